Source: an optimization exercise on an open RTL-to-GDS flow (aim: small area and a short achievable clock period). Production flows keep margins and buffers that such runs may drop. At most, simulation tests tie the RTL to the original design; equivalence was not proved. Runs are listed by start time; runs that overlapped did not see each other's results, and the first one shown may already differ from the original design. The series may have gaps, and a smaller design here may also do less where the tests do not look. Only the layout flow was run in run 2; the RTL was not checked for function there. No activity file was given, so power comes from the tool's default toggle rates.

File: config.mk
export PLATFORM = sky130hd
export DESIGN_NAME = enigma_part3
export DESIGN_NICKNAME = enigma_part3
export VERILOG_FILES = /design/flow/design.v
export SDC_FILE = /design/flow/constraint.sdc
export NUM_CORES = 8
export LEC_CHECK = 0
export CAP_MARGIN = 35
export CORE_MARGIN = 2
export CORE_UTILIZATION = 25
export SLEW_MARGIN = 35
File: constraint.sdc
create_clock -name core_clock -period 20.0 [get_ports {clk}]
set_input_delay 4.0000 -clock core_clock [delete_from_list [all_inputs] [get_ports {clk}]]
set_output_delay 4.0000 -clock core_clock [all_outputs]
set_load 0.01 [all_outputs]
File: design.v
module rotorA(clk, srst_n, load, encrypt, table_idx, code_in, rotorB_backward_out, rotorA_shift_amount, rotorA_forward_out, rotorA_backward_out);
input clk;
input srst_n;
input load;
input encrypt;
input [2-1:0] table_idx;
input [6-1:0] code_in;
input [6-1:0] rotorB_backward_out;
input [2-1:0] rotorA_shift_amount;
output reg [6-1:0] rotorA_forward_out;
output reg [6-1:0] rotorA_backward_out;
reg [6-1:0] rotorA_r   [0:64-1];
reg [6-1:0] rotorA_tmp [0:64-1];
reg [6-1:0] load_cnt;
reg [6-1:0] load_cnt_tmp;
integer i;
integer j;
always@(posedge clk)begin
    if (~srst_n) begin
        load_cnt <= 6'b0;
        for (i = 0; i < 64; i = i + 1) begin
            rotorA_r[i] <= 0;
        end
    end else begin
        load_cnt <= load_cnt_tmp;
        for (i = 0; i < 64; i = i + 1) begin
            rotorA_r[i] <= rotorA_tmp[i];
        end
    end
end
always@(*)begin
    if (load && table_idx == 2'b00) begin
        for (i = 0; i < 64; i = i + 1) begin
            rotorA_tmp[i] = rotorA_r[i];
        end
        rotorA_tmp[load_cnt] = code_in;
        if (load_cnt != 6'd63) begin
            load_cnt_tmp = load_cnt + 1;
        end else begin
            load_cnt_tmp = load_cnt;
        end
    end else if (encrypt) begin
        if (rotorA_shift_amount == 3) begin
            for (j = 63; j > 2; j = j - 1) begin
                rotorA_tmp[j] = rotorA_r[j - 3];
            end
            rotorA_tmp[0] = rotorA_r[61];
            rotorA_tmp[1] = rotorA_r[62];
            rotorA_tmp[2] = rotorA_r[63];
        end else if (rotorA_shift_amount == 2) begin
            for (j = 63; j > 1; j = j - 1) begin
                rotorA_tmp[j] = rotorA_r[j - 2];
            end
            rotorA_tmp[0] = rotorA_r[62];
            rotorA_tmp[1] = rotorA_r[63];
        end else if (rotorA_shift_amount == 1) begin
            for (j = 63; j > 0; j = j - 1) begin
                rotorA_tmp[j] = rotorA_r[j - 1];
            end
            rotorA_tmp[0] = rotorA_r[63];
        end else begin
            for (j = 63; j >= 0; j = j - 1) begin
                rotorA_tmp[j] = rotorA_r[j];
            end
        end
        load_cnt_tmp = load_cnt;
    end else begin
        for (j = 63; j >= 0; j = j - 1) begin
            rotorA_tmp[j] = rotorA_r[j];
        end
        load_cnt_tmp = load_cnt;
    end
end
always@(*)begin
    if (encrypt == 1) begin
        rotorA_forward_out = rotorA_r[code_in];
    end else begin
        rotorA_forward_out = 0;
    end
end
always@(*)begin
    case (rotorB_backward_out)
        rotorA_r[0]: rotorA_backward_out  = 6'd0;
        rotorA_r[1]: rotorA_backward_out  = 6'd1;
        rotorA_r[2]: rotorA_backward_out  = 6'd2;
        rotorA_r[3]: rotorA_backward_out  = 6'd3;
        rotorA_r[4]: rotorA_backward_out  = 6'd4;
        rotorA_r[5]: rotorA_backward_out  = 6'd5;
        rotorA_r[6]: rotorA_backward_out  = 6'd6;
        rotorA_r[7]: rotorA_backward_out  = 6'd7;
        rotorA_r[8]: rotorA_backward_out  = 6'd8;
        rotorA_r[9]: rotorA_backward_out  = 6'd9;
        rotorA_r[10]: rotorA_backward_out = 6'd10;
        rotorA_r[11]: rotorA_backward_out = 6'd11;
        rotorA_r[12]: rotorA_backward_out = 6'd12;
        rotorA_r[13]: rotorA_backward_out = 6'd13;
        rotorA_r[14]: rotorA_backward_out = 6'd14;
        rotorA_r[15]: rotorA_backward_out = 6'd15;
        rotorA_r[16]: rotorA_backward_out = 6'd16;
        rotorA_r[17]: rotorA_backward_out = 6'd17;
        rotorA_r[18]: rotorA_backward_out = 6'd18;
        rotorA_r[19]: rotorA_backward_out = 6'd19;
        rotorA_r[20]: rotorA_backward_out = 6'd20;
        rotorA_r[21]: rotorA_backward_out = 6'd21;
        rotorA_r[22]: rotorA_backward_out = 6'd22;
        rotorA_r[23]: rotorA_backward_out = 6'd23;
        rotorA_r[24]: rotorA_backward_out = 6'd24;
        rotorA_r[25]: rotorA_backward_out = 6'd25;
        rotorA_r[26]: rotorA_backward_out = 6'd26;
        rotorA_r[27]: rotorA_backward_out = 6'd27;
        rotorA_r[28]: rotorA_backward_out = 6'd28;
        rotorA_r[29]: rotorA_backward_out = 6'd29;
        rotorA_r[30]: rotorA_backward_out = 6'd30;
        rotorA_r[31]: rotorA_backward_out = 6'd31;
        rotorA_r[32]: rotorA_backward_out = 6'd32;
        rotorA_r[33]: rotorA_backward_out = 6'd33;
        rotorA_r[34]: rotorA_backward_out = 6'd34;
        rotorA_r[35]: rotorA_backward_out = 6'd35;
        rotorA_r[36]: rotorA_backward_out = 6'd36;
        rotorA_r[37]: rotorA_backward_out = 6'd37;
        rotorA_r[38]: rotorA_backward_out = 6'd38;
        rotorA_r[39]: rotorA_backward_out = 6'd39;
        rotorA_r[40]: rotorA_backward_out = 6'd40;
        rotorA_r[41]: rotorA_backward_out = 6'd41;
        rotorA_r[42]: rotorA_backward_out = 6'd42;
        rotorA_r[43]: rotorA_backward_out = 6'd43;
        rotorA_r[44]: rotorA_backward_out = 6'd44;
        rotorA_r[45]: rotorA_backward_out = 6'd45;
        rotorA_r[46]: rotorA_backward_out = 6'd46;
        rotorA_r[47]: rotorA_backward_out = 6'd47;
        rotorA_r[48]: rotorA_backward_out = 6'd48;
        rotorA_r[49]: rotorA_backward_out = 6'd49;
        rotorA_r[50]: rotorA_backward_out = 6'd50;
        rotorA_r[51]: rotorA_backward_out = 6'd51;
        rotorA_r[52]: rotorA_backward_out = 6'd52;
        rotorA_r[53]: rotorA_backward_out = 6'd53;
        rotorA_r[54]: rotorA_backward_out = 6'd54;
        rotorA_r[55]: rotorA_backward_out = 6'd55;
        rotorA_r[56]: rotorA_backward_out = 6'd56;
        rotorA_r[57]: rotorA_backward_out = 6'd57;
        rotorA_r[58]: rotorA_backward_out = 6'd58;
        rotorA_r[59]: rotorA_backward_out = 6'd59;
        rotorA_r[60]: rotorA_backward_out = 6'd60;
        rotorA_r[61]: rotorA_backward_out = 6'd61;
        rotorA_r[62]: rotorA_backward_out = 6'd62;
        rotorA_r[63]: rotorA_backward_out = 6'd63;
        default:    rotorA_backward_out = 6'd0;
    endcase
end
endmodule
module rotorB(clk, srst_n, load, encrypt, crypt_mode, table_idx, code_in, rotorA_forward_out, plugboard_backward_out, rotorB_shift_mode, rotorB_forward_out, rotorB_backward_out, rotorA_shift_amount);
input clk;
input srst_n;
input load;
input encrypt;
input crypt_mode;
input [2-1:0] table_idx;
input [6-1:0] code_in;
input [6-1:0] rotorA_forward_out;
input [6-1:0] plugboard_backward_out;
input [2-1:0] rotorB_shift_mode;
output reg [6-1:0] rotorB_forward_out;
output reg [6-1:0] rotorB_backward_out;
output reg [2-1:0] rotorA_shift_amount;
reg [6-1:0] rotorB_r   [0:64-1];
reg [6-1:0] rotorB_tmp [0:64-1];
reg [6-1:0] rotorB_fix [0:64-1];
reg [6-1:0] load_cnt;
reg [6-1:0] load_cnt_tmp;
integer i;
integer j;
always@(posedge clk)begin
    if (~srst_n) begin
        load_cnt <= 6'b0;
        for (i = 0; i < 64; i = i + 1) begin
            rotorB_r[i] <= 0;
        end
    end else begin
        load_cnt <= load_cnt_tmp;
        for (i = 0; i < 64; i = i + 1) begin
            rotorB_r[i] <= rotorB_fix[i];
        end
    end
end
always@(*)begin
    if (load && table_idx == 2'b01) begin
        for (i = 0; i < 64; i = i + 1) begin
            rotorB_fix[i] = rotorB_r[i];
        end
        rotorB_fix[load_cnt] = code_in;
        if (load_cnt != 6'd63) begin
            load_cnt_tmp = load_cnt + 1;
        end else begin
            load_cnt_tmp = load_cnt;
        end
    end else if (encrypt) begin
        if (rotorB_shift_mode == 3) begin
            for (j = 0; j < 16; j = j + 1) begin
                rotorB_tmp[j*4] =   rotorB_r[j*4];
                rotorB_tmp[j*4+1] = rotorB_r[j*4+3];
                rotorB_tmp[j*4+2] = rotorB_r[j*4+2];
                rotorB_tmp[j*4+3] = rotorB_r[j*4+1];
            end
        end else if (rotorB_shift_mode == 2) begin
            for (j = 0; j < 16; j = j + 1) begin
                rotorB_tmp[j*4] =   rotorB_r[j*4+1];
                rotorB_tmp[j*4+1] = rotorB_r[j*4+2];
                rotorB_tmp[j*4+2] = rotorB_r[j*4+3];
                rotorB_tmp[j*4+3] = rotorB_r[j*4];
            end
        end else if (rotorB_shift_mode == 1) begin
            for (j = 0; j < 16; j = j + 1) begin
                rotorB_tmp[j*4] =   rotorB_r[j*4+2];
                rotorB_tmp[j*4+1] = rotorB_r[j*4];
                rotorB_tmp[j*4+2] = rotorB_r[j*4+3];
                rotorB_tmp[j*4+3] = rotorB_r[j*4+1];
            end
        end else begin
            for (j = 0; j < 16; j = j + 1) begin
                rotorB_tmp[j*4] =   rotorB_r[j*4+1];
                rotorB_tmp[j*4+1] = rotorB_r[j*4+3];
                rotorB_tmp[j*4+2] = rotorB_r[j*4];
                rotorB_tmp[j*4+3] = rotorB_r[j*4+2];
            end
        end
        rotorB_fix[0]  = rotorB_tmp[56];
        rotorB_fix[1]  = rotorB_tmp[61];
        rotorB_fix[2]  = rotorB_tmp[25];
        rotorB_fix[3]  = rotorB_tmp[17];
        rotorB_fix[4]  = rotorB_tmp[42];
        rotorB_fix[5]  = rotorB_tmp[48];
        rotorB_fix[6]  = rotorB_tmp[23];
        rotorB_fix[7]  = rotorB_tmp[43];
        rotorB_fix[8]  = rotorB_tmp[10];
        rotorB_fix[9]  = rotorB_tmp[28];
        rotorB_fix[10] = rotorB_tmp[58];
        rotorB_fix[11] = rotorB_tmp[24];
        rotorB_fix[12] = rotorB_tmp[21];
        rotorB_fix[13] = rotorB_tmp[29];
        rotorB_fix[14] = rotorB_tmp[18];
        rotorB_fix[15] = rotorB_tmp[38];
        rotorB_fix[16] = rotorB_tmp[26];
        rotorB_fix[17] = rotorB_tmp[13];
        rotorB_fix[18] = rotorB_tmp[57];
        rotorB_fix[19] = rotorB_tmp[6];
        rotorB_fix[20] = rotorB_tmp[22];
        rotorB_fix[21] = rotorB_tmp[47];
        rotorB_fix[22] = rotorB_tmp[8];
        rotorB_fix[23] = rotorB_tmp[40];
        rotorB_fix[24] = rotorB_tmp[54];
        rotorB_fix[25] = rotorB_tmp[2];
        rotorB_fix[26] = rotorB_tmp[32];
        rotorB_fix[27] = rotorB_tmp[63];
        rotorB_fix[28] = rotorB_tmp[14];
        rotorB_fix[29] = rotorB_tmp[34];
        rotorB_fix[30] = rotorB_tmp[60];
        rotorB_fix[31] = rotorB_tmp[55];
        rotorB_fix[32] = rotorB_tmp[49];
        rotorB_fix[33] = rotorB_tmp[16];
        rotorB_fix[34] = rotorB_tmp[9];
        rotorB_fix[35] = rotorB_tmp[44];
        rotorB_fix[36] = rotorB_tmp[5];
        rotorB_fix[37] = rotorB_tmp[3];
        rotorB_fix[38] = rotorB_tmp[53];
        rotorB_fix[39] = rotorB_tmp[46];
        rotorB_fix[40] = rotorB_tmp[51];
        rotorB_fix[41] = rotorB_tmp[39];
        rotorB_fix[42] = rotorB_tmp[30];
        rotorB_fix[43] = rotorB_tmp[11];
        rotorB_fix[44] = rotorB_tmp[15];
        rotorB_fix[45] = rotorB_tmp[4];
        rotorB_fix[46] = rotorB_tmp[36];
        rotorB_fix[47] = rotorB_tmp[59];
        rotorB_fix[48] = rotorB_tmp[50];
        rotorB_fix[49] = rotorB_tmp[19];
        rotorB_fix[50] = rotorB_tmp[35];
        rotorB_fix[51] = rotorB_tmp[52];
        rotorB_fix[52] = rotorB_tmp[62];
        rotorB_fix[53] = rotorB_tmp[1];
        rotorB_fix[54] = rotorB_tmp[37];
        rotorB_fix[55] = rotorB_tmp[7];
        rotorB_fix[56] = rotorB_tmp[12];
        rotorB_fix[57] = rotorB_tmp[45];
        rotorB_fix[58] = rotorB_tmp[31];
        rotorB_fix[59] = rotorB_tmp[27];
        rotorB_fix[60] = rotorB_tmp[41];
        rotorB_fix[61] = rotorB_tmp[20];
        rotorB_fix[62] = rotorB_tmp[0];
        rotorB_fix[63] = rotorB_tmp[33];
        load_cnt_tmp = load_cnt;
    end else begin
        for (i = 0; i < 64; i = i + 1) begin
            rotorB_fix[i] = rotorB_r[i];
        end
        load_cnt_tmp = load_cnt;
    end
end
always@(*)begin
    if (encrypt == 1) begin
        rotorB_forward_out = rotorB_r[rotorA_forward_out];
    end else begin
        rotorB_forward_out = 0;
    end
end
always@(*)begin
    case (plugboard_backward_out)
        rotorB_r[0]: rotorB_backward_out  = 6'd0;
        rotorB_r[1]: rotorB_backward_out  = 6'd1;
        rotorB_r[2]: rotorB_backward_out  = 6'd2;
        rotorB_r[3]: rotorB_backward_out  = 6'd3;
        rotorB_r[4]: rotorB_backward_out  = 6'd4;
        rotorB_r[5]: rotorB_backward_out  = 6'd5;
        rotorB_r[6]: rotorB_backward_out  = 6'd6;
        rotorB_r[7]: rotorB_backward_out  = 6'd7;
        rotorB_r[8]: rotorB_backward_out  = 6'd8;
        rotorB_r[9]: rotorB_backward_out  = 6'd9;
        rotorB_r[10]: rotorB_backward_out = 6'd10;
        rotorB_r[11]: rotorB_backward_out = 6'd11;
        rotorB_r[12]: rotorB_backward_out = 6'd12;
        rotorB_r[13]: rotorB_backward_out = 6'd13;
        rotorB_r[14]: rotorB_backward_out = 6'd14;
        rotorB_r[15]: rotorB_backward_out = 6'd15;
        rotorB_r[16]: rotorB_backward_out = 6'd16;
        rotorB_r[17]: rotorB_backward_out = 6'd17;
        rotorB_r[18]: rotorB_backward_out = 6'd18;
        rotorB_r[19]: rotorB_backward_out = 6'd19;
        rotorB_r[20]: rotorB_backward_out = 6'd20;
        rotorB_r[21]: rotorB_backward_out = 6'd21;
        rotorB_r[22]: rotorB_backward_out = 6'd22;
        rotorB_r[23]: rotorB_backward_out = 6'd23;
        rotorB_r[24]: rotorB_backward_out = 6'd24;
        rotorB_r[25]: rotorB_backward_out = 6'd25;
        rotorB_r[26]: rotorB_backward_out = 6'd26;
        rotorB_r[27]: rotorB_backward_out = 6'd27;
        rotorB_r[28]: rotorB_backward_out = 6'd28;
        rotorB_r[29]: rotorB_backward_out = 6'd29;
        rotorB_r[30]: rotorB_backward_out = 6'd30;
        rotorB_r[31]: rotorB_backward_out = 6'd31;
        rotorB_r[32]: rotorB_backward_out = 6'd32;
        rotorB_r[33]: rotorB_backward_out = 6'd33;
        rotorB_r[34]: rotorB_backward_out = 6'd34;
        rotorB_r[35]: rotorB_backward_out = 6'd35;
        rotorB_r[36]: rotorB_backward_out = 6'd36;
        rotorB_r[37]: rotorB_backward_out = 6'd37;
        rotorB_r[38]: rotorB_backward_out = 6'd38;
        rotorB_r[39]: rotorB_backward_out = 6'd39;
        rotorB_r[40]: rotorB_backward_out = 6'd40;
        rotorB_r[41]: rotorB_backward_out = 6'd41;
        rotorB_r[42]: rotorB_backward_out = 6'd42;
        rotorB_r[43]: rotorB_backward_out = 6'd43;
        rotorB_r[44]: rotorB_backward_out = 6'd44;
        rotorB_r[45]: rotorB_backward_out = 6'd45;
        rotorB_r[46]: rotorB_backward_out = 6'd46;
        rotorB_r[47]: rotorB_backward_out = 6'd47;
        rotorB_r[48]: rotorB_backward_out = 6'd48;
        rotorB_r[49]: rotorB_backward_out = 6'd49;
        rotorB_r[50]: rotorB_backward_out = 6'd50;
        rotorB_r[51]: rotorB_backward_out = 6'd51;
        rotorB_r[52]: rotorB_backward_out = 6'd52;
        rotorB_r[53]: rotorB_backward_out = 6'd53;
        rotorB_r[54]: rotorB_backward_out = 6'd54;
        rotorB_r[55]: rotorB_backward_out = 6'd55;
        rotorB_r[56]: rotorB_backward_out = 6'd56;
        rotorB_r[57]: rotorB_backward_out = 6'd57;
        rotorB_r[58]: rotorB_backward_out = 6'd58;
        rotorB_r[59]: rotorB_backward_out = 6'd59;
        rotorB_r[60]: rotorB_backward_out = 6'd60;
        rotorB_r[61]: rotorB_backward_out = 6'd61;
        rotorB_r[62]: rotorB_backward_out = 6'd62;
        rotorB_r[63]: rotorB_backward_out = 6'd63;
        default:    rotorB_backward_out = 6'd0;
    endcase
end
always@(*)begin
    if (crypt_mode == 1'b1) begin
        rotorA_shift_amount = rotorB_backward_out[5:4];
    end else begin
        rotorA_shift_amount = rotorA_forward_out[5:4];
    end
end
endmodule
module plugboard(clk, srst_n, load, encrypt, crypt_mode, table_idx, code_in, rotorB_forward_out, reflector_out, rotorB_shift_mode, plugboard_forward_out, plugboard_backward_out);
input clk;
input srst_n;
input load;
input encrypt;
input crypt_mode;
input [2-1:0] table_idx;
input [6-1:0] code_in;
input [6-1:0] rotorB_forward_out;
input [6-1:0] reflector_out;
output reg [2-1:0] rotorB_shift_mode;
output reg [6-1:0] plugboard_forward_out;
output reg [6-1:0] plugboard_backward_out;
reg [6-1:0] plugboard_r   [0:64-1];
reg [6-1:0] plugboard_tmp [0:64-1];
reg count;
reg count_tmp;
reg [6-1:0] load_cnt;
reg [6-1:0] load_cnt_tmp;
reg [6-1:0] save;
reg [6-1:0] save_tmp;
integer i;
integer j;
always@(posedge clk)begin
    if (~srst_n) begin
        count <= 1'b0;
        save <= 6'b0;
        for (i = 0; i < 64; i = i + 1) begin
            plugboard_r[i] <= i;
        end
    end else begin
        count <= count_tmp;
        save <= save_tmp;
        for (i = 0; i < 64; i = i + 1) begin
            plugboard_r[i] <= plugboard_tmp[i];
        end
    end
end
always@(*)begin
    if (load && table_idx == 2'b10) begin
        if (count) begin
            count_tmp = 0;
            save_tmp = 0;
            for (i = 0; i < 64; i = i + 1) begin
                plugboard_tmp[i] = plugboard_r[i];
            end
            plugboard_tmp[save] = plugboard_r[code_in];
            plugboard_tmp[code_in] = plugboard_r[save];
        end else begin
	        count_tmp = 1;
            save_tmp = code_in;
            for (i = 0; i < 64; i = i + 1) begin
                plugboard_tmp[i] = plugboard_r[i];
            end
        end
    end else begin
        for (i = 0; i < 64; i = i + 1) begin
            plugboard_tmp[i] = plugboard_r[i];
        end
        save_tmp = 0;
        count_tmp = count;
    end
end
always@(*)begin
    if (encrypt == 1) begin
        plugboard_forward_out = plugboard_r[rotorB_forward_out];
    end else begin
        plugboard_forward_out = 0;
    end
end
always@(*)begin
    plugboard_backward_out = plugboard_r[reflector_out];
end
always@(*)begin
    if (crypt_mode == 1'b1) begin
        rotorB_shift_mode = plugboard_backward_out[1:0];
    end else begin
        rotorB_shift_mode = rotorB_forward_out[1:0];
    end
end
endmodule
module reflector(plugboard_forward_out, reflector_out);
input [6-1:0] plugboard_forward_out;
output reg [6-1:0] reflector_out;
always@(*)begin
    reflector_out = 6'd63 - plugboard_forward_out;
end
endmodule
module enigma_part3(clk, srst_n, load, encrypt, crypt_mode, table_idx, code_in, code_out, code_valid);
input clk;          
input srst_n;       
input load;         
input encrypt;      
input crypt_mode;   
input [2-1:0] table_idx;  
input [6-1:0] code_in;	 
output reg [6-1:0] code_out;    
output reg code_valid;          
wire [5:0] rotorA_forward_out;
wire [5:0] rotorA_backward_out;
wire [5:0] rotorB_forward_out;
wire [5:0] rotorB_backward_out;
wire [5:0] plugboard_forward_out;
wire [5:0] plugboard_backward_out;
wire [5:0] reflector_out;
wire [1:0] rotorA_shift_amount;
wire [1:0] rotorB_shift_mode;
reg load_reg;
reg encrypt_reg;
reg [1:0] table_idx_reg;
reg [5:0] code_in_reg;
reg crypt_mode_reg;
reg [5:0] code_out_reg;
reg code_valid_reg;
rotorA rotorA_U0
(
	.clk(clk),
	.srst_n(srst_n),
	.load(load_reg),
	.encrypt(encrypt_reg),
	.table_idx(table_idx_reg),
	.code_in(code_in_reg),
	.rotorB_backward_out(rotorB_backward_out),
	.rotorA_shift_amount(rotorA_shift_amount),
	.rotorA_forward_out(rotorA_forward_out),
	.rotorA_backward_out(rotorA_backward_out)
);
rotorB rotorB_U1
(
	.clk(clk),
	.srst_n(srst_n),
	.load(load_reg),
	.encrypt(encrypt_reg),
	.crypt_mode(crypt_mode_reg),
	.table_idx(table_idx_reg),
	.code_in(code_in_reg),
	.rotorA_forward_out(rotorA_forward_out),
	.plugboard_backward_out(plugboard_backward_out),
	.rotorB_shift_mode(rotorB_shift_mode),
	.rotorB_forward_out(rotorB_forward_out),
	.rotorB_backward_out(rotorB_backward_out),
	.rotorA_shift_amount(rotorA_shift_amount)
);
plugboard plugboard_U2
(
	.clk(clk),
	.srst_n(srst_n),
	.load(load_reg),
	.encrypt(encrypt_reg),
	.crypt_mode(crypt_mode_reg),
	.table_idx(table_idx_reg),
	.code_in(code_in_reg),
	.rotorB_forward_out(rotorB_forward_out),
	.reflector_out(reflector_out),
	.rotorB_shift_mode(rotorB_shift_mode),
	.plugboard_forward_out(plugboard_forward_out),
	.plugboard_backward_out(plugboard_backward_out)
);
reflector reflector_U3
(
	.plugboard_forward_out(plugboard_forward_out),
	.reflector_out(reflector_out)
);
always @(posedge clk) begin
	if (~srst_n) begin
		load_reg <= 0;
		encrypt_reg <= 0;
		table_idx_reg <= 0; 
		code_in_reg <= 0;
		crypt_mode_reg <= 0;
	end else begin
		load_reg <= load;
		encrypt_reg <= encrypt;
		table_idx_reg <= table_idx; 
		code_in_reg <= code_in;
		crypt_mode_reg <= crypt_mode;
	end
end
always @(*) begin
	if (encrypt_reg) begin
		code_out_reg = rotorA_backward_out; 
		code_valid_reg = 1;
	end else begin
		code_out_reg = 0; 
		code_valid_reg = 0;
	end
end
always @(posedge clk) begin
	if (~srst_n) begin
		code_out <= 0; 
		code_valid <= 0;
	end else begin
		code_out <= code_out_reg; 
		code_valid <= code_valid_reg;
	end
end
endmodule
File: run.sh
#!/bin/bash
# synth_recipe.tcl (not shown) runs the flow's synth.tcl, then flattens the netlist and writes it again
# the make line also repeats each setting of config.mk as NAME=value (left out here)
make -C /OpenROAD-flow-scripts/flow DESIGN_CONFIG=/design/flow/config.mk WORK_HOME=/design/flow/orfs CLKGATE_MAP_FILE= SYNTH_SCRIPT=/design/flow/synth_recipe.tcl finish
==> metrics.cfg, run 1 <==
[run_status]
status=finished clean

[timing]
rsz0062_at_grt=no
finClkSkew_ns=0.07178
period_share_pct=94.53
setup_slack_ns=1.093
worst_slew_pin_slew_ns=1.178
setup_tns_ns=0
maxSlewHeadroom_pct=21.45
whs_ns=0.4686
finalHoldViolations=0
setup_violations=0
fmax_mhz=52.89
min_period_ns=18.91
slew_violations=0

[worst_setup_path]
start_kind=register
crit_path_max_incr_delay_ns=1.13
rr_startpoint=code_in_reg[5]
arrival_ns=19.71
end_kind=register
r2r_slack_ns=1.09
critical_path_class=reg -> reg
path_max_fanout=30
worstPathRequired_ns=20.80
rr_worst_depth=55
slowest_stage=a211oi_4
reg2reg_to=code_out[0]
worst_path_most_repeated_cell=buf_4

[clocking]
root_buffer=clkbuf_16
cts_sinks=1189
tritoncts=done
cts_max_level=4
clock_latency_ns=0.99
holdBufCountCts=0
clockBufferDepth=4
cts.clk_slew.worst_paths_ns=0.06
cts_resized=0
numCtsBuffers=169
post_cts_buffers=0

[route]
drtIter0Drc=29520
drtAntennaViolNets=0
drc=0
firstDrtPassIters=17
vias=150600
avgViaCountPerCell=7.214
routedWlPerCell_um=54.79
wl_mm=1144

[synth]
synth_ff_type=dfxtp_1
syn-cell-area_mm2=0.09931
syn_area_per_cell_um2=6.969
yosysMostFrequentCell=nand2_1
synthMuxAreaShare_pct=2.907
synth-seq-cells=1189
synth.net_count=14270
synth_area_leaders=dfxtp_1 24%, o211ai_1 7.9%, nand2_1 7.0%, o21ai_0 6.8%, a31oi_1 5.0%
synthSimpleGateAreaFrac_pct=24.59
synth-adder-area-share_pct=0.1008
yosysUniqueCellTypes=130
synth_common_cells=1841 x nand2_1, 1353 x o21ai_0, 1189 x dfxtp_1
yosysWarnings=12
yosysSeqAreaShare_pct=23.97
async_reset_ff_share_pct=0
synth_top_family_by_area=compound AO/OA/AOI/OAI gates
synth_edf_count=0
synth_top_area_share_pct=23.97
yosysTopAreaCell=dfxtp_1
synth-compound-area-share_pct=36.33
synth-xor-area-share_pct=5.000
syn-instance-count=14250

[placed_design]
routabilityCongestion=1.219
io_buffers=19
placed_cells=20210
dpl_cell_area_mm2=0.1203
post-place-ws_ns=2.245
dp_hpwl_mm=878.3

[layout]
final_layout_size_suffix_gt1_share_pct=19.73
fin_cells=20870
final_util_pct=32.07
final_nets=15170
syn2layout_area_growth_pct=27.79
final_cell_area_mm2=0.1269
largestRegisters=plugboard_U2.plugboard_r: 384 flops, rotorA_U0.rotorA_r: 384 flops, rotorB_U1.rotorB_r: 384 flops

[die]
num_io_pins=20
core_region_area_mm2=0.3957
die_width_um=634.3
rows=231
die_h_um=634.3
dieArea_mm2=0.4023
start_util_pct=25.10

[power_and_ir_drop]
power.leakage_nw=44.56
irDropWorstVdd_uv=67.40
power.density_mw_per_mm2=96.03
power_mw=12.19

[hold_path]
hold_depth=2
hold_start=plugboard_U2.plugboard_r[54][4]
hp-class=reg -> reg
whs_endpoint=plugboard_U2.plugboard_r[54][4]

[global_routing]
antenna_found_initial=302
grt_max_degree=190
grt_pass1_wl_mm=1425
grt_overflow=0
gr-usage-all-layers_pct=54.26
grt_pass1_vias=125600

[job]
drv_cap=0

-- cells in the final DEF (no fill, tap or decap), types with 131 or more instances in the layout --
master     instances
mux2i_1          211
buf_4           2026
buf_12           190
o21ai_0         1319
nor3_1           217
a211oi_1         196
and3_1           138
a31oi_1          780
nor4_1           153
o21ai_1          168
xor2_1           261
diode_2          347
nand4_1          333
a221oi_1         131
o211ai_1        1046
nor2_1           938
xnor2_1          306
a22o_1           143
nand2_1         1820
clkbuf_16        170
dfxtp_1         1142
nand3_1          878
a21oi_1          427
a22oi_1          239
-- layout make-up --
| type | count | area (µm²) |
|---|---|---|
| diodes | 347 | 868.3 |
| clock buffers | 235 | 4788 |
| clock inverters | 66 | 782.0 |
| fillers | 42810 | 268800 |
| inverters | 113 | 431.7 |
| multi-input cells | 11420 | 70130 |
| flip-flops and latches | 1189 | 23860 |
| well taps | 5242 | 6559 |
| repair buffers | 2259 | 19490 |
-- cells by family after synthesis --
kind of cell | after synthesis
AOI/OAI and AO/OA | 5407
xor gates and xnor gates | 567
adders and majority gates | 8
buffers and inverters | 1641
DFF | 1189
muxes | 280
and+or+nand+nor | 5158
-- per-layer routing --
| layer | up-vias | part of all wire, % | global-route usage [%] |
|---|---|---|---|
| met4 | 114 | 8.7 | 39.36 |
| met3 | 3891 | 16 | 33.68 |
| li1 | 56470 | - | - |
| met2 | 15140 | 36 | 68.68 |
| met1 | 74940 | 39 | 64.21 |
| met5 | - | 0.39 | 11.39 |
-- critical path, delay by kind of cell, from the launching register on --
kind	cells	cell delay, ns
AO/OA/AOI/OAI	18	7.28
AND/OR/NAND/NOR	16	4.99
buffers and inverters	18	4.38
flip-flops	1	0.87
multiplexers	1	0.59
XOR/XNOR	2	0.39
-- power by group --
group,internal [mW],switching (mW)
Sequential,2.50,0.496
Clock,1.83,1.44
Combinational,2.24,3.68
Total,6.57,5.61
-- worst max-delay path by stage --
| stage | from | end | slack (ns) | depth (start not counted) |
|---|---|---|---|---|
| floorplan | code_in_reg[5] | code_out[0] | 8.23 | 54 |
| finish | code_in_reg[5] | code_out[0] | 1.09 | 55 |
| global placement | code_in_reg[5] | code_out[0] | 1.77 | 57 |
| CTS | code_in_reg[5] | code_out[2] | 2.17 | 56 |
| detailed placement | code_in_reg[5] | code_out[2] | 2.24 | 56 |
| global route | code_in_reg[5] | code_out[2] | 1.59 | 53 |
==> inputs of run 2 (changes only) <==
==> design.v (replaced) <==
module enigma_part3(clk, srst_n, load, encrypt, crypt_mode, table_idx, code_in, code_out, code_valid);
input clk;
input srst_n;
input load;
input encrypt;
input crypt_mode;
input [1:0] table_idx;
input [5:0] code_in;
output [5:0] code_out;
output code_valid;
integer i, j;
reg [5:0] A [0:63];    
reg [5:0] B [0:63];    
reg [5:0] P [0:63];    
reg ld_r, enc_r, md_r;
reg [1:0] ti_r;
reg [5:0] cu;          
reg [5:0] ra [0:3];    
reg [5:0] off;         
reg       pcnt;        
reg [5:0] psa;         
reg [5:0] ppa;         
reg       val_r;
reg [5:0] bb_r;
reg [5:0] off_r;
wire ldB = ld_r & (ti_r == 2'd1);
wire ldP = ld_r & (ti_r == 2'd2);
wire [5:0] fa = ra[cu[1:0]];
wire [5:0] fb = B[fa];
wire [5:0] i1 = enc_r ? fb : cu;
wire [5:0] fp = P[i1];
wire [5:0] bp = P[~fp];
reg [5:0] bb;
always @(*) begin
    bb = 6'd0;
    for (i = 0; i < 64; i = i + 1)
        if (B[i] == bp) bb = bb | i[5:0];
end
wire [1:0] s = md_r ? bb[5:4] : fa[5:4];
wire [1:0] m = md_r ? bp[1:0] : fb[1:0];
wire [1:0] s_eff = enc_r ? s : 2'd0;
wire [5:0] u = code_in - off;
wire [3:0] h = u[5:2];
wire [3:0] hm = h - 4'd1;
reg  [5:0] ra_nx [0:3];
always @(*) begin
    for (j = 0; j < 4; j = j + 1)
        ra_nx[j] = A[{(j[1:0] <= u[1:0]) ? h : hm, j[1:0]}];
end
always @(posedge clk) begin
    if (~srst_n) begin
        ld_r <= 1'b0;
        enc_r <= 1'b0;
        off <= 6'd0;
        val_r <= 1'b0;
    end else begin
        ld_r <= load;
        enc_r <= encrypt;
        off <= off + {4'd0, s_eff};
        val_r <= enc_r;
    end
    md_r <= crypt_mode;
    ti_r <= table_idx;
    cu <= {u[5:2], u[1:0] - s_eff};
    for (j = 0; j < 4; j = j + 1) ra[j] <= ra_nx[j];
    bb_r <= bb;
    off_r <= off;
end
always @(posedge clk) begin
    if (srst_n & load & (table_idx == 2'd0)) begin
        for (i = 0; i < 63; i = i + 1) A[i] <= A[i+1];
        A[63] <= code_in;
    end
end
reg [5:0] Bg [0:63];
always @(*) begin
    for (j = 0; j < 16; j = j + 1) begin
        case (m)
        2'd3: begin Bg[j*4] = B[j*4];   Bg[j*4+1] = B[j*4+3]; Bg[j*4+2] = B[j*4+2]; Bg[j*4+3] = B[j*4+1]; end
        2'd2: begin Bg[j*4] = B[j*4+1]; Bg[j*4+1] = B[j*4+2]; Bg[j*4+2] = B[j*4+3]; Bg[j*4+3] = B[j*4];   end
        2'd1: begin Bg[j*4] = B[j*4+2]; Bg[j*4+1] = B[j*4];   Bg[j*4+2] = B[j*4+3]; Bg[j*4+3] = B[j*4+1]; end
        default: begin Bg[j*4] = B[j*4+1]; Bg[j*4+1] = B[j*4+3]; Bg[j*4+2] = B[j*4]; Bg[j*4+3] = B[j*4+2]; end
        endcase
    end
end
always @(posedge clk) begin
    if (ldB) begin
        for (i = 0; i < 63; i = i + 1) B[i] <= B[i+1];
        B[63] <= cu;
    end else if (enc_r) begin
        B[0]  <= Bg[56]; B[1]  <= Bg[61]; B[2]  <= Bg[25]; B[3]  <= Bg[17];
        B[4]  <= Bg[42]; B[5]  <= Bg[48]; B[6]  <= Bg[23]; B[7]  <= Bg[43];
        B[8]  <= Bg[10]; B[9]  <= Bg[28]; B[10] <= Bg[58]; B[11] <= Bg[24];
        B[12] <= Bg[21]; B[13] <= Bg[29]; B[14] <= Bg[18]; B[15] <= Bg[38];
        B[16] <= Bg[26]; B[17] <= Bg[13]; B[18] <= Bg[57]; B[19] <= Bg[6];
        B[20] <= Bg[22]; B[21] <= Bg[47]; B[22] <= Bg[8];  B[23] <= Bg[40];
        B[24] <= Bg[54]; B[25] <= Bg[2];  B[26] <= Bg[32]; B[27] <= Bg[63];
        B[28] <= Bg[14]; B[29] <= Bg[34]; B[30] <= Bg[60]; B[31] <= Bg[55];
        B[32] <= Bg[49]; B[33] <= Bg[16]; B[34] <= Bg[9];  B[35] <= Bg[44];
        B[36] <= Bg[5];  B[37] <= Bg[3];  B[38] <= Bg[53]; B[39] <= Bg[46];
        B[40] <= Bg[51]; B[41] <= Bg[39]; B[42] <= Bg[30]; B[43] <= Bg[11];
        B[44] <= Bg[15]; B[45] <= Bg[4];  B[46] <= Bg[36]; B[47] <= Bg[59];
        B[48] <= Bg[50]; B[49] <= Bg[19]; B[50] <= Bg[35]; B[51] <= Bg[52];
        B[52] <= Bg[62]; B[53] <= Bg[1];  B[54] <= Bg[37]; B[55] <= Bg[7];
        B[56] <= Bg[12]; B[57] <= Bg[45]; B[58] <= Bg[31]; B[59] <= Bg[27];
        B[60] <= Bg[41]; B[61] <= Bg[20]; B[62] <= Bg[0];  B[63] <= Bg[33];
    end
end
wire [5:0] pd = ppa ^ fp;    
always @(posedge clk) begin
    if (~srst_n) begin
        pcnt <= 1'b0;
        for (i = 0; i < 64; i = i + 1) P[i] <= i[5:0];
    end else if (ldP) begin
        pcnt <= ~pcnt;
        if (pcnt) begin
            for (i = 0; i < 64; i = i + 1)
                if (i[5:0] == psa || i[5:0] == cu) P[i] <= P[i] ^ pd;
        end
    end
    if (ldP & ~pcnt) begin
        psa <= cu;
        ppa <= fp;
    end
end
reg [5:0] pa;
always @(*) begin
    pa = 6'd0;
    for (i = 0; i < 64; i = i + 1)
        if (A[i] == bb_r) pa = pa | i[5:0];
end
assign code_out = val_r ? pa + off_r : 6'd0;
assign code_valid = val_r;
endmodule
==> metrics.cfg, run 2 <==
[worst_setup_path]
startpoint=cu[0]
worst_path_most_repeated_cell=buf_4
end_kind=register
path_max_fanout=63
slowest_stage=mux4_2
arrival_ns=16.69
critical_path_class=reg -> reg
rr_worst_depth=37
crit_path_max_incr_delay_ns=1.02
worstPathRequired_ns=20.74
rr_startpoint=cu[0]
endpoint=off[4]
start_kind=register
reg2reg_to=off[4]
r2r_slack_ns=4.06

[clocking]
cts_resized=0
tritoncts=done
holdBufCountCts=0
cts.clk_slew.worst_paths_ns=0.06
root_buffer=clkbuf_16
clockBufferDepth=4
cts_max_level=4
post_cts_buffers=0
cts_sinks=1219
numCtsBuffers=153
clock_latency_ns=0.93

[timing]
slew_violations=0
fmax_mhz=62.72
period_share_pct=79.72
finClkSkew_ns=0.1395
maxSlewHeadroom_pct=21.11
worst_slew_pin_slew_ns=1.183
min_period_ns=15.94
setup_violations=0
rsz0062_at_grt=no
finalHoldViolations=0
setup_tns_ns=0
setup_slack_ns=4.056

[synth]
synth-compound-area-share_pct=22.64
yosysMostFrequentCell=o21ai_0
synth-xor-area-share_pct=8.865
synth_common_cells=1025 x o21ai_0, 801 x nand2_1, 780 x edfxtp_1
synth_top_area_share_pct=30.43
yosysWarnings=7
synthSimpleGateAreaFrac_pct=18.86
yosysUniqueCellTypes=121
synth.net_count=8629
synthMuxAreaShare_pct=1.879
syn_area_per_cell_um2=8.959
synth-adder-area-share_pct=0.4357
yosysTopAreaCell=edfxtp_1
synth_edf_count=780
synth_area_leaders=edfxtp_1 30%, dfxtp_1 11%, o21ai_0 6.7%, xnor2_1 4.6%, xor2_1 4.3%
syn-instance-count=8591
yosysSeqAreaShare_pct=41.85
async_reset_ff_share_pct=0
synth-seq-cells=1219
synth_top_family_by_area=compound AO/OA/AOI/OAI gates
synth_ff_type=edfxtp_1
syn-cell-area_mm2=0.07696

[die]
core_region_area_mm2=0.3061
dieArea_mm2=0.3123
die_h_um=558.8
num_io_pins=20
start_util_pct=25.15
die_width_um=558.8
rows=203

[layout]
final_layout_size_suffix_gt1_share_pct=8.219
largestRegisters=A: 384 flops, B: 384 flops, P: 384 flops
final_common_cell=o21ai_0
final_nets=8129
syn2layout_area_growth_pct=11.85
layout_common_cells=1025 x o21ai_0, 790 x nand2_1, 780 x edfxtp_1

[route]
avgViaCountPerCell=6.272
drtAntennaViolNets=0
route.met2.wl_mm=193.8
firstDrtPassIters=10
routedWlPerCell_um=38.94
drtIter0Drc=15010
top_layer=met5
routedLengthMet1_mm=190.8
wl_mm=480.3
wl_met3_mm=59.52
drc=0
vias=77370

[hold_path]
hp-class=reg -> reg

[run_status]
status=finished clean

[global_routing]
grt_overflow=0
grt_max_degree=256
gr-usage-all-layers_pct=29.60
antenna_found_initial=62
grt_pass1_wl_mm=637.6
grt_pass1_vias=68820

[placed_design]
post-place-ws_ns=4.914
dp_hpwl_mm=349.7
io_buffers=19
routabilityCongestion=1.137

[job]
drv_cap=0

run 2: cells by family after synthesis:
kind of cell | Yosys count
and+or+nand+nor | 2817
adders and majority gates | 25
xor gates and xnor gates | 779
AOI/OAI and AO/OA | 2638
buffers and inverters | 980
muxes | 133
DFF | 1219
run 2: critical path, delay by kind of cell (launching register included):
kind	cells	cell delay, ns
fa+ha+maj	2	0.74
simple gates	19	7.42
mux	1	1.02
xor+xnor	2	0.87
flops	1	0.90
buf+inv	6	1.85
compound gates	7	2.74
run 2: worst min-delay path by stage:
stage            from       end  cells after the start
2_1_floorplan  off[3]  off_r[3]                      0
3_3_place_gp   off[4]  off_r[4]                      0
3_5_place_dp   off[3]  off_r[3]                      0
4_1_cts        off[3]  off_r[3]                      0
5_1_grt        off[4]  off_r[4]                      0
6_report       off[3]  off_r[3]                      0
run 2: layout make-up:
class	instances	area, µm²
clock inverter	60	645.6
sequential	1219	32230
multi-input combinational	6392	41220
fill	32350	220000
inverter	63	237.7
antenna	34	85.08
tap	4100	5130
clock buffer	205	4239
timing repair buffer	262	2301
run 2: metrics by stage:
stage,utilization [%],hold WS (ns),area [µm²],std cells
final,28.13,0.2784,86090,12340
after global routing,28.10,0.3110,86020,12310
after CTS,28.04,0.2915,85810,12300
after detailed placement,26.44,0.3433,80920,12030
after global placement,26.37,0.3362,80720,12030
after floorplan,-,0.3308,76970,8591
run 2: metal layers:
layer  track usage, %  vias up
li1                 -    31310
met1            39.44    38200
met5                0        -
met2            41.33     6414
met4            18.74       32
met3            8.826     1412
Power of run 2 is not shown: default switching activity piles up to over one toggle a cycle in this logic, so the estimate is an artifact.
==> inputs of run 3 (changes only) <==
==> design.v (replaced) <==
module enigma_part3(clk, srst_n, load, encrypt, crypt_mode, table_idx, code_in, code_out, code_valid);
input clk;
input srst_n;
input load;
input encrypt;
input crypt_mode;
input [1:0] table_idx;
input [5:0] code_in;
output [5:0] code_out;
output code_valid;
integer i, j;
reg [5:0] A [0:63];    
reg [5:0] B [0:63];    
reg [5:0] P [0:63];    
wire [383:0] Av, Bv, Pv;
genvar g;
generate
    for (g = 0; g < 64; g = g + 1) begin : flat
        assign Av[g*6 +: 6] = A[g];
        assign Bv[g*6 +: 6] = B[g];
        assign Pv[g*6 +: 6] = P[g];
    end
endgenerate
reg ld_r, enc_r, md_r;
reg [1:0] ti_r;
reg [5:0] cu;          
reg [5:0] ra0, ra1, ra2, ra3;    
reg [5:0] offb;        
reg [1:0] sr;          
reg       pcnt;        
reg [5:0] psa;         
reg [5:0] ppa;         
reg       val_r;
reg [5:0] bb_r;
reg [5:0] off_r;
wire [5:0] off = offb + {4'd0, sr};    
wire ldB = ld_r & (ti_r == 2'd1);
wire ldP = ld_r & (ti_r == 2'd2);
wire [5:0] fa, fb, fp, bp, bb;
mux4x6 u_fa (.a(ra0), .b(ra1), .c(ra2), .d(ra3), .s(cu[1:0]), .y(fa));
lut64 u_b (.tbl(Bv), .idx(fa), .y(fb));
wire [5:0] i1 = enc_r ? fb : cu;
lut64 u_p1 (.tbl(Pv), .idx(i1), .y(fp));
lut64 u_p2 (.tbl(Pv), .idx(~fp), .y(bp));
cam64 u_bi (.tbl(Bv), .key(bp), .y(bb));
wire [1:0] m = md_r ? bp[1:0] : fb[1:0];
wire [1:0] s_e = fa[5:4];
wire [1:0] s_d = bb[5:4];
wire [1:0] s_eff = enc_r ? (md_r ? s_d : s_e) : 2'd0;
wire [5:0] u = code_in - off;
wire [3:0] h = u[5:2];
wire [3:0] hm = h - 4'd1;
wire [5:0] ra0_nx, ra1_nx, ra2_nx, ra3_nx;
lut16 u_a0 (.tbl({Av[378 +: 6], Av[354 +: 6], Av[330 +: 6], Av[306 +: 6], Av[282 +: 6], Av[258 +: 6], Av[234 +: 6], Av[210 +: 6],
                  Av[186 +: 6], Av[162 +: 6], Av[138 +: 6], Av[114 +: 6], Av[90 +: 6],  Av[66 +: 6],  Av[42 +: 6],  Av[18 +: 6]}),
            .idx(u[1:0] >= 2'd3 ? h : hm), .y(ra3_nx));
lut16 u_a1 (.tbl({Av[372 +: 6], Av[348 +: 6], Av[324 +: 6], Av[300 +: 6], Av[276 +: 6], Av[252 +: 6], Av[228 +: 6], Av[204 +: 6],
                  Av[180 +: 6], Av[156 +: 6], Av[132 +: 6], Av[108 +: 6], Av[84 +: 6],  Av[60 +: 6],  Av[36 +: 6],  Av[12 +: 6]}),
            .idx(u[1:0] >= 2'd2 ? h : hm), .y(ra2_nx));
lut16 u_a2 (.tbl({Av[366 +: 6], Av[342 +: 6], Av[318 +: 6], Av[294 +: 6], Av[270 +: 6], Av[246 +: 6], Av[222 +: 6], Av[198 +: 6],
                  Av[174 +: 6], Av[150 +: 6], Av[126 +: 6], Av[102 +: 6], Av[78 +: 6],  Av[54 +: 6],  Av[30 +: 6],  Av[6 +: 6]}),
            .idx(u[1:0] >= 2'd1 ? h : hm), .y(ra1_nx));
lut16 u_a3 (.tbl({Av[360 +: 6], Av[336 +: 6], Av[312 +: 6], Av[288 +: 6], Av[264 +: 6], Av[240 +: 6], Av[216 +: 6], Av[192 +: 6],
                  Av[168 +: 6], Av[144 +: 6], Av[120 +: 6], Av[96 +: 6],  Av[72 +: 6],  Av[48 +: 6],  Av[24 +: 6],  Av[0 +: 6]}),
            .idx(h), .y(ra0_nx));
wire [1:0] cu_nx;
mux4x2 u_cu (.a(u[1:0]), .b(u[1:0] - 2'd1), .c(u[1:0] - 2'd2), .d(u[1:0] - 2'd3), .s(s_eff), .y(cu_nx));
always @(posedge clk) begin
    if (~srst_n) begin
        ld_r <= 1'b0;
        enc_r <= 1'b0;
        offb <= 6'd0;
        sr <= 2'd0;
        val_r <= 1'b0;
    end else begin
        ld_r <= load;
        enc_r <= encrypt;
        offb <= off;
        sr <= s_eff;
        val_r <= enc_r;
    end
    md_r <= crypt_mode;
    ti_r <= table_idx;
    cu <= {u[5:2], cu_nx};
    ra0 <= ra0_nx; ra1 <= ra1_nx; ra2 <= ra2_nx; ra3 <= ra3_nx;
    bb_r <= bb;
    off_r <= off;
end
always @(posedge clk) begin
    if (srst_n & load & (table_idx == 2'd0)) begin
        for (i = 0; i < 63; i = i + 1) A[i] <= A[i+1];
        A[63] <= code_in;
    end
end
wire [3:0] bsel = {4{enc_r}} & {m == 2'd3, m == 2'd2, m == 2'd1, m == 2'd0};
wire bselh = ~enc_r & ~ldB;
wire bsell = ldB;    
always @(posedge clk) begin
    B[0] <= ({6{bsel[0]}} & B[57]) | ({6{bsel[1]}} & B[58]) | ({6{bsel[2]}} & B[57]) | ({6{bsel[3]}} & B[56]) | ({6{bsell}} & B[1]) | ({6{bselh}} & B[0]);
    B[1] <= ({6{bsel[0]}} & B[63]) | ({6{bsel[1]}} & B[60]) | ({6{bsel[2]}} & B[62]) | ({6{bsel[3]}} & B[63]) | ({6{bsell}} & B[2]) | ({6{bselh}} & B[1]);
    B[2] <= ({6{bsel[0]}} & B[27]) | ({6{bsel[1]}} & B[24]) | ({6{bsel[2]}} & B[26]) | ({6{bsel[3]}} & B[27]) | ({6{bsell}} & B[3]) | ({6{bselh}} & B[2]);
    B[3] <= ({6{bsel[0]}} & B[19]) | ({6{bsel[1]}} & B[16]) | ({6{bsel[2]}} & B[18]) | ({6{bsel[3]}} & B[19]) | ({6{bsell}} & B[4]) | ({6{bselh}} & B[3]);
    B[4] <= ({6{bsel[0]}} & B[40]) | ({6{bsel[1]}} & B[43]) | ({6{bsel[2]}} & B[43]) | ({6{bsel[3]}} & B[42]) | ({6{bsell}} & B[5]) | ({6{bselh}} & B[4]);
    B[5] <= ({6{bsel[0]}} & B[49]) | ({6{bsel[1]}} & B[50]) | ({6{bsel[2]}} & B[49]) | ({6{bsel[3]}} & B[48]) | ({6{bsell}} & B[6]) | ({6{bselh}} & B[5]);
    B[6] <= ({6{bsel[0]}} & B[22]) | ({6{bsel[1]}} & B[21]) | ({6{bsel[2]}} & B[20]) | ({6{bsel[3]}} & B[21]) | ({6{bsell}} & B[7]) | ({6{bselh}} & B[6]);
    B[7] <= ({6{bsel[0]}} & B[42]) | ({6{bsel[1]}} & B[41]) | ({6{bsel[2]}} & B[40]) | ({6{bsel[3]}} & B[41]) | ({6{bsell}} & B[8]) | ({6{bselh}} & B[7]);
    B[8] <= ({6{bsel[0]}} & B[8]) | ({6{bsel[1]}} & B[11]) | ({6{bsel[2]}} & B[11]) | ({6{bsel[3]}} & B[10]) | ({6{bsell}} & B[9]) | ({6{bselh}} & B[8]);
    B[9] <= ({6{bsel[0]}} & B[29]) | ({6{bsel[1]}} & B[30]) | ({6{bsel[2]}} & B[29]) | ({6{bsel[3]}} & B[28]) | ({6{bsell}} & B[10]) | ({6{bselh}} & B[9]);
    B[10] <= ({6{bsel[0]}} & B[56]) | ({6{bsel[1]}} & B[59]) | ({6{bsel[2]}} & B[59]) | ({6{bsel[3]}} & B[58]) | ({6{bsell}} & B[11]) | ({6{bselh}} & B[10]);
    B[11] <= ({6{bsel[0]}} & B[25]) | ({6{bsel[1]}} & B[26]) | ({6{bsel[2]}} & B[25]) | ({6{bsel[3]}} & B[24]) | ({6{bsell}} & B[12]) | ({6{bselh}} & B[11]);
    B[12] <= ({6{bsel[0]}} & B[23]) | ({6{bsel[1]}} & B[20]) | ({6{bsel[2]}} & B[22]) | ({6{bsel[3]}} & B[23]) | ({6{bsell}} & B[13]) | ({6{bselh}} & B[12]);
    B[13] <= ({6{bsel[0]}} & B[31]) | ({6{bsel[1]}} & B[28]) | ({6{bsel[2]}} & B[30]) | ({6{bsel[3]}} & B[31]) | ({6{bsell}} & B[14]) | ({6{bselh}} & B[13]);
    B[14] <= ({6{bsel[0]}} & B[16]) | ({6{bsel[1]}} & B[19]) | ({6{bsel[2]}} & B[19]) | ({6{bsel[3]}} & B[18]) | ({6{bsell}} & B[15]) | ({6{bselh}} & B[14]);
    B[15] <= ({6{bsel[0]}} & B[36]) | ({6{bsel[1]}} & B[39]) | ({6{bsel[2]}} & B[39]) | ({6{bsel[3]}} & B[38]) | ({6{bsell}} & B[16]) | ({6{bselh}} & B[15]);
    B[16] <= ({6{bsel[0]}} & B[24]) | ({6{bsel[1]}} & B[27]) | ({6{bsel[2]}} & B[27]) | ({6{bsel[3]}} & B[26]) | ({6{bsell}} & B[17]) | ({6{bselh}} & B[16]);
    B[17] <= ({6{bsel[0]}} & B[15]) | ({6{bsel[1]}} & B[12]) | ({6{bsel[2]}} & B[14]) | ({6{bsel[3]}} & B[15]) | ({6{bsell}} & B[18]) | ({6{bselh}} & B[17]);
    B[18] <= ({6{bsel[0]}} & B[59]) | ({6{bsel[1]}} & B[56]) | ({6{bsel[2]}} & B[58]) | ({6{bsel[3]}} & B[59]) | ({6{bsell}} & B[19]) | ({6{bselh}} & B[18]);
    B[19] <= ({6{bsel[0]}} & B[4]) | ({6{bsel[1]}} & B[7]) | ({6{bsel[2]}} & B[7]) | ({6{bsel[3]}} & B[6]) | ({6{bsell}} & B[20]) | ({6{bselh}} & B[19]);
    B[20] <= ({6{bsel[0]}} & B[20]) | ({6{bsel[1]}} & B[23]) | ({6{bsel[2]}} & B[23]) | ({6{bsel[3]}} & B[22]) | ({6{bsell}} & B[21]) | ({6{bselh}} & B[20]);
    B[21] <= ({6{bsel[0]}} & B[46]) | ({6{bsel[1]}} & B[45]) | ({6{bsel[2]}} & B[44]) | ({6{bsel[3]}} & B[45]) | ({6{bsell}} & B[22]) | ({6{bselh}} & B[21]);
    B[22] <= ({6{bsel[0]}} & B[9]) | ({6{bsel[1]}} & B[10]) | ({6{bsel[2]}} & B[9]) | ({6{bsel[3]}} & B[8]) | ({6{bsell}} & B[23]) | ({6{bselh}} & B[22]);
    B[23] <= ({6{bsel[0]}} & B[41]) | ({6{bsel[1]}} & B[42]) | ({6{bsel[2]}} & B[41]) | ({6{bsel[3]}} & B[40]) | ({6{bsell}} & B[24]) | ({6{bselh}} & B[23]);
    B[24] <= ({6{bsel[0]}} & B[52]) | ({6{bsel[1]}} & B[55]) | ({6{bsel[2]}} & B[55]) | ({6{bsel[3]}} & B[54]) | ({6{bsell}} & B[25]) | ({6{bselh}} & B[24]);
    B[25] <= ({6{bsel[0]}} & B[0]) | ({6{bsel[1]}} & B[3]) | ({6{bsel[2]}} & B[3]) | ({6{bsel[3]}} & B[2]) | ({6{bsell}} & B[26]) | ({6{bselh}} & B[25]);
    B[26] <= ({6{bsel[0]}} & B[33]) | ({6{bsel[1]}} & B[34]) | ({6{bsel[2]}} & B[33]) | ({6{bsel[3]}} & B[32]) | ({6{bsell}} & B[27]) | ({6{bselh}} & B[26]);
    B[27] <= ({6{bsel[0]}} & B[62]) | ({6{bsel[1]}} & B[61]) | ({6{bsel[2]}} & B[60]) | ({6{bsel[3]}} & B[61]) | ({6{bsell}} & B[28]) | ({6{bselh}} & B[27]);
    B[28] <= ({6{bsel[0]}} & B[12]) | ({6{bsel[1]}} & B[15]) | ({6{bsel[2]}} & B[15]) | ({6{bsel[3]}} & B[14]) | ({6{bsell}} & B[29]) | ({6{bselh}} & B[28]);
    B[29] <= ({6{bsel[0]}} & B[32]) | ({6{bsel[1]}} & B[35]) | ({6{bsel[2]}} & B[35]) | ({6{bsel[3]}} & B[34]) | ({6{bsell}} & B[30]) | ({6{bselh}} & B[29]);
    B[30] <= ({6{bsel[0]}} & B[61]) | ({6{bsel[1]}} & B[62]) | ({6{bsel[2]}} & B[61]) | ({6{bsel[3]}} & B[60]) | ({6{bsell}} & B[31]) | ({6{bselh}} & B[30]);
    B[31] <= ({6{bsel[0]}} & B[54]) | ({6{bsel[1]}} & B[53]) | ({6{bsel[2]}} & B[52]) | ({6{bsel[3]}} & B[53]) | ({6{bsell}} & B[32]) | ({6{bselh}} & B[31]);
    B[32] <= ({6{bsel[0]}} & B[51]) | ({6{bsel[1]}} & B[48]) | ({6{bsel[2]}} & B[50]) | ({6{bsel[3]}} & B[51]) | ({6{bsell}} & B[33]) | ({6{bselh}} & B[32]);
    B[33] <= ({6{bsel[0]}} & B[17]) | ({6{bsel[1]}} & B[18]) | ({6{bsel[2]}} & B[17]) | ({6{bsel[3]}} & B[16]) | ({6{bsell}} & B[34]) | ({6{bselh}} & B[33]);
    B[34] <= ({6{bsel[0]}} & B[11]) | ({6{bsel[1]}} & B[8]) | ({6{bsel[2]}} & B[10]) | ({6{bsel[3]}} & B[11]) | ({6{bsell}} & B[35]) | ({6{bselh}} & B[34]);
    B[35] <= ({6{bsel[0]}} & B[45]) | ({6{bsel[1]}} & B[46]) | ({6{bsel[2]}} & B[45]) | ({6{bsel[3]}} & B[44]) | ({6{bsell}} & B[36]) | ({6{bselh}} & B[35]);
    B[36] <= ({6{bsel[0]}} & B[7]) | ({6{bsel[1]}} & B[4]) | ({6{bsel[2]}} & B[6]) | ({6{bsel[3]}} & B[7]) | ({6{bsell}} & B[37]) | ({6{bselh}} & B[36]);
    B[37] <= ({6{bsel[0]}} & B[2]) | ({6{bsel[1]}} & B[1]) | ({6{bsel[2]}} & B[0]) | ({6{bsel[3]}} & B[1]) | ({6{bsell}} & B[38]) | ({6{bselh}} & B[37]);
    B[38] <= ({6{bsel[0]}} & B[55]) | ({6{bsel[1]}} & B[52]) | ({6{bsel[2]}} & B[54]) | ({6{bsel[3]}} & B[55]) | ({6{bsell}} & B[39]) | ({6{bselh}} & B[38]);
    B[39] <= ({6{bsel[0]}} & B[44]) | ({6{bsel[1]}} & B[47]) | ({6{bsel[2]}} & B[47]) | ({6{bsel[3]}} & B[46]) | ({6{bsell}} & B[40]) | ({6{bselh}} & B[39]);
    B[40] <= ({6{bsel[0]}} & B[50]) | ({6{bsel[1]}} & B[49]) | ({6{bsel[2]}} & B[48]) | ({6{bsel[3]}} & B[49]) | ({6{bsell}} & B[41]) | ({6{bselh}} & B[40]);
    B[41] <= ({6{bsel[0]}} & B[38]) | ({6{bsel[1]}} & B[37]) | ({6{bsel[2]}} & B[36]) | ({6{bsel[3]}} & B[37]) | ({6{bsell}} & B[42]) | ({6{bselh}} & B[41]);
    B[42] <= ({6{bsel[0]}} & B[28]) | ({6{bsel[1]}} & B[31]) | ({6{bsel[2]}} & B[31]) | ({6{bsel[3]}} & B[30]) | ({6{bsell}} & B[43]) | ({6{bselh}} & B[42]);
    B[43] <= ({6{bsel[0]}} & B[10]) | ({6{bsel[1]}} & B[9]) | ({6{bsel[2]}} & B[8]) | ({6{bsel[3]}} & B[9]) | ({6{bsell}} & B[44]) | ({6{bselh}} & B[43]);
    B[44] <= ({6{bsel[0]}} & B[14]) | ({6{bsel[1]}} & B[13]) | ({6{bsel[2]}} & B[12]) | ({6{bsel[3]}} & B[13]) | ({6{bsell}} & B[45]) | ({6{bselh}} & B[44]);
    B[45] <= ({6{bsel[0]}} & B[5]) | ({6{bsel[1]}} & B[6]) | ({6{bsel[2]}} & B[5]) | ({6{bsel[3]}} & B[4]) | ({6{bsell}} & B[46]) | ({6{bselh}} & B[45]);
    B[46] <= ({6{bsel[0]}} & B[37]) | ({6{bsel[1]}} & B[38]) | ({6{bsel[2]}} & B[37]) | ({6{bsel[3]}} & B[36]) | ({6{bsell}} & B[47]) | ({6{bselh}} & B[46]);
    B[47] <= ({6{bsel[0]}} & B[58]) | ({6{bsel[1]}} & B[57]) | ({6{bsel[2]}} & B[56]) | ({6{bsel[3]}} & B[57]) | ({6{bsell}} & B[48]) | ({6{bselh}} & B[47]);
    B[48] <= ({6{bsel[0]}} & B[48]) | ({6{bsel[1]}} & B[51]) | ({6{bsel[2]}} & B[51]) | ({6{bsel[3]}} & B[50]) | ({6{bsell}} & B[49]) | ({6{bselh}} & B[48]);
    B[49] <= ({6{bsel[0]}} & B[18]) | ({6{bsel[1]}} & B[17]) | ({6{bsel[2]}} & B[16]) | ({6{bsel[3]}} & B[17]) | ({6{bsell}} & B[50]) | ({6{bselh}} & B[49]);
    B[50] <= ({6{bsel[0]}} & B[34]) | ({6{bsel[1]}} & B[33]) | ({6{bsel[2]}} & B[32]) | ({6{bsel[3]}} & B[33]) | ({6{bsell}} & B[51]) | ({6{bselh}} & B[50]);
    B[51] <= ({6{bsel[0]}} & B[53]) | ({6{bsel[1]}} & B[54]) | ({6{bsel[2]}} & B[53]) | ({6{bsel[3]}} & B[52]) | ({6{bsell}} & B[52]) | ({6{bselh}} & B[51]);
    B[52] <= ({6{bsel[0]}} & B[60]) | ({6{bsel[1]}} & B[63]) | ({6{bsel[2]}} & B[63]) | ({6{bsel[3]}} & B[62]) | ({6{bsell}} & B[53]) | ({6{bselh}} & B[52]);
    B[53] <= ({6{bsel[0]}} & B[3]) | ({6{bsel[1]}} & B[0]) | ({6{bsel[2]}} & B[2]) | ({6{bsel[3]}} & B[3]) | ({6{bsell}} & B[54]) | ({6{bselh}} & B[53]);
    B[54] <= ({6{bsel[0]}} & B[39]) | ({6{bsel[1]}} & B[36]) | ({6{bsel[2]}} & B[38]) | ({6{bsel[3]}} & B[39]) | ({6{bsell}} & B[55]) | ({6{bselh}} & B[54]);
    B[55] <= ({6{bsel[0]}} & B[6]) | ({6{bsel[1]}} & B[5]) | ({6{bsel[2]}} & B[4]) | ({6{bsel[3]}} & B[5]) | ({6{bsell}} & B[56]) | ({6{bselh}} & B[55]);
    B[56] <= ({6{bsel[0]}} & B[13]) | ({6{bsel[1]}} & B[14]) | ({6{bsel[2]}} & B[13]) | ({6{bsel[3]}} & B[12]) | ({6{bsell}} & B[57]) | ({6{bselh}} & B[56]);
    B[57] <= ({6{bsel[0]}} & B[47]) | ({6{bsel[1]}} & B[44]) | ({6{bsel[2]}} & B[46]) | ({6{bsel[3]}} & B[47]) | ({6{bsell}} & B[58]) | ({6{bselh}} & B[57]);
    B[58] <= ({6{bsel[0]}} & B[30]) | ({6{bsel[1]}} & B[29]) | ({6{bsel[2]}} & B[28]) | ({6{bsel[3]}} & B[29]) | ({6{bsell}} & B[59]) | ({6{bselh}} & B[58]);
    B[59] <= ({6{bsel[0]}} & B[26]) | ({6{bsel[1]}} & B[25]) | ({6{bsel[2]}} & B[24]) | ({6{bsel[3]}} & B[25]) | ({6{bsell}} & B[60]) | ({6{bselh}} & B[59]);
    B[60] <= ({6{bsel[0]}} & B[43]) | ({6{bsel[1]}} & B[40]) | ({6{bsel[2]}} & B[42]) | ({6{bsel[3]}} & B[43]) | ({6{bsell}} & B[61]) | ({6{bselh}} & B[60]);
    B[61] <= ({6{bsel[0]}} & B[21]) | ({6{bsel[1]}} & B[22]) | ({6{bsel[2]}} & B[21]) | ({6{bsel[3]}} & B[20]) | ({6{bsell}} & B[62]) | ({6{bselh}} & B[61]);
    B[62] <= ({6{bsel[0]}} & B[1]) | ({6{bsel[1]}} & B[2]) | ({6{bsel[2]}} & B[1]) | ({6{bsel[3]}} & B[0]) | ({6{bsell}} & B[63]) | ({6{bselh}} & B[62]);
    B[63] <= ({6{bsel[0]}} & B[35]) | ({6{bsel[1]}} & B[32]) | ({6{bsel[2]}} & B[34]) | ({6{bsel[3]}} & B[35]) | ({6{bsell}} & cu) | ({6{bselh}} & B[63]);
end
wire [5:0] pd = ppa ^ fp;    
always @(posedge clk) begin
    if (~srst_n) begin
        pcnt <= 1'b0;
        for (i = 0; i < 64; i = i + 1) P[i] <= i[5:0];
    end else if (ldP) begin
        pcnt <= ~pcnt;
        if (pcnt) begin
            for (i = 0; i < 64; i = i + 1)
                if (i[5:0] == psa || i[5:0] == cu) P[i] <= P[i] ^ pd;
        end
    end
    if (ldP & ~pcnt) begin
        psa <= cu;
        ppa <= fp;
    end
end
wire [5:0] pa;
cam64 u_ai (.tbl(Av), .key(bb_r), .y(pa));
assign code_out = val_r ? pa + off_r : 6'd0;
assign code_valid = val_r;
endmodule
module lut64(tbl, idx, y);
input [383:0] tbl;
input [5:0] idx;
output reg [5:0] y;
reg [7:0] lo, hi;
integer i;
always @(*) begin
    lo = 8'd1 << idx[2:0];
    hi = 8'd1 << idx[5:3];
    y = 6'd0;
    for (i = 0; i < 64; i = i + 1)
        y = y | ({6{lo[i % 8] & hi[i / 8]}} & tbl[i*6 +: 6]);
end
endmodule
module lut16(tbl, idx, y);
input [95:0] tbl;
input [3:0] idx;
output [5:0] y;
assign y = tbl[idx*6 +: 6];
endmodule
module cam64(tbl, key, y);
input [383:0] tbl;
input [5:0] key;
output reg [5:0] y;
integer i;
always @(*) begin
    y = 6'd0;
    for (i = 0; i < 64; i = i + 1)
        if (tbl[i*6 +: 6] == key) y = y | i[5:0];
end
endmodule
module mux4x6(a, b, c, d, s, y);
input [5:0] a, b, c, d;
input [1:0] s;
output [5:0] y;
assign y = s[1] ? (s[0] ? d : c) : (s[0] ? b : a);
endmodule
module mux4x2(a, b, c, d, s, y);
input [1:0] a, b, c, d;
input [1:0] s;
output [1:0] y;
assign y = s[1] ? (s[0] ? d : c) : (s[0] ? b : a);
endmodule
==> flow/run.sh (new file) <==
#!/bin/bash
# The standard layout (standard.sh) with extra settings from
# flow/extra.mk. make's output goes to standard.log; each ORFS step writes
# its own log under orfs/logs/.
set -euo pipefail
cat flow/extra.mk >> config.mk
bash standard.sh > standard.log 2>&1
==> flow/extra.mk (new file) <==
# Settings added to the standard flow's config.mk by flow/run.sh.
# Timing repair aims for 12 ns of setup slack, so it keeps shortening the
# critical paths well past the 20 ns clock period.
export SETUP_SLACK_MARGIN = 12
# The slow OR3/OR4 cells are left out of mapping and repair.
export DONT_USE_CELLS = sky130_fd_sc_hd__or4_1 sky130_fd_sc_hd__or4_2 sky130_fd_sc_hd__or4_4 sky130_fd_sc_hd__or4b_1 sky130_fd_sc_hd__or4b_2 sky130_fd_sc_hd__or4b_4 sky130_fd_sc_hd__or4bb_1 sky130_fd_sc_hd__or4bb_2 sky130_fd_sc_hd__or4bb_4 sky130_fd_sc_hd__or3_1 sky130_fd_sc_hd__or3_2 sky130_fd_sc_hd__or3_4 sky130_fd_sc_hd__or3b_1 sky130_fd_sc_hd__or3b_2 sky130_fd_sc_hd__or3b_4
==> standard.sh (new file) <==
#!/bin/bash
# synth_recipe.tcl (not shown) runs the flow's synth.tcl, then flattens the netlist and writes it again
# the make line also repeats each setting of config.mk as NAME=value (left out here)
make -C /OpenROAD-flow-scripts/flow DESIGN_CONFIG=/design/flow/config.mk WORK_HOME=/design/flow/orfs CLKGATE_MAP_FILE= SYNTH_SCRIPT=/design/flow/synth_recipe.tcl "${@:-finish}"
==> config.mk (replaced) <==
export PLATFORM = sky130hd
export DESIGN_NAME = enigma_part3
export DESIGN_NICKNAME = enigma_part3
export VERILOG_FILES = /design/flow/design.v
export SDC_FILE = /design/flow/constraint.sdc
export NUM_CORES = 8
export LEC_CHECK = 0
export CAP_MARGIN = 10
export CORE_MARGIN = 2
export CORE_UTILIZATION = 40
export SLEW_MARGIN = 10
export SYNTH_HIERARCHICAL = 1
export SYNTH_MINIMUM_KEEP_SIZE = 0
export TNS_END_PERCENT = 5
# Settings added to bench's config.mk by flow/run.sh.
# Timing repair aims for 12 ns of setup slack, so it keeps shortening the
# critical paths well past the 20 ns clock period.
export SETUP_SLACK_MARGIN = 12
# The slow OR3/OR4 cells are left out of mapping and repair.
export DONT_USE_CELLS = sky130_fd_sc_hd__or4_1 sky130_fd_sc_hd__or4_2 sky130_fd_sc_hd__or4_4 sky130_fd_sc_hd__or4b_1 sky130_fd_sc_hd__or4b_2 sky130_fd_sc_hd__or4b_4 sky130_fd_sc_hd__or4bb_1 sky130_fd_sc_hd__or4bb_2 sky130_fd_sc_hd__or4bb_4 sky130_fd_sc_hd__or3_1 sky130_fd_sc_hd__or3_2 sky130_fd_sc_hd__or3_4 sky130_fd_sc_hd__or3b_1 sky130_fd_sc_hd__or3b_2 sky130_fd_sc_hd__or3b_4
removed: run.sh
==> metrics.cfg, run 3 <==
[worst_setup_path]
endpoint=cu[0]
path_buf_inv=11
crit_path_max_incr_delay_ns=0.62
end_kind=register
rr_startpoint=cu[0]
worst_path_most_repeated_cell=nand4_1
path_max_fanout=35
rr_worst_depth=39
critPathTopFamily=simple AND/OR/NAND/NOR gates
arrival_ns=10.85
start_kind=register
slowest_stage=nor4_4
worstPathRequired_ns=20.67
critical_path_class=reg -> reg
r2r_slack_ns=9.82
crit_cells=39
startpoint=cu[0]
reg2reg_to=cu[0]

[synth]
synth_area_leaders=dfxtp_1 23%, edfxtp_1 16%, a221o_1 7.9%, xor2_1 7.1%, xnor2_1 5.1%
yosysSeqAreaShare_pct=39.24
syn-cell-area_mm2=0.07239
synth_edf_count=396
yosysWarnings=12
synth_common_cells=825 x dfxtp_1, 588 x xor2_1, 573 x a221o_1
async_reset_ff_share_pct=0
synth_top_area_share_pct=22.82
syn_area_per_cell_um2=10.15
syn-instance-count=7133
synth.net_count=7164
synth_ff_type=dfxtp_1
synth-seq-cells=1221
yosysUniqueCellTypes=81
yosysTopAreaCell=dfxtp_1
yosysMostFrequentCell=dfxtp_1

[timing]
worst_slew_pin_slew_ns=1.444
slew_violations=0
period_share_pct=50.92
fmax_mhz=98.19
finalHoldViolations=0
setup_tns_ns=0
rsz0062_at_grt=yes
setup_violations=0
finClkSkew_ns=0.05875
maxSlewHeadroom_pct=3.720
min_period_ns=10.18

[hold_path]
hp-class=reg -> reg

[clocking]
clockBufferDepth=3
cts_sinks=1221
tritoncts=done
clock_latency_ns=0.84
root_buffer=clkbuf_16
cts.clk_slew.worst_paths_ns=0.06
cts_max_level=4
holdBufCountCts=0
numCtsBuffers=140

[die]
num_io_pins=20
die_h_um=429.4
die_width_um=429.4
start_util_pct=40.14
dieArea_mm2=0.1844
rows=156
core_region_area_mm2=0.1804

[run_status]
status=finished clean

[route]
firstDrtPassIters=10
routedWlPerCell_um=40.46
drtAntennaViolNets=0
vias=68850
avgViaCountPerCell=7.083
wl_mm=393.3
drtIter0Drc=10760
drc=0

[placed_design]
io_buffers=19
dp_hpwl_mm=261.3
routabilityCongestion=1.125

[layout]
largestRegisters=A: 384 flops, B: 384 flops, P: 384 flops
syn2layout_area_growth_pct=19.30
final_layout_size_suffix_gt1_share_pct=19.16
layout_common_cells=816 x dfxtp_1, 573 x a221o_1, 551 x xor2_1
final_common_cell=dfxtp_1
final_nets=7259

[job]
drv_cap=0

[global_routing]
gr-usage-all-layers_pct=40.88
antenna_found_initial=15
grt_pass1_wl_mm=533.2
grt_overflow=0
grt_pass1_vias=63010
grt_max_degree=208

-- run 3: worst min path at each step --
stage               startpoint       end  slack (ns)  depth (start not counted)
CTS                    A[2][0]   A[1][0]        0.47                          0
global placement       A[3][3]   A[2][3]        0.47                          0
detailed placement    A[42][1]  A[41][1]        0.48                          0
finish                 A[2][0]   A[1][0]        0.48                          0
global route           A[3][3]   A[2][3]        0.50                          0
floorplan                cu[2]    psa[2]        0.40                          0
-- run 3: cell type report --
class / instances / area (µm²)
flip-flops and latches: 1221 / 28440
clock buffers: 187 / 3916
repair buffers: 557 / 6342
well taps: 2370 / 2965
repair inverters: 1 / 6.256
multi-input cells: 5277 / 43610
inverters: 30 / 133.9
clock inverters: 66 / 914.6
fillers: 16690 / 93990
diodes: 12 / 30.03
-- run 3: repair_timing --
| item | CTS | global route |
|---|---|---|
| gates cloned | 46 | 7 |
| setup buffers | 235 | 31 |
| gates resized for setup | 642 | 171 |
| setup endpoints to repair | 786 | 527 |
| pin swaps | 119 | 50 |
-- run 3: kinds of logic (layout without fill, tap and decap cells) --
group	after synthesis	after routing	synth area share, %
buf+inv	642	841	5.123
mux	329	329	6.715
xor+xnor	1015	1015	12.34
other cells	0	12	0
flops	1221	1221	39.24
simple gates	2137	2140	16.71
compound gates	1769	1773	19.49
fa+ha+maj	20	20	0.3699
-- run 3: per-module statistics from Yosys, one instance, submodules excluded --
module | flip-flops and latches | cells | times used | cell area [µm²]
mux4x2 | 0 | 2 | 1 | 52.55
lut16 | 0 | 53 | 4 | 782.0
lut64 | 0 | 469 | 3 | 3328
enigma_part3 | 1221 | 4291 | 1 | 49230
cam64 | 0 | 607 | 2 | 4920
mux4x6 | 0 | 7 | 1 | 146.4
-- run 3: stage by stage --
stage / hold WS, ns / utilization, % / cell area [µm²] / cells / setup WS, ns
2_1_floorplan: 0.4029 / - / 72410 / 7133 / 5.644
3_3_place_gp: 0.4697 / 41.00 / 73940 / 9130 / 4.069
3_5_place_dp: 0.4771 / 41.02 / 73980 / 9134 / 5.251
4_1_cts: 0.4748 / 47.14 / 85030 / 9668 / 10.40
5_1_grt: 0.4957 / 47.87 / 86340 / 9713 / 10.04
6_report: 0.4814 / 47.88 / 86360 / 9721 / 9.815
-- run 3: layer usage --
metal	share of wire [%]	vias up	GRT usage, %
met4	9.0	4	29.19
met2	41	5496	58.88
li1	-	27540	-
met1	38	34390	52.34
met5	0.036	-	0.3903
met3	12	1427	11.61
Power of run 3 is left out for the same reason.
==> inputs of run 4 (changes only) <==
--- a/design.v
+++ b/design.v
@@ -24,66 +24,96 @@
 reg ld_r, enc_r, md_r;
 reg [1:0] ti_r;
 reg [5:0] cu;          
-reg [5:0] ra0, ra1, ra2, ra3;    
+reg [3:0] sel;         
+reg [7:0] ra0l, ra1l, ra2l, ra3l, ra0h, ra1h, ra2h, ra3h;
 reg [5:0] offb;        
-reg [1:0] sr;          
+reg [3:0] sro;         
 reg       pcnt;        
 reg [5:0] psa;         
 reg [5:0] ppa;         
 reg       val_r;
 reg [5:0] bb_r;
+reg [5:0] bbn_r;       
 reg [5:0] off_r;
-wire [5:0] off = offb + {4'd0, sr};    
+wire [5:0] off = offb + {4'd0, sro[3] | sro[2], sro[3] | sro[1]};    
 wire ldB = ld_r & (ti_r == 2'd1);
 wire ldP = ld_r & (ti_r == 2'd2);
-wire [5:0] fa, fb, fp, bp, bb;
-mux4x6 u_fa (.a(ra0), .b(ra1), .c(ra2), .d(ra3), .s(cu[1:0]), .y(fa));
-lut64 u_b (.tbl(Bv), .idx(fa), .y(fb));
-wire [5:0] i1 = enc_r ? fb : cu;
-lut64 u_p1 (.tbl(Pv), .idx(i1), .y(fp));
+wire [5:0] fb, fp, bp, bb;
+wire [3:0] bbg;        
+wire [7:0] fal, fah;   
+sel4x8 u_fal (.a(ra0l), .b(ra1l), .c(ra2l), .d(ra3l), .s(sel), .y(fal));
+sel4x8 u_fah (.a(ra0h), .b(ra1h), .c(ra2h), .d(ra3h), .s(sel), .y(fah));
+lut64d u_b (.tbl(Bv), .lo(fal), .hi(fah), .y(fb));
+lut64 u_p1 (.tbl(Pv), .idx(fb), .y(fp));
+wire [5:0] pc;         
+lut64 u_pl (.tbl(Pv), .idx(cu), .y(pc));
 lut64 u_p2 (.tbl(Pv), .idx(~fp), .y(bp));
-cam64 u_bi (.tbl(Bv), .key(bp), .y(bb));
+cam64g u_bi (.tbl(Bv), .key(bp), .y(bb), .g(bbg));
 wire [1:0] m = md_r ? bp[1:0] : fb[1:0];
-wire [1:0] s_e = fa[5:4];
-wire [1:0] s_d = bb[5:4];
-wire [1:0] s_eff = enc_r ? (md_r ? s_d : s_e) : 2'd0;
-wire [5:0] u = code_in - off;
-wire [3:0] h = u[5:2];
-wire [3:0] hm = h - 4'd1;
+wire [1:0] s_e = {|fah[7:4], fah[2] | fah[3] | fah[6] | fah[7]};
+wire [1:0] ul = code_in[1:0] - off[1:0];
+wire b0 = code_in[1:0] < off[1:0];
+wire [3:0] d0 = code_in[5:2] - off[5:2];
+wire [3:0] d1 = code_in[5:2] - (off[5:2] + 4'd1);
+wire [3:0] d2 = code_in[5:2] - (off[5:2] + 4'd2);
+wire [3:0] ix0 = b0 ? d1 : d0;
+wire [3:0] ix1 = (ul < 2'd1) ? (b0 ? d2 : d1) : (b0 ? d1 : d0);
+wire [3:0] ix2 = (ul < 2'd2) ? (b0 ? d2 : d1) : (b0 ? d1 : d0);
+wire [3:0] ix3 = (ul < 2'd3) ? (b0 ? d2 : d1) : (b0 ? d1 : d0);
 wire [5:0] ra0_nx, ra1_nx, ra2_nx, ra3_nx;
+wire [3:0] ge = enc_r ? (4'd1 << s_e) : 4'd1;    
+wire dmode = enc_r & md_r;
+reg [3:0] sel_e;       
+reg [15:0] sel_d;      
+integer q;
+always @(*) begin
+    sel_e = 4'd0;
+    sel_d = 16'd0;
+    for (q = 0; q < 4; q = q + 1) begin
+        if (ge[q] & ~dmode) sel_e = sel_e | (4'd1 << ((ul - q[1:0]) & 2'd3));
+        if (dmode) sel_d[4*q + ((ul - q[1:0]) & 2'd3)] = 1'b1;
+    end
+end
+wire [3:0] sel_nx;
+wire [3:0] sro_nx;
+pick4 u_sro (.a(bbg), .b(enc_r ? ge : 4'd0), .s(dmode), .y(sro_nx));
+selnx u_sel (.e(sel_e), .d(sel_d), .g(bbg), .y(sel_nx));
 lut16 u_a0 (.tbl({Av[378 +: 6], Av[354 +: 6], Av[330 +: 6], Av[306 +: 6], Av[282 +: 6], Av[258 +: 6], Av[234 +: 6], Av[210 +: 6],
                   Av[186 +: 6], Av[162 +: 6], Av[138 +: 6], Av[114 +: 6], Av[90 +: 6],  Av[66 +: 6],  Av[42 +: 6],  Av[18 +: 6]}),
-            .idx(u[1:0] >= 2'd3 ? h : hm), .y(ra3_nx));
+            .idx(ix3), .y(ra3_nx));
 lut16 u_a1 (.tbl({Av[372 +: 6], Av[348 +: 6], Av[324 +: 6], Av[300 +: 6], Av[276 +: 6], Av[252 +: 6], Av[228 +: 6], Av[204 +: 6],
                   Av[180 +: 6], Av[156 +: 6], Av[132 +: 6], Av[108 +: 6], Av[84 +: 6],  Av[60 +: 6],  Av[36 +: 6],  Av[12 +: 6]}),
-            .idx(u[1:0] >= 2'd2 ? h : hm), .y(ra2_nx));
+            .idx(ix2), .y(ra2_nx));
 lut16 u_a2 (.tbl({Av[366 +: 6], Av[342 +: 6], Av[318 +: 6], Av[294 +: 6], Av[270 +: 6], Av[246 +: 6], Av[222 +: 6], Av[198 +: 6],
                   Av[174 +: 6], Av[150 +: 6], Av[126 +: 6], Av[102 +: 6], Av[78 +: 6],  Av[54 +: 6],  Av[30 +: 6],  Av[6 +: 6]}),
-            .idx(u[1:0] >= 2'd1 ? h : hm), .y(ra1_nx));
+            .idx(ix1), .y(ra1_nx));
 lut16 u_a3 (.tbl({Av[360 +: 6], Av[336 +: 6], Av[312 +: 6], Av[288 +: 6], Av[264 +: 6], Av[240 +: 6], Av[216 +: 6], Av[192 +: 6],
                   Av[168 +: 6], Av[144 +: 6], Av[120 +: 6], Av[96 +: 6],  Av[72 +: 6],  Av[48 +: 6],  Av[24 +: 6],  Av[0 +: 6]}),
-            .idx(h), .y(ra0_nx));
-wire [1:0] cu_nx;
-mux4x2 u_cu (.a(u[1:0]), .b(u[1:0] - 2'd1), .c(u[1:0] - 2'd2), .d(u[1:0] - 2'd3), .s(s_eff), .y(cu_nx));
+            .idx(ix0), .y(ra0_nx));
 always @(posedge clk) begin
     if (~srst_n) begin
         ld_r <= 1'b0;
         enc_r <= 1'b0;
         offb <= 6'd0;
-        sr <= 2'd0;
+        sro <= 4'd0;
         val_r <= 1'b0;
     end else begin
         ld_r <= load;
         enc_r <= encrypt;
         offb <= off;
-        sr <= s_eff;
+        sro <= sro_nx;
         val_r <= enc_r;
     end
     md_r <= crypt_mode;
     ti_r <= table_idx;
-    cu <= {u[5:2], cu_nx};
-    ra0 <= ra0_nx; ra1 <= ra1_nx; ra2 <= ra2_nx; ra3 <= ra3_nx;
+    cu <= code_in;    
+    sel <= sel_nx;
+    ra0l <= 8'd1 << ra0_nx[2:0]; ra0h <= 8'd1 << ra0_nx[5:3];
+    ra1l <= 8'd1 << ra1_nx[2:0]; ra1h <= 8'd1 << ra1_nx[5:3];
+    ra2l <= 8'd1 << ra2_nx[2:0]; ra2h <= 8'd1 << ra2_nx[5:3];
+    ra3l <= 8'd1 << ra3_nx[2:0]; ra3h <= 8'd1 << ra3_nx[5:3];
     bb_r <= bb;
+    bbn_r <= ~bb;
     off_r <= off;
 end
 always @(posedge clk) begin
@@ -161,7 +191,7 @@
     B[62] <= ({6{bsel[0]}} & B[1]) | ({6{bsel[1]}} & B[2]) | ({6{bsel[2]}} & B[1]) | ({6{bsel[3]}} & B[0]) | ({6{bsell}} & B[63]) | ({6{bselh}} & B[62]);
     B[63] <= ({6{bsel[0]}} & B[35]) | ({6{bsel[1]}} & B[32]) | ({6{bsel[2]}} & B[34]) | ({6{bsel[3]}} & B[35]) | ({6{bsell}} & cu) | ({6{bselh}} & B[63]);
 end
-wire [5:0] pd = ppa ^ fp;    
+wire [5:0] pd = ppa ^ pc;    
 always @(posedge clk) begin
     if (~srst_n) begin
         pcnt <= 1'b0;
@@ -175,12 +205,12 @@
     end
     if (ldP & ~pcnt) begin
         psa <= cu;
-        ppa <= fp;
-    end
-end
-wire [5:0] pa;
-cam64 u_ai (.tbl(Av), .key(bb_r), .y(pa));
-assign code_out = val_r ? pa + off_r : 6'd0;
+        ppa <= pc;
+    end
+end
+wire [5:0] ba;
+camrot u_ai (.tbl(Av), .key(bb_r), .keyn(bbn_r), .en(val_r), .off(off_r), .y(ba));
+assign code_out = ba;
 assign code_valid = val_r;
 endmodule
 module lut64(tbl, idx, y);
@@ -196,6 +226,57 @@
     for (i = 0; i < 64; i = i + 1)
         y = y | ({6{lo[i % 8] & hi[i / 8]}} & tbl[i*6 +: 6]);
 end
+endmodule
+module lut64d(tbl, lo, hi, y);
+input [383:0] tbl;
+input [7:0] lo, hi;
+output reg [5:0] y;
+integer i;
+always @(*) begin
+    y = 6'd0;
+    for (i = 0; i < 64; i = i + 1)
+        y = y | ({6{lo[i % 8] & hi[i / 8]}} & tbl[i*6 +: 6]);
+end
+endmodule
+module cam64g(tbl, key, y, g);
+input [383:0] tbl;
+input [5:0] key;
+output reg [5:0] y;
+output reg [3:0] g;
+integer i;
+always @(*) begin
+    y = 6'd0;
+    g = 4'd0;
+    for (i = 0; i < 64; i = i + 1)
+        if (tbl[i*6 +: 6] == key) begin
+            y = y | i[5:0];
+            g[i / 16] = 1'b1;
+        end
+end
+endmodule
+module sel4x8(a, b, c, d, s, y);
+input [7:0] a, b, c, d;
+input [3:0] s;
+output [7:0] y;
+assign y = ({8{s[0]}} & a) | ({8{s[1]}} & b) | ({8{s[2]}} & c) | ({8{s[3]}} & d);
+endmodule
+module pick4(a, b, s, y);
+input [3:0] a, b;
+input s;
+output [3:0] y;
+assign y = ({4{s}} & a) | ({4{~s}} & b);
+endmodule
+module selnx(e, d, g, y);
+input [3:0] e;
+input [15:0] d;
+input [3:0] g;
+output [3:0] y;
+genvar j;
+generate
+    for (j = 0; j < 4; j = j + 1) begin : o
+        assign y[j] = e[j] | (g[0] & d[j]) | (g[1] & d[4+j]) | (g[2] & d[8+j]) | (g[3] & d[12+j]);
+    end
+endgenerate
 endmodule
 module lut16(tbl, idx, y);
 input [95:0] tbl;
@@ -214,6 +295,23 @@
         if (tbl[i*6 +: 6] == key) y = y | i[5:0];
 end
 endmodule
+module camrot(tbl, key, keyn, en, off, y);
+input [383:0] tbl;
+input [5:0] key;
+input [5:0] keyn;      
+input en;
+input [5:0] off;
+output reg [5:0] y;
+reg [5:0] k;
+integer i;
+always @(*) begin
+    y = 6'd0;
+    for (i = 0; i < 64; i = i + 1) begin
+        k = i[5:0] + off;
+        if (en && (i < 32 ? tbl[i*6 +: 6] == key : tbl[i*6 +: 6] == ~keyn)) y = y | k;
+    end
+end
+endmodule
 module mux4x6(a, b, c, d, s, y);
 input [5:0] a, b, c, d;
 input [1:0] s;
==> flow/extra.mk (replaced) <==
# Settings added to the standard flow's config.mk by flow/run.sh.
# Timing repair aims for 12 ns of setup slack, so it keeps shortening the
# critical paths well past the 20 ns clock period.
export SETUP_SLACK_MARGIN = 12
# The slow OR3/OR4 cells and the delay cells are left out of mapping, port
# buffering and repair.
export DONT_USE_CELLS = sky130_fd_sc_hd__or4_1 sky130_fd_sc_hd__or4_2 sky130_fd_sc_hd__or4_4 sky130_fd_sc_hd__or4b_1 sky130_fd_sc_hd__or4b_2 sky130_fd_sc_hd__or4b_4 sky130_fd_sc_hd__or4bb_1 sky130_fd_sc_hd__or4bb_2 sky130_fd_sc_hd__or4bb_4 sky130_fd_sc_hd__or3_1 sky130_fd_sc_hd__or3_2 sky130_fd_sc_hd__or3_4 sky130_fd_sc_hd__or3b_1 sky130_fd_sc_hd__or3b_2 sky130_fd_sc_hd__or3b_4 sky130_fd_sc_hd__clkdlybuf4s15_1 sky130_fd_sc_hd__clkdlybuf4s15_2 sky130_fd_sc_hd__clkdlybuf4s18_1 sky130_fd_sc_hd__clkdlybuf4s18_2 sky130_fd_sc_hd__clkdlybuf4s25_1 sky130_fd_sc_hd__clkdlybuf4s25_2 sky130_fd_sc_hd__clkdlybuf4s50_1 sky130_fd_sc_hd__clkdlybuf4s50_2 sky130_fd_sc_hd__dlygate4sd1_1 sky130_fd_sc_hd__dlygate4sd2_1 sky130_fd_sc_hd__dlygate4sd3_1 sky130_fd_sc_hd__dlymetal6s2s_1 sky130_fd_sc_hd__dlymetal6s4s_1 sky130_fd_sc_hd__dlymetal6s6s_1 
==> config.mk (replaced) <==
export PLATFORM = sky130hd
export DESIGN_NAME = enigma_part3
export DESIGN_NICKNAME = enigma_part3
export VERILOG_FILES = /design/flow/design.v
export SDC_FILE = /design/flow/constraint.sdc
export NUM_CORES = 8
export LEC_CHECK = 0
export CAP_MARGIN = 10
export CORE_MARGIN = 2
export CORE_UTILIZATION = 40
export CTS_BUF_LIST = sky130_fd_sc_hd__clkbuf_8 sky130_fd_sc_hd__clkbuf_16
export CTS_CLUSTER_DIAMETER = 100
export CTS_CLUSTER_SIZE = 20
export SLEW_MARGIN = 10
export SYNTH_HIERARCHICAL = 1
export SYNTH_MINIMUM_KEEP_SIZE = 0
export TNS_END_PERCENT = 5
# Settings added to bench's config.mk by flow/run.sh.
# Timing repair aims for 12 ns of setup slack, so it keeps shortening the
# critical paths well past the 20 ns clock period.
export SETUP_SLACK_MARGIN = 12
# The slow OR3/OR4 cells and the delay cells are left out of mapping, port
# buffering and repair.
export DONT_USE_CELLS = sky130_fd_sc_hd__or4_1 sky130_fd_sc_hd__or4_2 sky130_fd_sc_hd__or4_4 sky130_fd_sc_hd__or4b_1 sky130_fd_sc_hd__or4b_2 sky130_fd_sc_hd__or4b_4 sky130_fd_sc_hd__or4bb_1 sky130_fd_sc_hd__or4bb_2 sky130_fd_sc_hd__or4bb_4 sky130_fd_sc_hd__or3_1 sky130_fd_sc_hd__or3_2 sky130_fd_sc_hd__or3_4 sky130_fd_sc_hd__or3b_1 sky130_fd_sc_hd__or3b_2 sky130_fd_sc_hd__or3b_4 sky130_fd_sc_hd__clkdlybuf4s15_1 sky130_fd_sc_hd__clkdlybuf4s15_2 sky130_fd_sc_hd__clkdlybuf4s18_1 sky130_fd_sc_hd__clkdlybuf4s18_2 sky130_fd_sc_hd__clkdlybuf4s25_1 sky130_fd_sc_hd__clkdlybuf4s25_2 sky130_fd_sc_hd__clkdlybuf4s50_1 sky130_fd_sc_hd__clkdlybuf4s50_2 sky130_fd_sc_hd__dlygate4sd1_1 sky130_fd_sc_hd__dlygate4sd2_1 sky130_fd_sc_hd__dlygate4sd3_1 sky130_fd_sc_hd__dlymetal6s2s_1 sky130_fd_sc_hd__dlymetal6s4s_1 sky130_fd_sc_hd__dlymetal6s6s_1 
==> metrics.cfg, run 4 <==
[timing]
setup_tns_ns=0
fmax_mhz=114.4
min_period_ns=8.740
slew_violations=0
rsz0062_at_grt=yes
setup_violations=0
finClkSkew_ns=0.06145
finalHoldViolations=0
period_share_pct=43.70
maxSlewHeadroom_pct=7.972
worst_slew_pin_slew_ns=1.377

[synth]
syn_area_per_cell_um2=9.913
synth.net_count=8304
syn-instance-count=8250
yosysWarnings=14
syn-cell-area_mm2=0.08178

[route]
routedWlPerCell_um=43.00
avgViaCountPerCell=7.472
drc=0
vias=83020
drtIter0Drc=15040
wl_mm=477.7
drtAntennaViolNets=0
firstDrtPassIters=13

[worst_setup_path]
arrival_ns=9.41
path_max_fanout=16
end_kind=register
slowest_stage=xnor2_1
worstPathRequired_ns=20.67
worst_path_most_repeated_cell=nand4_1
start_kind=register
critical_path_class=reg -> reg
crit_path_max_incr_delay_ns=0.87
rr_worst_depth=35

[layout]
final_common_cell=dfxtp_1
multi_input_area_mm2=0.05220
largestRegisters=A: 384 flops, B: 384 flops, P: 384 flops
n_fill_cell=19160
final_nets=8424
seqCellArea_mm2=0.02951
final_layout_size_suffix_gt1_share_pct=17.07
fin_cells=11110
layout_common_cells=851 x dfxtp_1, 751 x a221o_1, 466 x o21ai_0
syn2layout_area_growth_pct=15.22

[clocking]
tritoncts=done
clockBufferDepth=3
cts.clk_slew.worst_paths_ns=0.09
numCtsBuffers=79
clock_latency_ns=0.80
cts_max_level=3
root_buffer=clkbuf_16
cts_sinks=1272
holdBufCountCts=0

[placed_design]
routabilityCongestion=1.155
io_buffers=19
placed_cells=10420
dp_hpwl_mm=331.0

[die]
die_h_um=456.2
num_io_pins=20
core_region_area_mm2=0.2027
start_util_pct=40.34
die_width_um=456.2
dieArea_mm2=0.2081
rows=165

[power_and_ir_drop]
power.leakage_nw=32.11
power.density_mw_per_mm2=191.5
irDropWorstVdd_uv=251.5

[global_routing]
gr-usage-all-layers_pct=43.30
grt_overflow=0
grt_pass1_wl_mm=637.5
grt_max_degree=148
antenna_found_initial=44
grt_pass1_vias=74150

[hold_path]
hold_depth=0
hp-class=reg -> reg

[job]
drv_cap=0

[run_status]
status=finished clean

-- run 4: final cells by class --
| cell class | instances | area share (%) |
|---|---|---|
| Clock buffer | 82 | 2.154 |
| Antenna cell | 23 | 0.06108 |
| Timing Repair Buffer | 798 | 6.651 |
| Clock inverter | 45 | 0.4661 |
| Timing Repair inverter | 2 | 0.01859 |
| Sequential cell | 1272 | 31.32 |
| Multi-Input combinational cell | 6147 | 55.40 |
| Tap cell | 2672 | 3.548 |
| Inverter | 70 | 0.3824 |
-- run 4: critical path: cells and delay by family (launching register included) --
kind,cells,cell delay [ns]
compound gates,8,1.94
flops,1,0.51
buf+inv,14,2.68
simple gates,12,2.54
xor+xnor,1,0.87
-- run 4: per-stage QoR --
stage	setup WS (ns)	utilization, %	power, mW	hold WS [ns]	instance area, µm²
detailed placement	6.116	40.51	11.86	0.4777	82130
global route	11.25	46.46	17.91	0.4972	94180
CTS	11.31	44.85	16.05	0.4902	90930
floorplan	5.651	-	8.810	0.4260	81820
global placement	5.990	40.51	11.95	0.4697	82130
finish	11.26	46.48	18.05	0.4880	94230
-- run 4: power breakdown --
part	leakage [nW]	switching, mW	internal (mW)
Combinational	20.1	7.42	4.46
Clock	1.29	1.02	0.788
Sequential	10.7	1.34	3.02
Total	32.1	9.78	8.27
-- run 4: timing repair --
action,4_1_cts,5_1_grt
setup endpoints to repair,441,536
gates resized for setup,860,410
setup buffers,266,224
endpoints found under the hold margin,0,0
pin swaps,129,148
gates cloned,41,6
-- run 4: worst paths after layout --
kind,slack [ns],endpoint,startpoint
min,0.49,A[45][2],A[46][2]
max,11.26,bbn_r[2],sel[0]
min reg2reg,0.49,A[45][2],A[46][2]
max reg2reg,11.26,bbn_r[2],sel[0]
-- run 4: per-layer routing --
metal | track usage [%] | up-vias | wire (µm)
met3 | 14.28 | 1706 | 61530
met5 | 0 | - | 329
met1 | 55.72 | 41510 | 181500
met2 | 62.02 | 6882 | 192900
met4 | 27.55 | 22 | 41420
li1 | - | 32910 | -
==> inputs of run 5 (changes only) <==
--- a/design.v
+++ b/design.v
@@ -46,20 +46,19 @@
 lut64d u_b (.tbl(Bv), .lo(fal), .hi(fah), .y(fb));
 lut64 u_p1 (.tbl(Pv), .idx(fb), .y(fp));
 wire [5:0] pc;         
-lut64 u_pl (.tbl(Pv), .idx(cu), .y(pc));
+lut64m u_pl (.tbl(Pv), .idx(cu), .y(pc));
 lut64 u_p2 (.tbl(Pv), .idx(~fp), .y(bp));
 cam64g u_bi (.tbl(Bv), .key(bp), .y(bb), .g(bbg));
 wire [1:0] m = md_r ? bp[1:0] : fb[1:0];
 wire [1:0] s_e = {|fah[7:4], fah[2] | fah[3] | fah[6] | fah[7]};
-wire [1:0] ul = code_in[1:0] - off[1:0];
-wire b0 = code_in[1:0] < off[1:0];
-wire [3:0] d0 = code_in[5:2] - off[5:2];
-wire [3:0] d1 = code_in[5:2] - (off[5:2] + 4'd1);
-wire [3:0] d2 = code_in[5:2] - (off[5:2] + 4'd2);
-wire [3:0] ix0 = b0 ? d1 : d0;
-wire [3:0] ix1 = (ul < 2'd1) ? (b0 ? d2 : d1) : (b0 ? d1 : d0);
-wire [3:0] ix2 = (ul < 2'd2) ? (b0 ? d2 : d1) : (b0 ? d1 : d0);
-wire [3:0] ix3 = (ul < 2'd3) ? (b0 ? d2 : d1) : (b0 ? d1 : d0);
+wire [5:0] u = code_in - off;
+wire [1:0] ul = u[1:0];
+wire [3:0] h = u[5:2];
+wire [3:0] hm = h - 4'd1;
+wire [3:0] ix0 = h;
+wire [3:0] ix1 = ul >= 2'd1 ? h : hm;
+wire [3:0] ix2 = ul >= 2'd2 ? h : hm;
+wire [3:0] ix3 = ul >= 2'd3 ? h : hm;
 wire [5:0] ra0_nx, ra1_nx, ra2_nx, ra3_nx;
 wire [3:0] ge = enc_r ? (4'd1 << s_e) : 4'd1;    
 wire dmode = enc_r & md_r;
@@ -209,8 +208,9 @@
     end
 end
 wire [5:0] ba;
-camrot u_ai (.tbl(Av), .key(bb_r), .keyn(bbn_r), .en(val_r), .off(off_r), .y(ba));
-assign code_out = ba;
+wire [5:0] pa;
+cam64h u_ai (.tbl(Av), .key(bb_r), .keyn(bbn_r), .y(pa));
+assign code_out = val_r ? pa + off_r : 6'd0;
 assign code_valid = val_r;
 endmodule
 module lut64(tbl, idx, y);
@@ -278,6 +278,23 @@
     end
 endgenerate
 endmodule
+module lut64m(tbl, idx, y);
+input [383:0] tbl;
+input [5:0] idx;
+output [5:0] y;
+wire [95:0] l1;
+wire [23:0] l2;
+genvar g;
+generate
+    for (g = 0; g < 16; g = g + 1) begin : a
+        mux4x6 u (.a(tbl[(4*g)*6 +: 6]), .b(tbl[(4*g+1)*6 +: 6]), .c(tbl[(4*g+2)*6 +: 6]), .d(tbl[(4*g+3)*6 +: 6]), .s(idx[1:0]), .y(l1[g*6 +: 6]));
+    end
+    for (g = 0; g < 4; g = g + 1) begin : b
+        mux4x6 u (.a(l1[(4*g)*6 +: 6]), .b(l1[(4*g+1)*6 +: 6]), .c(l1[(4*g+2)*6 +: 6]), .d(l1[(4*g+3)*6 +: 6]), .s(idx[3:2]), .y(l2[g*6 +: 6]));
+    end
+endgenerate
+mux4x6 u_c (.a(l2[0 +: 6]), .b(l2[6 +: 6]), .c(l2[12 +: 6]), .d(l2[18 +: 6]), .s(idx[5:4]), .y(y));
+endmodule
 module lut16(tbl, idx, y);
 input [95:0] tbl;
 input [3:0] idx;
@@ -295,6 +312,18 @@
         if (tbl[i*6 +: 6] == key) y = y | i[5:0];
 end
 endmodule
+module cam64h(tbl, key, keyn, y);
+input [383:0] tbl;
+input [5:0] key;
+input [5:0] keyn;
+output reg [5:0] y;
+integer i;
+always @(*) begin
+    y = 6'd0;
+    for (i = 0; i < 64; i = i + 1)
+        if (i < 32 ? tbl[i*6 +: 6] == key : tbl[i*6 +: 6] == ~keyn) y = y | i[5:0];
+end
+endmodule
 module camrot(tbl, key, keyn, en, off, y);
 input [383:0] tbl;
 input [5:0] key;
@@ -318,9 +347,3 @@
 output [5:0] y;
 assign y = s[1] ? (s[0] ? d : c) : (s[0] ? b : a);
 endmodule
-module mux4x2(a, b, c, d, s, y);
-input [1:0] a, b, c, d;
-input [1:0] s;
-output [1:0] y;
-assign y = s[1] ? (s[0] ? d : c) : (s[0] ? b : a);
-endmodule
--- a/config.mk
+++ b/config.mk
@@ -5,13 +5,13 @@
 export SDC_FILE = /design/flow/constraint.sdc
 export NUM_CORES = 8
 export LEC_CHECK = 0
-export CAP_MARGIN = 10
+export CAP_MARGIN = 20
 export CORE_MARGIN = 2
 export CORE_UTILIZATION = 40
 export CTS_BUF_LIST = sky130_fd_sc_hd__clkbuf_8 sky130_fd_sc_hd__clkbuf_16
 export CTS_CLUSTER_DIAMETER = 100
 export CTS_CLUSTER_SIZE = 20
-export SLEW_MARGIN = 10
+export SLEW_MARGIN = 20
 export SYNTH_HIERARCHICAL = 1
 export SYNTH_MINIMUM_KEEP_SIZE = 0
 export TNS_END_PERCENT = 5
==> metrics.cfg, run 5 <==
[global_routing]
grt_pass1_wl_mm=603.0
grt_overflow=0
antenna_found_initial=41
grt_pass1_vias=66270
gr-usage-all-layers_pct=44.27
grt_max_degree=144

[route]
firstDrtPassIters=17
avgViaCountPerCell=7.329
drtAntennaViolNets=0
vias=73540
drc=0
wl_mm=457.0
drtIter0Drc=13540
routedWlPerCell_um=45.54

[synth]
syn-cell-area_mm2=0.07742
yosysWarnings=14
syn_area_per_cell_um2=10.37
syn-instance-count=7465
synth.net_count=7497

[layout]
n_fill_cell=17950
syn2layout_area_growth_pct=12.60
largestRegisters=A: 384 flops, B: 384 flops, P: 384 flops
final_cell_area_mm2=0.08718
final_common_cell=dfxtp_1
final_nets=7475
layout_common_cells=855 x dfxtp_1, 575 x a221o_1, 517 x xnor2_1
final_layout_size_suffix_gt1_share_pct=17.05

[timing]
maxSlewHeadroom_pct=15.55
worst_slew_pin_slew_ns=1.267
rsz0062_at_grt=yes
period_share_pct=45.61
fmax_mhz=109.6
slew_violations=0
min_period_ns=9.122
finalHoldViolations=0
whs_ns=0.4899
setup_violations=0
finClkSkew_ns=0.09163
setup_tns_ns=0

[clocking]
root_buffer=clkbuf_16
holdBufCountCts=0
cts_max_level=3
tritoncts=done
numCtsBuffers=79
clockBufferDepth=3
cts_sinks=1272
clock_latency_ns=0.87
cts.clk_slew.worst_paths_ns=0.10

[power_and_ir_drop]
power.density_mw_per_mm2=186.9
power.leakage_nw=30.87
irDropWorstVdd_uv=241.4

[job]
drv_cap=0

[worst_setup_path]
critical_path_class=reg -> reg
critPathTopFamily=simple AND/OR/NAND/NOR gates
rr_worst_depth=35
path_buf_inv=13
end_kind=register
arrival_ns=9.83
start_kind=register
reg2reg_to=bbn_r[5]
path_max_fanout=36
crit_path_max_incr_delay_ns=0.75
rr_startpoint=sel[2]
slowest_stage=a222oi_1
worstPathRequired_ns=20.71
r2r_slack_ns=10.88

[run_status]
status=finished clean

[placed_design]
io_buffers=19
dpl_cell_area_mm2=0.07789
routabilityCongestion=1.152
dp_hpwl_mm=315.1

[hold_path]
whs_endpoint=off_r[5]
hp-class=reg -> reg
hold_depth=2
hold_start=offb[5]

[die]
die_h_um=444.0
dieArea_mm2=0.1971
start_util_pct=40.25
rows=161
num_io_pins=20
core_region_area_mm2=0.1924
die_width_um=444.0

[run 5: worst register-to-register path, delay by kind of cell, from the launching register on]
| kind | cells | cell delay, ns |
|---|---|---|
| AOI/OAI and AO/OA | 6 | 2.54 |
| xor gates and xnor gates | 1 | 0.53 |
| buffers and inverters | 13 | 2.33 |
| DFF | 1 | 0.43 |
| and+or+nand+nor | 15 | 3.19 |
[run 5: cell type report]
type	instances	area [µm²]	share of cell area (%)
multi-input cells	5498	47500	54.49
flip-flops and latches	1272	29500	33.84
repair buffers	539	4262	4.888
well taps	2526	3161	3.625
clock buffers	82	2029	2.328
clock inverters	45	407.9	0.4679
inverters	53	267.8	0.3071
diodes	19	47.55	0.05454
[run 5: where the power goes]
part           switching (mW)  leakage [nW]  internal [mW]
Clock                    1.03          1.26          0.768
Sequential               1.23          10.7           3.01
Combinational            6.78          18.9           3.49
Total                    9.03          30.9           7.26
[run 5: stage by stage]
step           power, mW  setup slack [ns]  cells  util (%)
4_1_cts            14.95             11.53   9940     44.56
3_3_place_gp       11.58             5.384   9514     40.44
2_1_floorplan      8.556             5.651   7465         -
5_1_grt            16.18             11.04  10020     45.29
3_5_place_dp       11.51             6.294   9518     40.49
6_report           16.29             10.88  10030     45.32
[run 5: worst max path at each step]
stage,from,end,slack [ns],cells past startpoint
after floorplan,srst_n,A[0][0],5.65,3
after global placement,sel[2],B[13][5],5.38,30
after detailed placement,sel[2],B[3][5],6.29,31
after CTS,bbn_r[1],code_out[4],11.53,17
after global routing,sel[2],sel[0],11.04,38
final,sel[2],bbn_r[5],10.88,35
[run 5: repair_timing]
action                                  CTS  global route
gates resized for setup                 720           168
buffers inserted                        267            61
gates cloned                             28            11
endpoints found under the setup margin  536           535
pin swaps                               127            41
[run 5: layer usage]
layer  part of all wire, %  track usage (%)  vias up
met2                    41            64.57     6150
met4                    10            33.58       22
met3                    13            15.23     1710
met5                 0.069          0.02442        -
li1                      -                -    28780
met1                    36            53.67    36870
==> inputs of run 6 (changes only) <==
--- a/config.mk
+++ b/config.mk
@@ -7,7 +7,7 @@
 export LEC_CHECK = 0
 export CAP_MARGIN = 20
 export CORE_MARGIN = 2
-export CORE_UTILIZATION = 40
+export CORE_UTILIZATION = 35
 export CTS_BUF_LIST = sky130_fd_sc_hd__clkbuf_8 sky130_fd_sc_hd__clkbuf_16
 export CTS_CLUSTER_DIAMETER = 100
 export CTS_CLUSTER_SIZE = 20
==> metrics.cfg, run 6 <==
[clocking]
tritoncts=done
holdBufCountCts=0
cts_max_level=3
numCtsBuffers=82
root_buffer=clkbuf_16
clockBufferDepth=3
clock_latency_ns=0.83
cts.clk_slew.worst_paths_ns=0.08
cts_sinks=1272

[route]
drtIter0Drc=12700
wl_met3_mm=51.48
drtAntennaViolNets=0
route.met2.wl_mm=202.3
routedWlPerCell_um=43.99
firstDrtPassIters=13
drc=0
wl_mm=473.7
vias=74590
routedLengthMet1_mm=169.9
top_layer=met5
avgViaCountPerCell=6.927

[synth]
yosysWarnings=14
synth.net_count=7497
syn-cell-area_mm2=0.07742
syn_area_per_cell_um2=10.37
syn-instance-count=7465

[global_routing]
gr-usage-all-layers_pct=39.66
antenna_found_initial=25
grt_pass1_wl_mm=611.6
grt_max_degree=135
grt_overflow=0
grt_pass1_vias=65970

[layout]
n_fill_cell=21050
fin_cells=10770
syn2layout_area_growth_pct=18.65
final_layout_size_suffix_gt1_share_pct=20.36
final_util_pct=41.81
final_nets=7760
multi_input_area_mm2=0.04887
layout_common_cells=854 x dfxtp_1, 576 x a221o_1, 497 x xnor2_1
final_common_cell=dfxtp_1
seqCellArea_mm2=0.02950
largestRegisters=A: 384 flops, B: 384 flops, P: 384 flops

[die]
rows=172
start_util_pct=35.24
dieArea_mm2=0.2250
core_region_area_mm2=0.2197
num_io_pins=20
die_h_um=474.3
die_width_um=474.3

[worst_setup_path]
start_kind=register
path_max_fanout=11
worstPathRequired_ns=20.65
slowest_stage=o211ai_1
end_kind=register
crit_path_max_incr_delay_ns=0.92
startpoint=sel[0]
critical_path_class=reg -> reg
rr_startpoint=sel[0]
arrival_ns=9.76

[timing]
setup_tns_ns=0
rsz0062_at_grt=yes
min_period_ns=9.111
period_share_pct=45.56
worst_slew_pin_slew_ns=1.248
finClkSkew_ns=0.07792
fmax_mhz=109.8
finalHoldViolations=0
slew_violations=0
maxSlewHeadroom_pct=16.53
setup_violations=0

[placed_design]
routabilityCongestion=1.107
io_buffers=19
placed_cells=9995
dp_hpwl_mm=320.0

[job]
drv_cap=0

[hold_path]
hold_start=A[37][1]
hp-class=reg -> reg

[run_status]
status=finished clean

## run 6: changes by cell type in the layout (fill, tap and decap cells not counted), sizes merged
| cell | before | now |
|---|---|---|
| inv | 69 | 70 |
| o21a | 9 | 8 |
| diode | 19 | 41 |
| nand3 | 103 | 104 |
| clkinvlp | 12 | 10 |
| clkbuf | 110 | 147 |
| nand2 | 527 | 530 |
| buf | 507 | 753 |
| clkinv | 15 | 11 |
| or2 | 17 | 16 |
## run 6: path summary, 6_finish.rpt
| check | end | slack, ns | cells past startpoint |
|---|---|---|---|
| worst max-delay path | sel[0] | 10.89 | 42 |
| worst min-delay path | A[36][1] | 0.47 | 0 |
| worst min register to register | A[36][1] | 0.47 | 0 |
| worst max register to register | sel[0] | 10.89 | 42 |
## run 6: worst max-delay path, delay by kind of cell, from the launching register on
family	cells	cell delay (ns)
AO/OA/AOI/OAI	9	2.74
XOR/XNOR	1	0.23
buffers and inverters	18	3.28
flip-flops	1	0.36
AND/OR/NAND/NOR	14	2.25
## run 6: area by class of cell
cell class,instances,area share (%)
Antenna cell,41,0.1117
Clock buffer,88,2.348
Clock inverter,37,0.4141
Inverter,53,0.3173
Multi-Input combinational cell,5500,53.20
Sequential cell,1272,32.12
Tap cell,2958,4.029
Timing Repair Buffer,816,7.431
Timing Repair inverter,3,0.03133
## run 6: through the flow
| stage | area, µm² | setup slack (ns) | hold WS [ns] |
|---|---|---|---|
| 5_1_grt | 91830 | 11.03 | 0.5105 |
| 2_1_floorplan | 77460 | 5.651 | 0.4619 |
| 3_3_place_gp | 78530 | 5.255 | 0.4753 |
| 3_5_place_dp | 78660 | 6.174 | 0.4773 |
| 6_report | 91860 | 10.89 | 0.4739 |
| 4_1_cts | 87060 | 11.25 | 0.4850 |
## run 6: routing by layer
metal	global-route usage (%)	vias to the layer above
met5	0	-
met4	31.55	8
met3	8.905	1614
met2	60.04	6059
met1	48.53	37550
li1	-	29360
## run 6: timing repair
| item | in CTS | in global routing |
|---|---|---|
| pin swaps | 114 | 149 |
| setup endpoints to repair | 469 | 467 |
| setup buffers | 288 | 250 |
| cloned | 37 | 32 |
| resized for setup | 772 | 608 |
Power of run 6 is not shown: the default activity estimate is doubtful for this run.
==> inputs of run 7 (changes only) <==
--- a/design.v
+++ b/design.v
@@ -21,8 +21,8 @@
         assign Pv[g*6 +: 6] = P[g];
     end
 endgenerate
-reg ld_r, enc_r, md_r;
-reg [1:0] ti_r;
+reg ldB, ldP;           
+reg enc_r, md_r;
 reg [5:0] cu;          
 reg [3:0] sel;         
 reg [7:0] ra0l, ra1l, ra2l, ra3l, ra0h, ra1h, ra2h, ra3h;
@@ -34,10 +34,7 @@
 reg       val_r;
 reg [5:0] bb_r;
 reg [5:0] bbn_r;       
-reg [5:0] off_r;
 wire [5:0] off = offb + {4'd0, sro[3] | sro[2], sro[3] | sro[1]};    
-wire ldB = ld_r & (ti_r == 2'd1);
-wire ldP = ld_r & (ti_r == 2'd2);
 wire [5:0] fb, fp, bp, bb;
 wire [3:0] bbg;        
 wire [7:0] fal, fah;   
@@ -91,20 +88,21 @@
             .idx(ix0), .y(ra0_nx));
 always @(posedge clk) begin
     if (~srst_n) begin
-        ld_r <= 1'b0;
+        ldB <= 1'b0;
+        ldP <= 1'b0;
         enc_r <= 1'b0;
         offb <= 6'd0;
         sro <= 4'd0;
         val_r <= 1'b0;
     end else begin
-        ld_r <= load;
+        ldB <= load & (table_idx == 2'd1);
+        ldP <= load & (table_idx == 2'd2);
         enc_r <= encrypt;
         offb <= off;
         sro <= sro_nx;
         val_r <= enc_r;
     end
     md_r <= crypt_mode;
-    ti_r <= table_idx;
     cu <= code_in;    
     sel <= sel_nx;
     ra0l <= 8'd1 << ra0_nx[2:0]; ra0h <= 8'd1 << ra0_nx[5:3];
@@ -113,7 +111,6 @@
     ra3l <= 8'd1 << ra3_nx[2:0]; ra3h <= 8'd1 << ra3_nx[5:3];
     bb_r <= bb;
     bbn_r <= ~bb;
-    off_r <= off;
 end
 always @(posedge clk) begin
     if (srst_n & load & (table_idx == 2'd0)) begin
@@ -210,7 +207,7 @@
 wire [5:0] ba;
 wire [5:0] pa;
 cam64h u_ai (.tbl(Av), .key(bb_r), .keyn(bbn_r), .y(pa));
-assign code_out = val_r ? pa + off_r : 6'd0;
+assign code_out = val_r ? pa + offb : 6'd0;
 assign code_valid = val_r;
 endmodule
 module lut64(tbl, idx, y);
--- a/config.mk
+++ b/config.mk
@@ -7,7 +7,7 @@
 export LEC_CHECK = 0
 export CAP_MARGIN = 20
 export CORE_MARGIN = 2
-export CORE_UTILIZATION = 35
+export CORE_UTILIZATION = 40
 export CTS_BUF_LIST = sky130_fd_sc_hd__clkbuf_8 sky130_fd_sc_hd__clkbuf_16
 export CTS_CLUSTER_DIAMETER = 100
 export CTS_CLUSTER_SIZE = 20
==> metrics.cfg, run 7 <==
[run_status]
status=finished clean

[power_and_ir_drop]
p_sw_mw=8.738
p_int_mw=7.108
power_mw=15.85
sequentialPowerShare_pct=26.4
swShare_pct=55.14
combPwrFrac_pct=62.6
power.density_mw_per_mm2=186.2
power.leakage_nw=29.96
clkPwrFrac_pct=11.1
irDropWorstVdd_uv=185.8

[global_routing]
grt_max_degree=133
grt_overflow=0
antenna_found_initial=38
gr-usage-all-layers_pct=45.88
grt_pass1_wl_mm=601.2
grt_pass1_vias=65620

[worst_setup_path]
critical_path_class=reg -> reg
arrival_ns=10.02
r2r_slack_ns=10.69
worst_path_most_repeated_cell=buf_12
slowest_stage=xor2_1
worstPathRequired_ns=20.71
start_kind=register
rr_worst_depth=33
crit_path_max_incr_delay_ns=0.66
path_max_fanout=43
end_kind=register

[synth]
synth.net_count=7639
yosysWarnings=14
syn-cell-area_mm2=0.07453
syn-instance-count=7607
syn_area_per_cell_um2=9.798

[die]
rows=158
die_width_um=435.7
core_region_area_mm2=0.1852
dieArea_mm2=0.1898
start_util_pct=40.24
die_h_um=435.7
num_io_pins=20

[layout]
multi_input_area_mm2=0.04485
n_fill_cell=17590
final_common_cell=nand2_1
final_cell_area_mm2=0.08511
largestRegisters=A: 384 flops, B: 384 flops, P: 384 flops
final_layout_size_suffix_gt1_share_pct=16.75
final_nets=7740
layout_common_cells=1036 x nand2_1, 847 x dfxtp_1, 514 x xnor2_1
syn2layout_area_growth_pct=14.19
fin_cells=10250
seqCellArea_mm2=0.02937

[route]
drtAntennaViolNets=0
wl_mm=458.9
avgViaCountPerCell=7.229
drc=0
drtIter0Drc=17150
firstDrtPassIters=17
vias=74080
routedWlPerCell_um=44.78

[clocking]
cts_sinks=1265
root_buffer=clkbuf_16
clock_latency_ns=0.81
clockBufferDepth=3
cts.clk_slew.worst_paths_ns=0.09
holdBufCountCts=0
tritoncts=done
cts_max_level=3
numCtsBuffers=78

[timing]
setup_slack_ns=10.69
finalHoldViolations=0
setup_violations=0
setup_tns_ns=0
min_period_ns=9.313
slew_violations=0
fmax_mhz=107.4
worst_slew_pin_slew_ns=1.311
finClkSkew_ns=0.06107
maxSlewHeadroom_pct=12.63
rsz0062_at_grt=yes
period_share_pct=46.56

[hold_path]
hp-class=reg -> reg
hold_depth=0

[placed_design]
dpl_cell_area_mm2=0.07553
routabilityCongestion=1.143
post-place-ws_ns=6.002
io_buffers=19
placed_cells=9706
dp_hpwl_mm=322.1

[job]
drv_cap=0

## run 7: layout make-up
class | instances | area share, %
clock buffer | 81 | 2.342
timing repair buffer | 620 | 5.974
inverter | 47 | 0.3396
tap | 2480 | 3.646
antenna | 17 | 0.04998
clock inverter | 41 | 0.4043
sequential | 1265 | 34.50
multi-input combinational | 5692 | 52.70
timing repair inverter | 4 | 0.04263
## run 7: through the flow
step           util [%]  hold WS [ns]
6_report          45.95        0.4756
5_1_grt           45.93        0.4929
4_1_cts           45.16        0.4625
3_5_place_dp      40.78        0.4782
3_3_place_gp      40.72        0.4666
2_1_floorplan         -        0.4619
## run 7: final timing paths
kind           start       to
max           sel[2]   sro[2]
min          A[8][5]  A[7][5]
max reg2reg   sel[2]   sro[2]
min reg2reg  A[8][5]  A[7][5]
## run 7: critical path, delay by kind of cell (launching register included)
family | cells | cell delay (ns)
flops | 1 | 0.40
simple gates | 14 | 3.86
xor+xnor | 1 | 0.66
mux | 2 | 0.85
buf+inv | 9 | 1.49
compound gates | 7 | 1.73
## run 7: power groups by stage
stage               Combinational (mW)  Clock, mW  Sequential (mW)
floorplan                         4.61          0             3.51
CTS                               8.86       1.76             4.06
global placement                  6.97          0             4.11
finish                            9.91       1.75             4.18
detailed placement                6.89          0             4.11
global route                      9.71       1.84             4.13
## run 7: timing repair
item,CTS,global route
setup endpoints to repair,457,456
gates cloned,38,12
resized for setup,758,168
buffers inserted,278,73
pin swaps,143,71
endpoints found under the hold margin,0,0
## run 7: metal layers
metal	vias to the layer above	routed length, µm	share of wire (%)	track usage [%]
li1	28950	-	-	-
met1	37350	185500	40	63.73
met2	6487	173700	38	60.23
met3	1264	73850	16	21.36
met4	25	25650	5.6	18.86
met5	-	226	0.049	0.2268
==> inputs of run 8 (changes only) <==
==> flow/extra.mk (replaced) <==
# Settings added to the standard flow's config.mk by flow/run.sh.
# Timing repair aims for 11 ns of setup slack, so it keeps shortening the
# critical paths well past the 20 ns clock period.
export SETUP_SLACK_MARGIN = 11
# The slow OR3/OR4 cells and the delay cells are left out of mapping, port
# buffering and repair.
export DONT_USE_CELLS = sky130_fd_sc_hd__or4_1 sky130_fd_sc_hd__or4_2 sky130_fd_sc_hd__or4_4 sky130_fd_sc_hd__or4b_1 sky130_fd_sc_hd__or4b_2 sky130_fd_sc_hd__or4b_4 sky130_fd_sc_hd__or4bb_1 sky130_fd_sc_hd__or4bb_2 sky130_fd_sc_hd__or4bb_4 sky130_fd_sc_hd__or3_1 sky130_fd_sc_hd__or3_2 sky130_fd_sc_hd__or3_4 sky130_fd_sc_hd__or3b_1 sky130_fd_sc_hd__or3b_2 sky130_fd_sc_hd__or3b_4 sky130_fd_sc_hd__clkdlybuf4s15_1 sky130_fd_sc_hd__clkdlybuf4s15_2 sky130_fd_sc_hd__clkdlybuf4s18_1 sky130_fd_sc_hd__clkdlybuf4s18_2 sky130_fd_sc_hd__clkdlybuf4s25_1 sky130_fd_sc_hd__clkdlybuf4s25_2 sky130_fd_sc_hd__clkdlybuf4s50_1 sky130_fd_sc_hd__clkdlybuf4s50_2 sky130_fd_sc_hd__dlygate4sd1_1 sky130_fd_sc_hd__dlygate4sd2_1 sky130_fd_sc_hd__dlygate4sd3_1 sky130_fd_sc_hd__dlymetal6s2s_1 sky130_fd_sc_hd__dlymetal6s4s_1 sky130_fd_sc_hd__dlymetal6s6s_1 
--- a/config.mk
+++ b/config.mk
@@ -16,9 +16,9 @@
 export SYNTH_MINIMUM_KEEP_SIZE = 0
 export TNS_END_PERCENT = 5
 # Settings added to bench's config.mk by flow/run.sh.
-# Timing repair aims for 12 ns of setup slack, so it keeps shortening the
+# Timing repair aims for 11 ns of setup slack, so it keeps shortening the
 # critical paths well past the 20 ns clock period.
-export SETUP_SLACK_MARGIN = 12
+export SETUP_SLACK_MARGIN = 11
 # The slow OR3/OR4 cells and the delay cells are left out of mapping, port
 # buffering and repair.
 export DONT_USE_CELLS = sky130_fd_sc_hd__or4_1 sky130_fd_sc_hd__or4_2 sky130_fd_sc_hd__or4_4 sky130_fd_sc_hd__or4b_1 sky130_fd_sc_hd__or4b_2 sky130_fd_sc_hd__or4b_4 sky130_fd_sc_hd__or4bb_1 sky130_fd_sc_hd__or4bb_2 sky130_fd_sc_hd__or4bb_4 sky130_fd_sc_hd__or3_1 sky130_fd_sc_hd__or3_2 sky130_fd_sc_hd__or3_4 sky130_fd_sc_hd__or3b_1 sky130_fd_sc_hd__or3b_2 sky130_fd_sc_hd__or3b_4 sky130_fd_sc_hd__clkdlybuf4s15_1 sky130_fd_sc_hd__clkdlybuf4s15_2 sky130_fd_sc_hd__clkdlybuf4s18_1 sky130_fd_sc_hd__clkdlybuf4s18_2 sky130_fd_sc_hd__clkdlybuf4s25_1 sky130_fd_sc_hd__clkdlybuf4s25_2 sky130_fd_sc_hd__clkdlybuf4s50_1 sky130_fd_sc_hd__clkdlybuf4s50_2 sky130_fd_sc_hd__dlygate4sd1_1 sky130_fd_sc_hd__dlygate4sd2_1 sky130_fd_sc_hd__dlygate4sd3_1 sky130_fd_sc_hd__dlymetal6s2s_1 sky130_fd_sc_hd__dlymetal6s4s_1 sky130_fd_sc_hd__dlymetal6s6s_1 
==> metrics.cfg, run 8 <==
[power_and_ir_drop]
irDropWorstVdd_uv=253.3
power.leakage_nw=29.19
power.density_mw_per_mm2=183.1

[clocking]
clockBufferDepth=3
cts_max_level=3
cts_sinks=1265
tritoncts=done
clock_latency_ns=0.81
numCtsBuffers=78
root_buffer=clkbuf_16
cts.clk_slew.worst_paths_ns=0.09

[worst_setup_path]
critical_path_class=reg -> reg
crit_path_max_incr_delay_ns=0.75
path_max_fanout=23
worstPathRequired_ns=20.71
arrival_ns=10.16
slowest_stage=mux2i_1
start_kind=register
end_kind=register
worst_path_most_repeated_cell=nand4_1

[synth]
syn-instance-count=7607
synth.net_count=7639
syn-cell-area_mm2=0.07453
syn_area_per_cell_um2=9.798
yosysWarnings=14

[die]
start_util_pct=40.24
die_width_um=435.7
rows=158
num_io_pins=20
core_region_area_mm2=0.1852
die_h_um=435.7
dieArea_mm2=0.1898

[job]
drv_cap=0

[layout]
final_common_cell=nand2_1
syn2layout_area_growth_pct=11.79
final_nets=7633
n_fill_cell=17710
layout_common_cells=1045 x nand2_1, 848 x dfxtp_1, 514 x xnor2_1
largestRegisters=A: 384 flops, B: 384 flops, P: 384 flops
final_layout_size_suffix_gt1_share_pct=15.20

[route]
drtIter0Drc=17250
vias=73100
routedWlPerCell_um=44.28
drtAntennaViolNets=0
firstDrtPassIters=13
avgViaCountPerCell=7.211
wl_mm=448.9
drc=0

[timing]
worst_slew_pin_slew_ns=1.447
rsz0062_at_grt=yes
min_period_ns=9.452
setup_violations=0
slew_violations=0
period_share_pct=47.26
finalHoldViolations=0
maxSlewHeadroom_pct=3.381
finClkSkew_ns=0.06420
setup_slack_ns=10.55
setup_tns_ns=0
fmax_mhz=105.8

[placed_design]
routabilityCongestion=1.143
post-place-ws_ns=6.002
dp_hpwl_mm=322.1
io_buffers=19

[hold_path]
hp-class=reg -> reg

[global_routing]
grt_overflow=0
grt_use_met1_pct=63.08
grt_busiest_layer=met1
grt_pass1_wl_mm=587.8
gr-usage-all-layers_pct=44.77
met2_usage_pct=59.41
antenna_found_initial=41
grt_pass1_vias=64170
grt_util_met3_pct=19.60
grt_max_degree=133

[run_status]
status=finished clean

[run 8: repair_timing]
item	in CTS	in global routing
hold buffers	0	0
setup endpoints to repair	408	405
resized for setup	469	292
pin swaps	80	101
setup buffers	111	149
cloned	24	10
[run 8: path summary, 6_finish.rpt]
| check | slack (ns) | endpoint | cells after the start | start |
|---|---|---|---|---|
| max | 10.55 | bbn_r[2] | 34 | sel[2] |
| min | 0.47 | A[7][5] | 0 | A[8][5] |
| max reg2reg | 10.55 | bbn_r[2] | 34 | sel[2] |
| min reg2reg | 0.47 | A[7][5] | 0 | A[8][5] |
[run 8: critical path: cells and delay by family, from the launching register on]
family | cells | cell delay [ns]
XOR/XNOR | 1 | 0.53
multiplexers | 1 | 0.75
AO/OA/AOI/OAI | 6 | 1.56
buffers and inverters | 10 | 1.80
flip-flops | 1 | 0.40
AND/OR/NAND/NOR | 16 | 4.20
[run 8: layer usage]
layer	wire (µm)	up-vias
met4	22700	34
met1	183100	36910
met3	70270	1078
li1	-	28750
met2	172300	6328
met5	513	-
[run 8: cell type report]
type                    count  area, µm²  area share (%)
clock inverters            41      344.1          0.4129
well taps                2480       3103           3.724
repair buffers            515       3701           4.442
inverters                  47      276.5          0.3319
multi-input cells        5690      44470           53.37
flip-flops and latches   1265      29360           35.24
repair inverters            4      33.78         0.04054
clock buffers              81       1993           2.392
diodes                     15      37.54         0.04505
[run 8: through the flow]
step / cells / power, mW / util [%] / instance area (µm²) / hold WS (ns)
after global routing: 10120 / 15.14 / 44.96 / 83290 / 0.4923
after CTS: 9963 / 13.81 / 43.70 / 80950 / 0.4625
after detailed placement: 9706 / 11.00 / 40.78 / 75530 / 0.4782
after floorplan: 7607 / 8.124 / - / 74600 / 0.4619
after global placement: 9703 / 11.07 / 40.72 / 75420 / 0.4666
final: 10140 / 15.26 / 44.98 / 83320 / 0.4720
[run 8: where the power goes]
group | total, mW | leakage (nW) | switching (mW) | internal, mW
logic | 9.34 | 17.3 | 6.32 | 3.02
registers | 4.17 | 10.6 | 1.17 | 3.00
clock network | 1.75 | 1.24 | 0.999 | 0.753
==> inputs of run 9 (changes only) <==
--- a/design.v
+++ b/design.v
@@ -21,8 +21,8 @@
         assign Pv[g*6 +: 6] = P[g];
     end
 endgenerate
-reg ldB, ldP;           
-reg enc_r, md_r;
+reg ld_r, enc_r, md_r;
+reg [1:0] ti_r;
 reg [5:0] cu;          
 reg [3:0] sel;         
 reg [7:0] ra0l, ra1l, ra2l, ra3l, ra0h, ra1h, ra2h, ra3h;
@@ -34,7 +34,10 @@
 reg       val_r;
 reg [5:0] bb_r;
 reg [5:0] bbn_r;       
+reg [5:0] off_r;
 wire [5:0] off = offb + {4'd0, sro[3] | sro[2], sro[3] | sro[1]};    
+wire ldB = ld_r & (ti_r == 2'd1);
+wire ldP = ld_r & (ti_r == 2'd2);
 wire [5:0] fb, fp, bp, bb;
 wire [3:0] bbg;        
 wire [7:0] fal, fah;   
@@ -88,21 +91,20 @@
             .idx(ix0), .y(ra0_nx));
 always @(posedge clk) begin
     if (~srst_n) begin
-        ldB <= 1'b0;
-        ldP <= 1'b0;
+        ld_r <= 1'b0;
         enc_r <= 1'b0;
         offb <= 6'd0;
         sro <= 4'd0;
         val_r <= 1'b0;
     end else begin
-        ldB <= load & (table_idx == 2'd1);
-        ldP <= load & (table_idx == 2'd2);
+        ld_r <= load;
         enc_r <= encrypt;
         offb <= off;
         sro <= sro_nx;
         val_r <= enc_r;
     end
     md_r <= crypt_mode;
+    ti_r <= table_idx;
     cu <= code_in;    
     sel <= sel_nx;
     ra0l <= 8'd1 << ra0_nx[2:0]; ra0h <= 8'd1 << ra0_nx[5:3];
@@ -111,6 +113,7 @@
     ra3l <= 8'd1 << ra3_nx[2:0]; ra3h <= 8'd1 << ra3_nx[5:3];
     bb_r <= bb;
     bbn_r <= ~bb;
+    off_r <= off;
 end
 always @(posedge clk) begin
     if (srst_n & load & (table_idx == 2'd0)) begin
@@ -207,7 +210,7 @@
 wire [5:0] ba;
 wire [5:0] pa;
 cam64h u_ai (.tbl(Av), .key(bb_r), .keyn(bbn_r), .y(pa));
-assign code_out = val_r ? pa + offb : 6'd0;
+assign code_out = val_r ? pa + off_r : 6'd0;
 assign code_valid = val_r;
 endmodule
 module lut64(tbl, idx, y);
==> flow/extra.mk (replaced) <==
# Settings added to the standard flow's config.mk by flow/run.sh.
# Timing repair aims for 12 ns of setup slack, so it keeps shortening the
# critical paths well past the 20 ns clock period.
export SETUP_SLACK_MARGIN = 12
# The slow OR3/OR4 cells and the delay cells are left out of mapping, port
# buffering and repair.
export DONT_USE_CELLS = sky130_fd_sc_hd__or4_1 sky130_fd_sc_hd__or4_2 sky130_fd_sc_hd__or4_4 sky130_fd_sc_hd__or4b_1 sky130_fd_sc_hd__or4b_2 sky130_fd_sc_hd__or4b_4 sky130_fd_sc_hd__or4bb_1 sky130_fd_sc_hd__or4bb_2 sky130_fd_sc_hd__or4bb_4 sky130_fd_sc_hd__or3_1 sky130_fd_sc_hd__or3_2 sky130_fd_sc_hd__or3_4 sky130_fd_sc_hd__or3b_1 sky130_fd_sc_hd__or3b_2 sky130_fd_sc_hd__or3b_4 sky130_fd_sc_hd__clkdlybuf4s15_1 sky130_fd_sc_hd__clkdlybuf4s15_2 sky130_fd_sc_hd__clkdlybuf4s18_1 sky130_fd_sc_hd__clkdlybuf4s18_2 sky130_fd_sc_hd__clkdlybuf4s25_1 sky130_fd_sc_hd__clkdlybuf4s25_2 sky130_fd_sc_hd__clkdlybuf4s50_1 sky130_fd_sc_hd__clkdlybuf4s50_2 sky130_fd_sc_hd__dlygate4sd1_1 sky130_fd_sc_hd__dlygate4sd2_1 sky130_fd_sc_hd__dlygate4sd3_1 sky130_fd_sc_hd__dlymetal6s2s_1 sky130_fd_sc_hd__dlymetal6s4s_1 sky130_fd_sc_hd__dlymetal6s6s_1 
--- a/config.mk
+++ b/config.mk
@@ -11,14 +11,15 @@
 export CTS_BUF_LIST = sky130_fd_sc_hd__clkbuf_8 sky130_fd_sc_hd__clkbuf_16
 export CTS_CLUSTER_DIAMETER = 100
 export CTS_CLUSTER_SIZE = 20
+export PLACE_DENSITY = 0.5
 export SLEW_MARGIN = 20
 export SYNTH_HIERARCHICAL = 1
 export SYNTH_MINIMUM_KEEP_SIZE = 0
 export TNS_END_PERCENT = 5
 # Settings added to bench's config.mk by flow/run.sh.
-# Timing repair aims for 11 ns of setup slack, so it keeps shortening the
+# Timing repair aims for 12 ns of setup slack, so it keeps shortening the
 # critical paths well past the 20 ns clock period.
-export SETUP_SLACK_MARGIN = 11
+export SETUP_SLACK_MARGIN = 12
 # The slow OR3/OR4 cells and the delay cells are left out of mapping, port
 # buffering and repair.
 export DONT_USE_CELLS = sky130_fd_sc_hd__or4_1 sky130_fd_sc_hd__or4_2 sky130_fd_sc_hd__or4_4 sky130_fd_sc_hd__or4b_1 sky130_fd_sc_hd__or4b_2 sky130_fd_sc_hd__or4b_4 sky130_fd_sc_hd__or4bb_1 sky130_fd_sc_hd__or4bb_2 sky130_fd_sc_hd__or4bb_4 sky130_fd_sc_hd__or3_1 sky130_fd_sc_hd__or3_2 sky130_fd_sc_hd__or3_4 sky130_fd_sc_hd__or3b_1 sky130_fd_sc_hd__or3b_2 sky130_fd_sc_hd__or3b_4 sky130_fd_sc_hd__clkdlybuf4s15_1 sky130_fd_sc_hd__clkdlybuf4s15_2 sky130_fd_sc_hd__clkdlybuf4s18_1 sky130_fd_sc_hd__clkdlybuf4s18_2 sky130_fd_sc_hd__clkdlybuf4s25_1 sky130_fd_sc_hd__clkdlybuf4s25_2 sky130_fd_sc_hd__clkdlybuf4s50_1 sky130_fd_sc_hd__clkdlybuf4s50_2 sky130_fd_sc_hd__dlygate4sd1_1 sky130_fd_sc_hd__dlygate4sd2_1 sky130_fd_sc_hd__dlygate4sd3_1 sky130_fd_sc_hd__dlymetal6s2s_1 sky130_fd_sc_hd__dlymetal6s4s_1 sky130_fd_sc_hd__dlymetal6s6s_1 
==> metrics.cfg, run 9 <==
[run_status]
status=finished clean

[route]
vias=74540
drc=0
wl_mm=468.5
routedWlPerCell_um=45.88
avgViaCountPerCell=7.299
drtIter0Drc=13210
drtAntennaViolNets=0
firstDrtPassIters=12

[die]
die_width_um=444.0
dieArea_mm2=0.1971
rows=161
die_h_um=444.0
core_region_area_mm2=0.1924
start_util_pct=40.25
num_io_pins=20

[clocking]
root_buffer=clkbuf_16
cts.clk_slew.worst_paths_ns=0.10
clock_latency_ns=0.83
tritoncts=done
numCtsBuffers=81
holdBufCountCts=0
cts_sinks=1272
clockBufferDepth=3
cts_max_level=3

[job]
drv_cap=0

[worst_setup_path]
path_max_fanout=11
path_buf_inv=15
rr_startpoint=sel[0]
crit_path_max_incr_delay_ns=0.63
arrival_ns=9.92
critical_path_class=reg -> reg
worstPathRequired_ns=20.68
startpoint=sel[0]
start_kind=register
end_kind=register
critPathTopFamily=simple AND/OR/NAND/NOR gates
slowest_stage=nor4_4
worst_path_most_repeated_cell=buf_6

[layout]
layout_common_cells=855 x dfxtp_1, 576 x a221o_1, 526 x xnor2_1
final_layout_size_suffix_gt1_share_pct=17.90
final_common_cell=dfxtp_1
n_fill_cell=18060
final_nets=7648
final_util_pct=46.05
multi_input_area_mm2=0.04757
largestRegisters=A: 384 flops, B: 384 flops, P: 384 flops
fin_cells=10210
seqCellArea_mm2=0.02950
syn2layout_area_growth_pct=14.43

[timing]
period_share_pct=46.21
maxSlewHeadroom_pct=9.111
rsz0062_at_grt=yes
fmax_mhz=108.2
setup_violations=0
setup_tns_ns=0
finalHoldViolations=0
worst_slew_pin_slew_ns=1.359
finClkSkew_ns=0.07096
slew_violations=0
min_period_ns=9.242

[hold_path]
hp-class=reg -> reg
hold_start=A[1][2]

[placed_design]
dp_hpwl_mm=327.0
routabilityCongestion=1.168
io_buffers=19
placed_cells=9559

[global_routing]
grt_pass1_vias=65120
grt_max_degree=152
antenna_found_initial=45
grt_pass1_wl_mm=606.4
grt_overflow=0
gr-usage-all-layers_pct=44.63

[synth]
syn-cell-area_mm2=0.07742
syn_area_per_cell_um2=10.37
synth.net_count=7497
yosysWarnings=14
syn-instance-count=7465

## run 9: routing by layer
metal | up-vias | share of wire (%) | GRT usage [%]
met3 | 1389 | 14 | 15.67
met5 | - | 0.17 | 0.2930
met1 | 37920 | 39 | 60.09
met4 | 52 | 6.5 | 20.32
li1 | 29130 | - | -
met2 | 6051 | 41 | 63.85
## run 9: final cells by class
| type | instances | area share [%] |
|---|---|---|
| multi-input combinational | 5496 | 53.69 |
| sequential | 1272 | 33.30 |
| timing repair buffer | 711 | 6.165 |
| tap | 2526 | 3.567 |
| clock buffer | 85 | 2.363 |
| clock inverter | 47 | 0.5692 |
| inverter | 53 | 0.2782 |
| antenna | 21 | 0.05932 |
| timing repair inverter | 1 | 0.007061 |
## run 9: what timing repair did
item,in CTS,in global routing
gates cloned,23,25
pin swaps,96,147
resized for setup,562,490
setup endpoints to repair,457,457
buffers inserted,151,299
## run 9: worst paths after layout
path                                end  slack (ns)  depth (start not counted)
worst max register to register   sel[1]       10.76                         37
worst min-delay path            A[0][2]        0.47                          0
worst min register to register  A[0][2]        0.47                          0
worst max-delay path             sel[1]       10.76                         37
## run 9: through the flow
step                      hold slack, ns  instance area, µm²  setup WS [ns]
after CTS                         0.4804               84250          11.24
after global routing              0.5033               88540          10.98
after floorplan                   0.4619               77460          5.651
after detailed placement          0.4727               78070          5.870
final                             0.4692               88590          10.76
after global placement            0.4738               77950          5.525
Power of run 9 is not shown: the default activity estimate is doubtful for this run.
==> inputs of run 10 (changes only) <==
--- a/config.mk
+++ b/config.mk
@@ -11,7 +11,7 @@
 export CTS_BUF_LIST = sky130_fd_sc_hd__clkbuf_8 sky130_fd_sc_hd__clkbuf_16
 export CTS_CLUSTER_DIAMETER = 100
 export CTS_CLUSTER_SIZE = 20
-export PLACE_DENSITY = 0.5
+export PLACE_DENSITY = 0.7
 export SLEW_MARGIN = 20
 export SYNTH_HIERARCHICAL = 1
 export SYNTH_MINIMUM_KEEP_SIZE = 0
==> metrics.cfg, run 10 <==
[power_and_ir_drop]
power.leakage_nw=32.84
irDropWorstVdd_uv=212.5
power.density_mw_per_mm2=195.9

[timing]
finalHoldViolations=0
period_share_pct=46.08
setup_violations=0
whs_ns=0.4899
worst_slew_pin_slew_ns=1.345
min_period_ns=9.216
setup_tns_ns=0
fmax_mhz=108.5
slew_violations=0
rsz0062_at_grt=yes
finClkSkew_ns=0.08651
maxSlewHeadroom_pct=10.32

[worst_setup_path]
start_kind=register
critical_path_class=reg -> reg
rr_worst_depth=43
path_max_fanout=14
arrival_ns=9.83
crit_path_max_incr_delay_ns=0.63
worstPathRequired_ns=20.62
rr_startpoint=sel[1]
r2r_slack_ns=10.78
slowest_stage=o21ai_2
end_kind=register
reg2reg_to=bb_r[0]

[clocking]
clock_latency_ns=0.82
cts_sinks=1272
cts_max_level=3
numCtsBuffers=83
root_buffer=clkbuf_16
tritoncts=done
cts.clk_slew.worst_paths_ns=0.10
clockBufferDepth=3

[hold_path]
hold_start=A[25][5]
hold_depth=0
whs_endpoint=A[24][5]
hp-class=reg -> reg

[synth]
syn_area_per_cell_um2=10.37
synth.net_count=7497
syn-instance-count=7465
syn-cell-area_mm2=0.07742
yosysWarnings=14

[layout]
largestRegisters=A: 384 flops, B: 384 flops, P: 384 flops
final_layout_size_suffix_gt1_share_pct=19.76
syn2layout_area_growth_pct=18.35
final_util_pct=47.63
final_cell_area_mm2=0.09163
final_nets=7833
fin_cells=10470
final_common_cell=dfxtp_1
layout_common_cells=854 x dfxtp_1, 576 x a221o_1, 520 x xnor2_1

[die]
dieArea_mm2=0.1971
core_region_area_mm2=0.1924
die_width_um=444.0
rows=161
die_h_um=444.0
start_util_pct=40.25
num_io_pins=20

[placed_design]
placed_cells=9586
dp_hpwl_mm=343.9
routabilityCongestion=1.138
io_buffers=19
dpl_cell_area_mm2=0.07819

[route]
avgViaCountPerCell=7.403
vias=77510
drtIter0Drc=14730
drc=0
wl_mm=512.1
drtAntennaViolNets=0
routedWlPerCell_um=48.91
firstDrtPassIters=15

[global_routing]
grt_overflow=0
antenna_found_initial=57
grt_pass1_wl_mm=650.9
gr-usage-all-layers_pct=48.75
grt_pass1_vias=68110
grt_max_degree=115

[run_status]
status=finished clean

[job]
drv_cap=0

==> run 10: cell count changes in the layout (fill, tap and decap cells not counted), sizes merged, moves of 3 or more <==
cell	delta
buf	+161
diode	+66
clkbuf	+17
bufbuf	+6
inv	+5
nand2	-5
clkinvlp	+3
==> run 10: critical path, delay by kind of cell, from the launching register on <==
family	cells	cell delay [ns]
AOI/OAI and AO/OA	8	2.01
and+or+nand+nor	15	3.03
buffers and inverters	19	3.16
xor gates and xnor gates	1	0.27
DFF	1	0.42
==> run 10: repair_timing <==
action / in CTS / in global routing
buffers inserted: 234 / 343
hold buffers: 0 / 0
gates cloned: 36 / 41
gates resized for setup: 755 / 487
endpoints found under the setup margin: 457 / 577
pin swaps: 139 / 152
==> run 10: worst max-delay path by stage <==
stage,from,to,slack (ns),cells after the start
after floorplan,srst_n,A[0][0],5.65,3
after global placement,sel[2],B[51][2],5.25,30
after detailed placement,sel[2],B[51][0],6.09,31
after CTS,sel[2],sel[2],11.43,35
after global routing,sel[1],bbn_r[0],10.85,44
final,sel[1],bb_r[0],10.78,43
==> run 10: stage by stage <==
stage	total power, mW	setup WS [ns]
floorplan	8.556	5.651
global placement	11.82	5.249
detailed placement	11.76	6.091
CTS	15.46	11.43
global route	17.75	10.85
finish	17.95	10.78
==> run 10: area by class of cell <==
class | count | area, µm²
flip-flops and latches | 1272 | 29500
inverters | 53 | 272.8
diodes | 87 | 217.7
well taps | 2526 | 3161
multi-input cells | 5496 | 48450
clock inverters | 55 | 556.8
repair buffers | 893 | 7312
clock buffers | 87 | 2143
fillers | 17750 | 100700
repair inverters | 2 | 17.52
==> run 10: power by group <==
group / internal [mW] / switching [mW]
Sequential: 3.01 / 1.21
Clock: 0.837 / 1.09
Combinational: 4.33 / 7.48
Total: 8.18 / 9.77
==> run 10: metal layers <==
metal | routed length, µm | track usage [%]
met3 | 66370 | 17.13
met1 | 171800 | 55.73
met2 | 212500 | 71.00
met5 | 172 | 0.07326
met4 | 61320 | 45.37
==> inputs of run 11 (changes only) <==
--- a/config.mk
+++ b/config.mk
@@ -11,11 +11,10 @@
 export CTS_BUF_LIST = sky130_fd_sc_hd__clkbuf_8 sky130_fd_sc_hd__clkbuf_16
 export CTS_CLUSTER_DIAMETER = 100
 export CTS_CLUSTER_SIZE = 20
-export PLACE_DENSITY = 0.7
 export SLEW_MARGIN = 20
 export SYNTH_HIERARCHICAL = 1
 export SYNTH_MINIMUM_KEEP_SIZE = 0
-export TNS_END_PERCENT = 5
+export TNS_END_PERCENT = 30
 # Settings added to bench's config.mk by flow/run.sh.
 # Timing repair aims for 12 ns of setup slack, so it keeps shortening the
 # critical paths well past the 20 ns clock period.
==> metrics.cfg, run 11 <==
[run_status]
status=finished with violations
so_faults=max-capacitance violations, max-slew violations

[synth]
syn-instance-count=7465
yosysWarnings=14
synth.net_count=7497
syn-cell-area_mm2=0.07742
syn_area_per_cell_um2=10.37

[hold_path]
hp-class=reg -> reg
hold_start=A[22][4]
whs_endpoint=A[21][4]
hold_depth=0

[timing]
min_period_ns=9.145
maxSlewHeadroom_pct=-0.3326
setup_tns_ns=0
fmax_mhz=109.3
setup_violations=0
slew_violations=1
rsz0062_at_grt=yes
worst_slew_pin_slew_ns=1.500
period_share_pct=45.73
finalHoldViolations=0
finClkSkew_ns=0.08771

[worst_setup_path]
end_kind=register
rr_worst_depth=37
critical_path_class=reg -> reg
arrival_ns=9.82
start_kind=register
reg2reg_to=bbn_r[5]
worstPathRequired_ns=20.68
crit_path_max_incr_delay_ns=0.93
r2r_slack_ns=10.85
rr_startpoint=sel[2]
slowest_stage=xnor2_1
path_max_fanout=12
worst_path_most_repeated_cell=nand4_1

[route]
wl_mm=477.9
drtIter0Drc=14560
drtAntennaViolNets=0
drc=0
vias=76940
firstDrtPassIters=28
routedWlPerCell_um=45.77
avgViaCountPerCell=7.370

[die]
core_region_area_mm2=0.1924
num_io_pins=20
start_util_pct=40.25
die_width_um=444.0
rows=161
dieArea_mm2=0.1971
die_h_um=444.0

[global_routing]
grt_pass1_vias=67590
grt_use_met1_pct=54.49
grt_busiest_layer=met2
grt_pass1_wl_mm=617.3
met2_usage_pct=65.13
grt_max_degree=144
gr-usage-all-layers_pct=45.46
grt_overflow=0
grt_util_met3_pct=17.27
antenna_found_initial=53

[layout]
syn2layout_area_growth_pct=19.67
final_nets=7862
final_common_cell=dfxtp_1
final_layout_size_suffix_gt1_share_pct=21.38
final_cell_area_mm2=0.09266
seqCellArea_mm2=0.02950
largestRegisters=A: 384 flops, B: 384 flops, P: 384 flops
n_fill_cell=17580
multi_input_area_mm2=0.04894
layout_common_cells=855 x dfxtp_1, 574 x a221o_1, 510 x xnor2_1

[clocking]
cts.clk_slew.worst_paths_ns=0.10
numCtsBuffers=79
cts_max_level=3
root_buffer=clkbuf_16
clockBufferDepth=3
clock_latency_ns=0.84
tritoncts=done
holdBufCountCts=0
cts_sinks=1272

[placed_design]
io_buffers=19
dpl_cell_area_mm2=0.07789
dp_hpwl_mm=315.1
routabilityCongestion=1.152

[job]
drv_cap=1

run 11: what timing repair did:
item                       in CTS  in global routing
setup endpoints to repair     536                535
gates resized for setup       990                427
cloned                         55                 50
buffers inserted              395                253
pin swaps                     174                164
run 11: worst max-delay path by stage:
stage / startpoint / to / cells past startpoint
CTS: bbn_r[1] / code_out[4] / 17
detailed placement: sel[2] / B[3][5] / 31
global placement: sel[2] / B[13][5] / 30
global route: sel[2] / sel[1] / 41
floorplan: srst_n / A[0][0] / 3
finish: sel[2] / bbn_r[5] / 37
run 11: worst max-delay path: cells and delay by family (launching register included):
| family | cells | cell delay (ns) |
|---|---|---|
| AO/OA/AOI/OAI | 9 | 2.81 |
| buffers and inverters | 15 | 2.46 |
| AND/OR/NAND/NOR | 11 | 1.99 |
| XOR/XNOR | 1 | 0.93 |
| flip-flops | 1 | 0.38 |
| multiplexers | 1 | 0.37 |
run 11: routing by layer:
metal	wire [µm]	vias to the layer above
li1	-	29630
met1	165100	38140
met2	192900	7030
met3	67500	2110
met4	51750	30
met5	585	-
run 11: layout make-up:
class / count / area share, %
timing repair buffer: 911 / 8.906
multi-input combinational: 5513 / 52.82
tap: 2526 / 3.411
inverter: 53 / 0.2944
clock inverter: 45 / 0.4402
clock buffer: 82 / 2.190
sequential: 1272 / 31.84
antenna: 38 / 0.1026
run 11: through the flow:
stage / setup slack [ns] / hold WS, ns / util [%] / cells
4_1_cts: 11.53 / 0.4845 / 45.97 / 10100
3_5_place_dp: 6.294 / 0.4768 / 40.49 / 9518
5_1_grt: 11.03 / 0.5131 / 48.13 / 10420
6_report: 10.85 / 0.4865 / 48.16 / 10440
2_1_floorplan: 5.651 / 0.4619 / - / 7465
3_3_place_gp: 5.384 / 0.4755 / 40.44 / 9514
Power of run 11 is not shown: the default activity estimate is doubtful for this run.
==> inputs of run 12 (changes only) <==
--- a/flow/extra.mk
+++ b/flow/extra.mk
@@ -5,3 +5,6 @@
 # The slow OR3/OR4 cells and the delay cells are left out of mapping, port
 # buffering and repair.
 export DONT_USE_CELLS = sky130_fd_sc_hd__or4_1 sky130_fd_sc_hd__or4_2 sky130_fd_sc_hd__or4_4 sky130_fd_sc_hd__or4b_1 sky130_fd_sc_hd__or4b_2 sky130_fd_sc_hd__or4b_4 sky130_fd_sc_hd__or4bb_1 sky130_fd_sc_hd__or4bb_2 sky130_fd_sc_hd__or4bb_4 sky130_fd_sc_hd__or3_1 sky130_fd_sc_hd__or3_2 sky130_fd_sc_hd__or3_4 sky130_fd_sc_hd__or3b_1 sky130_fd_sc_hd__or3b_2 sky130_fd_sc_hd__or3b_4 sky130_fd_sc_hd__clkdlybuf4s15_1 sky130_fd_sc_hd__clkdlybuf4s15_2 sky130_fd_sc_hd__clkdlybuf4s18_1 sky130_fd_sc_hd__clkdlybuf4s18_2 sky130_fd_sc_hd__clkdlybuf4s25_1 sky130_fd_sc_hd__clkdlybuf4s25_2 sky130_fd_sc_hd__clkdlybuf4s50_1 sky130_fd_sc_hd__clkdlybuf4s50_2 sky130_fd_sc_hd__dlygate4sd1_1 sky130_fd_sc_hd__dlygate4sd2_1 sky130_fd_sc_hd__dlygate4sd3_1 sky130_fd_sc_hd__dlymetal6s2s_1 sky130_fd_sc_hd__dlymetal6s4s_1 sky130_fd_sc_hd__dlymetal6s6s_1 
+# Clock tree synthesis with the standard flow's settings, without the dummy loads it adds
+# for balancing.
+export CTS_ARGS = -sink_clustering_enable -repair_clock_nets -sink_clustering_size 20 -sink_clustering_max_diameter 100 -buf_list "sky130_fd_sc_hd__clkbuf_8 sky130_fd_sc_hd__clkbuf_16" -dont_use_dummy_load
--- a/config.mk
+++ b/config.mk
@@ -14,7 +14,7 @@
 export SLEW_MARGIN = 20
 export SYNTH_HIERARCHICAL = 1
 export SYNTH_MINIMUM_KEEP_SIZE = 0
-export TNS_END_PERCENT = 30
+export TNS_END_PERCENT = 5
 # Settings added to bench's config.mk by flow/run.sh.
 # Timing repair aims for 12 ns of setup slack, so it keeps shortening the
 # critical paths well past the 20 ns clock period.
@@ -22,3 +22,6 @@
 # The slow OR3/OR4 cells and the delay cells are left out of mapping, port
 # buffering and repair.
 export DONT_USE_CELLS = sky130_fd_sc_hd__or4_1 sky130_fd_sc_hd__or4_2 sky130_fd_sc_hd__or4_4 sky130_fd_sc_hd__or4b_1 sky130_fd_sc_hd__or4b_2 sky130_fd_sc_hd__or4b_4 sky130_fd_sc_hd__or4bb_1 sky130_fd_sc_hd__or4bb_2 sky130_fd_sc_hd__or4bb_4 sky130_fd_sc_hd__or3_1 sky130_fd_sc_hd__or3_2 sky130_fd_sc_hd__or3_4 sky130_fd_sc_hd__or3b_1 sky130_fd_sc_hd__or3b_2 sky130_fd_sc_hd__or3b_4 sky130_fd_sc_hd__clkdlybuf4s15_1 sky130_fd_sc_hd__clkdlybuf4s15_2 sky130_fd_sc_hd__clkdlybuf4s18_1 sky130_fd_sc_hd__clkdlybuf4s18_2 sky130_fd_sc_hd__clkdlybuf4s25_1 sky130_fd_sc_hd__clkdlybuf4s25_2 sky130_fd_sc_hd__clkdlybuf4s50_1 sky130_fd_sc_hd__clkdlybuf4s50_2 sky130_fd_sc_hd__dlygate4sd1_1 sky130_fd_sc_hd__dlygate4sd2_1 sky130_fd_sc_hd__dlygate4sd3_1 sky130_fd_sc_hd__dlymetal6s2s_1 sky130_fd_sc_hd__dlymetal6s4s_1 sky130_fd_sc_hd__dlymetal6s6s_1 
+# Clock tree synthesis with bench's settings, without the dummy loads it adds
+# for balancing.
+export CTS_ARGS = -sink_clustering_enable -repair_clock_nets -sink_clustering_size 20 -sink_clustering_max_diameter 100 -buf_list "sky130_fd_sc_hd__clkbuf_8 sky130_fd_sc_hd__clkbuf_16" -dont_use_dummy_load
==> metrics.cfg, run 12 <==
[route]
routedWlPerCell_um=45.34
firstDrtPassIters=15
wl_mm=463.0
drtAntennaViolNets=0
drc=0
vias=74750
drtIter0Drc=13640
avgViaCountPerCell=7.321

[hold_path]
hold_start=offb[5]
hp-class=reg -> reg
hold_depth=2

[synth]
syn-cell-area_mm2=0.07742
synth.net_count=7497
syn_area_per_cell_um2=10.37
yosysWarnings=14
syn-instance-count=7465

[worst_setup_path]
rr_startpoint=sel[2]
startpoint=sel[2]
start_kind=register
crit_cells=36
path_max_fanout=17
crit_path_max_incr_delay_ns=0.81
arrival_ns=10.00
end_kind=register
rr_worst_depth=36
critical_path_class=reg -> reg
path_buf_inv=12
worstPathRequired_ns=20.75
slowest_stage=nor4_4
critPathTopFamily=simple AND/OR/NAND/NOR gates

[global_routing]
antenna_found_initial=52
grt_pass1_wl_mm=602.0
grt_pass1_vias=66210
grt_overflow=0
grt_max_degree=144
gr-usage-all-layers_pct=44.21

[die]
start_util_pct=40.25
die_width_um=444.0
num_io_pins=20
dieArea_mm2=0.1971
die_h_um=444.0
core_region_area_mm2=0.1924
rows=161

[layout]
final_layout_size_suffix_gt1_share_pct=19.16
syn2layout_area_growth_pct=15.43
final_nets=7663
final_common_cell=dfxtp_1
largestRegisters=A: 384 flops, B: 384 flops, P: 384 flops
layout_common_cells=855 x dfxtp_1, 574 x a221o_1, 513 x xnor2_1

[clocking]
clock_latency_ns=0.81
cts.clk_slew.worst_paths_ns=0.10
tritoncts=done
holdBufCountCts=0
cts_sinks=1272
numCtsBuffers=79
root_buffer=clkbuf_16
cts_max_level=3
clockBufferDepth=3

[timing]
finalHoldViolations=0
rsz0062_at_grt=yes
min_period_ns=9.252
setup_tns_ns=0
slew_violations=0
maxSlewHeadroom_pct=9.242
period_share_pct=46.26
finClkSkew_ns=0.1222
fmax_mhz=108.1
setup_violations=0
worst_slew_pin_slew_ns=1.357

[job]
drv_cap=0

[placed_design]
io_buffers=19
routabilityCongestion=1.152
dp_hpwl_mm=315.1

[run_status]
status=finished clean

## run 12: layout make-up
| type | count | area, µm² |
|---|---|---|
| flip-flops and latches | 1272 | 29500 |
| clock buffers | 79 | 1977 |
| well taps | 2526 | 3161 |
| fillers | 17840 | 103000 |
| diodes | 56 | 140.1 |
| multi-input cells | 5499 | 48560 |
| inverters | 53 | 267.8 |
| repair buffers | 726 | 5758 |
## run 12: layer usage
metal	vias up	routed length, µm	global-route usage (%)
met4	14	47980	34.46
met2	6459	188900	64.10
met5	-	137	0.02442
met3	1902	61800	15.57
li1	29130	-	-
met1	37240	164100	53.32
## run 12: worst min-delay path, cell delays in order (launching register included)
cell and delay [ns]:
dfxtp_1 0.33, xor2_1 0.11, inv_1 0.06
## run 12: worst paths after layout
check,end,slack [ns]
max,sro[1],10.75
min,off_r[5],0.46
max reg2reg,sro[1],10.75
min reg2reg,off_r[5],0.46
## run 12: repair_timing
item / CTS / global route
buffers inserted: 246 / 261
endpoints found under the hold margin: 0 / 0
gates cloned: 29 / 20
pin swaps: 110 / 137
gates resized for setup: 656 / 531
setup endpoints to repair: 536 / 535
## run 12: per-stage QoR
stage	utilization, %	std cells	hold WS [ns]	area [µm²]	setup slack, ns
floorplan	-	7465	0.4619	77460	5.651
global placement	40.44	9514	0.4755	77800	5.384
detailed placement	40.49	9518	0.4768	77890	6.294
CTS	44.16	9872	0.4547	84950	11.50
global route	46.41	10180	0.5056	89280	10.92
finish	46.45	10210	0.4618	89370	10.75
Power of run 12 is not shown: the default activity estimate is doubtful for this run.

port drivers added, routing unchanged:
The flow's constraints put no driver on any port. The routed layouts listed below were extracted and timed again, unchanged, in two steps. Step 1, drivers: a clkbuf_16 drives clk and a buf_2 each remaining input, both assumed. Step 2 moves the port delays by t, midway between the first and last clock arrival at a register: inputs arrive t later, outputs are due t later. That takes back most of the time a late clock gives input paths. a / b / c = no drivers / after step 1 / after step 2; a / b = the first two.
run	t (ns)	setup slack, ns	worst setup path after step 2
run 1	1.081	1.093 / 1.093 / 1.093	register to register
run 2	0.962	4.056 / 4.056 / 4.056	register to register
run 3	0.908	9.815 / 9.815 / 9.815	register to register
run 4	0.863	11.260 / 11.260 / 11.128	input to register
run 5	0.912	10.878 / 10.878 / 10.570	input to register
run 6	0.886	10.889 / 10.889 / 10.364	input to register
run 7	0.857	10.687 / 10.687 / 10.558	input to register
run 8	0.857	10.548 / 10.548 / 10.301	input to register
run 9	0.895	10.758 / 10.758 / 10.404	input to register
run 10	0.875	10.784 / 10.784 / 10.393	input to register
run 11	0.901	10.855 / 10.855 / 10.579	input to register
run 12	0.852	10.748 / 10.748 / 10.334	input to register
The setup slack of run 6, which loses most, moves by 0.000 ns with the drivers and by -0.525 ns with both steps.
